Background: an optimization exercise with open tools, aiming at small area. Do not read the settings as production practice.
RTL that was checked went through simulation tests only; none was proved equivalent to the original.
Order is by start time. A run may have started before the one above it ended, and the first run may already hold edits.
Some runs may be left out. An edit can pass the tests and still lose a function that they never use.
For runs 1 to 3, only the layout was checked, not whether the RTL still works.
The flow treats the clock pin as an ideal source, which a real chip does not have.
No activity file was given, so power comes from the tool's default toggle rates.

==> design.v <==
`timescale 1 ns / 100 ps
module whack_a_mole (
input Ack, Clk, Reset,
input BtnU, BtnL, BtnR,BtnC, BtnD,
input Sw0, Sw1, Sw2, Sw3, Sw4, Sw5, Sw6, Sw7, Sw8,
output reg game_timer_out,
output reg mole_timer_out,
output reg start_game,
output reg [6:0] score,  
output reg [22:0] game_counter,
output reg [21:0] mole_timer,
output reg [3:0]  mole_index,
output reg [4:0] state
);
reg [21:0] mole_max;
reg reset_mole_timer;
parameter [22:0] game_max = 23'd6000000 - 1;
reg [3:0] random_num;
reg [3:0] sw_num;
reg [3:0] lfsr;
localparam
WAIT   = 5'b00001,
INI    = 5'b00010,
SPAWN  = 5'b00100,
HIT    = 5'b01000,
DONE   = 5'b10000;
always @(posedge Clk or posedge Reset) begin
        if (Reset) begin
            lfsr <= 4'b1011;   
        end else begin
            lfsr <= {lfsr[2:0], lfsr[3] ^ lfsr[2]};
        end
    end
always @(posedge Clk or posedge Reset) begin
    if (Reset) begin
        game_counter   <= 0;
        game_timer_out <= 0;
    end else if (!game_timer_out) begin
        if (game_counter == game_max) begin
            game_timer_out <= 1;
        end else begin
            game_counter <= game_counter + 1;
        end
    end
end
always @(posedge Clk or posedge Reset) begin
    if (Reset) begin
        mole_timer     <= 0;
        mole_timer_out <= 0;
    end else if (reset_mole_timer) begin
        mole_timer     <= 0;
        mole_timer_out <= 0;
    end else begin
        if (mole_timer == mole_max) begin
            mole_timer_out <= 1;
            mole_timer     <= 0;
        end else begin
            mole_timer     <= mole_timer + 1;
            mole_timer_out <= 0;  
        end
    end
end
always @(posedge Clk or posedge Reset) begin
    if (Reset) begin
        state        <= INI;
        score        <= 7'd0;
        start_game   <= 1'b0;
        mole_max     <= 22'd3000000;  
        reset_mole_timer <= 1;
        random_num   <= 4'd14;
        mole_index   <= 4'd14;
        sw_num       <= 4'd15;
    end else begin
        reset_mole_timer <= 0; 
        case (state)
            WAIT: begin
                if (Reset) state <= INI;
                start_game <= 0;
            end
            INI: begin
                if (BtnL) begin
                    mole_max   <= 22'd300000 - 1;  
                    start_game <= 1;
                end else if (BtnU) begin
                    mole_max   <= 22'd200000 - 1;  
                    start_game <= 1;
                end else if (BtnR) begin
                    mole_max   <= 22'd100000 - 1;  
                    start_game <= 1;
                end
                if (BtnL || BtnU || BtnR)
                    state <= SPAWN;
            end
            SPAWN: begin
                if (mole_timer_out) begin
                    if (lfsr > 4'd8) begin
                        random_num <= lfsr - 4'd9;
                        mole_index <= lfsr - 4'd9;  
                    end else begin
                        random_num <= lfsr;           
                        mole_index <= lfsr;
                    end
                end
                if      (Sw0) sw_num <= 0;
                else if (Sw1) sw_num <= 1;
                else if (Sw2) sw_num <= 2;
                else if (Sw3) sw_num <= 3;
                else if (Sw4) sw_num <= 4;
                else if (Sw5) sw_num <= 5;
                else if (Sw6) sw_num <= 6;
                else if (Sw7) sw_num <= 7;
                else if (Sw8) sw_num <= 8;
                else sw_num <= 15;
                if (game_timer_out)
                    state <= DONE;
                else if (sw_num == random_num)
                    state <= HIT;
            end
            HIT: begin
                score <= score + 1;
                random_num <= 14;
                mole_index <= 14;
                reset_mole_timer <= 1;
                if (game_timer_out)
                    state <= DONE;
                else
                    state <= SPAWN;
            end
            DONE: begin
                if (Ack) state <= WAIT;
            end
            default: begin
                state <= WAIT;
            end
        endcase
    end
end
endmodule
module vga_sync (
input        clk,
input        pix_en,     
input        reset,
output       hSync,
output       vSync,
output       video_on,
output [9:0] pixel_x,
output [9:0] pixel_y
);
localparam HD   = 640;   
localparam HF   = 16;    
localparam HS   = 96;    
localparam HB   = 48;    
localparam HMAX = HD + HF + HS + HB - 1;  
localparam VD   = 480;
localparam VF   = 10;
localparam VS   = 2;
localparam VB   = 33;
localparam VMAX = VD + VF + VS + VB - 1;  
reg [9:0] h_count, v_count;
always @(posedge clk or posedge reset) begin
    if (reset)
        h_count <= 0;
    else if (!pix_en)
        h_count <= h_count;
    else if (h_count == HMAX)
        h_count <= 0;
    else
        h_count <= h_count + 1;
end
always @(posedge clk or posedge reset) begin
    if (reset)
        v_count <= 0;
    else if (pix_en && h_count == HMAX) begin
        if (v_count == VMAX)
            v_count <= 0;
        else
            v_count <= v_count + 1;
    end
end
assign hSync = ~((h_count >= HD + HF) && (h_count < HD + HF + HS));
assign vSync = ~((v_count >= VD + VF) && (v_count < VD + VF + VS));
assign video_on = (h_count < HD) && (v_count < VD);
assign pixel_x  = h_count;
assign pixel_y  = v_count;
endmodule
module clk_div_25MHz (
input  Clk100MHz,
input  Reset,
output pix_en
);
reg [1:0] div_cnt;
always @(posedge Clk100MHz or posedge Reset) begin
    if (Reset)
        div_cnt <= 0;
    else
        div_cnt <= div_cnt + 1;
end
assign pix_en = (div_cnt == 2'd1);
endmodule
module whackamole_video (
input        pix_clk,
input        pix_en,
input        reset,
input        video_on,
input  [9:0] pixel_x,
input  [9:0] pixel_y,
input  [3:0] mole_index,    
output reg [3:0] vgaR,
output reg [3:0] vgaG,
output reg [3:0] vgaB,
input in_wait,
input in_done
);
localparam HEADER_H = 80;   
localparam COL0_X = 110;
localparam COL1_X = 320;
localparam COL2_X = 530;
localparam ROW0_Y = 150;
localparam ROW1_Y = 260;
localparam ROW2_Y = 370;
localparam HOLE_W = 80;
localparam HOLE_H = 40;
localparam game_left = 140;  
localparam title_left = 50;
localparam game_btm = 40;  
localparam GO_LEFT = 200;   
localparam GO_BTM  = 220;   
localparam title_btm = 260;
localparam gap = 20;
localparam MOLE_W = 60;
localparam MOLE_H = 60;
wire in_header = (pixel_y < HEADER_H);
function automatic hole_rect;
    input [9:0] x, y;
    begin
        hole_rect =
            (pixel_x >= x - HOLE_W/2) && (pixel_x < x + HOLE_W/2) &&
            (pixel_y >= y - HOLE_H/2) && (pixel_y < y + HOLE_H/2);
    end
endfunction
function automatic square;
    input [9:0] x, y;
    begin
        square = 
            (pixel_x >= x - 5) && (pixel_x < x + 5) &&
            (pixel_y >= y - 5) && (pixel_y < y + 5);
    end
endfunction
function automatic mole_rect;
    input [9:0] x, y;
    begin
        mole_rect =
            (pixel_x >= x - MOLE_W/2) && (pixel_x < x + MOLE_W/2) &&
            (pixel_y >= y - HOLE_H/2 - MOLE_H) &&
            (pixel_y <  y - HOLE_H/2);
    end
endfunction
wire hole0 = hole_rect(COL0_X, ROW0_Y);
wire hole1 = hole_rect(COL1_X, ROW0_Y);
wire hole2 = hole_rect(COL2_X, ROW0_Y);
wire hole3 = hole_rect(COL0_X, ROW1_Y);
wire hole4 = hole_rect(COL1_X, ROW1_Y);
wire hole5 = hole_rect(COL2_X, ROW1_Y);
wire hole6 = hole_rect(COL0_X, ROW2_Y);
wire hole7 = hole_rect(COL1_X, ROW2_Y);
wire hole8 = hole_rect(COL2_X, ROW2_Y);
wire hole_pixel = hole0 | hole1 | hole2 |
                    hole3 | hole4 | hole5 |
                    hole6 | hole7 | hole8;
wire mole0 = (mole_index == 4'd0) && mole_rect(COL0_X, ROW0_Y);
wire mole1 = (mole_index == 4'd1) && mole_rect(COL1_X, ROW0_Y);
wire mole2 = (mole_index == 4'd2) && mole_rect(COL2_X, ROW0_Y);
wire mole3 = (mole_index == 4'd3) && mole_rect(COL0_X, ROW1_Y);
wire mole4 = (mole_index == 4'd4) && mole_rect(COL1_X, ROW1_Y);
wire mole5 = (mole_index == 4'd5) && mole_rect(COL2_X, ROW1_Y);
wire mole6 = (mole_index == 4'd6) && mole_rect(COL0_X, ROW2_Y);
wire mole7 = (mole_index == 4'd7) && mole_rect(COL1_X, ROW2_Y);
wire mole8 = (mole_index == 4'd8) && mole_rect(COL2_X, ROW2_Y);
wire mole_pixel = mole0 | mole1 | mole2 |
                    mole3 | mole4 | mole5 |
                    mole6 | mole7 | mole8;
wire one = square(COL0_X, ROW0_Y + 40) || 
            square(COL0_X, ROW0_Y + 50) ||
            square(COL0_X, ROW0_Y + 60);
wire two = square(COL1_X - 10, ROW0_Y + 40) ||
            square(COL1_X, ROW0_Y + 40) ||
            square(COL1_X, ROW0_Y + 50) ||
            square(COL1_X, ROW0_Y + 60) ||
            square(COL1_X - 10, ROW0_Y + 60) ||
            square(COL1_X - 10, ROW0_Y + 70) ||
            square(COL1_X - 10, ROW0_Y + 80) ||
            square(COL1_X, ROW0_Y + 80);
wire three = square(COL2_X - 10, ROW0_Y + 40) ||
                square(COL2_X, ROW0_Y + 40) ||
                square(COL2_X, ROW0_Y + 50) ||
                square(COL2_X, ROW0_Y + 60) ||
                square(COL2_X - 10, ROW0_Y + 60) ||
                square(COL2_X, ROW0_Y + 70) ||
                square(COL2_X - 10, ROW0_Y + 80) ||
                square(COL2_X, ROW0_Y + 80);
wire four = square(COL0_X - 20, ROW1_Y + 40) ||
            square(COL0_X, ROW1_Y + 40) ||
            square(COL0_X - 20, ROW1_Y + 50) ||
            square(COL0_X - 10, ROW1_Y + 50) ||
            square(COL0_X, ROW1_Y + 50) ||
            square(COL0_X, ROW1_Y + 60) ||
            square(COL0_X, ROW1_Y + 70);
wire five = square(COL1_X - 10, ROW1_Y + 40) ||
            square(COL1_X, ROW1_Y + 40) ||
            square(COL1_X - 10, ROW1_Y + 50) ||
            square(COL1_X, ROW1_Y + 60) ||
            square(COL1_X - 10, ROW1_Y + 60) ||
            square(COL1_X, ROW1_Y + 70) ||
            square(COL1_X - 10, ROW1_Y + 80) ||
            square(COL1_X, ROW1_Y + 80);
wire six = square(COL2_X - 20, ROW1_Y + 40) ||
            square(COL2_X - 10, ROW1_Y + 40) ||
            square(COL2_X, ROW1_Y + 40) ||
            square(COL2_X - 20, ROW1_Y + 50) ||
            square(COL2_X - 20, ROW1_Y + 60) ||
            square(COL2_X - 10, ROW1_Y + 60) ||
            square(COL2_X, ROW1_Y + 60) ||
            square(COL2_X - 20, ROW1_Y + 70) ||
            square(COL2_X, ROW1_Y + 70) ||
            square(COL2_X - 20, ROW1_Y + 80) ||
            square(COL2_X - 10, ROW1_Y + 80) ||
            square(COL2_X, ROW1_Y + 80);
wire seven = square(COL0_X - 10, ROW2_Y + 40) ||
                square(COL0_X, ROW2_Y + 40) ||
                square(COL0_X, ROW2_Y + 50) ||
                square(COL0_X, ROW2_Y + 60);
wire eight = square(COL1_X - 20, ROW2_Y + 40) ||
            square(COL1_X - 10, ROW2_Y + 40) ||
            square(COL1_X, ROW2_Y + 40) ||
            square(COL1_X - 20, ROW2_Y + 50) ||
            square(COL1_X, ROW2_Y + 50) ||
            square(COL1_X - 20, ROW2_Y + 60) ||
            square(COL1_X - 10, ROW2_Y + 60) ||
            square(COL1_X, ROW2_Y + 60) ||
            square(COL1_X - 20, ROW2_Y + 70) ||
            square(COL1_X, ROW2_Y + 70) ||
            square(COL1_X - 20, ROW2_Y + 80) ||
            square(COL1_X - 10, ROW2_Y + 80) ||
            square(COL1_X, ROW2_Y + 80);
wire nine = square(COL2_X - 20, ROW2_Y + 40) ||
            square(COL2_X - 10, ROW2_Y + 40) ||
            square(COL2_X, ROW2_Y + 40) ||
            square(COL2_X - 20, ROW2_Y + 50) ||
            square(COL2_X, ROW2_Y + 50) ||
            square(COL2_X - 20, ROW2_Y + 60) ||
            square(COL2_X - 10, ROW2_Y + 60) ||
            square(COL2_X, ROW2_Y + 60) ||
            square(COL2_X, ROW2_Y + 70) ||
            square(COL2_X, ROW2_Y + 80);
wire w =
    square(game_left + 0,  game_btm + 0)  ||
    square(game_left + 0,  game_btm + 10) ||
    square(game_left + 0,  game_btm + 20) ||
    square(game_left + 0,  game_btm + 30) ||
    square(game_left + 40, game_btm + 0)  ||
    square(game_left + 40, game_btm + 10) ||
    square(game_left + 40, game_btm + 20) ||
    square(game_left + 40, game_btm + 30) ||
    square(game_left + 20, game_btm + 30);
wire h =
    square(game_left + 60, game_btm + 0)  ||
    square(game_left + 60, game_btm + 10) ||
    square(game_left + 60, game_btm + 20) ||
    square(game_left + 60, game_btm + 30) ||
    square(game_left + 80, game_btm + 0)  ||
    square(game_left + 80, game_btm + 10) ||
    square(game_left + 80, game_btm + 20) ||
    square(game_left + 80, game_btm + 30) ||
    square(game_left + 70, game_btm + 15);
wire a =
    square(game_left + 100, game_btm + 0)  ||
    square(game_left + 120, game_btm + 0)  ||
    square(game_left + 110, game_btm + 10) ||
    square(game_left + 100, game_btm + 20) ||
    square(game_left + 100, game_btm + 30) ||
    square(game_left + 120, game_btm + 20) ||
    square(game_left + 120, game_btm + 30) ||
    square(game_left + 110, game_btm + 20);
wire c =
    square(game_left + 140, game_btm + 0)  ||
    square(game_left + 150, game_btm + 0)  ||
    square(game_left + 140, game_btm + 10) ||
    square(game_left + 140, game_btm + 20) ||
    square(game_left + 140, game_btm + 30) ||
    square(game_left + 140, game_btm + 30) ||
    square(game_left + 150, game_btm + 30);
wire k =
    square(game_left + 170, game_btm + 0)  ||
    square(game_left + 170, game_btm + 10) ||
    square(game_left + 170, game_btm + 20) ||
    square(game_left + 170, game_btm + 30) ||
    square(game_left + 180, game_btm + 10) ||
    square(game_left + 190, game_btm + 0)  ||
    square(game_left + 180, game_btm + 20) ||
    square(game_left + 190, game_btm + 30);
wire a2 =
    square(game_left + 210, game_btm + 0)  ||
    square(game_left + 230, game_btm + 0)  ||
    square(game_left + 220, game_btm + 10) ||
    square(game_left + 210, game_btm + 20) ||
    square(game_left + 210, game_btm + 30) ||
    square(game_left + 230, game_btm + 20) ||
    square(game_left + 230, game_btm + 30) ||
    square(game_left + 220, game_btm + 20);
wire m =
    square(game_left + 250, game_btm + 0)  ||
    square(game_left + 250, game_btm + 10) ||
    square(game_left + 250, game_btm + 20) ||
    square(game_left + 250, game_btm + 30) ||
    square(game_left + 290, game_btm + 0)  ||
    square(game_left + 290, game_btm + 10) ||
    square(game_left + 290, game_btm + 20) ||
    square(game_left + 290, game_btm + 30) ||
    square(game_left + 260, game_btm + 10) ||
    square(game_left + 280, game_btm + 10);
wire o =
    square(game_left + 310, game_btm + 0)  ||
    square(game_left + 320, game_btm + 0)  ||
    square(game_left + 330, game_btm + 0)  ||
    square(game_left + 310, game_btm + 10) ||
    square(game_left + 310, game_btm + 20) ||
    square(game_left + 330, game_btm + 10) ||
    square(game_left + 330, game_btm + 20) ||
    square(game_left + 310, game_btm + 30) ||
    square(game_left + 320, game_btm + 30) ||
    square(game_left + 330, game_btm + 30);
wire l =
    square(game_left + 350, game_btm + 0)  ||
    square(game_left + 350, game_btm + 10) ||
    square(game_left + 350, game_btm + 20) ||
    square(game_left + 350, game_btm + 30) ||
    square(game_left + 360, game_btm + 30);
wire e =
    square(game_left + 380, game_btm + 0)  ||
    square(game_left + 380, game_btm + 10) ||
    square(game_left + 380, game_btm + 20) ||
    square(game_left + 380, game_btm + 30) ||
    square(game_left + 390, game_btm + 0)  ||
    square(game_left + 400, game_btm + 0)  ||
    square(game_left + 390, game_btm + 15) ||
    square(game_left + 390, game_btm + 30) ||
    square(game_left + 400, game_btm + 30);
wire go_g =
    square(GO_LEFT + 0,  GO_BTM + 0)  ||
    square(GO_LEFT + 10, GO_BTM + 0)  ||
    square(GO_LEFT + 20, GO_BTM + 0)  ||
    square(GO_LEFT + 0,  GO_BTM + 10) ||
    square(GO_LEFT + 0,  GO_BTM + 20) ||
    square(GO_LEFT + 0,  GO_BTM + 30) ||
    square(GO_LEFT + 0,  GO_BTM + 30) ||
    square(GO_LEFT + 10, GO_BTM + 30) ||
    square(GO_LEFT + 20, GO_BTM + 30) ||
    square(GO_LEFT + 20, GO_BTM + 20) ||
    square(GO_LEFT + 10, GO_BTM + 20);
wire go_a =
    square(GO_LEFT + 40, GO_BTM + 0)  ||
    square(GO_LEFT + 60, GO_BTM + 0)  ||
    square(GO_LEFT + 50, GO_BTM + 10) ||
    square(GO_LEFT + 40, GO_BTM + 20) ||
    square(GO_LEFT + 40, GO_BTM + 30) ||
    square(GO_LEFT + 60, GO_BTM + 20) ||
    square(GO_LEFT + 60, GO_BTM + 30) ||
    square(GO_LEFT + 50, GO_BTM + 20);
wire go_m =
    square(GO_LEFT + 80,  GO_BTM + 0)  ||
    square(GO_LEFT + 80,  GO_BTM + 10) ||
    square(GO_LEFT + 80,  GO_BTM + 20) ||
    square(GO_LEFT + 80,  GO_BTM + 30) ||
    square(GO_LEFT + 110, GO_BTM + 0)  ||
    square(GO_LEFT + 110, GO_BTM + 10) ||
    square(GO_LEFT + 110, GO_BTM + 20) ||
    square(GO_LEFT + 110, GO_BTM + 30) ||
    square(GO_LEFT + 90,  GO_BTM + 10) ||
    square(GO_LEFT + 100, GO_BTM + 10);
wire go_e1 =
    square(GO_LEFT + 130, GO_BTM + 0)  ||
    square(GO_LEFT + 130, GO_BTM + 10) ||
    square(GO_LEFT + 130, GO_BTM + 20) ||
    square(GO_LEFT + 130, GO_BTM + 30) ||
    square(GO_LEFT + 140, GO_BTM + 0)  ||
    square(GO_LEFT + 150, GO_BTM + 0)  ||
    square(GO_LEFT + 140, GO_BTM + 15) ||
    square(GO_LEFT + 140, GO_BTM + 30) ||
    square(GO_LEFT + 150, GO_BTM + 30);
wire go_o =
    square(GO_LEFT + 190, GO_BTM + 0)  ||
    square(GO_LEFT + 200, GO_BTM + 0)  ||
    square(GO_LEFT + 210, GO_BTM + 0)  ||
    square(GO_LEFT + 190, GO_BTM + 10) ||
    square(GO_LEFT + 190, GO_BTM + 20) ||
    square(GO_LEFT + 210, GO_BTM + 10) ||
    square(GO_LEFT + 210, GO_BTM + 20) ||
    square(GO_LEFT + 190, GO_BTM + 30) ||
    square(GO_LEFT + 200, GO_BTM + 30) ||
    square(GO_LEFT + 210, GO_BTM + 30);
wire go_v =
    square(GO_LEFT + 230, GO_BTM + 0)  ||
    square(GO_LEFT + 250, GO_BTM + 0)  ||
    square(GO_LEFT + 235, GO_BTM + 10) ||
    square(GO_LEFT + 245, GO_BTM + 10) ||
    square(GO_LEFT + 240, GO_BTM + 20) ||
    square(GO_LEFT + 240, GO_BTM + 30);
wire go_e2 =
    square(GO_LEFT + 270, GO_BTM + 0)  ||
    square(GO_LEFT + 270, GO_BTM + 10) ||
    square(GO_LEFT + 270, GO_BTM + 20) ||
    square(GO_LEFT + 270, GO_BTM + 30) ||
    square(GO_LEFT + 280, GO_BTM + 0)  ||
    square(GO_LEFT + 290, GO_BTM + 0)  ||
    square(GO_LEFT + 280, GO_BTM + 15) ||
    square(GO_LEFT + 280, GO_BTM + 30) ||
    square(GO_LEFT + 290, GO_BTM + 30);
wire go_r =
    square(GO_LEFT + 310, GO_BTM + 0)  ||
    square(GO_LEFT + 310, GO_BTM + 10) ||
    square(GO_LEFT + 310, GO_BTM + 20) ||
    square(GO_LEFT + 310, GO_BTM + 30) ||
    square(GO_LEFT + 320, GO_BTM + 0)  ||
    square(GO_LEFT + 330, GO_BTM + 0)  ||
    square(GO_LEFT + 330, GO_BTM + 10) ||
    square(GO_LEFT + 320, GO_BTM + 20) ||
    square(GO_LEFT + 320, GO_BTM + 30);
wire game_over_letters = go_g | go_a | go_m | go_e1 | go_o | go_v | go_e2 | go_r;
wire number = one | two | three | four |
                five | six | seven | eight | nine;
wire letters = w | h | a | c | k | a2 | m | o | l | e;
always @(posedge pix_clk or posedge reset) begin
    if (reset) begin
        vgaR <= 0;
        vgaG <= 0;
        vgaB <= 0;
    end else if (!pix_en) begin
        vgaR <= vgaR;
        vgaG <= vgaG;
        vgaB <= vgaB;
    end else if (!video_on) begin
        vgaR <= 0;
        vgaG <= 0;
        vgaB <= 0;
    end else if (in_wait) begin
        if (letters) begin
            vgaR <= 4'hF;
            vgaG <= 4'hF;
            vgaB <= 4'hF;
        end else begin
            vgaR <= 4'h4;
            vgaG <= 4'h0;
            vgaB <= 4'h0;
        end
    end else if (in_done) begin
        if (game_over_letters) begin
            vgaR <= 4'hF;
            vgaG <= 4'hF;
            vgaB <= 4'hF;    
        end else begin
            vgaR <= 4'h0;
            vgaG <= 4'h0;
            vgaB <= 4'h4;    
        end
    end else if (in_header) begin
        if (letters) begin
            vgaR <= 4'hF;
            vgaG <= 4'hF;
            vgaB <= 4'hF;
        end else begin
            vgaR <= 4'h0;
            vgaG <= 4'h0;
            vgaB <= 4'hF;
        end
    end else if (mole_pixel) begin
        vgaR <= 4'h8;
        vgaG <= 4'h4;
        vgaB <= 4'h0;
    end else if (hole_pixel) begin
        vgaR <= 4'h0;
        vgaG <= 4'h0;
        vgaB <= 4'h0;
    end else if (number) begin
        vgaR <= 4'hF;
        vgaG <= 4'hF;
        vgaB <= 4'hF;
    end else if (letters) begin
        vgaR <= 4'hF;
        vgaG <= 4'hF;
        vgaB <= 4'hF;
    end else begin
        vgaR <= 4'h0;
        vgaG <= 4'h4;
        vgaB <= 4'h0;
    end
end
endmodule
module whackamole_top (
input        Clk100MHz,
input        BtnC, BtnU, BtnL, BtnR,BtnD,
output       Ld0, Ld1, Ld2, Ld3, Ld4,        
input        Sw0, Sw1, Sw2, Sw3, Sw4, Sw5, Sw6, Sw7, Sw8,
output       hSync,
output       vSync,
output [3:0] vgaR,
output [3:0] vgaG,
output [3:0] vgaB,
output [6:0] GameScore
);
localparam
WAIT   = 5'b00001,
INI    = 5'b00010,
SPAWN  = 5'b00100,
HIT    = 5'b01000,
DONE   = 5'b10000;
wire [4:0] state;
wire in_wait;
wire in_done;
wire Ack, Reset;
assign Ack = BtnD;
assign Reset = BtnC;
assign Ld0 = (state == WAIT);
assign Ld1 = (state == INI);
assign Ld2 = (state == SPAWN);
assign Ld3 = (state == HIT);
assign Ld4 = (state == DONE);
assign in_wait = (state == WAIT);
assign in_done = (state == DONE);
wire pix_en;
clk_div_25MHz clkdiv(
    .Clk100MHz(Clk100MHz),
    .Reset(Reset),
    .pix_en(pix_en)
);
wire        game_timer_out;
wire        mole_timer_out;
wire        start_game;
wire [6:0]  score;
wire [22:0] game_counter;
wire [21:0] mole_timer;
assign GameScore = score;
wire [3:0]  mole_index;
whack_a_mole game_core (
    .Clk(Clk100MHz),   
    .Reset(Reset),
    .Ack(Ack),
    .BtnC(BtnC), .BtnU(BtnU), .BtnL(BtnL), .BtnR(BtnR),
    .Sw0(Sw0), .Sw1(Sw1), .Sw2(Sw2), .Sw3(Sw3), .Sw4(Sw4),
    .Sw5(Sw5), .Sw6(Sw6), .Sw7(Sw7), .Sw8(Sw8),
    .game_timer_out(game_timer_out),
    .mole_timer_out(mole_timer_out),
    .start_game(start_game),
    .score(score),
    .game_counter(game_counter),
    .mole_timer(mole_timer),
    .mole_index(mole_index),
    .state(state)
);
wire [9:0] pixel_x;
wire [9:0] pixel_y;
wire       video_on;
vga_sync vga_timing (
    .clk(Clk100MHz),
    .pix_en(pix_en),
    .reset(Reset),
    .hSync(hSync),
    .vSync(vSync),
    .video_on(video_on),
    .pixel_x(pixel_x),
    .pixel_y(pixel_y)
);
whackamole_video video_unit (
    .pix_clk(Clk100MHz),
    .pix_en(pix_en),
    .reset(Reset),
    .video_on(video_on),
    .pixel_x(pixel_x),
    .pixel_y(pixel_y),
    .mole_index(mole_index),
    .in_wait(in_wait),
    .in_done(in_done),
    .vgaR(vgaR),
    .vgaG(vgaG),
    .vgaB(vgaB)
);
endmodule
==> run.sh <==
#!/bin/bash
# synth_recipe.tcl (not shown) runs the flow's synth.tcl, then flattens the netlist and writes it again
# the make line also repeats each setting of config.mk as NAME=value (left out here)
make -C /OpenROAD-flow-scripts/flow DESIGN_CONFIG=/design/flow/config.mk WORK_HOME=/design/flow/orfs CLKGATE_MAP_FILE= SYNTH_SCRIPT=/design/flow/synth_recipe.tcl finish
==> config.mk <==
export PLATFORM = sky130hd
export DESIGN_NAME = whackamole_top
export DESIGN_NICKNAME = whackamole_top
export VERILOG_FILES = /design/flow/design.v
export SDC_FILE = /design/flow/constraint.sdc
export NUM_CORES = 4
export LEC_CHECK = 0
export CAP_MARGIN = 20
export CORE_MARGIN = 2
export CORE_UTILIZATION = 40
export SLEW_MARGIN = 20
==> constraint.sdc <==
create_clock -name core_clock -period 10.0 [get_ports {Clk100MHz}]
set_input_delay 2.0000 -clock core_clock [delete_from_list [all_inputs] [get_ports {Clk100MHz}]]
set_output_delay 2.0000 -clock core_clock [all_outputs]
set_load 0.01 [all_outputs]
==> results.sh, run 1 <==
export IMPL_io_buffers=40
export IMPL_cts_tree="done"
export IMPL_ys_types=92
export IMPL_synth_edff_count=0
export IMPL_io_pins=41
export IMPL_clk_pin_slew_worst_paths_ps=70
export IMPL_worstSetupStartpointType="flip-flop"
export IMPL_antenna_found_initial=0
export IMPL_syn_num_nets=1003
export IMPL_grt_pass1_vias=7052
export IMPL_final_area_um2=8860
export IMPL_synthArstFlopShare_pct=100
export IMPL_synth_seq_cells=108
export IMPL_grt_usage_pct=21.6
export IMPL_clockRootBuffer="clkbuf_16"
export IMPL_fill_cells=1955
export IMPL_cp_buffers_inverters=1
export IMPL_crit_chain="nand2_1 > nand2_1 > o21ai_0 > nand4b_1 > clkdlybuf4s50_1"
export IMPL_cts_buffers=9
export IMPL_slew_violations=0
export IMPL_finalCritPeriodShare_pct=45.6
export IMPL_min_from="game_core.lfsr[0]"
export IMPL_hold_violations=0
export IMPL_hold_buffers=0
export IMPL_p_leak_nw=3.39
export IMPL_r2r_start="vga_timing.h_count[8]"
export IMPL_outcome="complete, no violations"
export IMPL_drc=0
export IMPL_vias_per_cell=6.09
export IMPL_final_util_pct=45.2
export IMPL_slew_headroom_pct=34.4
export IMPL_antenna_cells=0
export IMPL_die_x_um=146
export IMPL_cts_sinks=108
export IMPL_final_common_cell="nor2_1"
export IMPL_die_area_um2=21300
export IMPL_grt_max_degree=61
export IMPL_htreeDepth=3
export IMPL_multi_input_area_um2=4880
export IMPL_ir_drop_uv=91.7
export IMPL_via_count=7575
export IMPL_fin_skew_ps=8.78
export IMPL_wl_um=23000
export IMPL_core_um2=19600
export IMPL_fp_row_count=51
export IMPL_worstMarginPinSlew_ps=984
export IMPL_crit_top_cell="nand2_1"
export IMPL_setup_slack_ps=5440
export IMPL_area_growth_pct=10.0
export IMPL_detailed_place_hpwl_um=16800
export IMPL_syn_avg_cell_area_um2=8.26
export IMPL_final_nets=1002
export IMPL_clockBufferDepth=2
export IMPL_fin_crit_ps=4560
export IMPL_setup_violations_final=0
export IMPL_cts_setup_buffers=0
export IMPL_fmax_mhz=219
export IMPL_seq_area_um2=2720
export IMPL_drive_above_1_share_pct=7.87
export IMPL_rsz0062_at_grt="no"
export IMPL_power_mw=1.17
export IMPL_drv_cap=0
export IMPL_dpl_cell_area_um2=8540
export IMPL_cp_end_kind="output port"
export IMPL_tns_ps=0
export IMPL_cp_data_arrival_time_ps=2560
export IMPL_drtAntennaViolNets=0
export IMPL_syn_inst=975
export IMPL_drtIter0Drc=930
export IMPL_clock_latency_ps=340
export IMPL_required_ps=8000
export IMPL_critPathMaxFanout=31
export IMPL_place_congestion=0.961
export IMPL_path_class="reg2out"
export IMPL_synthesis_area_um2=8050
export IMPL_grt_overflow=0
export IMPL_layout_common_cells="nor2_1, dfrtp_1, nand2_1"
export IMPL_worstHoldPathType="reg2reg"
export IMPL_crit_slowest_cell="dfrtp_1"
export IMPL_synthFlopType="dfrtp_1"
export IMPL_dr_pass1_iters=5
export IMPL_grt_pass1_wl_um=37900
export IMPL_startpoint="vga_timing.h_count[6]"
export IMPL_die_y_um=146
export IMPL_wl_per_cell_um=18.5
export IMPL_p_per_area_nw_per_um2=132
export IMPL_yosysWarnings=4
export IMPL_cp_top_family="flip-flops"
export IMPL_post_place_ws_ps=5860
export IMPL_cpPeakStageDelay_ps=990
export IMPL_ctsResizeCount=0
export IMPL_initial_core_util_pct=41.1
export IMPL_ys_seq_area_share_pct=33.8
worst register-to-register path: stages (launching register included):
cell and delay (ps):
dfrtp_1 920, nand2b_1 350, nor3_1 470, a221oi_1 210, o41a_2 530, a211oi_1 240, nand4_1 250, o2bb2ai_1 360
o32ai_1 150
cell usage after synthesis, types with 19 or more instances:
cell type  instances  area, um^2
a21oi_1           40         200
and3_1            19         119
buf_2             26         130
clkbuf_1          21        78.8
dfrtp_1           92        2300
inv_1             41         154
nand2_1           81         304
nand2b_1          19         119
nand3_1           41         205
nand4_1           28         175
nor2_1           100         375
nor3_1            36         180
o21ai_0           53         265
xnor2_1           44         385
xor2_1            25         219
worst paths after layout:
path                                              endpoint  slack [ps]  cells past startpoint
worst min-delay path                     game_core.lfsr[1]         400                      0
max in group asynchronous            vga_timing.v_count[7]        6690                      3
worst min register to register           game_core.lfsr[1]         400                      0
min in group asynchronous       game_core.game_counter[11]        2190                      2
worst max-delay path                                 hSync        5440                      5
worst max register to register          video_unit.vgaR[2]        6360                      8
logic make-up after synthesis:
kind of cell / after synthesis / share of synthesized area, %
multiplexers: 5 / 0.668
flip-flops: 108 / 33.8
XOR/XNOR: 69 / 7.51
buffers and inverters: 100 / 5.58
AND/OR/NAND/NOR: 451 / 30.5
adder cells (fa/ha/maj): 13 / 2.02
AO/OA/AOI/OAI: 229 / 19.9
registers in the layout, indices dropped and copies added (netlist names), 4 cells and up:
| signal | cells |
|---|---|
| game_core.mole_max | 8 |
| game_core.lfsr | 4 |
| vga_timing.h_count | 10 |
| game_core.score | 7 |
| game_core.game_counter | 23 |
| game_core.state | 5 |
| game_core.mole_timer | 22 |
| game_core.random_num | 4 |
| game_core.sw_num | 4 |
| vga_timing.v_count | 10 |
stage by stage:
stage / hold slack [ps] / cells
final: 397 / 1244
after global routing: 400 / 1244
after CTS: 396 / 1244
after detailed placement: 386 / 1228
after global placement: 385 / 1228
after floorplan: 374 / 975
final cells by class:
type | instances | area share, %
clock inverters | 5 | 0.678
clock buffers | 11 | 2.85
multi-input cells | 767 | 55.1
inverters | 42 | 1.81
well taps | 265 | 3.74
flip-flops and latches | 108 | 30.7
repair buffers | 46 | 5.03
layer usage:
layer  GRT usage (%)  share of wire [%]
met1            30.1                 44
met2            33.6                 45
met3            2.82                7.0
met4            9.31                4.1
met5               0                  0
where the power goes:
group	internal, mW	leakage, nW	switching (mW)
logic	0.115	1.85	0.121
registers	0.508	1.38	0.0606
clock network	0.208	0.152	0.157
total	0.831	3.39	0.338
==> inputs of run 2 (changes only) <==
==> design.v (replaced) <==
`timescale 1 ns / 100 ps
module whackamole_top (
input        Clk100MHz,
input        BtnC, BtnU, BtnL, BtnR, BtnD,
output       Ld0, Ld1, Ld2, Ld3, Ld4,
input        Sw0, Sw1, Sw2, Sw3, Sw4, Sw5, Sw6, Sw7, Sw8,
output       hSync,
output       vSync,
output [3:0] vgaR,
output [3:0] vgaG,
output [3:0] vgaB,
output [6:0] GameScore
);
wire Reset = BtnC;
reg [4:0] hc;
reg [7:0] hx;    
reg [2:0] vr;    
reg [6:0] vy;    
reg [1:0] fc;    
wire pix_en   = (hc[1:0] == 2'd3);
wire hc_wrap  = (hc == 5'd19);
wire line_end = hc_wrap && (hx == 8'd159);
wire frm_end  = line_end && (vr == 3'd4) && (vy == 7'd104);
always @(posedge Clk100MHz or posedge Reset) begin
    if (Reset) begin
        hc <= 5'd2;
        hx <= 8'd0;
        vr <= 3'd0;
        vy <= 7'd0;
        fc <= 2'd0;
    end else begin
        hc <= hc_wrap ? 5'd0 : hc + 5'd1;
        if (hc_wrap)
            hx <= (hx == 8'd159) ? 8'd0 : hx + 8'd1;
        if (line_end) begin
            if (vr == 3'd4) begin
                vr <= 3'd0;
                vy <= (vy == 7'd104) ? 7'd0 : vy + 7'd1;
            end else
                vr <= vr + 3'd1;
        end
        if (frm_end)
            fc <= fc + 2'd1;
    end
end
wire [2:0] hr = hc[4:2];
assign hSync = ~(((hx > 8'd131) || (hx == 8'd131 && hr != 3'd0)) &&
                 ((hx < 8'd150) || (hx == 8'd150 && hr < 3'd2)));
assign vSync = ~(vy == 7'd98 && vr < 3'd2);
wire video_on = (hx < 8'd128) && (vy < 7'd96);
reg game_timer_out;
always @(posedge Clk100MHz or posedge Reset) begin
    if (Reset)
        game_timer_out <= 1'b0;
    else if (fc == 2'd3 && vy == 7'd60 && vr == 3'd0 && hx == 8'd0 && hc == 5'd1)
        game_timer_out <= 1'b1;
end
reg [4:0] state;
localparam S_WAIT = 0, S_INI = 1, S_SPAWN = 2, S_HIT = 3, S_DONE = 4;
assign Ld0 = state[S_WAIT];
assign Ld1 = state[S_INI];
assign Ld2 = state[S_SPAWN];
assign Ld3 = state[S_HIT];
assign Ld4 = state[S_DONE];
reg [3:0] lfsr;
reg [1:0] diff;           
reg [21:0] mole_timer;
reg mole_timer_out;
reg reset_mole_timer;
reg [3:0] mole_index;     
reg match;                
reg [6:0] score;
assign GameScore = score;
wire [21:0] mole_max = (diff == 2'd0) ? 22'd3000000 :
                       (diff == 2'd1) ? 22'd299999 :
                       (diff == 2'd2) ? 22'd199999 : 22'd99999;
wire btn_any = BtnL | BtnU | BtnR;
wire [3:0] rnd_new = (lfsr > 4'd8) ? lfsr - 4'd9 : lfsr;
wire [3:0] idx_next = (state[S_SPAWN] && mole_timer_out) ? rnd_new : mole_index;
reg  [3:0] sw_enc;
always @(*) begin
    if      (Sw0) sw_enc = 4'd0;
    else if (Sw1) sw_enc = 4'd1;
    else if (Sw2) sw_enc = 4'd2;
    else if (Sw3) sw_enc = 4'd3;
    else if (Sw4) sw_enc = 4'd4;
    else if (Sw5) sw_enc = 4'd5;
    else if (Sw6) sw_enc = 4'd6;
    else if (Sw7) sw_enc = 4'd7;
    else if (Sw8) sw_enc = 4'd8;
    else          sw_enc = 4'd15;
end
always @(posedge Clk100MHz or posedge Reset) begin
    if (Reset)
        lfsr <= 4'b1011;
    else
        lfsr <= {lfsr[2:0], lfsr[3] ^ lfsr[2]};
end
always @(posedge Clk100MHz or posedge Reset) begin
    if (Reset) begin
        mole_timer     <= 22'd0;
        mole_timer_out <= 1'b0;
    end else if (reset_mole_timer) begin
        mole_timer     <= 22'd0;
        mole_timer_out <= 1'b0;
    end else if (mole_timer == mole_max) begin
        mole_timer     <= 22'd0;
        mole_timer_out <= 1'b1;
    end else begin
        mole_timer     <= mole_timer + 22'd1;
        mole_timer_out <= 1'b0;
    end
end
always @(posedge Clk100MHz or posedge Reset) begin
    if (Reset) begin
        state            <= 5'b00010;
        score            <= 7'd0;
        diff             <= 2'd0;
        reset_mole_timer <= 1'b1;
        mole_index       <= 4'd14;
        match            <= 1'b0;
    end else begin
        reset_mole_timer <= state[S_HIT];
        match            <= state[S_SPAWN] && (sw_enc == idx_next);
        mole_index       <= state[S_HIT] ? 4'd14 : idx_next;
        if (state[S_HIT])
            score <= score + 7'd1;
        if (state[S_INI]) begin
            if (BtnL)      diff <= 2'd1;
            else if (BtnU) diff <= 2'd2;
            else if (BtnR) diff <= 2'd3;
        end
        state[S_WAIT]  <= state[S_WAIT] | (state[S_DONE] & BtnD);
        state[S_INI]   <= state[S_INI] & ~btn_any;
        state[S_SPAWN] <= (state[S_INI] & btn_any) |
                          (state[S_SPAWN] & ~game_timer_out & ~match) |
                          (state[S_HIT] & ~game_timer_out);
        state[S_HIT]   <= state[S_SPAWN] & ~game_timer_out & match;
        state[S_DONE]  <= (state[S_SPAWN] & game_timer_out) |
                          (state[S_HIT] & game_timer_out) |
                          (state[S_DONE] & ~BtnD);
    end
end
wire [6:0] X = hx[6:0];
wire [6:0] Y = vy;
wire letters =
    (X >= 7'd27 && X <= 7'd28 && Y >= 7'd7 && Y <= 7'd14) ||
    (X >= 7'd35 && X <= 7'd36 && Y >= 7'd7 && Y <= 7'd14) ||
    (X >= 7'd39 && X <= 7'd40 && Y >= 7'd7 && Y <= 7'd14) ||
    (X >= 7'd43 && X <= 7'd44 && Y >= 7'd7 && Y <= 7'd14) ||
    (X >= 7'd47 && X <= 7'd48 && Y >= 7'd7 && Y <= 7'd8) ||
    (X >= 7'd51 && X <= 7'd52 && Y >= 7'd7 && Y <= 7'd8) ||
    (X >= 7'd55 && X <= 7'd56 && Y >= 7'd7 && Y <= 7'd14) ||
    (X >= 7'd55 && X <= 7'd58 && Y >= 7'd7 && Y <= 7'd8) ||
    (X >= 7'd61 && X <= 7'd62 && Y >= 7'd7 && Y <= 7'd14) ||
    (X >= 7'd65 && X <= 7'd66 && Y >= 7'd7 && Y <= 7'd8) ||
    (X >= 7'd69 && X <= 7'd70 && Y >= 7'd7 && Y <= 7'd8) ||
    (X >= 7'd73 && X <= 7'd74 && Y >= 7'd7 && Y <= 7'd8) ||
    (X >= 7'd77 && X <= 7'd78 && Y >= 7'd7 && Y <= 7'd14) ||
    (X >= 7'd85 && X <= 7'd86 && Y >= 7'd7 && Y <= 7'd14) ||
    (X >= 7'd89 && X <= 7'd90 && Y >= 7'd7 && Y <= 7'd14) ||
    (X >= 7'd89 && X <= 7'd94 && Y >= 7'd7 && Y <= 7'd8) ||
    (X >= 7'd97 && X <= 7'd98 && Y >= 7'd7 && Y <= 7'd14) ||
    (X >= 7'd103 && X <= 7'd104 && Y >= 7'd7 && Y <= 7'd14) ||
    (X >= 7'd103 && X <= 7'd108 && Y >= 7'd7 && Y <= 7'd8) ||
    (X >= 7'd49 && X <= 7'd50 && Y >= 7'd9 && Y <= 7'd12) ||
    (X >= 7'd61 && X <= 7'd64 && Y >= 7'd9 && Y <= 7'd12) ||
    (X >= 7'd71 && X <= 7'd72 && Y >= 7'd9 && Y <= 7'd12) ||
    (X >= 7'd77 && X <= 7'd80 && Y >= 7'd9 && Y <= 7'd10) ||
    (X >= 7'd83 && X <= 7'd84 && Y >= 7'd9 && Y <= 7'd10) ||
    (X >= 7'd93 && X <= 7'd94 && Y >= 7'd7 && Y <= 7'd14) ||
    (X >= 7'd39 && X <= 7'd42 && Y >= 7'd10 && Y <= 7'd11) ||
    (X >= 7'd103 && X <= 7'd106 && Y >= 7'd10 && Y <= 7'd11) ||
    (X >= 7'd47 && X <= 7'd48 && Y >= 7'd11 && Y <= 7'd14) ||
    (X >= 7'd51 && X <= 7'd52 && Y >= 7'd11 && Y <= 7'd14) ||
    (X >= 7'd69 && X <= 7'd70 && Y >= 7'd11 && Y <= 7'd14) ||
    (X >= 7'd73 && X <= 7'd74 && Y >= 7'd11 && Y <= 7'd14) ||
    (X >= 7'd31 && X <= 7'd32 && Y >= 7'd13 && Y <= 7'd14) ||
    (X >= 7'd55 && X <= 7'd58 && Y >= 7'd13 && Y <= 7'd14) ||
    (X >= 7'd65 && X <= 7'd66 && Y >= 7'd13 && Y <= 7'd14) ||
    (X >= 7'd89 && X <= 7'd92 && Y >= 7'd13 && Y <= 7'd14) ||
    (X >= 7'd97 && X <= 7'd100 && Y >= 7'd13 && Y <= 7'd14) ||
    (X >= 7'd103 && X <= 7'd108 && Y >= 7'd13 && Y <= 7'd14);
wire game_over_letters =
    (X >= 7'd39 && X <= 7'd40 && Y >= 7'd43 && Y <= 7'd50) ||
    (X >= 7'd39 && X <= 7'd44 && Y >= 7'd43 && Y <= 7'd44) ||
    (X >= 7'd47 && X <= 7'd48 && Y >= 7'd43 && Y <= 7'd44) ||
    (X >= 7'd51 && X <= 7'd52 && Y >= 7'd43 && Y <= 7'd44) ||
    (X >= 7'd55 && X <= 7'd56 && Y >= 7'd43 && Y <= 7'd50) ||
    (X >= 7'd61 && X <= 7'd62 && Y >= 7'd43 && Y <= 7'd50) ||
    (X >= 7'd65 && X <= 7'd66 && Y >= 7'd43 && Y <= 7'd50) ||
    (X >= 7'd65 && X <= 7'd70 && Y >= 7'd43 && Y <= 7'd44) ||
    (X >= 7'd77 && X <= 7'd78 && Y >= 7'd43 && Y <= 7'd50) ||
    (X >= 7'd77 && X <= 7'd82 && Y >= 7'd43 && Y <= 7'd44) ||
    (X >= 7'd85 && X <= 7'd86 && Y >= 7'd43 && Y <= 7'd44) ||
    (X >= 7'd89 && X <= 7'd89 && Y >= 7'd43 && Y <= 7'd46) ||
    (X >= 7'd89 && X <= 7'd90 && Y >= 7'd43 && Y <= 7'd44) ||
    (X >= 7'd93 && X <= 7'd94 && Y >= 7'd43 && Y <= 7'd50) ||
    (X >= 7'd93 && X <= 7'd98 && Y >= 7'd43 && Y <= 7'd44) ||
    (X >= 7'd101 && X <= 7'd102 && Y >= 7'd43 && Y <= 7'd50) ||
    (X >= 7'd101 && X <= 7'd106 && Y >= 7'd43 && Y <= 7'd44) ||
    (X >= 7'd49 && X <= 7'd50 && Y >= 7'd45 && Y <= 7'd48) ||
    (X >= 7'd55 && X <= 7'd60 && Y >= 7'd45 && Y <= 7'd46) ||
    (X >= 7'd81 && X <= 7'd82 && Y >= 7'd43 && Y <= 7'd50) ||
    (X >= 7'd86 && X <= 7'd88 && Y >= 7'd45 && Y <= 7'd46) ||
    (X >= 7'd105 && X <= 7'd106 && Y >= 7'd43 && Y <= 7'd46) ||
    (X >= 7'd65 && X <= 7'd68 && Y >= 7'd46 && Y <= 7'd47) ||
    (X >= 7'd93 && X <= 7'd96 && Y >= 7'd46 && Y <= 7'd47) ||
    (X >= 7'd39 && X <= 7'd44 && Y >= 7'd47 && Y <= 7'd50) ||
    (X >= 7'd47 && X <= 7'd48 && Y >= 7'd47 && Y <= 7'd50) ||
    (X >= 7'd51 && X <= 7'd52 && Y >= 7'd47 && Y <= 7'd50) ||
    (X >= 7'd87 && X <= 7'd88 && Y >= 7'd45 && Y <= 7'd50) ||
    (X >= 7'd101 && X <= 7'd104 && Y >= 7'd47 && Y <= 7'd50) ||
    (X >= 7'd65 && X <= 7'd70 && Y >= 7'd49 && Y <= 7'd50) ||
    (X >= 7'd77 && X <= 7'd80 && Y >= 7'd49 && Y <= 7'd50) ||
    (X >= 7'd93 && X <= 7'd98 && Y >= 7'd49 && Y <= 7'd50);
wire number =
    (X >= 7'd21 && X <= 7'd22 && Y >= 7'd37 && Y <= 7'd42) ||
    (X >= 7'd61 && X <= 7'd64 && Y >= 7'd37 && Y <= 7'd38) ||
    (X >= 7'd103 && X <= 7'd106 && Y >= 7'd37 && Y <= 7'd38) ||
    (X >= 7'd63 && X <= 7'd64 && Y >= 7'd37 && Y <= 7'd42) ||
    (X >= 7'd105 && X <= 7'd106 && Y >= 7'd37 && Y <= 7'd46) ||
    (X >= 7'd61 && X <= 7'd62 && Y >= 7'd41 && Y <= 7'd46) ||
    (X >= 7'd103 && X <= 7'd104 && Y >= 7'd41 && Y <= 7'd42) ||
    (X >= 7'd61 && X <= 7'd64 && Y >= 7'd45 && Y <= 7'd46) ||
    (X >= 7'd103 && X <= 7'd104 && Y >= 7'd45 && Y <= 7'd46) ||
    (X >= 7'd17 && X <= 7'd18 && Y >= 7'd59 && Y <= 7'd62) ||
    (X >= 7'd21 && X <= 7'd22 && Y >= 7'd59 && Y <= 7'd66) ||
    (X >= 7'd61 && X <= 7'd62 && Y >= 7'd59 && Y <= 7'd64) ||
    (X >= 7'd61 && X <= 7'd64 && Y >= 7'd59 && Y <= 7'd60) ||
    (X >= 7'd101 && X <= 7'd102 && Y >= 7'd59 && Y <= 7'd68) ||
    (X >= 7'd101 && X <= 7'd106 && Y >= 7'd59 && Y <= 7'd60) ||
    (X >= 7'd17 && X <= 7'd20 && Y >= 7'd61 && Y <= 7'd62) ||
    (X >= 7'd63 && X <= 7'd64 && Y >= 7'd63 && Y <= 7'd68) ||
    (X >= 7'd101 && X <= 7'd106 && Y >= 7'd63 && Y <= 7'd64) ||
    (X >= 7'd105 && X <= 7'd106 && Y >= 7'd63 && Y <= 7'd68) ||
    (X >= 7'd61 && X <= 7'd62 && Y >= 7'd67 && Y <= 7'd68) ||
    (X >= 7'd101 && X <= 7'd104 && Y >= 7'd67 && Y <= 7'd68) ||
    (X >= 7'd19 && X <= 7'd22 && Y >= 7'd81 && Y <= 7'd82) ||
    (X >= 7'd59 && X <= 7'd60 && Y >= 7'd81 && Y <= 7'd90) ||
    (X >= 7'd59 && X <= 7'd64 && Y >= 7'd81 && Y <= 7'd82) ||
    (X >= 7'd101 && X <= 7'd102 && Y >= 7'd81 && Y <= 7'd86) ||
    (X >= 7'd101 && X <= 7'd106 && Y >= 7'd81 && Y <= 7'd82) ||
    (X >= 7'd21 && X <= 7'd22 && Y >= 7'd81 && Y <= 7'd86) ||
    (X >= 7'd63 && X <= 7'd64 && Y >= 7'd81 && Y <= 7'd90) ||
    (X >= 7'd105 && X <= 7'd106 && Y >= 7'd81 && Y <= 7'd90) ||
    (X >= 7'd59 && X <= 7'd62 && Y >= 7'd85 && Y <= 7'd86) ||
    (X >= 7'd101 && X <= 7'd104 && Y >= 7'd85 && Y <= 7'd86) ||
    (X >= 7'd59 && X <= 7'd62 && Y >= 7'd89 && Y <= 7'd90);
wire hc0 = (X >= 7'd14 && X <= 7'd29);
wire hc1 = (X >= 7'd56 && X <= 7'd71);
wire hc2 = (X >= 7'd98 && X <= 7'd113);
wire hr0 = (Y >= 7'd26 && Y <= 7'd33);
wire hr1 = (Y >= 7'd48 && Y <= 7'd55);
wire hr2 = (Y >= 7'd70 && Y <= 7'd77);
wire hole_pixel = (hc0 | hc1 | hc2) & (hr0 | hr1 | hr2);
wire mc0 = (X >= 7'd16 && X <= 7'd27);
wire mc1 = (X >= 7'd58 && X <= 7'd69);
wire mc2 = (X >= 7'd100 && X <= 7'd111);
wire mr0 = (Y >= 7'd14 && Y <= 7'd25);
wire mr1 = (Y >= 7'd36 && Y <= 7'd47);
wire mr2 = (Y >= 7'd58 && Y <= 7'd69);
reg mole_pixel;
always @(*) begin
    case (mole_index)
        4'd0: mole_pixel = mc0 & mr0;
        4'd1: mole_pixel = mc1 & mr0;
        4'd2: mole_pixel = mc2 & mr0;
        4'd3: mole_pixel = mc0 & mr1;
        4'd4: mole_pixel = mc1 & mr1;
        4'd5: mole_pixel = mc2 & mr1;
        4'd6: mole_pixel = mc0 & mr2;
        4'd7: mole_pixel = mc1 & mr2;
        4'd8: mole_pixel = mc2 & mr2;
        default: mole_pixel = 1'b0;
    endcase
end
reg [2:0] col;
reg [2:0] col_next;
always @(*) begin
    if (!video_on)                 col_next = 3'd0;
    else if (state[S_WAIT])        col_next = letters ? 3'd7 : 3'd1;
    else if (state[S_DONE])        col_next = game_over_letters ? 3'd7 : 3'd6;
    else if (Y < 7'd16)            col_next = letters ? 3'd7 : 3'd2;
    else if (mole_pixel)           col_next = 3'd5;
    else if (hole_pixel)           col_next = 3'd0;
    else if (number)               col_next = 3'd7;
    else                           col_next = 3'd4;
end
always @(posedge Clk100MHz or posedge Reset) begin
    if (Reset)
        col <= 3'd0;
    else if (pix_en)
        col <= col_next;
end
wire white = col[0] & col[1];
assign vgaR = {col[2] & col[0], col[0] & (col[1] | ~col[2]), white, white};
assign vgaG = {white, col[2] & (col[0] | ~col[1]), white, white};
assign vgaB = {col[1] & (col[0] | ~col[2]), col[1], col[1] & (col[0] | ~col[2]), col[1] & (col[0] | ~col[2])};
endmodule
==> run 2 against run 1 <==
Global-route usage increased by 1.2 points; clock power decreased by 17%; hold slack got worse by 24 ps; die area decreased by 23%; design area decreased by 23%; highest routed layer unchanged; via count decreased by 20%; largest cell class unchanged; clock skew about the same.
==> results.sh, run 2 <==
export IMPL_grt_overflow=0
export IMPL_reg_top3="mole_timer (22), hx (8)"
export IMPL_final_util_pct=45.1
export IMPL_ys_seq_area_share_pct=31.1
export IMPL_synthMostInstantiatedCell="nor2_1"
export IMPL_via_count=6076
export IMPL_tns_ps=0
export IMPL_slew_headroom_pct=35.2
export IMPL_drc=0
export IMPL_wl_um=18300
export IMPL_p_per_area_nw_per_um2=116
export IMPL_fp_row_count=45
export IMPL_r2r_start="hx[1]"
export IMPL_p_leak_nw=2.62
export IMPL_fin_skew_ps=8.66
export IMPL_place_congestion=0.936
export IMPL_antenna_cells=0
export IMPL_grt_max_degree=77
export IMPL_synthesis_area_um2=6160
export IMPL_synth_seq_cells=76
export IMPL_regToRegSetupSlack_ps=6100
export IMPL_final_common_cell="nor2_1"
export IMPL_min_to="lfsr[3]"
export IMPL_hold_violations=0
export IMPL_cts_sinks=76
export IMPL_grt_usage_pct=22.8
export IMPL_min_from="lfsr[2]"
export IMPL_drtIter0Drc=666
export IMPL_dpl_cell_area_um2=6540
export IMPL_antenna_found_initial=0
export IMPL_synthFlopType="dfrtp_1"
export IMPL_drtAntennaViolNets=0
export IMPL_path_class="reg2out"
export IMPL_top_register="mole_timer"
export IMPL_ctsResizeCount=0
export IMPL_grt_pass1_wl_um=29800
export IMPL_yosysTopAreaCell="dfrtp_1"
export IMPL_cp_data_arrival_time_ps=2530
export IMPL_hold_buffers=0
export IMPL_slew_violations=0
export IMPL_rsz0062_at_grt="no"
export IMPL_io_pins=41
export IMPL_syn_avg_cell_area_um2=7.86
export IMPL_worstHoldPathType="reg2reg"
export IMPL_fmax_mhz=221
export IMPL_worstSetupStartpointType="flip-flop"
export IMPL_synth_edff_count=0
export IMPL_r2r_end="col[0]"
export IMPL_required_ps=8000
export IMPL_top_usage_layer="met2"
export IMPL_clockBufferDepth=2
export IMPL_area_growth_pct=10.9
export IMPL_layout_common_cells="nor2_1, nand2_1, dfrtp_1"
export IMPL_die_y_um=128
export IMPL_fin_crit_ps=4530
export IMPL_detailed_place_hpwl_um=13500
export IMPL_grtUsageMet2_pct=36.0
export IMPL_ys_top_cells_by_area="dfrtp_1, nor2_1, o21ai_0, nand2_1, ha_1"
export IMPL_yosysWarnings=1
export IMPL_ff2ff_path_depth=10
export IMPL_synthArstFlopShare_pct=100
export IMPL_final_nets=813
export IMPL_final_area_um2=6830
export IMPL_ys_types=76
export IMPL_die_x_um=128
export IMPL_cts_buffers=9
export IMPL_ys_top_cells_by_count="nor2_1, nand2_1, dfrtp_1"
export IMPL_htreeDepth=3
export IMPL_syn_inst=783
export IMPL_core_um2=15100
export IMPL_wl_per_cell_um=18.8
export IMPL_met1_usage_pct=31.3
export IMPL_hold_path_depth=0
export IMPL_grt_pass1_vias=5620
export IMPL_synth_top_area_share_pct=27.2
export IMPL_hold_slack_ps=372
export IMPL_worstMarginPinSlew_ps=972
export IMPL_cts_setup_buffers=0
export IMPL_cp_end_kind="output port"
export IMPL_post_place_ws_ps=5840
export IMPL_ir_drop_uv=96.7
export IMPL_drv_cap=0
export IMPL_finalCritPeriodShare_pct=45.3
export IMPL_clk_pin_slew_worst_paths_ps=60
export IMPL_grt_use_met3_pct=4.09
export IMPL_clockRootBuffer="clkbuf_16"
export IMPL_setup_violations_final=0
export IMPL_outcome="complete, no violations"
export IMPL_clock_latency_ps=330
export IMPL_dr_pass1_iters=5
export IMPL_setup_slack_ps=5470
export IMPL_vias_per_cell=6.26
export IMPL_initial_core_util_pct=40.7
export IMPL_die_area_um2=16400
export IMPL_syn_num_nets=818
export IMPL_critPathMaxFanout=24
export IMPL_io_buffers=40
export IMPL_cts_tree="done"
export IMPL_largest_register_ffs=22
export IMPL_drive_above_1_share_pct=6.26
-- run 2: changes by cell type after synthesis, moves of 8 or more --
cell      before  now
nand2b_1      19   11
clkbuf_1      21   38
nor3_1        36   28
nor2_1       100   92
inv_1         41   32
xnor2_1       44   22
nand3_1       41   32
buf_2         26   11
nand4_1       28   14
and3_1        19   10
nand2_1       81   68
dfrtp_1       92   67
-- run 2: layout make-up --
| class | count | area (um^2) |
|---|---|---|
| fill | 1463 | 8320 |
| timing repair buffer | 45 | 438 |
| clock inverter | 5 | 35.0 |
| multi-input combinational | 614 | 3840 |
| sequential | 76 | 1910 |
| clock buffer | 11 | 243 |
| tap | 188 | 235 |
| inverter | 32 | 120 |
-- run 2: worst max-delay path by stage --
| stage | startpoint | to | slack [ps] | depth (start not counted) |
|---|---|---|---|---|
| 2_1_floorplan | BtnC | col[0] | 6080 | 1 |
| 3_3_place_gp | hx[0] | hSync | 5900 | 6 |
| 3_5_place_dp | hx[0] | hSync | 5840 | 6 |
| 4_1_cts | hx[0] | hSync | 5470 | 6 |
| 5_1_grt | hx[0] | hSync | 5250 | 6 |
| 6_report | hx[0] | hSync | 5470 | 6 |
-- run 2: per-layer routing --
metal,part of all wire (%),wire [um]
met5,0,0
met4,3.4,619
met3,6.8,1240
met2,46,8380
met1,44,8050
-- run 2: where the power goes --
part	switching, mW	internal, mW
sequential	0.0387	0.339
combinational	0.0559	0.0572
clock	0.128	0.176
total	0.223	0.572
-- run 2: stage by stage --
| stage | cells | total power [mW] |
|---|---|---|
| finish | 971 | 0.795 |
| global route | 971 | 0.837 |
| CTS | 971 | 0.807 |
| detailed placement | 955 | 0.497 |
| global placement | 955 | 0.492 |
| floorplan | 783 | 0.449 |
-- run 2: worst max-delay path: stages (launching register included) --
cell and delay [ps]:
dfrtp_1 780, inv_1 240, ha_1 260, a31oi_1 130, o21ai_0 90, nand4_1 150, clkdlybuf4s50_1 540
-- run 2: cell families (layout without fill, tap and decap cells) --
kind of cell,count (synthesis),after routing,share of synthesized area [%]
buffers and inverters,93,93,6.62
adder cells (fa/ha/maj),20,20,4.06
AO/OA/AOI/OAI,209,209,23.0
multiplexers,3,3,0.549
flip-flops,76,76,31.1
AND/OR/NAND/NOR,340,340,28.7
XOR/XNOR,42,42,5.97
==> inputs of run 3 (changes only) <==
==> design.v (replaced) <==
`timescale 1 ns / 100 ps
module whackamole_top (
input        Clk100MHz,
input        BtnC, BtnU, BtnL, BtnR, BtnD,
output       Ld0, Ld1, Ld2, Ld3, Ld4,
input        Sw0, Sw1, Sw2, Sw3, Sw4, Sw5, Sw6, Sw7, Sw8,
output       hSync,
output       vSync,
output [3:0] vgaR,
output [3:0] vgaG,
output [3:0] vgaB,
output [6:0] GameScore
);
wire Reset = BtnC;
reg [4:0] hc;
reg [7:0] hx;    
reg [2:0] vr;    
reg [6:0] vy;    
reg [1:0] fc;    
wire pix_en   = (hc[1:0] == 2'd3);
wire hc_wrap  = (hc == 5'd19);
wire line_end = hc_wrap && (hx == 8'd160);
wire frm_end  = line_end && (vr == 3'd4) && (vy == 7'd105);
always @(posedge Clk100MHz or posedge Reset) begin
    if (Reset) begin
        hc <= 5'd2;
        hx <= 8'd1;
        vr <= 3'd0;
        vy <= 7'd1;
        fc <= 2'd0;
    end else begin
        hc <= hc_wrap ? 5'd0 : hc + 5'd1;
        if (hc_wrap)
            hx <= (hx == 8'd160) ? 8'd1 : hx + 8'd1;
        if (line_end) begin
            if (vr == 3'd4) begin
                vr <= 3'd0;
                vy <= (vy == 7'd105) ? 7'd1 : vy + 7'd1;
            end else
                vr <= vr + 3'd1;
        end
        if (frm_end)
            fc <= fc + 2'd1;
    end
end
wire [2:0] hr = hc[4:2];
assign hSync = ~(((hx > 8'd132) || (hx == 8'd132 && hr != 3'd0)) &&
                 ((hx < 8'd151) || (hx == 8'd151 && hr < 3'd2)));
assign vSync = ~(vy == 7'd99 && vr < 3'd2);
wire video_on = (hx <= 8'd128) && (vy <= 7'd96);
reg game_timer_out;
always @(posedge Clk100MHz or posedge Reset) begin
    if (Reset)
        game_timer_out <= 1'b0;
    else if (fc == 2'd3 && vy == 7'd61 && vr == 3'd0 && hx == 8'd1 && hc == 5'd1)
        game_timer_out <= 1'b1;
end
reg [4:0] state;
localparam S_WAIT = 0, S_INI = 1, S_SPAWN = 2, S_HIT = 3, S_DONE = 4;
assign Ld0 = state[S_WAIT];
assign Ld1 = state[S_INI];
assign Ld2 = state[S_SPAWN];
assign Ld3 = state[S_HIT];
assign Ld4 = state[S_DONE];
reg [3:0] lfsr;
reg [1:0] diff;           
reg [21:0] mole_timer;
reg mole_timer_out;
reg reset_mole_timer;
reg [3:0] mole_index;     
reg match;                
reg [6:0] score;
assign GameScore = score;
wire [21:0] mole_max = (diff == 2'd0) ? 22'h3AE17C :
                       (diff == 2'd1) ? 22'h20F89A :
                       (diff == 2'd2) ? 22'h1F4232 : 22'h2C5648;
wire btn_any = BtnL | BtnU | BtnR;
wire [3:0] rnd_new = (lfsr > 4'd8) ? lfsr - 4'd9 : lfsr;
wire [3:0] idx_next = (state[S_SPAWN] && mole_timer_out) ? rnd_new : mole_index;
reg  [3:0] sw_enc;
always @(*) begin
    if      (Sw0) sw_enc = 4'd0;
    else if (Sw1) sw_enc = 4'd1;
    else if (Sw2) sw_enc = 4'd2;
    else if (Sw3) sw_enc = 4'd3;
    else if (Sw4) sw_enc = 4'd4;
    else if (Sw5) sw_enc = 4'd5;
    else if (Sw6) sw_enc = 4'd6;
    else if (Sw7) sw_enc = 4'd7;
    else if (Sw8) sw_enc = 4'd8;
    else          sw_enc = 4'd15;
end
always @(posedge Clk100MHz or posedge Reset) begin
    if (Reset)
        lfsr <= 4'b1011;
    else
        lfsr <= {lfsr[2:0], lfsr[3] ^ lfsr[2]};
end
always @(posedge Clk100MHz or posedge Reset) begin
    if (Reset) begin
        mole_timer     <= 22'd0;
        mole_timer_out <= 1'b0;
    end else if (reset_mole_timer) begin
        mole_timer     <= 22'd0;
        mole_timer_out <= 1'b0;
    end else if (mole_timer == mole_max) begin
        mole_timer     <= 22'd0;
        mole_timer_out <= 1'b1;
    end else begin
        mole_timer     <= {mole_timer[20:0], mole_timer[21] ^ mole_timer[20] ^ (mole_timer[20:0] == 21'd0)};
        mole_timer_out <= 1'b0;
    end
end
always @(posedge Clk100MHz or posedge Reset) begin
    if (Reset) begin
        state            <= 5'b00010;
        score            <= 7'd0;
        diff             <= 2'd0;
        reset_mole_timer <= 1'b1;
        mole_index       <= 4'd14;
        match            <= 1'b0;
    end else begin
        reset_mole_timer <= state[S_HIT];
        match            <= state[S_SPAWN] && (sw_enc == idx_next);
        mole_index       <= state[S_HIT] ? 4'd14 : idx_next;
        if (state[S_HIT])
            score <= score + 7'd1;
        if (state[S_INI]) begin
            if (BtnL)      diff <= 2'd1;
            else if (BtnU) diff <= 2'd2;
            else if (BtnR) diff <= 2'd3;
        end
        state[S_WAIT]  <= state[S_WAIT] | (state[S_DONE] & BtnD);
        state[S_INI]   <= state[S_INI] & ~btn_any;
        state[S_SPAWN] <= (state[S_INI] & btn_any) |
                          (state[S_SPAWN] & ~game_timer_out & ~match) |
                          (state[S_HIT] & ~game_timer_out);
        state[S_HIT]   <= state[S_SPAWN] & ~game_timer_out & match;
        state[S_DONE]  <= (state[S_SPAWN] & game_timer_out) |
                          (state[S_HIT] & game_timer_out) |
                          (state[S_DONE] & ~BtnD);
    end
end
wire [6:0] X = hx[6:0];
wire [6:0] Y = vy;
wire letters =
    (X >= 7'd28 && X <= 7'd29 && Y >= 7'd8 && Y <= 7'd15) ||
    (X >= 7'd36 && X <= 7'd37 && Y >= 7'd8 && Y <= 7'd15) ||
    (X >= 7'd40 && X <= 7'd41 && Y >= 7'd8 && Y <= 7'd15) ||
    (X >= 7'd44 && X <= 7'd45 && Y >= 7'd8 && Y <= 7'd15) ||
    (X >= 7'd48 && X <= 7'd49 && Y >= 7'd8 && Y <= 7'd9) ||
    (X >= 7'd52 && X <= 7'd53 && Y >= 7'd8 && Y <= 7'd9) ||
    (X >= 7'd56 && X <= 7'd57 && Y >= 7'd8 && Y <= 7'd15) ||
    (X >= 7'd56 && X <= 7'd59 && Y >= 7'd8 && Y <= 7'd9) ||
    (X >= 7'd62 && X <= 7'd63 && Y >= 7'd8 && Y <= 7'd15) ||
    (X >= 7'd66 && X <= 7'd67 && Y >= 7'd8 && Y <= 7'd9) ||
    (X >= 7'd70 && X <= 7'd71 && Y >= 7'd8 && Y <= 7'd9) ||
    (X >= 7'd74 && X <= 7'd75 && Y >= 7'd8 && Y <= 7'd9) ||
    (X >= 7'd78 && X <= 7'd79 && Y >= 7'd8 && Y <= 7'd15) ||
    (X >= 7'd86 && X <= 7'd87 && Y >= 7'd8 && Y <= 7'd15) ||
    (X >= 7'd90 && X <= 7'd91 && Y >= 7'd8 && Y <= 7'd15) ||
    (X >= 7'd90 && X <= 7'd95 && Y >= 7'd8 && Y <= 7'd9) ||
    (X >= 7'd98 && X <= 7'd99 && Y >= 7'd8 && Y <= 7'd15) ||
    (X >= 7'd104 && X <= 7'd105 && Y >= 7'd8 && Y <= 7'd15) ||
    (X >= 7'd104 && X <= 7'd109 && Y >= 7'd8 && Y <= 7'd9) ||
    (X >= 7'd50 && X <= 7'd51 && Y >= 7'd10 && Y <= 7'd13) ||
    (X >= 7'd62 && X <= 7'd65 && Y >= 7'd10 && Y <= 7'd13) ||
    (X >= 7'd72 && X <= 7'd73 && Y >= 7'd10 && Y <= 7'd13) ||
    (X >= 7'd78 && X <= 7'd81 && Y >= 7'd10 && Y <= 7'd11) ||
    (X >= 7'd84 && X <= 7'd85 && Y >= 7'd10 && Y <= 7'd11) ||
    (X >= 7'd94 && X <= 7'd95 && Y >= 7'd8 && Y <= 7'd15) ||
    (X >= 7'd40 && X <= 7'd43 && Y >= 7'd11 && Y <= 7'd12) ||
    (X >= 7'd104 && X <= 7'd107 && Y >= 7'd11 && Y <= 7'd12) ||
    (X >= 7'd48 && X <= 7'd49 && Y >= 7'd12 && Y <= 7'd15) ||
    (X >= 7'd52 && X <= 7'd53 && Y >= 7'd12 && Y <= 7'd15) ||
    (X >= 7'd70 && X <= 7'd71 && Y >= 7'd12 && Y <= 7'd15) ||
    (X >= 7'd74 && X <= 7'd75 && Y >= 7'd12 && Y <= 7'd15) ||
    (X >= 7'd32 && X <= 7'd33 && Y >= 7'd14 && Y <= 7'd15) ||
    (X >= 7'd56 && X <= 7'd59 && Y >= 7'd14 && Y <= 7'd15) ||
    (X >= 7'd66 && X <= 7'd67 && Y >= 7'd14 && Y <= 7'd15) ||
    (X >= 7'd90 && X <= 7'd93 && Y >= 7'd14 && Y <= 7'd15) ||
    (X >= 7'd98 && X <= 7'd101 && Y >= 7'd14 && Y <= 7'd15) ||
    (X >= 7'd104 && X <= 7'd109 && Y >= 7'd14 && Y <= 7'd15);
wire game_over_letters =
    (X >= 7'd40 && X <= 7'd41 && Y >= 7'd44 && Y <= 7'd51) ||
    (X >= 7'd40 && X <= 7'd45 && Y >= 7'd44 && Y <= 7'd45) ||
    (X >= 7'd48 && X <= 7'd49 && Y >= 7'd44 && Y <= 7'd45) ||
    (X >= 7'd52 && X <= 7'd53 && Y >= 7'd44 && Y <= 7'd45) ||
    (X >= 7'd56 && X <= 7'd57 && Y >= 7'd44 && Y <= 7'd51) ||
    (X >= 7'd62 && X <= 7'd63 && Y >= 7'd44 && Y <= 7'd51) ||
    (X >= 7'd66 && X <= 7'd67 && Y >= 7'd44 && Y <= 7'd51) ||
    (X >= 7'd66 && X <= 7'd71 && Y >= 7'd44 && Y <= 7'd45) ||
    (X >= 7'd78 && X <= 7'd79 && Y >= 7'd44 && Y <= 7'd51) ||
    (X >= 7'd78 && X <= 7'd83 && Y >= 7'd44 && Y <= 7'd45) ||
    (X >= 7'd86 && X <= 7'd87 && Y >= 7'd44 && Y <= 7'd45) ||
    (X >= 7'd90 && X <= 7'd90 && Y >= 7'd44 && Y <= 7'd47) ||
    (X >= 7'd90 && X <= 7'd91 && Y >= 7'd44 && Y <= 7'd45) ||
    (X >= 7'd94 && X <= 7'd95 && Y >= 7'd44 && Y <= 7'd51) ||
    (X >= 7'd94 && X <= 7'd99 && Y >= 7'd44 && Y <= 7'd45) ||
    (X >= 7'd102 && X <= 7'd103 && Y >= 7'd44 && Y <= 7'd51) ||
    (X >= 7'd102 && X <= 7'd107 && Y >= 7'd44 && Y <= 7'd45) ||
    (X >= 7'd50 && X <= 7'd51 && Y >= 7'd46 && Y <= 7'd49) ||
    (X >= 7'd56 && X <= 7'd61 && Y >= 7'd46 && Y <= 7'd47) ||
    (X >= 7'd82 && X <= 7'd83 && Y >= 7'd44 && Y <= 7'd51) ||
    (X >= 7'd87 && X <= 7'd89 && Y >= 7'd46 && Y <= 7'd47) ||
    (X >= 7'd106 && X <= 7'd107 && Y >= 7'd44 && Y <= 7'd47) ||
    (X >= 7'd66 && X <= 7'd69 && Y >= 7'd47 && Y <= 7'd48) ||
    (X >= 7'd94 && X <= 7'd97 && Y >= 7'd47 && Y <= 7'd48) ||
    (X >= 7'd40 && X <= 7'd45 && Y >= 7'd48 && Y <= 7'd51) ||
    (X >= 7'd48 && X <= 7'd49 && Y >= 7'd48 && Y <= 7'd51) ||
    (X >= 7'd52 && X <= 7'd53 && Y >= 7'd48 && Y <= 7'd51) ||
    (X >= 7'd88 && X <= 7'd89 && Y >= 7'd46 && Y <= 7'd51) ||
    (X >= 7'd102 && X <= 7'd105 && Y >= 7'd48 && Y <= 7'd51) ||
    (X >= 7'd66 && X <= 7'd71 && Y >= 7'd50 && Y <= 7'd51) ||
    (X >= 7'd78 && X <= 7'd81 && Y >= 7'd50 && Y <= 7'd51) ||
    (X >= 7'd94 && X <= 7'd99 && Y >= 7'd50 && Y <= 7'd51);
wire [1:0] number_d0_r38 = 2'b11;
wire [1:0] number_d0_r39 = 2'b11;
wire [1:0] number_d0_r40 = 2'b11;
wire [1:0] number_d0_r41 = 2'b11;
wire [1:0] number_d0_r42 = 2'b11;
wire [1:0] number_d0_r43 = 2'b11;
wire [6:0] number_d0_xi = X - 7'd22;
reg number_d0;
always @(*) begin
    number_d0 = 1'b0;
    if (X >= 7'd22 && X <= 7'd23)
        case (Y)
            7'd38: number_d0 = number_d0_r38[number_d0_xi];
            7'd39: number_d0 = number_d0_r39[number_d0_xi];
            7'd40: number_d0 = number_d0_r40[number_d0_xi];
            7'd41: number_d0 = number_d0_r41[number_d0_xi];
            7'd42: number_d0 = number_d0_r42[number_d0_xi];
            7'd43: number_d0 = number_d0_r43[number_d0_xi];
            default: number_d0 = 1'b0;
        endcase
end
wire [3:0] number_d1_r38 = 4'b1111;
wire [3:0] number_d1_r39 = 4'b1111;
wire [3:0] number_d1_r40 = 4'b1100;
wire [3:0] number_d1_r41 = 4'b1100;
wire [3:0] number_d1_r42 = 4'b1111;
wire [3:0] number_d1_r43 = 4'b1111;
wire [3:0] number_d1_r44 = 4'b0011;
wire [3:0] number_d1_r45 = 4'b0011;
wire [3:0] number_d1_r46 = 4'b1111;
wire [3:0] number_d1_r47 = 4'b1111;
wire [6:0] number_d1_xi = X - 7'd62;
reg number_d1;
always @(*) begin
    number_d1 = 1'b0;
    if (X >= 7'd62 && X <= 7'd65)
        case (Y)
            7'd38: number_d1 = number_d1_r38[number_d1_xi];
            7'd39: number_d1 = number_d1_r39[number_d1_xi];
            7'd40: number_d1 = number_d1_r40[number_d1_xi];
            7'd41: number_d1 = number_d1_r41[number_d1_xi];
            7'd42: number_d1 = number_d1_r42[number_d1_xi];
            7'd43: number_d1 = number_d1_r43[number_d1_xi];
            7'd44: number_d1 = number_d1_r44[number_d1_xi];
            7'd45: number_d1 = number_d1_r45[number_d1_xi];
            7'd46: number_d1 = number_d1_r46[number_d1_xi];
            7'd47: number_d1 = number_d1_r47[number_d1_xi];
            default: number_d1 = 1'b0;
        endcase
end
wire [3:0] number_d2_r38 = 4'b1111;
wire [3:0] number_d2_r39 = 4'b1111;
wire [3:0] number_d2_r40 = 4'b1100;
wire [3:0] number_d2_r41 = 4'b1100;
wire [3:0] number_d2_r42 = 4'b1111;
wire [3:0] number_d2_r43 = 4'b1111;
wire [3:0] number_d2_r44 = 4'b1100;
wire [3:0] number_d2_r45 = 4'b1100;
wire [3:0] number_d2_r46 = 4'b1111;
wire [3:0] number_d2_r47 = 4'b1111;
wire [6:0] number_d2_xi = X - 7'd104;
reg number_d2;
always @(*) begin
    number_d2 = 1'b0;
    if (X >= 7'd104 && X <= 7'd107)
        case (Y)
            7'd38: number_d2 = number_d2_r38[number_d2_xi];
            7'd39: number_d2 = number_d2_r39[number_d2_xi];
            7'd40: number_d2 = number_d2_r40[number_d2_xi];
            7'd41: number_d2 = number_d2_r41[number_d2_xi];
            7'd42: number_d2 = number_d2_r42[number_d2_xi];
            7'd43: number_d2 = number_d2_r43[number_d2_xi];
            7'd44: number_d2 = number_d2_r44[number_d2_xi];
            7'd45: number_d2 = number_d2_r45[number_d2_xi];
            7'd46: number_d2 = number_d2_r46[number_d2_xi];
            7'd47: number_d2 = number_d2_r47[number_d2_xi];
            default: number_d2 = 1'b0;
        endcase
end
wire [5:0] number_d3_r60 = 6'b110011;
wire [5:0] number_d3_r61 = 6'b110011;
wire [5:0] number_d3_r62 = 6'b111111;
wire [5:0] number_d3_r63 = 6'b111111;
wire [5:0] number_d3_r64 = 6'b110000;
wire [5:0] number_d3_r65 = 6'b110000;
wire [5:0] number_d3_r66 = 6'b110000;
wire [5:0] number_d3_r67 = 6'b110000;
wire [6:0] number_d3_xi = X - 7'd18;
reg number_d3;
always @(*) begin
    number_d3 = 1'b0;
    if (X >= 7'd18 && X <= 7'd23)
        case (Y)
            7'd60: number_d3 = number_d3_r60[number_d3_xi];
            7'd61: number_d3 = number_d3_r61[number_d3_xi];
            7'd62: number_d3 = number_d3_r62[number_d3_xi];
            7'd63: number_d3 = number_d3_r63[number_d3_xi];
            7'd64: number_d3 = number_d3_r64[number_d3_xi];
            7'd65: number_d3 = number_d3_r65[number_d3_xi];
            7'd66: number_d3 = number_d3_r66[number_d3_xi];
            7'd67: number_d3 = number_d3_r67[number_d3_xi];
            default: number_d3 = 1'b0;
        endcase
end
wire [3:0] number_d4_r60 = 4'b1111;
wire [3:0] number_d4_r61 = 4'b1111;
wire [3:0] number_d4_r62 = 4'b0011;
wire [3:0] number_d4_r63 = 4'b0011;
wire [3:0] number_d4_r64 = 4'b1111;
wire [3:0] number_d4_r65 = 4'b1111;
wire [3:0] number_d4_r66 = 4'b1100;
wire [3:0] number_d4_r67 = 4'b1100;
wire [3:0] number_d4_r68 = 4'b1111;
wire [3:0] number_d4_r69 = 4'b1111;
wire [6:0] number_d4_xi = X - 7'd62;
reg number_d4;
always @(*) begin
    number_d4 = 1'b0;
    if (X >= 7'd62 && X <= 7'd65)
        case (Y)
            7'd60: number_d4 = number_d4_r60[number_d4_xi];
            7'd61: number_d4 = number_d4_r61[number_d4_xi];
            7'd62: number_d4 = number_d4_r62[number_d4_xi];
            7'd63: number_d4 = number_d4_r63[number_d4_xi];
            7'd64: number_d4 = number_d4_r64[number_d4_xi];
            7'd65: number_d4 = number_d4_r65[number_d4_xi];
            7'd66: number_d4 = number_d4_r66[number_d4_xi];
            7'd67: number_d4 = number_d4_r67[number_d4_xi];
            7'd68: number_d4 = number_d4_r68[number_d4_xi];
            7'd69: number_d4 = number_d4_r69[number_d4_xi];
            default: number_d4 = 1'b0;
        endcase
end
wire [5:0] number_d5_r60 = 6'b111111;
wire [5:0] number_d5_r61 = 6'b111111;
wire [5:0] number_d5_r62 = 6'b000011;
wire [5:0] number_d5_r63 = 6'b000011;
wire [5:0] number_d5_r64 = 6'b111111;
wire [5:0] number_d5_r65 = 6'b111111;
wire [5:0] number_d5_r66 = 6'b110011;
wire [5:0] number_d5_r67 = 6'b110011;
wire [5:0] number_d5_r68 = 6'b111111;
wire [5:0] number_d5_r69 = 6'b111111;
wire [6:0] number_d5_xi = X - 7'd102;
reg number_d5;
always @(*) begin
    number_d5 = 1'b0;
    if (X >= 7'd102 && X <= 7'd107)
        case (Y)
            7'd60: number_d5 = number_d5_r60[number_d5_xi];
            7'd61: number_d5 = number_d5_r61[number_d5_xi];
            7'd62: number_d5 = number_d5_r62[number_d5_xi];
            7'd63: number_d5 = number_d5_r63[number_d5_xi];
            7'd64: number_d5 = number_d5_r64[number_d5_xi];
            7'd65: number_d5 = number_d5_r65[number_d5_xi];
            7'd66: number_d5 = number_d5_r66[number_d5_xi];
            7'd67: number_d5 = number_d5_r67[number_d5_xi];
            7'd68: number_d5 = number_d5_r68[number_d5_xi];
            7'd69: number_d5 = number_d5_r69[number_d5_xi];
            default: number_d5 = 1'b0;
        endcase
end
wire [3:0] number_d6_r82 = 4'b1111;
wire [3:0] number_d6_r83 = 4'b1111;
wire [3:0] number_d6_r84 = 4'b1100;
wire [3:0] number_d6_r85 = 4'b1100;
wire [3:0] number_d6_r86 = 4'b1100;
wire [3:0] number_d6_r87 = 4'b1100;
wire [6:0] number_d6_xi = X - 7'd20;
reg number_d6;
always @(*) begin
    number_d6 = 1'b0;
    if (X >= 7'd20 && X <= 7'd23)
        case (Y)
            7'd82: number_d6 = number_d6_r82[number_d6_xi];
            7'd83: number_d6 = number_d6_r83[number_d6_xi];
            7'd84: number_d6 = number_d6_r84[number_d6_xi];
            7'd85: number_d6 = number_d6_r85[number_d6_xi];
            7'd86: number_d6 = number_d6_r86[number_d6_xi];
            7'd87: number_d6 = number_d6_r87[number_d6_xi];
            default: number_d6 = 1'b0;
        endcase
end
wire [5:0] number_d7_r82 = 6'b111111;
wire [5:0] number_d7_r83 = 6'b111111;
wire [5:0] number_d7_r84 = 6'b110011;
wire [5:0] number_d7_r85 = 6'b110011;
wire [5:0] number_d7_r86 = 6'b111111;
wire [5:0] number_d7_r87 = 6'b111111;
wire [5:0] number_d7_r88 = 6'b110011;
wire [5:0] number_d7_r89 = 6'b110011;
wire [5:0] number_d7_r90 = 6'b111111;
wire [5:0] number_d7_r91 = 6'b111111;
wire [6:0] number_d7_xi = X - 7'd60;
reg number_d7;
always @(*) begin
    number_d7 = 1'b0;
    if (X >= 7'd60 && X <= 7'd65)
        case (Y)
            7'd82: number_d7 = number_d7_r82[number_d7_xi];
            7'd83: number_d7 = number_d7_r83[number_d7_xi];
            7'd84: number_d7 = number_d7_r84[number_d7_xi];
            7'd85: number_d7 = number_d7_r85[number_d7_xi];
            7'd86: number_d7 = number_d7_r86[number_d7_xi];
            7'd87: number_d7 = number_d7_r87[number_d7_xi];
            7'd88: number_d7 = number_d7_r88[number_d7_xi];
            7'd89: number_d7 = number_d7_r89[number_d7_xi];
            7'd90: number_d7 = number_d7_r90[number_d7_xi];
            7'd91: number_d7 = number_d7_r91[number_d7_xi];
            default: number_d7 = 1'b0;
        endcase
end
wire [5:0] number_d8_r82 = 6'b111111;
wire [5:0] number_d8_r83 = 6'b111111;
wire [5:0] number_d8_r84 = 6'b110011;
wire [5:0] number_d8_r85 = 6'b110011;
wire [5:0] number_d8_r86 = 6'b111111;
wire [5:0] number_d8_r87 = 6'b111111;
wire [5:0] number_d8_r88 = 6'b110000;
wire [5:0] number_d8_r89 = 6'b110000;
wire [5:0] number_d8_r90 = 6'b110000;
wire [5:0] number_d8_r91 = 6'b110000;
wire [6:0] number_d8_xi = X - 7'd102;
reg number_d8;
always @(*) begin
    number_d8 = 1'b0;
    if (X >= 7'd102 && X <= 7'd107)
        case (Y)
            7'd82: number_d8 = number_d8_r82[number_d8_xi];
            7'd83: number_d8 = number_d8_r83[number_d8_xi];
            7'd84: number_d8 = number_d8_r84[number_d8_xi];
            7'd85: number_d8 = number_d8_r85[number_d8_xi];
            7'd86: number_d8 = number_d8_r86[number_d8_xi];
            7'd87: number_d8 = number_d8_r87[number_d8_xi];
            7'd88: number_d8 = number_d8_r88[number_d8_xi];
            7'd89: number_d8 = number_d8_r89[number_d8_xi];
            7'd90: number_d8 = number_d8_r90[number_d8_xi];
            7'd91: number_d8 = number_d8_r91[number_d8_xi];
            default: number_d8 = 1'b0;
        endcase
end
wire number = number_d0 | number_d1 | number_d2 | number_d3 | number_d4 | number_d5 | number_d6 | number_d7 | number_d8;
wire hc0 = (X >= 7'd15 && X <= 7'd30);
wire hc1 = (X >= 7'd57 && X <= 7'd72);
wire hc2 = (X >= 7'd99 && X <= 7'd114);
wire hr0 = (Y >= 7'd27 && Y <= 7'd34);
wire hr1 = (Y >= 7'd49 && Y <= 7'd56);
wire hr2 = (Y >= 7'd71 && Y <= 7'd78);
wire hole_pixel = (hc0 | hc1 | hc2) & (hr0 | hr1 | hr2);
wire mc0 = (X >= 7'd17 && X <= 7'd28);
wire mc1 = (X >= 7'd59 && X <= 7'd70);
wire mc2 = (X >= 7'd101 && X <= 7'd112);
wire mr0 = (Y >= 7'd15 && Y <= 7'd26);
wire mr1 = (Y >= 7'd37 && Y <= 7'd48);
wire mr2 = (Y >= 7'd59 && Y <= 7'd70);
reg mole_pixel;
always @(*) begin
    case (mole_index)
        4'd0: mole_pixel = mc0 & mr0;
        4'd1: mole_pixel = mc1 & mr0;
        4'd2: mole_pixel = mc2 & mr0;
        4'd3: mole_pixel = mc0 & mr1;
        4'd4: mole_pixel = mc1 & mr1;
        4'd5: mole_pixel = mc2 & mr1;
        4'd6: mole_pixel = mc0 & mr2;
        4'd7: mole_pixel = mc1 & mr2;
        4'd8: mole_pixel = mc2 & mr2;
        default: mole_pixel = 1'b0;
    endcase
end
reg [2:0] col;
reg [2:0] col_next;
always @(*) begin
    if (!video_on)                 col_next = 3'd0;
    else if (state[S_WAIT])        col_next = letters ? 3'd7 : 3'd1;
    else if (state[S_DONE])        col_next = game_over_letters ? 3'd7 : 3'd6;
    else if (Y <= 7'd16)            col_next = letters ? 3'd7 : 3'd2;
    else if (mole_pixel)           col_next = 3'd5;
    else if (hole_pixel)           col_next = 3'd0;
    else if (number)               col_next = 3'd7;
    else                           col_next = 3'd4;
end
always @(posedge Clk100MHz or posedge Reset) begin
    if (Reset)
        col <= 3'd0;
    else if (pix_en)
        col <= col_next;
end
wire white = col[0] & col[1];
assign vgaR = {col[2] & col[0], col[0] & (col[1] | ~col[2]), white, white};
assign vgaG = {white, col[2] & (col[0] | ~col[1]), white, white};
assign vgaB = {col[1] & (col[0] | ~col[2]), col[1], col[1] & (col[0] | ~col[2]), col[1] & (col[0] | ~col[2])};
endmodule
==> flow/run.sh (new file) <==
#!/bin/bash
# Layout flow: the standard synthesis, then an area re-mapping of the
# combinational logic between the (untouched) flip-flops, proved equivalent
# to the standard netlist, then the standard layout steps.
set -euo pipefail
W=$PWD
F=$W/flow
R=$W/orfs/results/${FLOW_PLATFORM}/whackamole_top/base
LIB=$FLOW_HOME/platforms/${FLOW_PLATFORM}/lib/sky130_fd_sc_hd__tt_025C_1v80.lib
YOSYS=$(command -v yosys || echo "$FLOW_HOME/../tools/install/yosys/bin/yosys")
DEEP_T=${DEEP_T:-300}

# 1. standard synthesis
bash standard.sh synth > $W/synth_standard.log 2>&1
cp $R/1_2_yosys.v $W/synth_standard.v

# 2. re-map the combinational logic for area (flip-flops are kept as they are)
DU=$(sed 's/^/-dont_use /' $F/dont_use.txt | tr '\n' ' ')
sed "s/@T@/$DEEP_T/" $F/deep.abc > $W/deep.abc
cat > $W/reopt.ys <<EOS
read_liberty -ignore_miss_func $LIB
read_verilog $W/synth_standard.v
hierarchy -top $FLOW_TOP
blackbox sky130_fd_sc_hd__df*
flatten
opt_clean -purge
abc -liberty $LIB $DU -script $W/deep.abc
opt_clean -purge
hilomap -singleton -hicell sky130_fd_sc_hd__conb_1 HI -locell sky130_fd_sc_hd__conb_1 LO
insbuf -buf sky130_fd_sc_hd__buf_4 A X
tee -o $W/reopt_stat.txt stat -liberty $LIB
write_verilog -noattr -nohex -nodec $W/synth_reopt.v
EOS
ok=0
if $YOSYS -s $W/reopt.ys > $W/reopt.log 2>&1; then
  # 3. prove the re-mapped netlist equivalent to the standard one
  cat > $W/equiv.ys <<EOS
read_liberty -ignore_miss_func $LIB
read_verilog $W/synth_standard.v
rename $FLOW_TOP gold
read_verilog $W/synth_reopt.v
rename $FLOW_TOP gate
flatten gold gate
rename -hide gold/w:_* gate/w:_*
opt_clean
async2sync
equiv_make gold gate equiv
hierarchy -top equiv
equiv_simple -seq 2
equiv_induct
equiv_status -assert
EOS
  if $YOSYS -s $W/equiv.ys > $W/equiv.log 2>&1; then ok=1; fi
fi
if [[ $ok == 1 ]]; then
  echo "using the re-mapped netlist"
  cp $W/synth_reopt.v $R/1_2_yosys.v
  rm -f $R/1_synth.odb $R/1_synth.sdc
else
  echo "re-mapping failed or not proven; keeping the standard netlist"
fi

# 4. standard layout, with the smallest buffer on each port
export BUFFER_PORTS_ARGS="-buffer_cell sky130_fd_sc_hd__buf_1"
bash standard.sh finish > $W/layout.log 2>&1
==> flow/deep.abc (new file) <==
strash
&get -n
&deepsyn -T @T@
&put
dch -f
map -a
topo
==> flow/dont_use.txt (new file) <==
sky130_fd_sc_hd__lpflow_bleeder_1
sky130_fd_sc_hd__lpflow_clkbufkapwr_1
sky130_fd_sc_hd__lpflow_clkbufkapwr_16
sky130_fd_sc_hd__lpflow_clkbufkapwr_2
sky130_fd_sc_hd__lpflow_clkbufkapwr_4
sky130_fd_sc_hd__lpflow_clkbufkapwr_8
sky130_fd_sc_hd__lpflow_clkinvkapwr_1
sky130_fd_sc_hd__lpflow_clkinvkapwr_16
sky130_fd_sc_hd__lpflow_clkinvkapwr_2
sky130_fd_sc_hd__lpflow_clkinvkapwr_4
sky130_fd_sc_hd__lpflow_clkinvkapwr_8
sky130_fd_sc_hd__lpflow_decapkapwr_12
sky130_fd_sc_hd__lpflow_decapkapwr_3
sky130_fd_sc_hd__lpflow_decapkapwr_4
sky130_fd_sc_hd__lpflow_decapkapwr_6
sky130_fd_sc_hd__lpflow_decapkapwr_8
sky130_fd_sc_hd__lpflow_inputiso0n_1
sky130_fd_sc_hd__lpflow_inputiso0p_1
sky130_fd_sc_hd__lpflow_inputiso1n_1
sky130_fd_sc_hd__lpflow_inputiso1p_1
sky130_fd_sc_hd__lpflow_inputisolatch_1
sky130_fd_sc_hd__lpflow_isobufsrc_1
sky130_fd_sc_hd__lpflow_isobufsrc_16
sky130_fd_sc_hd__lpflow_isobufsrc_2
sky130_fd_sc_hd__lpflow_isobufsrc_4
sky130_fd_sc_hd__lpflow_isobufsrc_8
sky130_fd_sc_hd__lpflow_isobufsrckapwr_16
sky130_fd_sc_hd__lpflow_lsbuf_lh_hl_isowell_tap_1
sky130_fd_sc_hd__lpflow_lsbuf_lh_hl_isowell_tap_2
sky130_fd_sc_hd__lpflow_lsbuf_lh_hl_isowell_tap_4
sky130_fd_sc_hd__lpflow_lsbuf_lh_isowell_4
sky130_fd_sc_hd__lpflow_lsbuf_lh_isowell_tap_1
sky130_fd_sc_hd__lpflow_lsbuf_lh_isowell_tap_2
sky130_fd_sc_hd__lpflow_lsbuf_lh_isowell_tap_4
sky130_fd_sc_hd__probe_p_8
sky130_fd_sc_hd__probec_p_8
==> standard.sh (new file) <==
#!/bin/bash
# synth_recipe.tcl (not shown) runs the flow's synth.tcl, then flattens the netlist and writes it again
# the make line also repeats each setting of config.mk as NAME=value (left out here)
make -C /OpenROAD-flow-scripts/flow DESIGN_CONFIG=/design/flow/config.mk WORK_HOME=/design/flow/orfs CLKGATE_MAP_FILE= SYNTH_SCRIPT=/design/flow/synth_recipe.tcl "${@:-finish}"
removed: run.sh
==> run 3 against run 2 <==
Flip-flop and latch count is the same; clock power is 24% lower; first-iteration DRC count is 58% lower; critical endpoint is now vSync; highest routed layer unchanged; setup slack worse by 1.9 ps; via count is 32% lower; register-to-register slack improved by 520 ps; critical path depth increased by 2; design area is 30% lower; die area is 29% lower; synthesized area decreased by 30%; non-clock buffer count decreased by 3.
==> results.sh, run 3 <==
export IMPL_outcome="complete, no violations"
export IMPL_yosysWarnings=1
export IMPL_fill_cells=1078
export IMPL_die_x_um=108
export IMPL_grt_use_met3_pct=5.30
export IMPL_syn_num_nets=589
export IMPL_drtIter0Drc=278
export IMPL_slew_headroom_pct=38.4
export IMPL_wl_per_cell_um=15.5
export IMPL_drc=0
export IMPL_place_congestion=0.931
export IMPL_crit_chain="clkinv_1 > nor2_1 > o21ai_0 > o31ai_1 > a21oi_1 > nand3_1 > or4_2 > buf_1"
export IMPL_fin_crit_ps=4530
export IMPL_critPathMaxFanout=9
export IMPL_antenna_cells=0
export IMPL_dr_pass1_iters=5
export IMPL_drv_cap=0
export IMPL_die_y_um=108
export IMPL_clk_pin_slew_worst_paths_ps=80
export IMPL_cts_sinks=76
export IMPL_initial_core_util_pct=41.5
export IMPL_power_uw=745
export IMPL_drtAntennaViolNets=0
export IMPL_grt_pass1_wl_um=19500
export IMPL_worstHoldPathType="reg2reg"
export IMPL_final_nets=628
export IMPL_cp_buffers_inverters=2
export IMPL_largest_register_ffs=22
export IMPL_hold_violations=0
export IMPL_instances_no_fill=752
export IMPL_drive_above_1_share_pct=5.52
export IMPL_cts_setup_buffers=0
export IMPL_met1_usage_pct=28.0
export IMPL_grt_max_degree=77
export IMPL_top_register="mole_timer"
export IMPL_hold_buffers=0
export IMPL_via_count=4102
export IMPL_rsz0062_at_grt="no"
export IMPL_htreeDepth=3
export IMPL_fin_skew_ps=10.0
export IMPL_grt_overflow=0
export IMPL_finalCritPeriodShare_pct=45.3
export IMPL_cp_end_kind="output port"
export IMPL_p_per_area_nw_per_um2=157
export IMPL_die_area_um2=11700
export IMPL_setup_slack_ps=5470
export IMPL_syn_inst=574
export IMPL_setup_violations_final=0
export IMPL_cts_tree="done"
export IMPL_io_pins=41
export IMPL_area_growth_pct=9.72
export IMPL_p_leak_nw=1.87
export IMPL_worstSetupStartpointType="flip-flop"
export IMPL_tns_ps=0
export IMPL_reg_top3="mole_timer (22), hx (8)"
export IMPL_top_usage_layer="met2"
export IMPL_cp_data_arrival_time_ps=2530
export IMPL_ctsResizeCount=0
export IMPL_clockRootBuffer="clkbuf_8"
export IMPL_layout_common_cells="nor2_1, clkinv_1, dfrtp_1"
export IMPL_cp_top_family="simple AND/OR/NAND/NOR gates"
export IMPL_cts_buffers=9
export IMPL_antenna_found_initial=0
export IMPL_hold_slack_ps=370
export IMPL_post_place_ws_ps=5890
export IMPL_syn_avg_cell_area_um2=7.54
export IMPL_clock_latency_ps=350
export IMPL_io_buffers=40
export IMPL_crit_slowest_cell="or4_2"
export IMPL_core_um2=10400
export IMPL_grt_usage_pct=21.5
export IMPL_ir_drop_uv=114
export IMPL_synthesis_area_um2=4330
export IMPL_final_common_cell="nor2_1"
export IMPL_fmax_mhz=221
export IMPL_required_ps=8000
export IMPL_grtUsageMet2_pct=34.1
export IMPL_clockBufferDepth=2
export IMPL_slew_violations=0
export IMPL_cpPeakStageDelay_ps=540
export IMPL_path_class="reg2out"
export IMPL_fp_row_count=37
export IMPL_detailed_place_hpwl_um=8900
export IMPL_dp_cells=738
export IMPL_vias_per_cell=5.45
export IMPL_wl_um=11700
export IMPL_grt_pass1_vias=3920
export IMPL_worstMarginPinSlew_ps=923
==> run 3: power by group <==
part           internal [mW]  switching [mW]  total [mW]
combinational         0.0473          0.0754       0.123
clock                  0.126           0.105       0.231
sequential             0.352          0.0393       0.392
==> run 3: path summary, 6_finish.rpt <==
check / start / cells past startpoint / slack (ps) / to
max in group asynchronous: BtnC / 3 / 7500 / hx[1]
min in group asynchronous: BtnC / 3 / 1920 / score[4]
max reg2reg: hx[3] / 13 / 6620 / vy[6]
min reg2reg: lfsr[0] / 0 / 370 / lfsr[1]
max: vy[1] / 8 / 5470 / vSync
min: lfsr[0] / 0 / 370 / lfsr[1]
==> run 3: metrics by stage <==
| step | area [um^2] | util (%) |
|---|---|---|
| floorplan | 4330 | - |
| global placement | 4560 | 43.7 |
| detailed placement | 4560 | 43.7 |
| CTS | 4750 | 45.6 |
| global route | 4750 | 45.6 |
| finish | 4750 | 45.6 |
==> run 3: routing by layer <==
metal | vias to the layer above | routed length [um]
met2 | 150 | 5510
met3 | 19 | 645
li1 | 2012 | -
met5 | - | 0
met4 | 0 | 301
met1 | 1921 | 5200
==> run 3: layout make-up <==
cell class / count / area (um^2) / area share (%)
Tap cell: 136 / 170 / 3.58
Timing Repair Buffer: 42 / 165 / 3.48
Inverter: 99 / 372 / 7.83
Clock inverter: 2 / 35.0 / 0.738
Sequential cell: 76 / 1920 / 40.4
Multi-Input combinational cell: 385 / 1930 / 40.7
Clock buffer: 12 / 155 / 3.27
==> inputs of run 4 (changes only) <==
--- a/design.v
+++ b/design.v
@@ -56,16 +56,22 @@
         game_timer_out <= 1'b1;
 end
-reg [4:0] state;
-localparam S_WAIT = 0, S_INI = 1, S_SPAWN = 2, S_HIT = 3, S_DONE = 4;
-assign Ld0 = state[S_WAIT];
-assign Ld1 = state[S_INI];
-assign Ld2 = state[S_SPAWN];
-assign Ld3 = state[S_HIT];
-assign Ld4 = state[S_DONE];
+reg [2:0] state;
+localparam [2:0] INI = 3'b000, WAIT = 3'b001, HIT = 3'b010, DONE = 3'b011,
+                 SPAWN = 3'b100, SPAWN_H = 3'b101;
+wire in_ini   = (state == INI);
+wire in_wait  = (state == WAIT);
+wire in_hit   = state[1] & ~state[0];
+wire in_done  = state[1] & state[0];
+wire in_spawn = state[2];               
+wire reset_mole_timer = state[2] & state[0];
+assign Ld0 = in_wait;
+assign Ld1 = in_ini;
+assign Ld2 = in_spawn;
+assign Ld3 = in_hit;
+assign Ld4 = in_done;
 reg [3:0] lfsr;
 reg [1:0] diff;           
 reg [21:0] mole_timer;
 reg mole_timer_out;
-reg reset_mole_timer;
 reg [3:0] mole_index;     
 reg match;                
@@ -77,5 +83,5 @@
 wire btn_any = BtnL | BtnU | BtnR;
 wire [3:0] rnd_new = (lfsr > 4'd8) ? lfsr - 4'd9 : lfsr;
-wire [3:0] idx_next = (state[S_SPAWN] && mole_timer_out) ? rnd_new : mole_index;
+wire [3:0] idx_next = (in_spawn && mole_timer_out) ? rnd_new : mole_index;
 reg  [3:0] sw_enc;
 always @(*) begin
@@ -99,5 +105,5 @@
 always @(posedge Clk100MHz or posedge Reset) begin
     if (Reset) begin
-        mole_timer     <= 22'd0;
+        mole_timer     <= 22'h200000;
         mole_timer_out <= 1'b0;
     end else if (reset_mole_timer) begin
@@ -114,105 +120,78 @@
 always @(posedge Clk100MHz or posedge Reset) begin
     if (Reset) begin
-        state            <= 5'b00010;
+        state            <= INI;
         score            <= 7'd0;
         diff             <= 2'd0;
-        reset_mole_timer <= 1'b1;
         mole_index       <= 4'd14;
         match            <= 1'b0;
     end else begin
-        reset_mole_timer <= state[S_HIT];
-        match            <= state[S_SPAWN] && (sw_enc == idx_next);
-        mole_index       <= state[S_HIT] ? 4'd14 : idx_next;
-        if (state[S_HIT])
+        match            <= in_spawn && (sw_enc == idx_next);
+        mole_index       <= in_hit ? 4'd14 : idx_next;
+        if (in_hit)
             score <= score + 7'd1;
-        if (state[S_INI]) begin
+        if (in_ini) begin
             if (BtnL)      diff <= 2'd1;
             else if (BtnU) diff <= 2'd2;
             else if (BtnR) diff <= 2'd3;
         end
-        state[S_WAIT]  <= state[S_WAIT] | (state[S_DONE] & BtnD);
-        state[S_INI]   <= state[S_INI] & ~btn_any;
-        state[S_SPAWN] <= (state[S_INI] & btn_any) |
-                          (state[S_SPAWN] & ~game_timer_out & ~match) |
-                          (state[S_HIT] & ~game_timer_out);
-        state[S_HIT]   <= state[S_SPAWN] & ~game_timer_out & match;
-        state[S_DONE]  <= (state[S_SPAWN] & game_timer_out) |
-                          (state[S_HIT] & game_timer_out) |
-                          (state[S_DONE] & ~BtnD);
+        state[2] <= (in_ini & btn_any) | (in_hit & ~game_timer_out) |
+                    (in_spawn & ~game_timer_out & ~match);
+        state[1] <= (in_hit & game_timer_out) | (in_done & ~BtnD) |
+                    (in_spawn & (game_timer_out | match));
+        state[0] <= (~state[2] & (state[1] | state[0])) | (in_spawn & game_timer_out);
     end
 end
 wire [6:0] X = hx[6:0];
 wire [6:0] Y = vy;
-wire letters =
-    (X >= 7'd28 && X <= 7'd29 && Y >= 7'd8 && Y <= 7'd15) ||
-    (X >= 7'd36 && X <= 7'd37 && Y >= 7'd8 && Y <= 7'd15) ||
-    (X >= 7'd40 && X <= 7'd41 && Y >= 7'd8 && Y <= 7'd15) ||
-    (X >= 7'd44 && X <= 7'd45 && Y >= 7'd8 && Y <= 7'd15) ||
-    (X >= 7'd48 && X <= 7'd49 && Y >= 7'd8 && Y <= 7'd9) ||
-    (X >= 7'd52 && X <= 7'd53 && Y >= 7'd8 && Y <= 7'd9) ||
-    (X >= 7'd56 && X <= 7'd57 && Y >= 7'd8 && Y <= 7'd15) ||
-    (X >= 7'd56 && X <= 7'd59 && Y >= 7'd8 && Y <= 7'd9) ||
-    (X >= 7'd62 && X <= 7'd63 && Y >= 7'd8 && Y <= 7'd15) ||
-    (X >= 7'd66 && X <= 7'd67 && Y >= 7'd8 && Y <= 7'd9) ||
-    (X >= 7'd70 && X <= 7'd71 && Y >= 7'd8 && Y <= 7'd9) ||
-    (X >= 7'd74 && X <= 7'd75 && Y >= 7'd8 && Y <= 7'd9) ||
-    (X >= 7'd78 && X <= 7'd79 && Y >= 7'd8 && Y <= 7'd15) ||
-    (X >= 7'd86 && X <= 7'd87 && Y >= 7'd8 && Y <= 7'd15) ||
-    (X >= 7'd90 && X <= 7'd91 && Y >= 7'd8 && Y <= 7'd15) ||
-    (X >= 7'd90 && X <= 7'd95 && Y >= 7'd8 && Y <= 7'd9) ||
-    (X >= 7'd98 && X <= 7'd99 && Y >= 7'd8 && Y <= 7'd15) ||
-    (X >= 7'd104 && X <= 7'd105 && Y >= 7'd8 && Y <= 7'd15) ||
-    (X >= 7'd104 && X <= 7'd109 && Y >= 7'd8 && Y <= 7'd9) ||
-    (X >= 7'd50 && X <= 7'd51 && Y >= 7'd10 && Y <= 7'd13) ||
-    (X >= 7'd62 && X <= 7'd65 && Y >= 7'd10 && Y <= 7'd13) ||
-    (X >= 7'd72 && X <= 7'd73 && Y >= 7'd10 && Y <= 7'd13) ||
-    (X >= 7'd78 && X <= 7'd81 && Y >= 7'd10 && Y <= 7'd11) ||
-    (X >= 7'd84 && X <= 7'd85 && Y >= 7'd10 && Y <= 7'd11) ||
-    (X >= 7'd94 && X <= 7'd95 && Y >= 7'd8 && Y <= 7'd15) ||
-    (X >= 7'd40 && X <= 7'd43 && Y >= 7'd11 && Y <= 7'd12) ||
-    (X >= 7'd104 && X <= 7'd107 && Y >= 7'd11 && Y <= 7'd12) ||
-    (X >= 7'd48 && X <= 7'd49 && Y >= 7'd12 && Y <= 7'd15) ||
-    (X >= 7'd52 && X <= 7'd53 && Y >= 7'd12 && Y <= 7'd15) ||
-    (X >= 7'd70 && X <= 7'd71 && Y >= 7'd12 && Y <= 7'd15) ||
-    (X >= 7'd74 && X <= 7'd75 && Y >= 7'd12 && Y <= 7'd15) ||
-    (X >= 7'd32 && X <= 7'd33 && Y >= 7'd14 && Y <= 7'd15) ||
-    (X >= 7'd56 && X <= 7'd59 && Y >= 7'd14 && Y <= 7'd15) ||
-    (X >= 7'd66 && X <= 7'd67 && Y >= 7'd14 && Y <= 7'd15) ||
-    (X >= 7'd90 && X <= 7'd93 && Y >= 7'd14 && Y <= 7'd15) ||
-    (X >= 7'd98 && X <= 7'd101 && Y >= 7'd14 && Y <= 7'd15) ||
-    (X >= 7'd104 && X <= 7'd109 && Y >= 7'd14 && Y <= 7'd15);
-wire game_over_letters =
-    (X >= 7'd40 && X <= 7'd41 && Y >= 7'd44 && Y <= 7'd51) ||
-    (X >= 7'd40 && X <= 7'd45 && Y >= 7'd44 && Y <= 7'd45) ||
-    (X >= 7'd48 && X <= 7'd49 && Y >= 7'd44 && Y <= 7'd45) ||
-    (X >= 7'd52 && X <= 7'd53 && Y >= 7'd44 && Y <= 7'd45) ||
-    (X >= 7'd56 && X <= 7'd57 && Y >= 7'd44 && Y <= 7'd51) ||
-    (X >= 7'd62 && X <= 7'd63 && Y >= 7'd44 && Y <= 7'd51) ||
-    (X >= 7'd66 && X <= 7'd67 && Y >= 7'd44 && Y <= 7'd51) ||
-    (X >= 7'd66 && X <= 7'd71 && Y >= 7'd44 && Y <= 7'd45) ||
-    (X >= 7'd78 && X <= 7'd79 && Y >= 7'd44 && Y <= 7'd51) ||
-    (X >= 7'd78 && X <= 7'd83 && Y >= 7'd44 && Y <= 7'd45) ||
-    (X >= 7'd86 && X <= 7'd87 && Y >= 7'd44 && Y <= 7'd45) ||
-    (X >= 7'd90 && X <= 7'd90 && Y >= 7'd44 && Y <= 7'd47) ||
-    (X >= 7'd90 && X <= 7'd91 && Y >= 7'd44 && Y <= 7'd45) ||
-    (X >= 7'd94 && X <= 7'd95 && Y >= 7'd44 && Y <= 7'd51) ||
-    (X >= 7'd94 && X <= 7'd99 && Y >= 7'd44 && Y <= 7'd45) ||
-    (X >= 7'd102 && X <= 7'd103 && Y >= 7'd44 && Y <= 7'd51) ||
-    (X >= 7'd102 && X <= 7'd107 && Y >= 7'd44 && Y <= 7'd45) ||
-    (X >= 7'd50 && X <= 7'd51 && Y >= 7'd46 && Y <= 7'd49) ||
-    (X >= 7'd56 && X <= 7'd61 && Y >= 7'd46 && Y <= 7'd47) ||
-    (X >= 7'd82 && X <= 7'd83 && Y >= 7'd44 && Y <= 7'd51) ||
-    (X >= 7'd87 && X <= 7'd89 && Y >= 7'd46 && Y <= 7'd47) ||
-    (X >= 7'd106 && X <= 7'd107 && Y >= 7'd44 && Y <= 7'd47) ||
-    (X >= 7'd66 && X <= 7'd69 && Y >= 7'd47 && Y <= 7'd48) ||
-    (X >= 7'd94 && X <= 7'd97 && Y >= 7'd47 && Y <= 7'd48) ||
-    (X >= 7'd40 && X <= 7'd45 && Y >= 7'd48 && Y <= 7'd51) ||
-    (X >= 7'd48 && X <= 7'd49 && Y >= 7'd48 && Y <= 7'd51) ||
-    (X >= 7'd52 && X <= 7'd53 && Y >= 7'd48 && Y <= 7'd51) ||
-    (X >= 7'd88 && X <= 7'd89 && Y >= 7'd46 && Y <= 7'd51) ||
-    (X >= 7'd102 && X <= 7'd105 && Y >= 7'd48 && Y <= 7'd51) ||
-    (X >= 7'd66 && X <= 7'd71 && Y >= 7'd50 && Y <= 7'd51) ||
-    (X >= 7'd78 && X <= 7'd81 && Y >= 7'd50 && Y <= 7'd51) ||
-    (X >= 7'd94 && X <= 7'd99 && Y >= 7'd50 && Y <= 7'd51);
+wire [81:0] letters_r8 = 82'b1111110000110011111100110000001100110011001100110011110011001100110011001100000011;
+wire [81:0] letters_r9 = 82'b1111110000110011111100110000001100110011001100110011110011001100110011001100000011;
+wire [81:0] letters_r10 = 82'b0000110000110011001100111100111100001100000011110000110000110000110011001100000011;
+wire [81:0] letters_r11 = 82'b0011110000110011001100111100111100001100000011110000110000110000111111001100000011;
+wire [81:0] letters_r12 = 82'b0011110000110011001100110000001100111111000011110000110011111100111111001100000011;
+wire [81:0] letters_r13 = 82'b0000110000110011001100110000001100111111000011110000110011111100110011001100000011;
+wire [81:0] letters_r14 = 82'b1111110011110011111100110000001100110011001100110011110011001100110011001100110011;
+wire [81:0] letters_r15 = 82'b1111110011110011111100110000001100110011001100110011110011001100110011001100110011;
+wire [6:0] letters_xi = X - 7'd28;
+reg letters;
+always @(*) begin
+    letters = 1'b0;
+    if (X >= 7'd28 && X <= 7'd109)
+        case (Y)
+            7'd8: letters = letters_r8[letters_xi];
+            7'd9: letters = letters_r9[letters_xi];
+            7'd10: letters = letters_r10[letters_xi];
+            7'd11: letters = letters_r11[letters_xi];
+            7'd12: letters = letters_r12[letters_xi];
+            7'd13: letters = letters_r13[letters_xi];
+            7'd14: letters = letters_r14[letters_xi];
+            7'd15: letters = letters_r15[letters_xi];
+            default: letters = 1'b0;
+        endcase
+end
+wire [67:0] game_over_letters_r44 = 68'b11111100111111001100110011111100000011111100110000110011001100111111;
+wire [67:0] game_over_letters_r45 = 68'b11111100111111001100110011111100000011111100110000110011001100111111;
+wire [67:0] game_over_letters_r46 = 68'b11001100000011000111100011001100000000001100111111110000110000000011;
+wire [67:0] game_over_letters_r47 = 68'b11001100001111000111100011001100000000111100111111110000110000000011;
+wire [67:0] game_over_letters_r48 = 68'b00111100001111000011000011001100000000111100110000110011111100111111;
+wire [67:0] game_over_letters_r49 = 68'b00111100000011000011000011001100000000001100110000110011111100111111;
+wire [67:0] game_over_letters_r50 = 68'b00111100111111000011000011111100000011111100110000110011001100111111;
+wire [67:0] game_over_letters_r51 = 68'b00111100111111000011000011111100000011111100110000110011001100111111;
+wire [6:0] game_over_letters_xi = X - 7'd40;
+reg game_over_letters;
+always @(*) begin
+    game_over_letters = 1'b0;
+    if (X >= 7'd40 && X <= 7'd107)
+        case (Y)
+            7'd44: game_over_letters = game_over_letters_r44[game_over_letters_xi];
+            7'd45: game_over_letters = game_over_letters_r45[game_over_letters_xi];
+            7'd46: game_over_letters = game_over_letters_r46[game_over_letters_xi];
+            7'd47: game_over_letters = game_over_letters_r47[game_over_letters_xi];
+            7'd48: game_over_letters = game_over_letters_r48[game_over_letters_xi];
+            7'd49: game_over_letters = game_over_letters_r49[game_over_letters_xi];
+            7'd50: game_over_letters = game_over_letters_r50[game_over_letters_xi];
+            7'd51: game_over_letters = game_over_letters_r51[game_over_letters_xi];
+            default: game_over_letters = 1'b0;
+        endcase
+end
 wire [1:0] number_d0_r38 = 2'b11;
 wire [1:0] number_d0_r39 = 2'b11;
@@ -489,6 +468,6 @@
 always @(*) begin
     if (!video_on)                 col_next = 3'd0;
-    else if (state[S_WAIT])        col_next = letters ? 3'd7 : 3'd1;
-    else if (state[S_DONE])        col_next = game_over_letters ? 3'd7 : 3'd6;
+    else if (in_wait)        col_next = letters ? 3'd7 : 3'd1;
+    else if (in_done)        col_next = game_over_letters ? 3'd7 : 3'd6;
     else if (Y <= 7'd16)            col_next = letters ? 3'd7 : 3'd2;
     else if (mole_pixel)           col_next = 3'd5;
--- a/flow/run.sh
+++ b/flow/run.sh
@@ -61,5 +61,7 @@
 fi
 
-# 4. standard layout, with the smallest buffer on each port
+# 4. standard layout, with the smallest buffer on each port and a clock tree
+#    without dummy balancing loads
 export BUFFER_PORTS_ARGS="-buffer_cell sky130_fd_sc_hd__buf_1"
+export CTS_ARGS="-sink_clustering_enable -repair_clock_nets -dont_use_dummy_load -buf_list ${CTS_BUF:-sky130_fd_sc_hd__clkbuf_8}"
 bash standard.sh finish > $W/layout.log 2>&1
--- a/config.mk
+++ b/config.mk
@@ -8,4 +8,4 @@
 export CAP_MARGIN = 20
 export CORE_MARGIN = 2
-export CORE_UTILIZATION = 40
+export CORE_UTILIZATION = 60
 export SLEW_MARGIN = 20
==> run 4 against run 3 <==
Count of clock-buffer cells in the layout down 3; largest power group unchanged; sequential share of layout area about the same; design area is 3.9% lower; first-iteration DRC count increased by 24%; power is 9.7% lower; critical endpoint is now hSync.
==> results.sh, run 4 <==
export IMPL_outcome="complete, no violations"
export IMPL_clk_pin_slew_worst_paths_ps=80
export IMPL_top_register="mole_timer"
export IMPL_syn_num_nets=599
export IMPL_cts_sinks=73
export IMPL_final_nets=638
export IMPL_synthesis_area_um2=4250
export IMPL_detailed_place_hpwl_um=9280
export IMPL_clock_latency_ps=360
export IMPL_fill_cells=571
export IMPL_htreeDepth=3
export IMPL_die_x_um=88.2
export IMPL_hold_violations=0
export IMPL_vias_per_cell=6.08
export IMPL_ff2ff_path_depth=17
export IMPL_drtAntennaViolNets=0
export IMPL_dr_pass1_iters=5
export IMPL_setup_violations_final=0
export IMPL_final_common_cell="nor2_1"
export IMPL_largest_register_ffs=22
export IMPL_antenna_cells=0
export IMPL_fmax_mhz=231
export IMPL_drive_above_1_share_pct=4.19
export IMPL_die_area_um2=7780
export IMPL_hold_path_depth=0
export IMPL_path_class="reg2out"
export IMPL_worstMarginPinSlew_ps=897
export IMPL_fp_row_count=30
export IMPL_via_count=4359
export IMPL_drv_cap=0
export IMPL_area_growth_pct=7.27
export IMPL_dpl_cell_area_um2=4440
export IMPL_yosysWarnings=1
export IMPL_initial_core_util_pct=62.3
export IMPL_syn_inst=584
export IMPL_reg_top3="mole_timer (22), hx (8)"
export IMPL_slew_headroom_pct=40.2
export IMPL_antenna_found_initial=0
export IMPL_required_ps=8000
export IMPL_multi_input_area_um2=1920
export IMPL_drtIter0Drc=344
export IMPL_fin_crit_ps=4330
export IMPL_hold_slack_ps=392
export IMPL_hold_buffers=0
export IMPL_worstHoldPathType="reg2reg"
export IMPL_syn_avg_cell_area_um2=7.28
export IMPL_ctsResizeCount=0
export IMPL_min_to="lfsr[1]"
export IMPL_io_buffers=40
export IMPL_cts_setup_buffers=0
export IMPL_cp_end_kind="output port"
export IMPL_die_y_um=88.2
export IMPL_io_pins=41
export IMPL_r2r_end="vy[6]"
export IMPL_ir_drop_uv=142
export IMPL_wl_per_cell_um=16.9
export IMPL_core_um2=6830
export IMPL_p_leak_nw=1.79
export IMPL_tns_ps=0
export IMPL_place_congestion=0.931
export IMPL_final_area_um2=4560
export IMPL_grt_max_degree=74
export IMPL_cp_data_arrival_time_ps=2330
export IMPL_critPathMaxFanout=15
export IMPL_grt_overflow=0
export IMPL_worstSetupStartpointType="flip-flop"
export IMPL_p_per_area_nw_per_um2=148
export IMPL_regToRegSetupSlack_ps=6590
export IMPL_grt_pass1_wl_um=19300
export IMPL_rsz0062_at_grt="no"
export IMPL_power_uw=673
export IMPL_finalCritPeriodShare_pct=43.3
export IMPL_r2r_start="hx[3]"
export IMPL_wl_um=12100
export IMPL_drc=0
export IMPL_cts_tree="done"
export IMPL_clockBufferDepth=2
export IMPL_min_from="lfsr[0]"
export IMPL_cts_buffers=9
export IMPL_clockRootBuffer="clkbuf_8"
export IMPL_layout_common_cells="nor2_1, clkinv_1, nand2_1"
export IMPL_grt_usage_pct=32.5
export IMPL_seq_area_um2=1840
export IMPL_fin_skew_ps=34.3
export IMPL_grt_pass1_vias=4214
export IMPL_slew_violations=0
## run 4: through the flow
step / setup slack [ps] / utilization, % / cells
floorplan: 6590 / - / 584
global placement: 6160 / 65.0 / 708
detailed placement: 6130 / 65.0 / 708
CTS: 5750 / 66.8 / 717
global route: 5570 / 66.8 / 717
finish: 5670 / 66.8 / 717
## run 4: report_power, final
part	switching [mW]	leakage [nW]	internal, mW	total [mW]
clock network	0.0994	0.0647	0.0803	0.180
logic	0.0858	0.791	0.0434	0.129
registers	0.0290	0.935	0.335	0.364
total	0.214	1.79	0.459	0.673
## run 4: worst max path at each step
stage,start,depth (start not counted),to,slack (ps)
2_1_floorplan,hx[1],6,hSync,6590
5_1_grt,hx[1],7,hSync,5570
3_5_place_dp,hx[1],7,hSync,6130
3_3_place_gp,hx[1],7,hSync,6160
4_1_cts,hx[1],7,hSync,5750
6_report,hx[1],7,hSync,5670
## run 4: cell type report
cell class              count  share of cell area, %
multi-input cells         393                   42.2
flip-flops and latches     73                   40.3
inverters                 104                   8.56
repair buffers             42                   3.62
clock buffers               9                   2.72
well taps                  96                   2.63
## run 4: worst max-delay path, stage by stage (launching register included)
cell	delay (ps)
dfrtp_1	650
clkinv_1	300
nor2_1	330
nand2_1	170
o21ai_0	190
nand2_1	70
o2111ai_1	70
buf_1	180
## run 4: per-layer routing
metal	vias up	share of wire [%]	GRT usage [%]
met5	-	0	0
met2	219	50	55.9
met4	0	5.5	19.6
met1	2042	38	37.6
met3	60	6.4	5.94
li1	2038	-	-
==> inputs of run 5 (changes only) <==
--- a/design.v
+++ b/design.v
@@ -13,16 +13,22 @@
 );
 wire Reset = BtnC;
-reg [4:0] hc;
+reg [1:0] dv;    
+reg [2:0] hr;    
 reg [7:0] hx;    
 reg [2:0] vr;    
 reg [6:0] vy;    
 reg [1:0] fc;    
-wire pix_en   = (hc[1:0] == 2'd3);
-wire hc_wrap  = (hc == 5'd19);
-wire line_end = hc_wrap && (hx == 8'd160);
-wire frm_end  = line_end && (vr == 3'd4) && (vy == 7'd105);
+wire pix_en   = dv[1] & dv[0];
+wire hr_last  = hr[2];
+wire hx_last  = hx[7] & hx[5];
+wire vr_last  = vr[2];
+wire vy_last  = vy[6] & vy[5] & vy[3] & vy[0];
+wire hc_wrap  = pix_en & hr_last;
+wire line_end = hc_wrap & hx_last;
+wire frm_end  = line_end & vr_last & vy_last;
 always @(posedge Clk100MHz or posedge Reset) begin
     if (Reset) begin
-        hc <= 5'd2;
+        dv <= 2'd2;
+        hr <= 3'd0;
         hx <= 8'd1;
         vr <= 3'd0;
@@ -30,11 +36,13 @@
         fc <= 2'd0;
     end else begin
-        hc <= hc_wrap ? 5'd0 : hc + 5'd1;
+        dv <= dv + 2'd1;
+        if (pix_en)
+            hr <= hr_last ? 3'd0 : hr + 3'd1;
         if (hc_wrap)
-            hx <= (hx == 8'd160) ? 8'd1 : hx + 8'd1;
+            hx <= hx_last ? 8'd1 : hx + 8'd1;
         if (line_end) begin
-            if (vr == 3'd4) begin
+            if (vr_last) begin
                 vr <= 3'd0;
-                vy <= (vy == 7'd105) ? 7'd1 : vy + 7'd1;
+                vy <= vy_last ? 7'd1 : vy + 7'd1;
             end else
                 vr <= vr + 3'd1;
@@ -44,8 +52,7 @@
     end
 end
-wire [2:0] hr = hc[4:2];
 assign hSync = ~(((hx > 8'd132) || (hx == 8'd132 && hr != 3'd0)) &&
-                 ((hx < 8'd151) || (hx == 8'd151 && hr < 3'd2)));
-assign vSync = ~(vy == 7'd99 && vr < 3'd2);
+                 ((hx < 8'd151) || (hx == 8'd151 && !hr[2] && !hr[1])));
+assign vSync = ~(vy[6] & vy[5] & ~vy[2] & vy[1] & vy[0] & ~vr[2] & ~vr[1]);
 wire video_on = (hx <= 8'd128) && (vy <= 7'd96);
 reg game_timer_out;
@@ -53,5 +60,5 @@
     if (Reset)
         game_timer_out <= 1'b0;
-    else if (fc == 2'd3 && vy == 7'd61 && vr == 3'd0 && hx == 8'd1 && hc == 5'd1)
+    else if (fc == 2'd3 && vy == 7'd61 && vr == 3'd0 && hx[7:1] == 7'd0 && hr == 3'd0 && dv == 2'd1)
         game_timer_out <= 1'b1;
 end
@@ -78,7 +85,8 @@
 reg [6:0] score;
 assign GameScore = score;
-wire [21:0] mole_max = (diff == 2'd0) ? 22'h3AE17C :
-                       (diff == 2'd1) ? 22'h20F89A :
-                       (diff == 2'd2) ? 22'h1F4232 : 22'h2C5648;
+localparam [1:0] D_DEFAULT = 2'd0, D_EASY = 2'd1, D_MEDIUM = 2'd3, D_HARD = 2'd2;
+wire [21:0] mole_max = (diff == 2'd0) ? 22'h337C1B :
+                       (diff == 2'd1) ? 22'h01A44B :
+                       (diff == 2'd2) ? 22'h030C58 : 22'h015448;
 wire btn_any = BtnL | BtnU | BtnR;
 wire [3:0] rnd_new = (lfsr > 4'd8) ? lfsr - 4'd9 : lfsr;
@@ -103,18 +111,16 @@
         lfsr <= {lfsr[2:0], lfsr[3] ^ lfsr[2]};
 end
+wire timer_hit = (mole_timer == mole_max);
 always @(posedge Clk100MHz or posedge Reset) begin
-    if (Reset) begin
-        mole_timer     <= 22'h200000;
-        mole_timer_out <= 1'b0;
-    end else if (reset_mole_timer) begin
-        mole_timer     <= 22'd0;
-        mole_timer_out <= 1'b0;
-    end else if (mole_timer == mole_max) begin
-        mole_timer     <= 22'd0;
-        mole_timer_out <= 1'b1;
-    end else begin
-        mole_timer     <= {mole_timer[20:0], mole_timer[21] ^ mole_timer[20] ^ (mole_timer[20:0] == 21'd0)};
-        mole_timer_out <= 1'b0;
-    end
+    if (Reset)
+        mole_timer <= 22'h0888B3;
+    else if (reset_mole_timer || timer_hit)
+        mole_timer <= 22'h111166;
+    else
+        mole_timer <= {mole_timer[20:0], mole_timer[21] ^ mole_timer[20] ^ (mole_timer[20:0] == 21'd0)};
+end
+always @(posedge Clk100MHz) begin
+    mole_timer_out <= timer_hit & ~reset_mole_timer;
+    match          <= in_spawn && (sw_enc == idx_next);
 end
 always @(posedge Clk100MHz or posedge Reset) begin
@@ -122,16 +128,14 @@
         state            <= INI;
         score            <= 7'd0;
-        diff             <= 2'd0;
+        diff             <= D_DEFAULT;
         mole_index       <= 4'd14;
-        match            <= 1'b0;
     end else begin
-        match            <= in_spawn && (sw_enc == idx_next);
         mole_index       <= in_hit ? 4'd14 : idx_next;
         if (in_hit)
             score <= score + 7'd1;
         if (in_ini) begin
-            if (BtnL)      diff <= 2'd1;
-            else if (BtnU) diff <= 2'd2;
-            else if (BtnR) diff <= 2'd3;
+            if (BtnL)      diff <= D_EASY;
+            else if (BtnU) diff <= D_MEDIUM;
+            else if (BtnR) diff <= D_HARD;
         end
         state[2] <= (in_ini & btn_any) | (in_hit & ~game_timer_out) |
@@ -451,15 +455,13 @@
 reg mole_pixel;
 always @(*) begin
-    case (mole_index)
-        4'd0: mole_pixel = mc0 & mr0;
-        4'd1: mole_pixel = mc1 & mr0;
-        4'd2: mole_pixel = mc2 & mr0;
-        4'd3: mole_pixel = mc0 & mr1;
-        4'd4: mole_pixel = mc1 & mr1;
-        4'd5: mole_pixel = mc2 & mr1;
-        4'd6: mole_pixel = mc0 & mr2;
-        4'd7: mole_pixel = mc1 & mr2;
-        4'd8: mole_pixel = mc2 & mr2;
-        default: mole_pixel = 1'b0;
+    case (mole_index[2:0])
+        3'd0: mole_pixel = ~mole_index[3] ? mc0 & mr0 : mc2 & mr2;
+        3'd1: mole_pixel = mc1 & mr0;
+        3'd2: mole_pixel = mc2 & mr0;
+        3'd3: mole_pixel = mc0 & mr1;
+        3'd4: mole_pixel = mc1 & mr1;
+        3'd5: mole_pixel = mc2 & mr1;
+        3'd6: mole_pixel = ~mole_index[3] & mc0 & mr2;
+        default: mole_pixel = mc1 & mr2;
     endcase
 end
--- a/flow/run.sh
+++ b/flow/run.sh
@@ -9,5 +9,5 @@
 LIB=$FLOW_HOME/platforms/${FLOW_PLATFORM}/lib/sky130_fd_sc_hd__tt_025C_1v80.lib
 YOSYS=$(command -v yosys || echo "$FLOW_HOME/../tools/install/yosys/bin/yosys")
-DEEP_T=${DEEP_T:-300}
+DEEP_T=${DEEP_T:-480}
 
 # 1. standard synthesis
@@ -28,5 +28,5 @@
 opt_clean -purge
 hilomap -singleton -hicell sky130_fd_sc_hd__conb_1 HI -locell sky130_fd_sc_hd__conb_1 LO
-insbuf -buf sky130_fd_sc_hd__buf_4 A X
+insbuf -buf sky130_fd_sc_hd__buf_1 A X
 tee -o $W/reopt_stat.txt stat -liberty $LIB
 write_verilog -noattr -nohex -nodec $W/synth_reopt.v
@@ -61,7 +61,31 @@
 fi
 
-# 4. standard layout, with the smallest buffer on each port and a clock tree
-#    without dummy balancing loads
 export BUFFER_PORTS_ARGS="-buffer_cell sky130_fd_sc_hd__buf_1"
-export CTS_ARGS="-sink_clustering_enable -repair_clock_nets -dont_use_dummy_load -buf_list ${CTS_BUF:-sky130_fd_sc_hd__clkbuf_8}"
+cts_args() { echo "-sink_clustering_enable -repair_clock_nets -dont_use_dummy_load -buf_list sky130_fd_sc_hd__$1"; }
+export CTS_ARGS="$(cts_args clkbuf_4)"
 bash standard.sh finish > $W/layout.log 2>&1
+
+cat > $W/clkslew.tcl <<EOS
+read_db $R/6_final.odb
+read_liberty $LIB
+read_sdc $R/6_final.sdc
+read_spef $R/6_final.spef
+set_propagated_clock [all_clocks]
+set mx 0
+foreach pin [all_registers -clock_pins -edge_triggered] {
+  foreach edge {rise fall} { foreach a {min max} {
+    set mx [expr {max(\$mx, [sta::time_ui_sta [get_property \$pin slew_\${a}_\$edge]] * 1e12)}]
+  } }
+}
+puts "CLKSLEW \$mx"
+EOS
+slew=$(openroad -no_init -exit $W/clkslew.tcl 2>&1 | tee $W/clkslew.log | awk '/^CLKSLEW/ {print $2}')
+echo "clock pin slew with clkbuf_4: ${slew:-unknown} ps"
+if [[ -z "$slew" ]] || awk -v s="$slew" 'BEGIN { exit !(s > 120) }'; then
+  echo "redoing the clock tree with clkbuf_8"
+  mkdir -p $W/first_try
+  cp $R/6_final.v $W/first_try/ 2>/dev/null || true
+  rm -f $R/4_* $R/5_* $R/6_* $R/updated_clks.sdc $R/route.guide
+  export CTS_ARGS="$(cts_args clkbuf_8)"
+  bash standard.sh finish > $W/layout_clkbuf8.log 2>&1
+fi
==> run 5 against run 4 <==
Still clean on timing, DRC and antenna; power grew 15%; setup slack gained 260 ps; hold slack lost 7.4 ps; largest power group unchanged; highest routed layer unchanged.
==> results.sh, run 5 <==
export IMPL_hold_violations=0
export IMPL_dr_pass1_iters=5
export IMPL_ctsResizeCount=0
export IMPL_fill_cells=551
export IMPL_grt_pass1_wl_um=17700
export IMPL_antenna_cells=0
export IMPL_wl_um=10900
export IMPL_fp_row_count=30
export IMPL_ir_drop_uv=160
export IMPL_synthesis_area_um2=4140
export IMPL_cts_buffers=9
export IMPL_antenna_found_initial=0
export IMPL_p_leak_nw=1.80
export IMPL_grt_pass1_vias=3863
export IMPL_final_common_cell="nor2_1"
export IMPL_htreeDepth=3
export IMPL_die_x_um=87.1
export IMPL_grt_usage_pct=30.4
export IMPL_hold_buffers=0
export IMPL_path_class="reg2out"
export IMPL_drive_above_1_share_pct=5.50
export IMPL_setup_violations_final=0
export IMPL_layout_common_cells="nor2_1, clkinv_1, nand2_1"
export IMPL_clk_pin_slew_worst_paths_ps=70
export IMPL_outcome="complete, no violations"
export IMPL_clockBufferDepth=2
export IMPL_final_nets=635
export IMPL_slew_violations=0
export IMPL_fmax_mhz=246
export IMPL_p_per_area_nw_per_um2=174
export IMPL_grt_max_degree=72
export IMPL_fin_skew_ps=25.0
export IMPL_regToRegSetupSlack_ps=6600
export IMPL_power_uw=777
export IMPL_cts_setup_buffers=0
export IMPL_grt_overflow=0
export IMPL_largest_register_ffs=22
export IMPL_yosysWarnings=1
export IMPL_slew_headroom_pct=42.6
export IMPL_core_um2=6720
export IMPL_syn_avg_cell_area_um2=7.12
export IMPL_tns_ps=0
export IMPL_io_buffers=40
export IMPL_initial_core_util_pct=61.7
export IMPL_io_pins=41
export IMPL_cts_sinks=73
export IMPL_die_y_um=87.1
export IMPL_dpl_cell_area_um2=4350
export IMPL_cp_data_arrival_time_ps=2070
export IMPL_cts_tree="done"
export IMPL_critPathMaxFanout=8
export IMPL_worstSetupStartpointType="flip-flop"
export IMPL_clock_latency_ps=360
export IMPL_clockRootBuffer="clkbuf_8"
export IMPL_required_ps=8000
export IMPL_rsz0062_at_grt="no"
export IMPL_worstHoldPathType="reg2reg"
export IMPL_drtIter0Drc=282
export IMPL_wl_per_cell_um=15.6
export IMPL_via_count=4095
export IMPL_final_area_um2=4470
export IMPL_top_register="mole_timer"
export IMPL_detailed_place_hpwl_um=8330
export IMPL_syn_num_nets=597
export IMPL_finalCritPeriodShare_pct=40.7
export IMPL_fin_crit_ps=4070
export IMPL_drtAntennaViolNets=0
export IMPL_cp_end_kind="output port"
export IMPL_reg_top3="mole_timer (22), hx (8)"
export IMPL_worstMarginPinSlew_ps=862
export IMPL_area_growth_pct=7.94
export IMPL_place_congestion=0.998
export IMPL_syn_inst=582
export IMPL_vias_per_cell=5.87
export IMPL_drc=0
export IMPL_drv_cap=0
export IMPL_die_area_um2=7590
==> run 5: cell types whose count changed in the layout (fill, tap and decap cells not counted), sizes merged, moves of 6 or more <==
cell,previous run,this run
nor2,143,130
o21ai,24,36
dfrtp,63,54
clkinv,103,110
dfstp,10,17
nand4,10,4
==> run 5: final cells by class <==
class                      instances  area, um^2  area share (%)
timing repair buffer              41         158            3.53
tap                               80         100            2.24
clock buffer                       9         124            2.77
sequential                        73        1840            41.1
inverter                         111         417            9.32
multi-input combinational        384        1840            41.0
==> run 5: metal layers <==
layer	global-route usage, %	vias up	wire (um)
met3	7.11	33	705
met5	0	-	0
li1	-	1988	-
met1	38.1	1876	4550
met2	49.7	198	5260
met4	14.5	0	385
==> run 5: per-stage QoR <==
stage / instances / util, % / setup WS [ps] / hold slack, ps
floorplan: 582 / - / 6690 / 361
global placement: 689 / 64.7 / 6340 / 371
detailed placement: 689 / 64.7 / 6290 / 369
CTS: 698 / 66.6 / 5910 / 384
global route: 698 / 66.6 / 5670 / 389
finish: 698 / 66.6 / 5930 / 384
==> run 5: final timing paths <==
path	startpoint	end	cells past startpoint
max in group asynchronous	BtnC	vy[1]	3
setup / recovery	hx[4]	hSync	8
hold / removal	lfsr[0]	lfsr[1]	0
min in group asynchronous	BtnC	score[6]	3
hold reg to reg	lfsr[0]	lfsr[1]	0
setup reg to reg	dv[1]	vy[6]	14
==> run 5: worst max-delay path: stages, from the launching register on <==
cell and delay, ps:
dfrtp_1 470, clkinv_1 230, nor2_1 220, clkinv_1 90, nor2_1 160, clkinv_1 140, nor3_1 130, o21ai_0 120
buf_1 150
==> run 5: power by group <==
group	switching (mW)	total, mW	leakage (nW)	internal (mW)
clock	0.0961	0.176	0.0647	0.0803
combinational	0.119	0.181	0.851	0.0624
sequential	0.0466	0.419	0.880	0.372
total	0.262	0.777	1.80	0.515
==> inputs of run 6 (changes only) <==
--- a/flow/run.sh
+++ b/flow/run.sh
@@ -9,5 +9,6 @@
 LIB=$FLOW_HOME/platforms/${FLOW_PLATFORM}/lib/sky130_fd_sc_hd__tt_025C_1v80.lib
 YOSYS=$(command -v yosys || echo "$FLOW_HOME/../tools/install/yosys/bin/yosys")
-DEEP_T=${DEEP_T:-480}
+DEEP_T=${DEEP_T:-300}
+NSEED=${NSEED:-4}
 
 # 1. standard synthesis
@@ -15,8 +16,11 @@
 cp $R/1_2_yosys.v $W/synth_standard.v
 
-# 2. re-map the combinational logic for area (flip-flops are kept as they are)
+# 2. re-map the combinational logic for area (flip-flops are kept as they
+#    are), a few times in parallel with different seeds; each run's log is
+#    reopt_<seed>.log
 DU=$(sed 's/^/-dont_use /' $F/dont_use.txt | tr '\n' ' ')
-sed "s/@T@/$DEEP_T/" $F/deep.abc > $W/deep.abc
-cat > $W/reopt.ys <<EOS
+for s in $(seq 0 $((NSEED - 1))); do
+  sed "s/@T@/$DEEP_T/; s/@S@/$s/" $F/deep.abc > $W/deep_$s.abc
+  cat > $W/reopt_$s.ys <<EOS
 read_liberty -ignore_miss_func $LIB
 read_verilog $W/synth_standard.v
@@ -25,19 +29,27 @@
 flatten
 opt_clean -purge
-abc -liberty $LIB $DU -script $W/deep.abc
+abc -liberty $LIB $DU -script $W/deep_$s.abc
 opt_clean -purge
 hilomap -singleton -hicell sky130_fd_sc_hd__conb_1 HI -locell sky130_fd_sc_hd__conb_1 LO
 insbuf -buf sky130_fd_sc_hd__buf_1 A X
-tee -o $W/reopt_stat.txt stat -liberty $LIB
-write_verilog -noattr -nohex -nodec $W/synth_reopt.v
+tee -o $W/reopt_stat_$s.txt stat -liberty $LIB
+write_verilog -noattr -nohex -nodec $W/synth_reopt_$s.v
 EOS
+  $YOSYS -s $W/reopt_$s.ys > $W/reopt_$s.log 2>&1 &
+done
+wait || true
+
+# 3. take the smallest re-mapped netlist that is proved equivalent to the
+#    standard one (equiv_<seed>.log)
 ok=0
-if $YOSYS -s $W/reopt.ys > $W/reopt.log 2>&1; then
-  # 3. prove the re-mapped netlist equivalent to the standard one
-  cat > $W/equiv.ys <<EOS
+for s in $(for f in $W/reopt_stat_*.txt; do
+             a=$(awk '/Chip area for module/ {print $NF}' $f)
+             [[ -n "$a" ]] && echo "$a ${f##*_}"
+           done | sort -g | awk '{sub(/\.txt$/, "", $2); print $2}'); do
+  cat > $W/equiv_$s.ys <<EOS
 read_liberty -ignore_miss_func $LIB
 read_verilog $W/synth_standard.v
 rename $FLOW_TOP gold
-read_verilog $W/synth_reopt.v
+read_verilog $W/synth_reopt_$s.v
 rename $FLOW_TOP gate
 flatten gold gate
@@ -51,8 +63,9 @@
 equiv_status -assert
 EOS
-  if $YOSYS -s $W/equiv.ys > $W/equiv.log 2>&1; then ok=1; fi
-fi
+  if $YOSYS -s $W/equiv_$s.ys > $W/equiv_$s.log 2>&1; then ok=1; break; fi
+done
 if [[ $ok == 1 ]]; then
-  echo "using the re-mapped netlist"
+  echo "using the re-mapped netlist of seed $s"
+  cp $W/synth_reopt_$s.v $W/synth_reopt.v
   cp $W/synth_reopt.v $R/1_2_yosys.v
   rm -f $R/1_synth.odb $R/1_synth.sdc
==> flow/deep.abc (replaced) <==
strash
&get -n
&deepsyn -T @T@ -S @S@
&put
dch -f
map -a
topo
==> run 6 against run 5 <==
Power is 7.1% lower; global-route usage increased by 0.064 points; die area decreased by 1.2%; synthesized area is 1.3% lower; setup slack lost 250 ps; hold slack improved by 7.3 ps; design area is 1.0% lower; utilization decreased by 0.32 points; non-clock buffer count grew 1; largest cell class unchanged.
==> results.sh, run 6 <==
export IMPL_synthesis_area_um2=4090
export IMPL_multi_input_area_um2=1830
export IMPL_slew_headroom_pct=41.0
export IMPL_fin_crit_ps=4320
export IMPL_fmax_mhz=232
export IMPL_p_sw_share_pct=30.6
export IMPL_drtAntennaViolNets=0
export IMPL_die_y_um=86.6
export IMPL_detailed_place_hpwl_um=8160
export IMPL_wl_um=10600
export IMPL_p_leak_nw=1.76
export IMPL_finalCritPeriodShare_pct=43.2
export IMPL_initial_core_util_pct=61.2
export IMPL_drtIter0Drc=374
export IMPL_wl_per_cell_um=15.7
export IMPL_io_buffers=40
export IMPL_worstSetupStartpointType="flip-flop"
export IMPL_via_count=4010
export IMPL_cts_setup_buffers=0
export IMPL_fill_cells=601
export IMPL_cp_end_kind="output port"
export IMPL_reg_top3="mole_timer (22), hx (8)"
export IMPL_setup_violations_final=0
export IMPL_drc=0
export IMPL_p_per_area_nw_per_um2=163
export IMPL_p_sw_uw=220
export IMPL_top_register="mole_timer"
export IMPL_core_um2=6680
export IMPL_die_x_um=86.6
export IMPL_ir_drop_uv=174
export IMPL_seqPwrFrac_pct=56.4
export IMPL_grt_usage_pct=30.5
export IMPL_largest_register_ffs=22
export IMPL_outcome="complete, no violations"
export IMPL_final_common_cell="nor2_1"
export IMPL_tns_ps=0
export IMPL_die_area_um2=7490
export IMPL_power_uw=721
export IMPL_grt_overflow=0
export IMPL_drv_cap=0
export IMPL_instances_no_fill=674
export IMPL_vias_per_cell=5.95
export IMPL_antenna_found_initial=0
export IMPL_cts_tree="done"
export IMPL_critPathMaxFanout=11
export IMPL_path_class="reg2out"
export IMPL_yosysWarnings=1
export IMPL_syn_avg_cell_area_um2=7.34
export IMPL_worstMarginPinSlew_ps=884
export IMPL_combPwrFrac_pct=19.0
export IMPL_grt_pass1_vias=3772
export IMPL_grt_pass1_wl_um=17600
export IMPL_seq_area_um2=1840
export IMPL_p_int_uw=501
export IMPL_rsz0062_at_grt="no"
export IMPL_dr_pass1_iters=5
export IMPL_hold_buffers=0
export IMPL_grt_max_degree=72
export IMPL_syn_num_nets=572
export IMPL_fp_row_count=30
export IMPL_fin_skew_ps=19.1
export IMPL_htreeDepth=3
export IMPL_cts_buffers=9
export IMPL_clock_latency_ps=350
export IMPL_antenna_cells=0
export IMPL_required_ps=8000
export IMPL_cp_data_arrival_time_ps=2320
export IMPL_syn_inst=557
export IMPL_ctsResizeCount=0
export IMPL_io_pins=41
export IMPL_place_congestion=0.960
export IMPL_drive_above_1_share_pct=6.40
export IMPL_cts_sinks=73
export IMPL_clk_pin_slew_worst_paths_ps=70
export IMPL_dp_cells=665
export IMPL_final_nets=611
export IMPL_area_growth_pct=8.23
export IMPL_clockBufferDepth=2
export IMPL_clockRootBuffer="clkbuf_8"
export IMPL_layout_common_cells="nor2_1, clkinv_1, dfrtp_1"
export IMPL_hold_violations=0
export IMPL_worstHoldPathType="reg2reg"
export IMPL_slew_violations=0
export IMPL_clkPwrFrac_pct=24.6
[run 6: final cells by class]
class                      instances  area share (%)
inverter                          99            8.40
multi-input combinational        371            41.3
tap                               80            2.26
timing repair buffer              42            3.73
clock buffer                       9            2.80
sequential                        73            41.5
[run 6: final timing paths]
check | from | end | slack (ps) | depth (start not counted)
setup / recovery | hx[1] | hSync | 5680 | 7
hold / removal | lfsr[0] | lfsr[1] | 390 | 0
setup reg to reg | dv[1] | vy[6] | 6390 | 14
hold reg to reg | lfsr[0] | lfsr[1] | 390 | 0
max in group asynchronous | BtnC | hx[1] | 7500 | 3
min in group asynchronous | BtnC | mole_timer[17] | 1870 | 3
[run 6: worst max-delay path, cell delays in order, from the launching register on]
cell      delay (ps)
dfrtp_1          560
clkinv_1         410
nor2_1           210
clkinv_1         120
a21oi_1          260
a21oi_1          110
o21ai_0          150
buf_1            170
[run 6: stage by stage]
stage	setup WS (ps)	util (%)	hold slack, ps	area [um^2]
2_1_floorplan	6490	-	363	4090
3_3_place_gp	6200	64.4	371	4300
3_5_place_dp	6120	64.4	372	4300
4_1_cts	5740	66.2	397	4430
5_1_grt	5500	66.2	402	4430
6_report	5680	66.2	392	4430
[run 6: power by group through the flow]
stage / Clock [mW] / Sequential, mW / Combinational [mW]
detailed placement: 0 / 0.412 / 0.137
CTS: 0.180 / 0.408 / 0.138
finish: 0.177 / 0.407 / 0.137
global placement: 0 / 0.410 / 0.131
global route: 0.188 / 0.415 / 0.160
floorplan: 0 / 0.401 / 0.109
[run 6: per-layer routing]
layer  wire (um)  up-vias  part of all wire, %  track usage [%]
li1            -     1927                    -                -
met1        4260     1891                   40             38.1
met2        5290      151                   50             51.9
met3         594       41                  5.6             5.14
met4         440        0                  4.2             13.5
met5           0        -                    0                0
==> inputs of run 7 (changes only) <==
--- a/design.v
+++ b/design.v
@@ -79,5 +79,4 @@
 reg [3:0] lfsr;
 reg [1:0] diff;           
-reg [21:0] mole_timer;
 reg mole_timer_out;
 reg [3:0] mole_index;     
@@ -111,12 +110,15 @@
         lfsr <= {lfsr[2:0], lfsr[3] ^ lfsr[2]};
 end
+localparam [21:0] MT_POL = 22'h155555;
+reg  [21:0] mt_q;
+wire [21:0] mole_timer = mt_q ^ MT_POL;
 wire timer_hit = (mole_timer == mole_max);
 always @(posedge Clk100MHz or posedge Reset) begin
     if (Reset)
-        mole_timer <= 22'h0888B3;
+        mt_q <= 22'h0888B3 ^ MT_POL;
     else if (reset_mole_timer || timer_hit)
-        mole_timer <= 22'h111166;
+        mt_q <= 22'h111166 ^ MT_POL;
     else
-        mole_timer <= {mole_timer[20:0], mole_timer[21] ^ mole_timer[20] ^ (mole_timer[20:0] == 21'd0)};
+        mt_q <= ({mole_timer[20:0], mole_timer[21] ^ mole_timer[20] ^ (mole_timer[20:0] == 21'd0)}) ^ MT_POL;
 end
 always @(posedge Clk100MHz) begin
--- a/flow/run.sh
+++ b/flow/run.sh
@@ -77,4 +77,7 @@
 cts_args() { echo "-sink_clustering_enable -repair_clock_nets -dont_use_dummy_load -buf_list sky130_fd_sc_hd__$1"; }
 export CTS_ARGS="$(cts_args clkbuf_4)"
+bash standard.sh cts > $W/layout_to_cts.log 2>&1
+# leaf buffers with more than 9 flip-flops get clkbuf_8
+UPCLK_DB=$R/4_cts.odb UPCLK_MAX=9 openroad -no_init -exit $F/upclk.tcl > $W/upclk.log 2>&1 || echo "clock buffer upsizing failed"
 bash standard.sh finish > $W/layout.log 2>&1
 
==> flow/upclk.tcl (new file) <==
# Upsize the clock tree's clkbuf_4 buffers that drive more than UPCLK_MAX
# pins to clkbuf_8, then legalise the placement again.
read_db $::env(UPCLK_DB)
set block [ord::get_db_block]
set big [[ord::get_db] findMaster sky130_fd_sc_hd__clkbuf_8]
set n 0
foreach inst [$block getInsts] {
  if {[[$inst getMaster] getName] ne "sky130_fd_sc_hd__clkbuf_4"} continue
  set net [[$inst findITerm X] getNet]
  if {$net eq "NULL"} continue
  set loads 0
  foreach it [$net getITerms] { if {[$it isInputSignal]} { incr loads } }
  puts "UPCLK [$inst getName] loads $loads"
  if {$loads > $::env(UPCLK_MAX)} {
    $inst swapMaster $big
    incr n
  }
}
puts "UPCLK upsized $n"
if {$n > 0} {
  detailed_placement
  check_placement -verbose
}
write_db $::env(UPCLK_DB)
==> run 7 against run 6 <==
Still clean on timing, DRC and antenna; combinational power is 15% lower; maximum frequency up 7.0%; non-clock buffer count grew 1; register-to-register slack better by 360 ps; hold slack got worse by 48 ps; power down 4.3%; synthesized area decreased by 0.67%; largest cell class unchanged.
==> results.sh, run 7 <==
export IMPL_setup_violations_final=0
export IMPL_die_area_um2=7440
export IMPL_wl_per_cell_um=16.8
export IMPL_r2r_start="dv[1]"
export IMPL_antenna_found_initial=0
export IMPL_hold_violations=0
export IMPL_p_leak_nw=1.70
export IMPL_crit_end="hSync"
export IMPL_grt_overflow=0
export IMPL_seq_area_um2=1850
export IMPL_fin_skew_ps=46.4
export IMPL_worstSetupStartpointType="flip-flop"
export IMPL_clockRootBuffer="clkbuf_4"
export IMPL_drtIter0Drc=332
export IMPL_post_place_ws_ps=6430
export IMPL_grt_max_degree=72
export IMPL_fin_crit_ps=4040
export IMPL_p_per_area_nw_per_um2=158
export IMPL_antenna_cells=0
export IMPL_cp_buffers_inverters=2
export IMPL_dpl_cell_area_um2=4280
export IMPL_slew_headroom_pct=41.9
export IMPL_multi_input_area_um2=1840
export IMPL_drv_cap=0
export IMPL_cts_setup_buffers=0
export IMPL_cpPeakStageDelay_ps=520
export IMPL_top_register="mt_q"
export IMPL_syn_inst=546
export IMPL_fp_row_count=29
export IMPL_power_uw=690
export IMPL_ctsResizeCount=0
export IMPL_area_growth_pct=7.46
export IMPL_layout_common_cells="nor2_1, clkinv_1, nand2_1"
export IMPL_final_util_pct=67.6
export IMPL_die_y_um=86.3
export IMPL_setup_slack_ps=5960
export IMPL_path_class="reg2out"
export IMPL_final_area_um2=4360
export IMPL_cts_sinks=73
export IMPL_clk_pin_slew_worst_paths_ps=110
export IMPL_drc=0
export IMPL_rsz0062_at_grt="no"
export IMPL_slew_violations=0
export IMPL_grt_usage_pct=32.1
export IMPL_htreeDepth=3
export IMPL_cts_buffers=9
export IMPL_syn_num_nets=561
export IMPL_final_common_cell="nor2_1"
export IMPL_die_x_um=86.3
export IMPL_regToRegSetupSlack_ps=6750
export IMPL_startpoint="hx[3]"
export IMPL_reg_top3="mt_q (22), hx (8)"
export IMPL_worstHoldPathType="reg2reg"
export IMPL_finalCritPeriodShare_pct=40.4
export IMPL_wl_um=11100
export IMPL_syn_avg_cell_area_um2=7.44
export IMPL_largest_register_ffs=22
export IMPL_core_um2=6460
export IMPL_cts_tree="done"
export IMPL_via_count=4083
export IMPL_cp_end_kind="output port"
export IMPL_required_ps=8000
export IMPL_outcome="complete, no violations"
export IMPL_io_pins=41
export IMPL_grt_pass1_vias=3847
export IMPL_hold_buffers=0
export IMPL_cp_depth=6
export IMPL_vias_per_cell=6.18
export IMPL_place_congestion=0.931
export IMPL_critPathMaxFanout=10
export IMPL_tns_ps=0
export IMPL_detailed_place_hpwl_um=8400
export IMPL_r2r_end="fc[1]"
export IMPL_clockBufferDepth=2
export IMPL_ff2ff_path_depth=13
export IMPL_drive_above_1_share_pct=7.53
export IMPL_clock_latency_ps=430
export IMPL_cp_top_family="flip-flops"
export IMPL_io_buffers=40
export IMPL_ir_drop_uv=182
export IMPL_fill_cells=545
export IMPL_worstMarginPinSlew_ps=871
export IMPL_crit_slowest_cell="dfrtp_1"
export IMPL_yosysWarnings=1
export IMPL_cp_data_arrival_time_ps=2040
export IMPL_synthesis_area_um2=4060
export IMPL_crit_chain="nor2_1 > clkinv_1 > nand3_1 > a31oi_1 > o21ai_0 > buf_1"
export IMPL_grt_pass1_wl_um=18600
export IMPL_fmax_mhz=248
export IMPL_final_nets=601
export IMPL_drtAntennaViolNets=0
export IMPL_dr_pass1_iters=5
export IMPL_initial_core_util_pct=62.9
## run 7: final cells by class
class | instances | area share [%]
clock buffer | 9 | 1.98
timing repair buffer | 43 | 3.96
multi-input combinational | 374 | 42.2
tap | 77 | 2.21
sequential | 73 | 42.3
inverter | 85 | 7.31
## run 7: power by group
group	switching, mW	internal (mW)
registers	0.0509	0.377
logic	0.0705	0.0465
clock network	0.0904	0.0544
total	0.212	0.478
## run 7: through the flow
stage / hold slack, ps / cells
6_report: 343 / 661
5_1_grt: 344 / 661
4_1_cts: 401 / 661
3_5_place_dp: 373 / 652
3_3_place_gp: 368 / 652
2_1_floorplan: 363 / 546
## run 7: worst min-delay path by stage
stage	slack [ps]	to	depth (start not counted)	start
6_report	340	lfsr[1]	0	lfsr[0]
5_1_grt	340	lfsr[1]	0	lfsr[0]
4_1_cts	400	lfsr[1]	0	lfsr[0]
3_5_place_dp	370	lfsr[1]	0	lfsr[0]
3_3_place_gp	370	lfsr[1]	0	lfsr[0]
2_1_floorplan	360	lfsr[1]	0	lfsr[0]
## run 7: metal layers
metal	wire length, um	vias to the layer above	track usage, %
met2	5360	214	53.6
met3	800	42	5.43
met4	450	0	13.4
met5	0	-	0
met1	4490	1912	41.9
li1	-	1915	-
==> inputs of run 8 (changes only) <==
--- a/design.v
+++ b/design.v
@@ -110,5 +110,5 @@
         lfsr <= {lfsr[2:0], lfsr[3] ^ lfsr[2]};
 end
-localparam [21:0] MT_POL = 22'h155555;
+localparam [21:0] MT_POL = 22'h2AAAAA;
 reg  [21:0] mt_q;
 wire [21:0] mole_timer = mt_q ^ MT_POL;
--- a/flow/run.sh
+++ b/flow/run.sh
@@ -10,5 +10,5 @@
 YOSYS=$(command -v yosys || echo "$FLOW_HOME/../tools/install/yosys/bin/yosys")
 DEEP_T=${DEEP_T:-300}
-NSEED=${NSEED:-4}
+NSEED=${NSEED:-8}
 
 # 1. standard synthesis
==> run 8 against run 7 <==
First-iteration DRC count is 55% higher; design area decreased by 0.77%; highest routed layer unchanged; global-route usage is 0.49 points lower; still clean on timing, DRC and antenna; maximum frequency is 12% lower; sequential power fell by 6.1%; synthesized cell count decreased by 0.73%; die area fell by 0.47%.
==> results.sh, run 8 <==
export IMPL_outcome="complete, no violations"
export IMPL_die_x_um=86.1
export IMPL_rsz0062_at_grt="no"
export IMPL_dpl_cell_area_um2=4250
export IMPL_ctsResizeCount=0
export IMPL_grt_pass1_wl_um=18100
export IMPL_cts_setup_buffers=0
export IMPL_fin_skew_ps=30.3
export IMPL_drive_above_1_share_pct=6.04
export IMPL_drv_cap=0
export IMPL_clk_pin_slew_worst_paths_ps=100
export IMPL_largest_register_ffs=22
export IMPL_cts_buffers=9
export IMPL_die_y_um=86.1
export IMPL_cpPeakStageDelay_ps=680
export IMPL_ff2ff_path_depth=14
export IMPL_clockBufferDepth=2
export IMPL_htreeDepth=3
export IMPL_drtAntennaViolNets=0
export IMPL_grt_usage_pct=31.7
export IMPL_crit_chain="clkinv_1 > nor2_1 > clkinv_1 > nor2_1 > nand3_1 > nand3_1 > buf_1"
export IMPL_dr_pass1_iters=7
export IMPL_worstMarginPinSlew_ps=854
export IMPL_ir_drop_uv=174
export IMPL_detailed_place_hpwl_um=8450
export IMPL_via_count=4031
export IMPL_vias_per_cell=6.14
export IMPL_grt_max_degree=72
export IMPL_initial_core_util_pct=62.9
export IMPL_final_area_um2=4330
export IMPL_grt_overflow=0
export IMPL_die_area_um2=7410
export IMPL_crit_end="hSync"
export IMPL_hold_slack_ps=388
export IMPL_clockRootBuffer="clkbuf_4"
export IMPL_cp_buffers_inverters=3
export IMPL_cts_sinks=73
export IMPL_setup_violations_final=0
export IMPL_hold_violations=0
export IMPL_wl_per_cell_um=16.8
export IMPL_wl_um=11100
export IMPL_antenna_found_initial=0
export IMPL_required_ps=8000
export IMPL_crit_slowest_cell="dfrtp_1"
export IMPL_place_congestion=1.07
export IMPL_cp_end_kind="output port"
export IMPL_layout_common_cells="nor2_1, clkinv_1, nand2_1"
export IMPL_tns_ps=0
export IMPL_top_register="mt_q"
export IMPL_cp_depth=7
export IMPL_startpoint="hx[1]"
export IMPL_cts_tree="done"
export IMPL_fin_crit_ps=4600
export IMPL_drc=0
export IMPL_finalCritPeriodShare_pct=46.0
export IMPL_cp_top_family="simple AND/OR/NAND/NOR gates"
export IMPL_syn_num_nets=557
export IMPL_r2r_end="vy[5]"
export IMPL_path_class="reg2out"
export IMPL_antenna_cells=0
export IMPL_slew_headroom_pct=43.1
export IMPL_reg_top3="mt_q (22), hx (8)"
export IMPL_area_growth_pct=7.15
export IMPL_p_leak_nw=1.73
export IMPL_fmax_mhz=218
export IMPL_synthesis_area_um2=4040
export IMPL_worstHoldPathType="reg2reg"
export IMPL_drtIter0Drc=516
export IMPL_clock_latency_ps=420
export IMPL_final_nets=596
export IMPL_final_common_cell="nor2_1"
export IMPL_cp_data_arrival_time_ps=2600
export IMPL_final_util_pct=67.4
export IMPL_r2r_start="dv[1]"
export IMPL_yosysWarnings=1
export IMPL_critPathMaxFanout=16
export IMPL_worstSetupStartpointType="flip-flop"
export IMPL_slew_violations=0
export IMPL_hold_buffers=0
export IMPL_p_per_area_nw_per_um2=148
export IMPL_io_pins=41
export IMPL_syn_inst=542
export IMPL_grt_pass1_vias=3930
export IMPL_io_buffers=40
export IMPL_syn_avg_cell_area_um2=7.46
export IMPL_core_um2=6420
export IMPL_regToRegSetupSlack_ps=5900
export IMPL_fp_row_count=29
## run 8: metrics by stage
stage          setup WS (ps)  power [mW]  std cells
2_1_floorplan           6460       0.465        542
3_3_place_gp            5950       0.494        647
3_5_place_dp            5890       0.505        647
4_1_cts                 5450       0.634        656
5_1_grt                 5220       0.676        656
6_report                5400       0.642        656
## run 8: worst min-delay path by stage
stage / from / endpoint / slack (ps) / cells after the start
after floorplan: lfsr[0] / lfsr[1] / 360 / 0
after global placement: lfsr[0] / lfsr[1] / 370 / 0
after detailed placement: lfsr[0] / lfsr[1] / 370 / 0
after CTS: lfsr[0] / lfsr[1] / 380 / 0
after global routing: lfsr[0] / lfsr[1] / 390 / 0
final: lfsr[0] / lfsr[1] / 390 / 0
## run 8: worst register-to-register path, stage by stage (launching register included)
cell and delay, ps:
dfstp_2 550, clkinv_1 90, nor2_1 270, clkinv_1 200, nor2_1 380, clkinv_1 200, nor2_1 470, clkinv_1 240
nor2_1 320, clkinv_1 200, nor2_1 230, clkinv_1 130, nor4_1 490, a21oi_1 110, a21oi_1 150
## run 8: cell type report
| cell class | instances | area (um^2) |
|---|---|---|
| clock buffer | 9 | 80.1 |
| fill | 516 | 2090 |
| inverter | 80 | 300 |
| multi-input combinational | 375 | 1850 |
| sequential | 73 | 1840 |
| tap | 77 | 96.3 |
| timing repair buffer | 42 | 165 |
## run 8: power by group
group | internal [mW] | leakage [nW] | switching, mW
logic | 0.0373 | 0.802 | 0.0621
clock network | 0.0503 | 0.0466 | 0.0902
registers | 0.357 | 0.882 | 0.0450
total | 0.444 | 1.73 | 0.197
## run 8: layer usage
layer  share of wire (%)  track usage, %  wire [um]
met1                  40            40.0       4460
met2                  48            51.9       5290
met3                 7.7            5.77        856
met4                 4.0            16.5        444
met5                   0               0          0

[re-timing with driven ports]
Ports are ideal in the flow. The routed layouts listed here were re-timed in OpenROAD. Step 1 assumes that a clkbuf_16 drives the clock port and a buf_2 every other input. Step 2 also shifts input and output timing later by t, the mid clock arrival at the registers, as if the neighbouring blocks saw the same clock. a / b / c = ideal ports / drivers / drivers and shift; a / b = the first two.
| run | shift t [ns] | slack for setup (ns) | hold slack, ns | clock arrival spread, ns | slew at the worst register clock pin (ns) |
|---|---|---|---|---|---|
| run 1 | 0.378 | 5.440 / 5.401 / 5.779 | 0.397 / 0.397 / 0.397 | 0.010 / 0.009 | 0.07 / 0.07 |
| run 2 | 0.367 | 5.467 / 5.427 / 5.795 | 0.372 / 0.372 / 0.372 | 0.008 / 0.009 | 0.06 / 0.06 |
| run 3 | 0.378 | 5.465 / 5.433 / 5.811 | 0.370 / 0.370 / 0.370 | 0.010 / 0.010 | 0.08 / 0.08 |
| run 4 | 0.375 | 5.674 / 5.642 / 6.017 | 0.392 / 0.392 / 0.392 | 0.034 / 0.034 | 0.08 / 0.08 |
| run 5 | 0.377 | 5.930 / 5.898 / 6.275 | 0.384 / 0.384 / 0.384 | 0.025 / 0.025 | 0.08 / 0.08 |
| run 6 | 0.371 | 5.681 / 5.650 / 6.021 | 0.392 / 0.391 / 0.391 | 0.021 / 0.021 | 0.08 / 0.08 |
| run 7 | 0.438 | 5.963 / 5.932 / 6.370 | 0.343 / 0.343 / 0.343 | 0.046 / 0.047 | 0.11 / 0.11 |
| run 8 | 0.435 | 5.405 / 5.372 / 5.808 | 0.388 / 0.388 / 0.388 | 0.030 / 0.031 | 0.10 / 0.10 |
After both steps every run listed still meets setup and hold.
